What follows belongs to an exercise in optimizing a design on an open flow for small area; a production flow would make more cautious choices.
Where RTL was checked, it was by simulation tests only, not by an equivalence proof against the original.
Order is by start time. A run may have started before the one above it ended, and the first run may already hold edits.
Some runs may be left out. An edit can pass the tests and still lose a function that they never use.
Function not checked in run 1: the RTL went through the layout flow alone.
No driver is modelled on the clock port, so clocking that relies on it looks cheaper here than on a real chip.
Power and IR drop assume default switching activity.

[flow/config.mk]
export PLATFORM = sky130hd
export DESIGN_NAME = ppu
export DESIGN_NICKNAME = ppu
export VERILOG_FILES = /design/flow/design.v
export SDC_FILE = /design/flow/constraint.sdc
export NUM_CORES = 4
export LEC_CHECK = 0
export CAP_MARGIN = 20
export CORE_MARGIN = 2
export CORE_UTILIZATION = 40
export SLEW_MARGIN = 20
[flow/constraint.sdc]
create_clock -name core_clock -period 40.0 [get_ports {clk}]
set_input_delay 8.0000 -clock core_clock [delete_from_list [all_inputs] [get_ports {clk}]]
set_output_delay 8.0000 -clock core_clock [all_outputs]
set_load 0.01 [all_outputs]
[flow/design.v]
`timescale 1ns / 1ps
module ppu(
	input wire clk,
	input wire rst,
	input wire sync,
	input wire [2:0] mode,
	input wire [7:0] data_i,
	input wire stb_i,
	output reg ack_i,
	output reg [7:0] data_o,
	output reg stb_o,
	input wire ack_o
);
parameter buffer_num = 32;
parameter buffer_index_bits = 4;
parameter buffer_size = buffer_num * 8 - 1;
/*verilator lint_off UNUSEDSIGNAL*/
reg [19:0] ring_line;  
/*verilator lint_on UNUSEDSIGNAL*/
reg output_available;
parameter LINE = 799;
parameter SCREEN = 524;
reg [9:0] sx;
reg [9:0] sy;
reg frame_alternate;
reg frame_alternate_delayed;
always @(posedge clk or negedge rst ) begin
	if (!rst) begin
		sx <= 0;
		sy <= 0;
		frame_alternate <= 0;
		frame_alternate_delayed <= 0;
  end else begin
    if (sync == 1) begin
      sx <= 0;
      sy <= 0;
      frame_alternate <= 0;
    end else begin
      frame_alternate_delayed <= frame_alternate;
      if (sx == LINE) begin   
        sx <= 0;
        if (sy == SCREEN) begin   
          sy <= 0;
          frame_alternate <= ~frame_alternate;
        end else begin
          sy <= sy + 1;
        end
      end else begin
        sx <= sx + 1;
      end
    end
	end
end
reg [7:0] frame_counter;
reg [9:0] pattern_counter;  
always @(posedge clk or negedge rst) begin
	if (!rst) begin
		frame_counter <= 0;
		pattern_counter <= 0;
	end else begin
		if (frame_alternate & !frame_alternate_delayed) begin
			frame_counter <= frame_counter + 1;
			if (frame_counter == 1) begin
				frame_counter <= 0;
				pattern_counter <= pattern_counter + 1;
			end
		end
		if (sync == 1) begin
			pattern_counter <= ring_line[19:10];
		end
	end
end
always @(posedge clk or negedge rst) begin
	if (!rst) begin
		ring_line <= 20'b0;
		ack_i <= 1'b0;
	end else if(stb_i == 1) begin
		ring_line <= {ring_line[11:0], data_i};
		ack_i <= 1'b1;
	end else begin
		ack_i <= 1'b0;
	end
end
reg [4:0] random_pattern;  
/*verilator lint_off UNUSEDSIGNAL*/
reg [0:0] pixel_pattern_r;  
reg [0:0] pixel_pattern_g;
reg [0:0] pixel_pattern_b;
/*verilator lint_off UNUSEDSIGNAL*/
always @(posedge clk or negedge rst) begin
	if (!rst) begin
		data_o <= 0;
		stb_o <= 0;
		output_available <= 1;
		random_pattern <= 0;
		pixel_pattern_r <= 0;
		pixel_pattern_g <= 0;
		pixel_pattern_b <= 0;
  end else begin
	if (ack_o==1) begin
		stb_o <= 0;
		output_available <= 1'b1;
	end
	if (output_available) begin
		case (mode)
			3'd0: begin
				data_o <= data_i;  
			end
			3'd1: begin
				if (((((sy+pattern_counter) ^ (sx+pattern_counter))%7) | (((sy+pattern_counter) ^ (sx+pattern_counter))%9))>1)  begin
					data_o[7:6] <= 2'b00;
					data_o[5:4] <= 2'b11;
				end else begin
					data_o[7:6] <= 2'b11;
					data_o[5:4] <= 2'b00;
				end
				if (((((sy+pattern_counter+1) ^ (sx+pattern_counter+1))%7) | (((sy+pattern_counter+1) ^ (sx+pattern_counter+1))%9))>1)  begin
					data_o[3:2] <= 2'b00;
				end else begin
					data_o[3:2] <= 2'b11;
				end
			end
			3'd2: begin
				data_o [7:6] <= {2{sx[5]}};
				data_o [5:4] <= {2{sx[6]}};
				data_o [3:2] <= {2{sx[7]}};
				data_o [1] <= 0;
			end
			3'd3: begin
				random_pattern <= ring_line[9:0];
				pixel_pattern_r <=  (((((sx>>1)+pattern_counter) ^ ((sy>>1)+pattern_counter)) %7) | ((((sx>>1)+pattern_counter) ^ ((sy>>1)+pattern_counter)) %11)) ^ random_pattern;
				pixel_pattern_g <=  (((((sx>>1)+pattern_counter) ^ ((sy>>1)+pattern_counter)) %7) | ((((sx>>1)+pattern_counter) ^ ((sy>>1)+pattern_counter)) %11)) ^ (random_pattern>>2);
				pixel_pattern_b <=  (((((sx>>1)+pattern_counter+3) ^ ((sy>>1)+pattern_counter+3)) %7) | ((((sx>>1)+pattern_counter+3) ^ ((sy>>1)+pattern_counter+3)) %11))  ^ (random_pattern>>4);
				data_o [7:6] <= {2{pixel_pattern_r[0]}};
				data_o [5:4] <= {2{pixel_pattern_g[0]}};
				data_o [3:2] <= {2{pixel_pattern_b[0]}};
				data_o [1:0] <= 0;
			end
			3'd4: begin
				data_o [7] <= (((sy>>2) + pattern_counter) ^ (sx>>2) ) % 7 < 1;
				data_o [6] <= (((sy>>2) + pattern_counter) ^ (sx>>2)) % 7 < 1;
				data_o [5] <= (((sy) + pattern_counter + pattern_counter) ^ (sx)) % 7 < 1;
				data_o [4] <= (((sy) + pattern_counter + pattern_counter) ^ (sx)) % 7 < 1;
				data_o [3] <= ((sy>>2) ^ (sx>>2)) % 7 < 1;
				data_o [2] <= ((sy>>2) ^ (sx>>2)) % 7 < 1;
				data_o [1:0] <= 0;
			end
			3'd5: begin
				data_o[7:6] <= (((sy >> 3) + (pattern_counter >> 2)) ^ (sx >> 3)) % 9 < 1 ? 2'b11 : 2'b00;  
				data_o[5:4] <= (((sy >> 3) + (pattern_counter >> 2)) ^ (sx >> 3)) % 9 < 1 ? 2'b10 : 2'b00;  
				data_o[3:2] <= (((sy >> 3) + (pattern_counter >> 2)) ^ (sx >> 3)) % 9 < 1 ? 2'b01 : 2'b00;  
				data_o[1:0] <= 2'b00;
				if ((((sy >> 3) + (pattern_counter >> 2) + 1) ^ (sx >> 3)) % 9 < 1) begin
					data_o[7:6] <= 2'b01;  
					data_o[5:4] <= 2'b01;  
					data_o[3:2] <= 2'b01;  
				end
			end
			3'd6: begin
			end
			3'd7: begin
			end
		endcase
		stb_o <= 1;
		output_available <= 1'b0;
	end
  end
end
endmodule
[flow/run.sh]
#!/bin/bash
# synth_recipe.tcl (not shown) runs the flow's synth.tcl, then flattens the netlist and writes it again
# the make line also repeats each setting of config.mk as NAME=value (left out here)
make -C /OpenROAD-flow-scripts/flow DESIGN_CONFIG=/design/flow/config.mk WORK_HOME=/design/flow/orfs CLKGATE_MAP_FILE= SYNTH_SCRIPT=/design/flow/synth_recipe.tcl finish
==> results of run 1 <==
worst reg2reg max path: cells and delay by family, from the launching register on:
kind                       cells  cell delay [ps]
AOI/OAI and AO/OA             26             7190
xor gates and xnor gates       2              880
adders and majority gates      6             1870
buffers and inverters          1              110
DFF                            1              530
and+or+nand+nor                8             2000
sequential cells by signal, indices dropped and copies added (netlist names), 3 cells and up:
register and cells:
pattern_counter 10, frame_counter 8, sy 10, ring_line 20
random_pattern 3, data_o 8, sx 10
worst min path at each step:
stage | endpoint | startpoint | slack (ps)
floorplan | pattern_counter[8] | ring_line[18] | 450
global placement | pattern_counter[8] | ring_line[18] | 470
detailed placement | frame_counter[7] | frame_counter[7] | 460
CTS | frame_counter[7] | frame_counter[7] | 480
global route | frame_counter[7] | frame_counter[7] | 500
finish | frame_counter[7] | frame_counter[7] | 480
per-layer routing:
layer | GRT usage, % | wire length [um]
met1 | 34.4 | 34400
met2 | 36.1 | 29900
met3 | 2.56 | 3860
met4 | 4.00 | 1060
met5 | 0 | 0
cells by family (layout without fill, tap and decap cells):
kind of cell | Yosys count | in the layout
flops | 77 | 77
simple gates | 1236 | 1236
buf+inv | 236 | 209
mux | 90 | 90
compound gates | 1101 | 1101
fa+ha+maj | 143 | 143
xor+xnor | 334 | 334
through the flow:
stage               worst slack (ps)  instances
CTS                            27570       3938
floorplan                      30160       3217
detailed placement             27650       3922
global route                   26240       3938
global placement               27740       3922
finish                         27330       3938
final cells by class:
cell class,instances,share of cell area (%)
clock buffers,9,0.941
clock inverters,7,0.303
inverters,111,1.74
multi-input cells,2904,82.2
flip-flops and latches,77,8.05
well taps,748,3.91
repair buffers,82,2.84
layout by cell type, fill, tap and decap left out, types with 14 or more instances in the layout:
master	instances
a211o_1	17
a211oi_1	61
a21boi_0	17
a21o_1	39
a21oi_1	234
a31oi_1	53
and2_1	38
and3_1	50
buf_4	57
clkdlybuf4s50_1	24
dfrtp_1	76
ha_1	111
inv_1	107
maj3_1	25
mux2_2	36
mux2i_1	51
nand2_1	296
nand2b_1	39
nand3_1	119
nand4_1	51
nor2_1	296
nor2b_1	37
nor3_1	114
nor4_1	35
o211ai_1	52
o21a_1	32
o21ai_0	212
o21ai_1	25
o21bai_1	22
o221ai_1	15
o22ai_1	35
o31a_1	15
o31ai_1	40
or2_2	34
or3_1	38
or4_1	14
xnor2_1	225
xor2_1	88
==> out/qor.tcl, run 1 <==
set qor(post_route_cells_drive_above_1_share_pct) 7.34
set qor(first_global_vias) 21657
set qor(timing_worst_setup_path_type) {register to register}
set qor(hold-worst-slack_ps) 479
set qor(grt_start_max_net_pins) 78
set qor(post_synth_fa_ha_maj_area_fraction_pct) 7.90
set qor(placedInstanceArea_mm2) 0.0236
set qor(reg2reg_from) {pattern_counter[0]}
set qor(setup_skew_after_layout_ps) 7.69
set qor(area_growth_syn_to_layout_pct) 6.31
set qor(io-pin-count) 26
set qor(slew_headroom_pct) 25.8
set qor(synth_top_cell_by_area) {xnor2_1}
set qor(drcViolationCount) 0
set qor(drt_first_pass_iters) 5
set qor(hpwlAfterDp_um) 53300
set qor(post_synth_main_area_contributors) {xnor2_1, dfrtp_1, ha_1, a21oi_1, nand2_1}
set qor(compound_cell_area_share_of_the_yosys_netlist_pct) 33.6
set qor(numClockSinks) 77
set qor(critical_path_launch_point_type) {register}
set qor(asyncSetResetFlopFracSynth_pct) 100
set qor(die_w_um) 241
set qor(synthXorXnorAreaFrac_pct) 14.1
set qor(gpl.final_weighted_congestion) 0.895
set qor(timing_hold_violations_final) 0
set qor(worstPathMaxFanout) 10
set qor(die-height_um) 241
set qor(maxClockFrequency_mhz) 78.9
set qor(ff2ff_path_depth) 43
set qor(cp_slowest_cell) {o31ai_1}
set qor(route.final.wire_length_um) 69300
set qor(num_vias) 24313
set qor(muxShareOfSynthArea_pct) 4.24
set qor(placement.io_buffers) 25
set qor(core_area_mm2) 0.0554
set qor(initial_util_pct) 40.6
set qor(total_cts_buffers) 9
set qor(count_of_flip_flops_with_a_built_in_enable_after_synthesis) 0
set qor(setup_tns_ps) 0
set qor(critical_path.startpoint) {pattern_counter[0]}
set qor(ctsHoldBuffers) 0
set qor(mappedNetlistNets) 3351
set qor(groute.usage.overall_pct) 23.1
set qor(min_delay_path_depth) 1
set qor(synth-warning-count) 1
set qor(syn-instance-count) 3217
set qor(cts.repair_timing.setup_buffer_count) 0
set qor(timing.critical_path.buf_inv) 1
set qor(status) {timing/DRC/antenna clean}
set qor(netlist-cell-type-count) 124
set qor(setup_violation_total_in_the_final_timing_report) 0
set qor(clockBufferDepth) 2
set qor(sequential_cell_area_mm2) 0.00193
set qor(setup_repair_after_global_routing_missed_its_margin) {false}
set qor(multi_input_area_mm2) 0.0197
set qor(synth_common_cells) {nand2_1, nor2_1, a21oi_1, xnor2_1, o21ai_0}
set qor(finalCritPeriodShare_pct) 31.7
set qor(final_util_pct) 43.2
set qor(vias_per_cell) 6.17
set qor(antenna_found_initial) 0
set qor(synth_top_area_share_pct) 8.79
set qor(reg2reg_to) {data_o[4]}
set qor(critPathCapture) {data_o[4]}
set qor(path_delay_family) {compound AO/OA/AOI/OAI gates}
set qor(synth_top_flop_cell) {dfrtp_1}
set qor(post_synth.cell_area_avg_um2) 7.00
set qor(worst_setup_hold_path_clk_slew_ps) 70
set qor(crit_path_frequent_cell) {a21oi_1}
set qor(critical_path_depth) 43
set qor(simple_gate_area_share_of_the_yosys_netlist_pct) 27.5
set qor(final_design_area_no_fill_mm2) 0.0239
set qor(timing.final.max_slew_violations) 0
set qor(fp_rows) 86
set qor(regToRegSetupSlack_ps) 27330
set qor(timing.critical_path.slowest_cell_delay_ps) 900
set qor(cts.root.buffer_cell) {clkbuf_16}
set qor(cts-resized-gates) 0
set qor(synth-seq-area-share_pct) 8.56
set qor(netlist_area_mm2) 0.0225
set qor(max_cap_violations) 0
set qor(tightestPinTransition_ps) 1100
set qor(layout.nets) 3319
set qor(period_minus_slack_ps) 12670
set qor(final.fill_count) 5716
set qor(h-tree-depth) 3
set qor(tritoncts) {yes}
set qor(routed_wire_length_per_instance_um) 17.6
set qor(yosys_register_bits) 77
set qor(hold_path.class) {register to register}
set qor(worstPathArrival_ps) 12930
set qor(drt-initial-drc-count) 2044
set qor(grt.overflow.total) 0
set qor(clock_insertion_delay_worst_skew_ps) 350
set qor(worst-endpoint-required_ps) 40260
set qor(drt.antenna.violating_nets) 0
set qor(grt_pass1_wl_um) 113000
set qor(die-area_mm2) 0.0582
set qor(dominant_combinational_cell_family_by_area_after_synthesis) {compound AO/OA/AOI/OAI gates}
set qor(critPathCaptureType) {register}
set qor(num_antenna_cells) 0
Power of run 1 is not shown: default switching activity piles up to over one toggle a cycle in this logic, so the estimate is an artifact.
==> inputs of run 2 (changes only) <==
==> flow/design.v (replaced) <==
`timescale 1ns / 1ps
module ppu(
	input wire clk,
	input wire rst,
	input wire sync,
	input wire [2:0] mode,
	input wire [7:0] data_i,
	input wire stb_i,
	output reg ack_i,
	output reg [7:0] data_o,
	output reg stb_o,
	input wire ack_o
);
function [11:0] radd;
	input [11:0] a;
	input [11:0] b;
	input        c;
	integer i;
	reg cy;
	begin
		cy = c;
		for (i = 0; i < 12; i = i + 1) begin
			radd[i] = a[i] ^ b[i] ^ cy;
			cy = (a[i] & b[i]) | (cy & (a[i] ^ b[i]));
		end
	end
endfunction
function [5:0] mod63;
	input [11:0] x;
	reg [6:0] s;
	begin
		s = {1'b0, x[5:0]} + {1'b0, x[11:6]};
		mod63 = s[5:0] + {5'b0, s[6]};
	end
endfunction
function odd11;
	input [10:0] x;
	reg [6:0] t;
	begin
		t = {2'b0, x[4:0]} + {6'b0, x[10]} + {2'b0, ~x[9:5]} + 7'd2;  
		case (t)
			7'd2, 7'd4, 7'd6, 7'd8, 7'd10, 7'd11, 7'd13, 7'd15, 7'd17, 7'd19, 7'd21, 7'd22, 7'd24, 7'd26, 7'd28, 7'd30, 7'd32, 7'd33, 7'd35, 7'd37, 7'd39, 7'd41, 7'd43, 7'd44, 7'd46, 7'd48, 7'd50, 7'd52, 7'd54, 7'd55, 7'd57, 7'd59, 7'd61, 7'd63, 7'd65: odd11 = 1'b0;
			default: odd11 = 1'b1;
		endcase
	end
endfunction
reg [19:0] ring_line;
reg [9:0] sx;
reg [9:0] sy;
reg frame_alternate;
reg frame_rise;       
reg frame_counter;
reg [9:0] pattern_counter;
wire sx_end = sx[9] & sx[8] & (&sx[4:0]);    
wire sy_end = sy[9] & sy[3] & sy[2];         
always @(posedge clk or negedge rst) begin
	if (!rst) begin
		sx <= 0;
		sy <= 0;
		frame_alternate <= 0;
		frame_rise <= 0;
	end else begin
		frame_rise <= !sync & sx_end & sy_end & !frame_alternate;
		if (sync) begin
			sx <= 0;
			sy <= 0;
			frame_alternate <= 0;
		end else if (sx_end) begin
			sx <= 0;
			if (sy_end) begin
				sy <= 0;
				frame_alternate <= ~frame_alternate;
			end else begin
				sy <= sy + 1'b1;
			end
		end else begin
			sx <= sx + 1'b1;
		end
	end
end
always @(posedge clk or negedge rst) begin
	if (!rst) begin
		frame_counter <= 0;
		pattern_counter <= 0;
	end else begin
		if (frame_rise)
			frame_counter <= ~frame_counter;
		if (sync)
			pattern_counter <= ring_line[19:10];
		else if (frame_rise & frame_counter)
			pattern_counter <= pattern_counter + 1'b1;
	end
end
always @(posedge clk or negedge rst) begin
	if (!rst) begin
		ring_line <= 20'b0;
		ack_i <= 1'b0;
	end else begin
		ack_i <= stb_i;
		if (stb_i)
			ring_line <= {ring_line[11:0], data_i};
	end
end
wire [9:0] pc = pattern_counter;
wire m1 = (mode == 3'd1);
wire m3 = (mode == 3'd3);
wire m4 = (mode == 3'd4);
wire m5 = (mode == 3'd5);
reg [11:0] ysel, pca, xsel, pcb;
always @(*) begin
	case (mode[2:1])
		2'b00: ysel = {2'b0, sy};             
		2'b01: ysel = {3'b0, sy[9:1]};        
		default: ysel = mode[0] ? {5'b0, sy[9:3]} : {4'b0, sy[9:2]};  
	endcase
	pca  = m5 ? {4'b0, pc[9:2]} : {2'b0, pc};
	xsel = mode[2] ? {2'b0, sy} : (mode[1] ? {3'b0, sx[9:1]} : {2'b0, sx});
	pcb  = mode[2] ? {1'b0, pc, 1'b0} : {2'b0, pc};
end
wire [11:0] ay = radd(ysel, pca, 1'b0);
wire [11:0] ax = radd(xsel, pcb, 1'b0);
wire [11:0] kk = {10'b0, mode[1], 1'b1};    
wire [11:0] by = radd(ay, kk, 1'b0);
wire [11:0] bx = radd(ax, kk, 1'b0);
wire [11:0] sx2 = {4'b0, sx[9:2]};
wire [11:0] sx3 = {5'b0, sx[9:3]};
wire [11:0] op1 = ay ^ (mode[2] ? (mode[0] ? sx3 : sx2) : ax);
wire [11:0] op2 = m4 ? (ax ^ {2'b0, sx}) : (by ^ (mode[2] ? sx3 : bx));
wire [7:0]  op3 = sy[9:2] ^ sx[9:2];
wire [5:0] r1 = mod63(op1);
wire [5:0] r2 = mod63(op2);
wire [5:0] r3 = mod63({4'b0, op3});
function z7;    
	input [5:0] r;
	z7 = (r == 0) | (r == 7) | (r == 14) | (r == 21) | (r == 28) | (r == 35) |
	     (r == 42) | (r == 49) | (r == 56) | (r == 63);
endfunction
function z9;    
	input [5:0] r;
	z9 = (r == 0) | (r == 9) | (r == 18) | (r == 27) | (r == 36) | (r == 45) |
	     (r == 54) | (r == 63);
endfunction
function lo1;   
	input [5:0] r;
	lo1 = (r == 0) | (r == 63) | (r == 1) | (r == 28) | (r == 36);
endfunction
function odd7;  
	input [5:0] r;
	case (r)
		6'd1, 6'd3, 6'd5, 6'd8, 6'd10, 6'd12, 6'd15, 6'd17, 6'd19, 6'd22, 6'd24, 6'd26, 6'd29, 6'd31, 6'd33, 6'd36, 6'd38, 6'd40, 6'd43, 6'd45, 6'd47, 6'd50, 6'd52, 6'd54, 6'd57, 6'd59, 6'd61: odd7 = 1'b1;
		default: odd7 = 1'b0;
	endcase
endfunction
wire fu = odd7(r1) | odd11(op1[10:0]);
wire fv = odd7(r2) | odd11(op2[10:0]);
reg [2:0] random_pattern;   
reg pixel_pattern_r, pixel_pattern_g, pixel_pattern_b;
wire slot = ~stb_o;   
always @(posedge clk or negedge rst) begin
	if (!rst) begin
		data_o <= 0;
		stb_o <= 0;
		random_pattern <= 0;
		pixel_pattern_r <= 0;
		pixel_pattern_g <= 0;
		pixel_pattern_b <= 0;
	end else if (slot) begin
		stb_o <= 1'b1;
		case (mode)
			3'd0: data_o <= data_i;
			3'd1: data_o[7:2] <= {{2{lo1(r1)}}, {2{~lo1(r1)}}, {2{lo1(r2)}}};
			3'd2: data_o[7:1] <= {{2{sx[5]}}, {2{sx[6]}}, {2{sx[7]}}, 1'b0};
			3'd3: begin
				random_pattern <= {ring_line[4], ring_line[2], ring_line[0]};
				pixel_pattern_r <= fu ^ random_pattern[0];
				pixel_pattern_g <= fu ^ random_pattern[1];
				pixel_pattern_b <= fv ^ random_pattern[2];
				data_o <= {{2{pixel_pattern_r}}, {2{pixel_pattern_g}},
				           {2{pixel_pattern_b}}, 2'b00};
			end
			3'd4: data_o <= {{2{z7(r1)}}, {2{z7(r2)}}, {2{z7(r3)}}, 2'b00};
			3'd5: data_o <= z9(r2) ? 8'b01010100 : (z9(r1) ? 8'b11100100 : 8'b00000000);
			default: ;
		endcase
	end else if (ack_o) begin
		stb_o <= 1'b0;
	end
end
endmodule
==> run 2 against run 1 <==
Effect of this change:
- setup slack worse by 4400 ps
- register-to-register slack improved by 4000 ps
- sequential cell count down 8
- utilization is 0.97 points higher
- area after synthesis is 64% lower
- fmax is 26% lower
- non-clock buffer count is 52 lower
==> out/qor.tcl, run 2 <==
set qor(routed_wire_length_per_instance_um) 16.7 ;# -4.9%
set qor(gpl.final_weighted_congestion) 0.855 ;# -4.4%
set qor(h-tree-depth) 3 ;# unchanged
set qor(max_flop_register) {ring_line}
set qor(tightestPinTransition_ps) 921 ;# -182 ps
set qor(cts.root.buffer_cell) {clkbuf_16}
set qor(max_cap_violations) 0 ;# unchanged
set qor(period_minus_slack_ps) 17050 ;# +4380 ps
set qor(worst-endpoint-required_ps) 40220 ;# -40 ps
set qor(worst_setup_hold_path_clk_slew_ps) 60 ;# about the same
set qor(synth-warning-count) 1 ;# unchanged
set qor(cp_slowest_cell) {mux4_2}
set qor(route.final.wire_length_um) 19900 ;# -71%
set qor(numClockSinks) 69 ;# -10%
set qor(preCtsSetupSlack_ps) 22680 ;# -4960 ps
set qor(worst_setup_margin_ps) 22950 ;# -4380 ps
set qor(fp_rows) 52 ;# -40%
set qor(cts-resized-gates) 0 ;# unchanged
set qor(regToRegSetupSlack_ps) 31330 ;# +4000 ps
set qor(synth-seq-area-share_pct) 21.1 ;# +13 points
set qor(clockBufferDepth) 2 ;# unchanged
set qor(path_delay_family) {adder cells}
set qor(numPlacedInstances) 1175 ;# -70%
set qor(setup_violation_total_in_the_final_timing_report) 0 ;# unchanged
set qor(syn-instance-count) 929 ;# -71%
set qor(setup_repair_after_global_routing_missed_its_margin) {false}
set qor(die-area_mm2) 0.0216 ;# -63%
set qor(num_antenna_cells) 0 ;# unchanged
set qor(layout.nets) 1039 ;# -69%
set qor(grt_pass1_wl_um) 33400 ;# -70%
set qor(core_area_mm2) 0.0201 ;# -64%
set qor(count_of_flip_flops_with_a_built_in_enable_after_synthesis) 0 ;# unchanged
set qor(first_global_vias) 6384 ;# -71%
set qor(netlist-cell-type-count) 78 ;# -37%
set qor(power.ir.vdd_worst_mv) 0.0353
set qor(timing_hold_violations_final) 0 ;# unchanged
set qor(placedInstanceArea_mm2) 0.00856 ;# -64%
set qor(area_growth_syn_to_layout_pct) 8.73
set qor(finalCritPeriodShare_pct) 42.6 ;# +11 points
set qor(worstPathMaxFanout) 72 ;# +62
set qor(final_design_area_no_fill_mm2) 0.00888 ;# -63%
set qor(worstPathArrival_ps) 17270 ;# +4340 ps
set qor(clock_insertion_delay_worst_skew_ps) 330 ;# -20 ps
set qor(groute.usage.overall_pct) 19.0 ;# -4.2 points
set qor(timing.critical_path.slowest_cell_delay_ps) 580 ;# -320 ps
set qor(num_vias) 6673 ;# -73%
set qor(antenna_found_initial) 0 ;# unchanged
set qor(synth_common_cells) {ha_1, nand2_1, dfrtp_1, nor2_1}
set qor(initial_util_pct) 40.6 ;# about the same
set qor(stdcell_count) 1192 ;# -70%
set qor(io-pin-count) 26 ;# unchanged
set qor(tritoncts) {yes}
set qor(drt_first_pass_iters) 5 ;# unchanged
set qor(final_cell_mix) {ha_1, nand2_1, dfrtp_1}
set qor(mostFrequentLayoutCell) {ha_1}
set qor(ctsHoldBuffers) 0 ;# unchanged
set qor(placement.io_buffers) 25 ;# unchanged
set qor(grt_start_max_net_pins) 73 ;# -6.4%
set qor(grt.overflow.total) 0 ;# unchanged
set qor(critPathCaptureType) {register}
set qor(post_route_cells_drive_above_1_share_pct) 8.79 ;# +1.4 points
set qor(cts.repair_timing.setup_buffer_count) 0 ;# unchanged
set qor(vias_per_cell) 5.60 ;# -9.3%
set qor(drt.antenna.violating_nets) 0 ;# unchanged
set qor(setup_tns_ps) 0 ;# unchanged
set qor(asyncSetResetFlopFracSynth_pct) 100 ;# unchanged
set qor(drt-initial-drc-count) 466 ;# -77%
set qor(crit_path_frequent_cell) {fa_1}
set qor(netlist_area_mm2) 0.00817 ;# -64%
set qor(setup_skew_after_layout_ps) 5.69 ;# -2.00 ps
set qor(die_w_um) 147 ;# -39%
set qor(synth_top_flop_cell) {dfrtp_1}
set qor(timing.critical_path.buf_inv) 8 ;# +7
set qor(timing.final.max_slew_violations) 0 ;# unchanged
set qor(maxClockFrequency_mhz) 58.6 ;# -26%
set qor(hpwlAfterDp_um) 15600 ;# -71%
set qor(status) {timing/DRC/antenna clean}
set qor(total_cts_buffers) 9 ;# unchanged
set qor(synth_top_area_share_pct) 21.1 ;# +12 points
set qor(synth_top_cell_by_area) {dfrtp_1}
set qor(largest_reg_flops) 20 ;# unchanged
set qor(mappedNetlistNets) 1051 ;# -69%
set qor(yosys_register_bits) 69 ;# -10%
set qor(synth_most_common_cell) {ha_1}
set qor(slew_headroom_pct) 38.2 ;# +12 points
set qor(hold_path.class) {register to register}
set qor(standby_leakage_power_nw) 3.91
set qor(drcViolationCount) 0 ;# unchanged
set qor(powerDensity_mw_per_mm2) 68.8
set qor(die-height_um) 147 ;# -39%
set qor(critical_path_launch_point_type) {input pin}
set qor(timing_worst_setup_path_type) {input pin to register}
set qor(post_synth.cell_area_avg_um2) 8.79 ;# +26%
set qor(post_synth_main_area_contributors) {dfrtp_1, ha_1, fa_1, xnor2_1, mux2_2}
==> run 2: changes by cell type in the layout (fill, tap and decap cells not counted), moves of 45 or more <==
cell | previous run | this run
a211oi_1 | 61 | 11
a21oi_1 | 234 | 38
a31oi_1 | 53 | 8
buf_4 | 57 | 5
inv_1 | 107 | 56
nand2_1 | 296 | 76
nand3_1 | 119 | 22
nor2_1 | 296 | 65
nor3_1 | 114 | 10
o21ai_0 | 212 | 46
xnor2_1 | 225 | 56
==> run 2: through the flow <==
step           hold slack [ps]  utilization [%]  power (W)
3_5_place_dp               444             42.6   0.000525
6_report                   447             44.2   0.000611
2_1_floorplan              419                -   0.000430
3_3_place_gp               436             42.6   0.000522
5_1_grt                    476             44.2   0.000667
4_1_cts                    452             44.1   0.000611
==> run 2: logic make-up after synthesis <==
logic type	share of synthesized area, %
AND/OR/NAND/NOR	15.6
adder cells (fa/ha/maj)	18.8
flip-flops	21.1
buffers and inverters	5.19
AO/OA/AOI/OAI	16.3
XOR/XNOR	11.7
multiplexers	11.1
==> run 2: final timing paths <==
path                            cells after the start             from            end
worst max-delay path                               40          mode[2]      data_o[2]
worst min-delay path                                1  frame_alternate     frame_rise
worst max register to register                     35            sx[0]      data_o[2]
worst min register to register                      1  frame_alternate     frame_rise
max in group asynchronous                           2              rst          sy[2]
min in group asynchronous                           2              rst  ring_line[10]
==> run 2: worst reg2reg max path: cells and delay by family (launching register included) <==
| kind | cells | cell delay, ps |
|---|---|---|
| DFF | 1 | 450 |
| buffers and inverters | 6 | 460 |
| adders and majority gates | 15 | 4720 |
| xor gates and xnor gates | 2 | 700 |
| muxes | 2 | 730 |
| and+or+nand+nor | 5 | 550 |
| AOI/OAI and AO/OA | 5 | 960 |
==> run 2: layer usage <==
layer	vias up	wire length (um)	track usage [%]
li1	3262	-	-
met1	3248	9430	26.5
met2	149	9490	31.5
met3	14	738	2.05
met4	0	267	4.95
met5	-	0	0
==> run 2: area by class of cell <==
| cell class | count | area, um2 |
|---|---|---|
| Timing Repair Buffer | 30 | 278 |
| Fill cell | 1967 | 11200 |
| Clock buffer | 12 | 256 |
| Tap cell | 270 | 338 |
| Inverter | 56 | 210 |
| Multi-Input combinational cell | 751 | 6020 |
| Clock inverter | 4 | 55.1 |
| Sequential cell | 69 | 1730 |
==> run 2: report_power, final <==
group | switching, W | leakage (nW) | internal, W
Sequential | 0.00000955 | 0.865 | 0.0000796
Clock | 0.0000297 | 0.149 | 0.0000520
Combinational | 0.000254 | 2.89 | 0.000186
==> inputs of run 3 (changes only) <==
==> flow/design.v (replaced) <==
`timescale 1ns / 1ps
module ppu(
	input wire clk,
	input wire rst,
	input wire sync,
	input wire [2:0] mode,
	input wire [7:0] data_i,
	input wire stb_i,
	output reg ack_i,
	output reg [7:0] data_o,
	output reg stb_o,
	input wire ack_o
);
function [11:0] radd;
	input [11:0] a;
	input [11:0] b;
	input        c;
	integer i;
	reg cy;
	begin
		cy = c;
		for (i = 0; i < 12; i = i + 1) begin
			radd[i] = a[i] ^ b[i] ^ cy;
			cy = (a[i] & b[i]) | (cy & (a[i] ^ b[i]));
		end
	end
endfunction
function [7:0] res79;
	input [11:0] x;
	reg [11:0] s, p, q;
	begin
		s = radd({6'b0, x[5:0]}, {6'b0, x[11:6]}, 1'b0);
		p = radd({9'b0, s[2:0]}, {9'b0, s[5:3]}, s[6]);
		q = radd({9'b0, s[2:0]}, {9'b0, ~s[5:3]}, s[6]);
		res79 = {q[3:0], p[3:0]};
	end
endfunction
function odd11;
	input [10:0] x;
	reg [11:0] e;
	reg k;
	begin
		e = radd({7'b0, x[4:0]}, {7'b0, ~x[9:5]}, x[10]);
		k = (e[5:0] >= 6'd9 && e[5:0] <= 6'd19) || (e[5:0] >= 6'd31 && e[5:0] <= 6'd41) || (e[5:0] >= 6'd53);
		odd11 = e[0] ^ k;
	end
endfunction
reg [19:0] ring_line;
reg [9:0] sx;
reg [9:0] sy;
reg frame_alternate;
reg frame_rise;       
reg frame_counter;
reg [9:0] pattern_counter;
wire sx_end = sx[9] & sx[8] & (&sx[4:0]);    
wire sy_end = sy[9] & sy[3] & sy[2];         
always @(posedge clk or negedge rst) begin
	if (!rst) begin
		sx <= 0;
		sy <= 0;
		frame_alternate <= 0;
		frame_rise <= 0;
	end else begin
		frame_rise <= !sync & sx_end & sy_end & !frame_alternate;
		if (sync) begin
			sx <= 0;
			sy <= 0;
			frame_alternate <= 0;
		end else if (sx_end) begin
			sx <= 0;
			if (sy_end) begin
				sy <= 0;
				frame_alternate <= ~frame_alternate;
			end else begin
				sy <= radd({2'b0, sy}, 12'b0, 1'b1);
			end
		end else begin
			sx <= radd({2'b0, sx}, 12'b0, 1'b1);
		end
	end
end
always @(posedge clk or negedge rst) begin
	if (!rst) begin
		frame_counter <= 0;
		pattern_counter <= 0;
	end else begin
		if (frame_rise)
			frame_counter <= ~frame_counter;
		if (sync)
			pattern_counter <= ring_line[19:10];
		else if (frame_rise & frame_counter)
			pattern_counter <= radd({2'b0, pattern_counter}, 12'b0, 1'b1);
	end
end
always @(posedge clk or negedge rst) begin
	if (!rst) begin
		ring_line <= 20'b0;
		ack_i <= 1'b0;
	end else begin
		ack_i <= stb_i;
		if (stb_i)
			ring_line <= {ring_line[11:0], data_i};
	end
end
wire [9:0] pc = pattern_counter;
wire m1 = (mode == 3'd1);
wire m3 = (mode == 3'd3);
wire m4 = (mode == 3'd4);
wire m5 = (mode == 3'd5);
reg [11:0] ysel, pca, xsel;
always @(*) begin
	case (mode[2:1])
		2'b00: ysel = {2'b0, sy};             
		2'b01: ysel = {3'b0, sy[9:1]};        
		default: ysel = mode[0] ? {5'b0, sy[9:3]} : {4'b0, sy[9:2]};  
	endcase
	pca  = m5 ? {4'b0, pc[9:2]} : {2'b0, pc};
	case (mode[2:1])
		2'b00: xsel = {2'b0, sx};             
		2'b01: xsel = {3'b0, sx[9:1]};        
		default: xsel = mode[0] ? {5'b0, sx[9:3]} : {3'b0, sy[9:1]};  
	endcase
end
wire [11:0] ay_f = radd(ysel, pca, 1'b0);
wire [11:0] ax_f = radd(xsel, {2'b0, pc & {10{~m5}}}, 1'b0);
wire [11:0] ky = {10'b0, mode[1], 1'b1};              
wire [11:0] kx = {10'b0, mode[1], ~m5};               
wire [11:0] ay = {1'b0, ay_f[10:0]};
wire [11:0] ax = {1'b0, ax_f[10:0]};
wire [11:0] by_f = radd(ay, ky, 1'b0);
wire [11:0] bx_f = radd(ax, kx, 1'b0);
wire [11:0] by = {1'b0, by_f[10:0]};
wire [11:0] bx = {1'b0, bx_f[10:0]};
wire [11:0] sx2 = {4'b0, sx[9:2]};
wire [11:0] op1 = ay ^ (m4 ? sx2 : ax);
wire [11:0] op2 = m4 ? ({ax[10:0], sy[0]} ^ {2'b0, sx}) : (by ^ bx);
wire [7:0]  op3 = sy[9:2] ^ sx[9:2];
wire [7:0] q1 = res79(op1);
wire [7:0] q2 = res79(op2);
wire [7:0] q3 = res79({4'b0, op3});
function z7;    
	input [3:0] t;
	z7 = (t == 0) | (t == 7) | (t == 14);
endfunction
function lo7;   
	input [3:0] t;
	lo7 = (t == 0) | (t == 7) | (t == 14) | (t == 1) | (t == 8) | (t == 15);
endfunction
function odd7;  
	input [3:0] t;
	odd7 = (t == 1) | (t == 3) | (t == 5) | (t == 8) | (t == 10) | (t == 12) | (t == 15);
endfunction
function z9;    
	input [3:0] t;
	z9 = (t == 7);
endfunction
function lo9;   
	input [3:0] t;
	lo9 = (t == 7) | (t == 8);
endfunction
wire lo1_1 = lo7(q1[3:0]) & lo9(q1[7:4]);
wire lo1_2 = lo7(q2[3:0]) & lo9(q2[7:4]);
wire fu = odd7(q1[3:0]) | odd11(op1[10:0]);
wire fv = odd7(q2[3:0]) | odd11(op2[10:0]);
reg [2:0] random_pattern;   
reg pixel_pattern_r, pixel_pattern_g, pixel_pattern_b;
wire slot = ~stb_o;   
always @(posedge clk or negedge rst) begin
	if (!rst) begin
		data_o <= 0;
		stb_o <= 0;
		random_pattern <= 0;
		pixel_pattern_r <= 0;
		pixel_pattern_g <= 0;
		pixel_pattern_b <= 0;
	end else if (slot) begin
		stb_o <= 1'b1;
		case (mode)
			3'd0: data_o <= data_i;
			3'd1: data_o[7:2] <= {{2{lo1_1}}, {2{~lo1_1}}, {2{lo1_2}}};
			3'd2: data_o[7:1] <= {{2{sx[5]}}, {2{sx[6]}}, {2{sx[7]}}, 1'b0};
			3'd3: begin
				random_pattern <= {ring_line[4], ring_line[2], ring_line[0]};
				pixel_pattern_r <= fu ^ random_pattern[0];
				pixel_pattern_g <= fu ^ random_pattern[1];
				pixel_pattern_b <= fv ^ random_pattern[2];
				data_o <= {{2{pixel_pattern_r}}, {2{pixel_pattern_g}},
				           {2{pixel_pattern_b}}, 2'b00};
			end
			3'd4: data_o <= {{2{z7(q1[3:0])}}, {2{z7(q2[3:0])}}, {2{z7(q3[3:0])}}, 2'b00};
			3'd5: data_o <= z9(q2[7:4]) ? 8'b01010100 : (z9(q1[7:4]) ? 8'b11100100 : 8'b00000000);
			default: ;
		endcase
	end else if (ack_o) begin
		stb_o <= 1'b0;
	end
end
endmodule
==> run 3 against run 2 <==
Effect of this change:
- total power shrank 8.3%
- largest cell class unchanged
- critical path type unchanged
- still clean on timing, DRC and antenna
- clock power down 5.6%
- utilization is 0.98 points higher
- count of clock-buffer cells in the layout shrank 3
==> out/qor.tcl, run 3 <==
set qor(mappedNetlistNets) 780 ;# -26%
set qor(synth_most_common_cell) {dfrtp_1}
set qor(die_w_um) 131 ;# -11%
set qor(grt_start_max_net_pins) 70 ;# -4.1%
set qor(total_cts_buffers) 9 ;# unchanged
set qor(die-height_um) 131 ;# -11%
set qor(timing.final.max_slew_violations) 0 ;# unchanged
set qor(setup_skew_after_layout_ps) 7.83 ;# +2.14 ps
set qor(h-tree-depth) 3 ;# unchanged
set qor(critPathCaptureType) {register}
set qor(initial_util_pct) 40.9 ;# +0.26 points
set qor(die-area_mm2) 0.0173 ;# -20%
set qor(numClockSinks) 69 ;# unchanged
set qor(ff2ff_path_depth) 33 ;# -5.7%
set qor(setup_repair_after_global_routing_missed_its_margin) {false}
set qor(synth_top_cell_by_area) {dfrtp_1}
set qor(powerDensity_mw_per_mm2) 78.1 ;# +14%
set qor(grt_pass1_wl_um) 25900 ;# -23%
set qor(worstPathArrival_ps) 17920 ;# +650 ps
set qor(count_of_flip_flops_with_a_built_in_enable_after_synthesis) 0 ;# unchanged
set qor(core_area_mm2) 0.0159 ;# -21%
set qor(critical_path_launch_point_type) {input pin}
set qor(synth_common_cells) {dfrtp_1, inv_1, fa_1, ha_1, o21ai_0}
set qor(period_minus_slack_ps) 17660 ;# +605 ps
set qor(placement.io_buffers) 25 ;# unchanged
set qor(status) {timing/DRC/antenna clean}
set qor(power.ir.vdd_worst_mv) 0.0480 ;# +36%
set qor(timing_hold_violations_final) 0 ;# unchanged
set qor(netlist_area_mm2) 0.00649 ;# -20%
set qor(fp_rows) 46 ;# -12%
set qor(first_global_vias) 4900 ;# -23%
set qor(standby_leakage_power_nw) 3.36 ;# -14%
set qor(clock_insertion_delay_worst_skew_ps) 340 ;# about the same
set qor(final_cell_mix) {dfrtp_1, inv_1, fa_1, ha_1, o21ai_0}
set qor(tightestPinTransition_ps) 931 ;# +9.59 ps
set qor(drcViolationCount) 0 ;# unchanged
set qor(max_flop_register) {ring_line}
set qor(final.fill_count) 1558 ;# -21%
set qor(worstPathMaxFanout) 14 ;# -81%
set qor(routed_wire_length_per_instance_um) 17.6 ;# +5.4%
set qor(clockBufferDepth) 2 ;# unchanged
set qor(netlist-cell-type-count) 55 ;# -29%
set qor(groute.usage.overall_pct) 18.8 ;# -0.21 points
set qor(grt.overflow.total) 0 ;# unchanged
set qor(num_vias) 4633 ;# -31%
set qor(hold_path.class) {register to register}
set qor(drt.antenna.violating_nets) 0 ;# unchanged
set qor(post_synth.cell_area_avg_um2) 9.93 ;# +13%
set qor(setup_tns_ps) 0 ;# unchanged
set qor(vias_per_cell) 5.28 ;# -5.7%
set qor(ctsHoldBuffers) 0 ;# unchanged
set qor(synth-seq-area-share_pct) 26.6 ;# +5.4 points
set qor(numPlacedInstances) 861 ;# -27%
set qor(stdcell_count) 878 ;# -26%
set qor(syn-instance-count) 654 ;# -30%
set qor(cts.root.buffer_cell) {clkbuf_16}
set qor(cts.repair_timing.setup_buffer_count) 0 ;# unchanged
set qor(worst-endpoint-required_ps) 40260 ;# +40 ps
set qor(antenna_found_initial) 0 ;# unchanged
set qor(drt-initial-drc-count) 326 ;# -30%
set qor(tritoncts) {yes}
set qor(layout.nets) 783 ;# -25%
set qor(timing_worst_setup_path_type) {input pin to register}
set qor(min_delay_path_depth) 1 ;# unchanged
set qor(cp_slowest_cell) {clkdlybuf4s50_1}
set qor(maxClockFrequency_mhz) 56.6 ;# -3.4%
set qor(io-pin-count) 26 ;# unchanged
set qor(slew_headroom_pct) 37.8 ;# -0.46 points
set qor(synth-warning-count) 1 ;# unchanged
set qor(largest_reg_flops) 20 ;# unchanged
set qor(post_route_cells_drive_above_1_share_pct) 8.16 ;# -0.63 points
set qor(timing.critical_path.buf_inv) 8 ;# unchanged
set qor(critical_path_depth) 36 ;# -10%
set qor(crit_path_frequent_cell) {fa_1}
set qor(cts-resized-gates) 0 ;# unchanged
set qor(finalCritPeriodShare_pct) 44.1 ;# +1.5 points
set qor(worst_setup_hold_path_clk_slew_ps) 60 ;# about the same
set qor(final_util_pct) 45.1 ;# +0.98 points
set qor(setup_violation_total_in_the_final_timing_report) 0 ;# unchanged
set qor(hold-worst-slack_ps) 451 ;# +3.70 ps
set qor(yosys_register_bits) 69 ;# unchanged
set qor(synth_top_flop_cell) {dfrtp_1}
set qor(synth_top_area_share_pct) 26.6 ;# +5.4 points
set qor(asyncSetResetFlopFracSynth_pct) 100 ;# unchanged
set qor(num_antenna_cells) 0 ;# unchanged
set qor(total_power_w) 0.000560 ;# -8.3%
set qor(timing.critical_path.slowest_cell_delay_ps) 760 ;# +180 ps
set qor(max_cap_violations) 0 ;# unchanged
set qor(route.final.wire_length_um) 15500 ;# -22%
set qor(post_synth_main_area_contributors) {dfrtp_1, fa_1, ha_1, mux2_2, xnor2_1}
set qor(mostFrequentLayoutCell) {dfrtp_1}
set qor(gpl.final_weighted_congestion) 0.883 ;# +3.3%
set qor(hpwlAfterDp_um) 12500 ;# -20%
set qor(area_growth_syn_to_layout_pct) 10.4
set qor(path_delay_family) {adder cells}
set qor(drt_first_pass_iters) 4 ;# -1
[run 3: changes by cell type in the layout (fill, tap and decap cells not counted), moves of 21 or more]
cell	delta
xnor2_1	-29
mux2i_1	-21
fa_1	+27
nand2_1	-35
nor2_1	-40
xor2_1	-21
ha_1	-23
[run 3: stage by stage]
stage / cell area, um2 / setup WS, ps
3_3_place_gp: 6870 / 22200
5_1_grt: 7170 / 21680
4_1_cts: 7160 / 22360
3_5_place_dp: 6870 / 22000
6_report: 7170 / 22340
2_1_floorplan: 6490 / 23570
[run 3: path summary, 6_finish.rpt]
kind	startpoint	to	slack (ps)
min in group asynchronous	rst	sy[5]	7860
setup / recovery	mode[2]	data_o[2]	22340
setup reg to reg	sy[2]	data_o[2]	31420
hold reg to reg	frame_alternate	frame_rise	450
max in group asynchronous	rst	data_o[0]	31550
hold / removal	frame_alternate	frame_rise	450
[run 3: metal layers]
layer  global-route usage [%]  wire [um]  vias to the layer above
li1                         -          -                     2243
met1                     25.7       7440                     2300
met4                     6.04        297                        0
met3                     2.28        319                       19
met2                     30.9       7410                       71
met5                        0          0                        -
[run 3: area by class of cell]
cell class | instances | area (um2) | share of cell area, %
Clock buffer | 9 | 225 | 3.14
Inverter | 61 | 229 | 3.19
Multi-Input combinational cell | 488 | 4390 | 61.2
Tap cell | 216 | 270 | 3.77
Clock inverter | 7 | 65.1 | 0.907
Sequential cell | 69 | 1730 | 24.1
Timing Repair Buffer | 28 | 268 | 3.73
[run 3: kinds of logic after synthesis]
logic type | Yosys count | synth area share, %
AO/OA/AOI/OAI | 136 | 13.7
XOR/XNOR | 50 | 6.74
buffers and inverters | 97 | 5.84
AND/OR/NAND/NOR | 149 | 12.5
adder cells (fa/ha/maj) | 110 | 27.6
multiplexers | 43 | 7.11
flip-flops | 69 | 26.6
[run 3: power by group]
group / switching [W] / leakage, nW / internal, W
logic: 0.000218 / 2.35 / 0.000176
registers: 0.00000939 / 0.867 / 0.0000800
clock network: 0.0000335 / 0.141 / 0.0000436
total: 0.000261 / 3.36 / 0.000299
==> inputs of run 4 (changes only) <==
--- a/flow/config.mk
+++ b/flow/config.mk
@@ -8,4 +8,5 @@
 export CAP_MARGIN = 20
 export CORE_MARGIN = 2
 export CORE_UTILIZATION = 40
+export CTS_BUF_LIST = sky130_fd_sc_hd__clkbuf_8
 export SLEW_MARGIN = 20
==> run 4 against run 3 <==
Effect of this change:
- die area unchanged
- final cell count unchanged
- area after synthesis unchanged
- still clean
==> out/qor.tcl, run 4 <==
set qor(status) {timing/DRC/antenna clean}
set qor(area_growth_syn_to_layout_pct) 8.88
set qor(critPathCaptureType) {register}
set qor(netlist_area_mm2) 0.00649 ;# unchanged
set qor(slew_headroom_pct) 37.0 ;# -0.82 points
set qor(hold_end) {frame_rise}
set qor(critical_path_launch_point_type) {input pin}
set qor(switching_share_pct) 48.0 ;# +1.4 points
set qor(numClockSinks) 69 ;# unchanged
set qor(gpl.final_weighted_congestion) 0.883 ;# unchanged
set qor(asyncSetResetFlopFracSynth_pct) 100 ;# unchanged
set qor(clockBufferDepth) 2 ;# unchanged
set qor(power.ir.vdd_worst_mv) 0.0480 ;# about the same
set qor(synth_top_flop_cell) {dfrtp_1}
set qor(final_cell_mix) {dfrtp_1, inv_1, fa_1, ha_1, o21ai_0}
set qor(synth_common_cells) {dfrtp_1, inv_1, fa_1, ha_1, o21ai_0}
set qor(die-area_mm2) 0.0173 ;# unchanged
set qor(worst-endpoint-required_ps) 40280 ;# +20 ps
set qor(initial_util_pct) 40.9 ;# unchanged
set qor(post_synth.cell_area_avg_um2) 9.93 ;# unchanged
set qor(mostFrequentLayoutCell) {dfrtp_1}
set qor(ff2ff_path_depth) 33 ;# unchanged
set qor(setup_repair_after_global_routing_missed_its_margin) {false}
set qor(num_antenna_cells) 0 ;# unchanged
set qor(die-height_um) 131 ;# unchanged
set qor(route.final.wire_length_um) 15300 ;# -1.2%
set qor(internal-power_w) 0.000280 ;# -6.6%
set qor(finalCritPeriodShare_pct) 44.0 ;# -0.13 points
set qor(combinational_group_share_of_total_power_pct) 73.2 ;# +2.9 points
set qor(core_area_mm2) 0.0159 ;# unchanged
set qor(max_cap_violations) 0 ;# unchanged
set qor(netlist-cell-type-count) 55 ;# unchanged
set qor(die_w_um) 131 ;# unchanged
set qor(timing.critical_path.slowest_cell_delay_ps) 760 ;# about the same
set qor(maxClockFrequency_mhz) 56.8 ;# +0.30%
set qor(worstPathMaxFanout) 14 ;# unchanged
set qor(grt_start_max_net_pins) 70 ;# unchanged
set qor(groute.usage.overall_pct) 18.6 ;# -0.17 points
set qor(fp_rows) 46 ;# unchanged
set qor(worst_setup_hold_path_clk_slew_ps) 80 ;# +20 ps
set qor(tritoncts) {yes}
set qor(timing_worst_setup_path_type) {input pin to register}
set qor(reg2reg_to) {data_o[2]}
set qor(vias_per_cell) 5.27 ;# -0.13%
set qor(regToRegSetupSlack_ps) 31430 ;# about the same
set qor(hold-worst-slack_ps) 454 ;# +3.00 ps
set qor(min_from) {frame_alternate}
set qor(cts.root.buffer_cell) {clkbuf_8}
set qor(routed_wire_length_per_instance_um) 17.4 ;# -1.2%
set qor(synth_top_area_share_pct) 26.6 ;# unchanged
set qor(min_delay_path_depth) 1 ;# unchanged
set qor(timing.critical_path.buf_inv) 8 ;# unchanged
set qor(worstPathArrival_ps) 17880 ;# -40 ps
set qor(synth_most_common_cell) {dfrtp_1}
set qor(synth-warning-count) 1 ;# unchanged
set qor(io-pin-count) 26 ;# unchanged
set qor(reg2reg_from) {sy[2]}
set qor(final.fill_count) 1565 ;# +0.45%
set qor(grt.overflow.total) 0 ;# unchanged
set qor(cts-resized-gates) 0 ;# unchanged
set qor(first_global_vias) 4885 ;# -0.31%
set qor(setup_skew_after_layout_ps) 8.23 ;# +0.407 ps
set qor(yosys_register_bits) 69 ;# unchanged
set qor(timing_hold_violations_final) 0 ;# unchanged
set qor(total_cts_buffers) 9 ;# unchanged
set qor(drt-initial-drc-count) 291 ;# -11%
set qor(tightestPinTransition_ps) 943 ;# +12.2 ps
set qor(drcViolationCount) 0 ;# unchanged
set qor(ctsHoldBuffers) 0 ;# unchanged
set qor(grt_pass1_wl_um) 25700 ;# -0.43%
set qor(h-tree-depth) 3 ;# unchanged
set qor(syn-instance-count) 654 ;# unchanged
set qor(hold_path.class) {register to register}
set qor(placement.io_buffers) 25 ;# unchanged
set qor(num_vias) 4627 ;# -0.13%
set qor(antenna_found_initial) 0 ;# unchanged
set qor(period_minus_slack_ps) 17600 ;# -52.4 ps
set qor(standby_leakage_power_nw) 3.31 ;# -1.4%
set qor(post_route_cells_drive_above_1_share_pct) 8.16 ;# unchanged
set qor(mappedNetlistNets) 780 ;# unchanged
set qor(hpwlAfterDp_um) 12500 ;# unchanged
set qor(timing.final.max_slew_violations) 0 ;# unchanged
set qor(largest_reg_flops) 20 ;# unchanged
set qor(cp_slowest_cell) {clkdlybuf4s50_1}
set qor(count_of_flip_flops_with_a_built_in_enable_after_synthesis) 0 ;# unchanged
set qor(drt.antenna.violating_nets) 0 ;# unchanged
set qor(share_seq_of_total_power_pct) 16.6 ;# +0.6 points
set qor(synth_top_cell_by_area) {dfrtp_1}
set qor(drt_first_pass_iters) 5 ;# +1
set qor(powerDensity_mw_per_mm2) 76.0 ;# -2.7%
set qor(setup_violation_total_in_the_final_timing_report) 0 ;# unchanged
set qor(critical_path_depth) 36 ;# unchanged
set qor(setup_tns_ps) 0 ;# unchanged
set qor(power_frac_clock_pct) 10.2 ;# -3.6 points
set qor(layout.nets) 783 ;# unchanged
set qor(cts.repair_timing.setup_buffer_count) 0 ;# unchanged
set qor(crit_path_frequent_cell) {fa_1}
set qor(max_flop_register) {ring_line}
set qor(switchingPower_w) 0.000258 ;# -1.3%
set qor(clock_insertion_delay_worst_skew_ps) 350 ;# about the same
set qor(synth-seq-area-share_pct) 26.6 ;# unchanged
set qor(post_synth_main_area_contributors) {dfrtp_1, fa_1, ha_1, mux2_2, xnor2_1}
set qor(path_delay_family) {adder cells}
## run 4: through the flow
step / total power (W) / setup slack [ps] / cell area (um2) / utilization (%) / instances
final: 0.000537 / 22400 / 7070 / 44.5 / 878
after global routing: 0.000595 / 21740 / 7070 / 44.5 / 878
after CTS: 0.000539 / 22410 / 7060 / 44.5 / 877
after detailed placement: 0.000481 / 22000 / 6870 / 43.3 / 861
after global placement: 0.000462 / 22200 / 6870 / 43.3 / 861
after floorplan: 0.000387 / 23570 / 6490 / - / 654
## run 4: area by class of cell
type / instances / area, um2 / area share [%]
clock buffer: 9 / 124 / 1.75
clock inverter: 7 / 65.1 / 0.920
inverter: 61 / 229 / 3.24
multi-input combinational: 488 / 4390 / 62.1
sequential: 69 / 1730 / 24.4
tap: 216 / 270 / 3.82
timing repair buffer: 28 / 268 / 3.79
## run 4: worst max path at each step
stage            start        end  slack [ps]
6_report       mode[2]  data_o[2]       22400
2_1_floorplan  mode[2]  data_o[3]       23570
4_1_cts        mode[2]  data_o[2]       22410
5_1_grt        mode[2]  data_o[2]       21740
3_5_place_dp   mode[2]  data_o[2]       22000
3_3_place_gp   mode[2]  data_o[3]       22200
## run 4: kinds of logic (layout without fill, tap and decap cells)
group | count (synthesis) | after routing | synth area share (%)
AO/OA/AOI/OAI | 136 | 136 | 13.7
XOR/XNOR | 50 | 50 | 6.74
adder cells (fa/ha/maj) | 110 | 110 | 27.6
buffers and inverters | 97 | 105 | 5.84
flip-flops | 69 | 69 | 26.6
multiplexers | 43 | 43 | 7.11
AND/OR/NAND/NOR | 149 | 149 | 12.5
## run 4: power by group through the flow
stage                     registers (W)  clock network, W  logic (W)
after floorplan               0.0000879                 0   0.000299
after global placement        0.0000901                 0   0.000372
after detailed placement      0.0000905                 0   0.000390
after CTS                     0.0000892         0.0000574   0.000393
after global routing          0.0000907         0.0000604   0.000444
final                         0.0000891         0.0000548   0.000393
## run 4: layer usage
layer  global-route usage [%]  vias to the layer above  share of wire [%]
met2                     30.7                       74                 48
met4                     5.37                        0                1.6
met1                     25.8                     2299                 47
met3                     2.16                       16                2.5
met5                        0                        -                  0
li1                         -                     2238                  -
==> inputs of run 5 (changes only) <==
==> flow/flow/run.sh (new file) <==
#!/bin/bash
# Standard ORFS layout, with two changes: port buffers use the smallest
# buffer cell, and clock tree synthesis adds no dummy loads.
set -euo pipefail
export BUFFER_PORTS_ARGS="-buffer_cell sky130_fd_sc_hd__buf_1"
export CTS_ARGS="-sink_clustering_enable -repair_clock_nets -dont_use_dummy_load -buf_list sky130_fd_sc_hd__clkbuf_8"
bash standard.sh > standard.log 2>&1
==> flow/standard.sh (new file) <==
#!/bin/bash
# synth_recipe.tcl (not shown) runs the flow's synth.tcl, then flattens the netlist and writes it again
# the make line also repeats each setting of config.mk as NAME=value (left out here)
make -C /OpenROAD-flow-scripts/flow DESIGN_CONFIG=/design/flow/config.mk WORK_HOME=/design/flow/orfs CLKGATE_MAP_FILE= SYNTH_SCRIPT=/design/flow/synth_recipe.tcl "${@:-finish}"
--- a/flow/config.mk
+++ b/flow/config.mk
@@ -5,8 +5,8 @@
 export SDC_FILE = /design/flow/constraint.sdc
 export NUM_CORES = 4
 export LEC_CHECK = 0
+export ABC_AREA = 1
 export CAP_MARGIN = 20
 export CORE_MARGIN = 2
 export CORE_UTILIZATION = 40
-export CTS_BUF_LIST = sky130_fd_sc_hd__clkbuf_8
 export SLEW_MARGIN = 20
removed: flow/run.sh
==> run 5 against run 4 <==
Effect of this change:
- via count increased by 7.6%
- global-route usage increased by 0.073 points
- die area is 1.3% lower
- clock skew is 23 ps higher
- register-to-register slack improved by 50 ps
- synthesized cell count increased by 20%
- first-iteration DRC count grew 10%
- hold slack gained 7.6 ps
- critical endpoint is now data_o[5]
==> out/qor.tcl, run 5 <==
set qor(synth_top_area_share_pct) 26.9 ;# +0.36 points
set qor(timing_hold_violations_final) 0 ;# unchanged
set qor(h-tree-depth) 3 ;# unchanged
set qor(timing_worst_setup_path_type) {input pin to register}
set qor(final_cell_mix) {nand2_1, inv_1, dfrtp_1}
set qor(synth-warning-count) 1 ;# unchanged
set qor(synth_most_common_cell) {nand2_1}
set qor(layout.nets) 933 ;# +19%
set qor(timing.final.max_slew_violations) 0 ;# unchanged
set qor(critical_path_launch_point_type) {input pin}
set qor(total_cts_buffers) 9 ;# unchanged
set qor(post_route_cells_drive_above_1_share_pct) 3.23 ;# -4.9 points
set qor(cts-resized-gates) 0 ;# unchanged
set qor(grt_pass1_wl_um) 24600 ;# -4.3%
set qor(antenna_found_initial) 0 ;# unchanged
set qor(reg2reg_from) {sy[2]}
set qor(setup_skew_after_layout_ps) 30.9 ;# +22.7 ps
set qor(placement.io_buffers) 25 ;# unchanged
set qor(clock_insertion_delay_worst_skew_ps) 360 ;# about the same
set qor(numClockSinks) 69 ;# unchanged
set qor(gpl.final_weighted_congestion) 0.899 ;# +1.8%
set qor(drt-initial-drc-count) 321 ;# +10%
set qor(die_w_um) 131 ;# -0.65%
set qor(synth_top_cell_by_area) {dfrtp_1}
set qor(worst-endpoint-required_ps) 40190 ;# -90 ps
set qor(min_from) {frame_rise}
set qor(setup_violation_total_in_the_final_timing_report) 0 ;# unchanged
set qor(reg2reg_to) {data_o[5]}
set qor(synth_top_flop_cell) {dfrtp_1}
set qor(num_vias) 4980 ;# +7.6%
set qor(largest_reg_flops) 20 ;# unchanged
set qor(syn-instance-count) 788 ;# +20%
set qor(synth-seq-area-share_pct) 26.9 ;# +0.36 points
set qor(vias_per_cell) 4.88 ;# -7.4%
set qor(drt.antenna.violating_nets) 0 ;# unchanged
set qor(groute.usage.overall_pct) 18.7 ;# +0.073 points
set qor(worst_setup_hold_path_clk_slew_ps) 50 ;# -30 ps
set qor(num_antenna_cells) 0 ;# unchanged
set qor(die-area_mm2) 0.0170 ;# -1.3%
set qor(period_minus_slack_ps) 16910 ;# -697 ps
set qor(maxClockFrequency_mhz) 59.1 ;# +4.1%
set qor(critPathCaptureType) {register}
set qor(cts.repair_timing.setup_buffer_count) 0 ;# unchanged
set qor(max_flop_register) {ring_line}
set qor(drcViolationCount) 0 ;# unchanged
set qor(core_area_mm2) 0.0158 ;# -0.72%
set qor(post_synth.cell_area_avg_um2) 8.13 ;# -18%
set qor(worstPathArrival_ps) 17100 ;# -780 ps
set qor(timing.critical_path.buf_inv) 9 ;# +1
set qor(routed_wire_length_per_instance_um) 14.4 ;# -17%
set qor(hold_end) {frame_counter}
set qor(min_delay_path_depth) 1 ;# unchanged
set qor(yosys_register_bits) 69 ;# unchanged
set qor(hold_path.class) {register to register}
set qor(fp_rows) 46 ;# unchanged
set qor(finalCritPeriodShare_pct) 42.3 ;# -1.7 points
set qor(timing.critical_path.slowest_cell_delay_ps) 520 ;# -240 ps
set qor(setup_tns_ps) 0 ;# unchanged
set qor(worstPathMaxFanout) 12 ;# -2
set qor(area_growth_syn_to_layout_pct) 6.39
set qor(synth_common_cells) {nand2_1, inv_1, dfrtp_1, nor2_1, o21ai_0}
set qor(io-pin-count) 26 ;# unchanged
set qor(netlist_area_mm2) 0.00641 ;# -1.3%
set qor(hpwlAfterDp_um) 12000 ;# -3.4%
set qor(die-height_um) 131 ;# -0.65%
set qor(cts.root.buffer_cell) {clkbuf_8}
set qor(ctsHoldBuffers) 0 ;# unchanged
set qor(cp_slowest_cell) {ha_1}
set qor(mostFrequentLayoutCell) {nand2_1}
set qor(regToRegSetupSlack_ps) 31480 ;# +50 ps
set qor(route.final.wire_length_um) 14700 ;# -3.9%
set qor(first_global_vias) 4800 ;# -1.7%
set qor(max_cap_violations) 0 ;# unchanged
set qor(initial_util_pct) 40.6 ;# -0.25 points
set qor(tritoncts) {yes}
set qor(tightestPinTransition_ps) 943 ;# -0.0139 ps
set qor(mappedNetlistNets) 914 ;# +17%
set qor(post_synth_main_area_contributors) {dfrtp_1, fa_1, ha_1, nand2_1, inv_1}
set qor(count_of_flip_flops_with_a_built_in_enable_after_synthesis) 0 ;# unchanged
set qor(grt_start_max_net_pins) 70 ;# unchanged
set qor(ff2ff_path_depth) 37 ;# +12%
set qor(crit_path_frequent_cell) {fa_1}
set qor(setup_repair_after_global_routing_missed_its_margin) {false}
set qor(status) {timing/DRC/antenna clean}
set qor(asyncSetResetFlopFracSynth_pct) 100 ;# unchanged
set qor(clockBufferDepth) 2 ;# unchanged
set qor(path_delay_family) {adder cells}
set qor(drt_first_pass_iters) 5 ;# unchanged
set qor(slew_headroom_pct) 37.1 ;# +0.20 points
set qor(grt.overflow.total) 0 ;# unchanged
set qor(netlist-cell-type-count) 33 ;# -40%
## run 5: changes by cell type in the layout (fill, tap and decap cells not counted), sizes merged, moves of 18 or more
cell           delta
nand3            +19
inv              +75
mux2i            -18
buf              +22
mux2             -24
nor2             +42
nand2           +122
clkdlybuf4s50    -24
o21ai            +19
## run 5: routing by layer
| layer | track usage, % | vias up | part of all wire [%] |
|---|---|---|---|
| met5 | 0 | - | 0 |
| met2 | 29.8 | 104 | 46 |
| met4 | 4.01 | 0 | 1.3 |
| li1 | - | 2530 | - |
| met3 | 3.14 | 18 | 4.2 |
| met1 | 26.9 | 2328 | 49 |
## run 5: final cells by class
cell class | count | area [um2]
multi-input cells | 556 | 4040
clock buffers | 9 | 124
flip-flops and latches | 69 | 1730
well taps | 216 | 270
repair buffers | 27 | 113
inverters | 144 | 541
fillers | 1638 | 8950
## run 5: how the worst max path moves through the flow
stage                     slack [ps]         to  depth (start not counted)    start
after floorplan                24060  data_o[5]                         39  mode[1]
after detailed placement       22860  data_o[5]                         39  mode[1]
after CTS                      23230  data_o[5]                         39  mode[1]
after global placement         23110  data_o[5]                         39  mode[1]
after global routing           22610  data_o[5]                         39  mode[1]
final                          23090  data_o[5]                         39  mode[1]
## run 5: cell families (layout without fill, tap and decap cells)
family / Yosys count / count (layout) / share of synthesized area [%]
muxes: 1 / 1 / 0.176
DFF: 69 / 69 / 26.9
AOI/OAI and AO/OA: 135 / 135 / 12.0
xor gates and xnor gates: 44 / 44 / 6.01
and+or+nand+nor: 266 / 266 / 17.0
buffers and inverters: 163 / 180 / 9.96
adders and majority gates: 110 / 110 / 27.9
## run 5: stage by stage
step                worst slack (ps)  util [%]  instances  hold WS, ps  area, um2
floorplan                      24060         -        788          439       6410
finish                         23090      43.2       1021          461       6820
global placement               23110      42.4       1012          448       6690
detailed placement             22860      42.4       1012          459       6690
CTS                            23230      43.2       1021          467       6820
global route                   22610      43.2       1021          476       6820
Power of run 5 is not shown: the default activity estimate is doubtful for this run.
==> inputs of run 6 (changes only) <==
==> flow/flow/run.sh (replaced) <==
#!/bin/bash
# Standard ORFS layout, with two changes: port buffers use the smallest
# buffer cell, and clock tree synthesis adds no dummy loads.
set -euo pipefail
export BUFFER_PORTS_ARGS="-buffer_cell sky130_fd_sc_hd__buf_1"
export CTS_ARGS="-sink_clustering_enable -repair_clock_nets -dont_use_dummy_load -buf_list sky130_fd_sc_hd__clkbuf_16 -sink_clustering_size 70 -sink_clustering_max_diameter 500"
bash standard.sh > standard.log 2>&1
==> run 6 against run 5 <==
Effect of this change:
- setup slack improved by 23 ps
- global-route usage rose by 0.17 points
- first-iteration DRC count fell by 1.9%
- die area did not move
- critical path depth did not move
- final cell count did not move
- non-clock buffer count did not move
- count of clock-buffer cells in the layout did not move
- clock skew fell by 8.7 ps
- via count fell by 0.10%
- critical path type unchanged
==> out/qor.tcl, run 6 <==
set qor(first_global_vias) 4846 ;# +0.96%
set qor(critical_path_launch_point_type) {input pin}
set qor(timing.final.max_slew_violations) 0 ;# unchanged
set qor(initial_util_pct) 40.6 ;# unchanged
set qor(layout.nets) 933 ;# unchanged
set qor(synth_common_cells) {nand2_1, inv_1, dfrtp_1, nor2_1, o21ai_0}
set qor(drt.antenna.violating_nets) 0 ;# unchanged
set qor(post_synth_main_area_contributors) {dfrtp_1, fa_1, ha_1, nand2_1, inv_1}
set qor(compound_cell_area_share_of_the_yosys_netlist_pct) 12.0 ;# unchanged
set qor(route.final.wire_length_um) 14700 ;# +0.29%
set qor(synth-seq-area-share_pct) 26.9 ;# unchanged
set qor(grt_pass1_wl_um) 24700 ;# +0.48%
set qor(h-tree-depth) 3 ;# unchanged
set qor(mappedNetlistNets) 914 ;# unchanged
set qor(synth_top_area_share_pct) 26.9 ;# unchanged
set qor(drcViolationCount) 0 ;# unchanged
set qor(synthXorXnorAreaFrac_pct) 6.01 ;# unchanged
set qor(die-height_um) 131 ;# unchanged
set qor(final_cell_mix) {nand2_1, inv_1, dfrtp_1}
set qor(tightestPinTransition_ps) 952 ;# +8.81 ps
set qor(post_route_cells_drive_above_1_share_pct) 3.23 ;# unchanged
set qor(worst_setup_hold_path_clk_slew_ps) 40 ;# about the same
set qor(grtUsageMet2_pct) 30.0 ;# +0.21 points
set qor(post_synth_fa_ha_maj_area_fraction_pct) 27.9 ;# unchanged
set qor(groute.usage.overall_pct) 18.8 ;# +0.17 points
set qor(num_vias) 4975 ;# -0.10%
set qor(setup_skew_after_layout_ps) 22.2 ;# -8.72 ps
set qor(grt_start_max_net_pins) 70 ;# unchanged
set qor(clock_insertion_delay_worst_skew_ps) 340 ;# -20 ps
set qor(tritoncts) {yes}
set qor(post_synth.cell_area_avg_um2) 8.13 ;# unchanged
set qor(count_of_flip_flops_with_a_built_in_enable_after_synthesis) 0 ;# unchanged
set qor(die_w_um) 131 ;# unchanged
set qor(netlist-cell-type-count) 33 ;# unchanged
set qor(hold-worst-slack_ps) 458 ;# -3.76 ps
set qor(numClockSinks) 69 ;# unchanged
set qor(slew_headroom_pct) 36.6 ;# -0.59 points
set qor(gpl.final_weighted_congestion) 0.899 ;# unchanged
set qor(timing_worst_setup_path_type) {input pin to register}
set qor(maxClockFrequency_mhz) 59.2 ;# +0.13%
set qor(max_flop_register) {ring_line}
set qor(syn-instance-count) 788 ;# unchanged
set qor(muxShareOfSynthArea_pct) 0.176 ;# unchanged
set qor(simple_gate_area_share_of_the_yosys_netlist_pct) 17.0 ;# unchanged
set qor(asyncSetResetFlopFracSynth_pct) 100 ;# unchanged
set qor(fp_rows) 46 ;# unchanged
set qor(mostFrequentLayoutCell) {nand2_1}
set qor(cp_slowest_cell) {ha_1}
set qor(synth_top_cell_by_area) {dfrtp_1}
set qor(synth-warning-count) 1 ;# unchanged
set qor(worstPathMaxFanout) 12 ;# unchanged
set qor(critPathCaptureType) {register}
set qor(grt.met1_usage_pct) 27.0 ;# +0.086 points
set qor(setup_violation_total_in_the_final_timing_report) 0 ;# unchanged
set qor(total_cts_buffers) 9 ;# unchanged
set qor(max_cap_violations) 0 ;# unchanged
set qor(timing_hold_violations_final) 0 ;# unchanged
set qor(io-pin-count) 26 ;# unchanged
set qor(synth_most_common_cell) {nand2_1}
set qor(dominant_combinational_cell_family_by_area_after_synthesis) {adder cells}
set qor(antenna_found_initial) 0 ;# unchanged
set qor(clockBufferDepth) 2 ;# unchanged
set qor(cts.repair_timing.setup_buffer_count) 0 ;# unchanged
set qor(min_delay_path_depth) 1 ;# unchanged
set qor(area_growth_syn_to_layout_pct) 7.97
set qor(setup_tns_ps) 0 ;# unchanged
set qor(synth_top_flop_cell) {dfrtp_1}
set qor(drt-initial-drc-count) 315 ;# -1.9%
set qor(met3_usage_pct) 3.01 ;# -0.12 points
set qor(yosys_register_bits) 69 ;# unchanged
set qor(status) {timing/DRC/antenna clean}
set qor(period_minus_slack_ps) 16880 ;# -22.7 ps
set qor(finalCritPeriodShare_pct) 42.2 ;# -0.057 points
set qor(cts.root.buffer_cell) {clkbuf_16}
set qor(netlist_area_mm2) 0.00641 ;# unchanged
set qor(worst-endpoint-required_ps) 40180 ;# about the same
set qor(grt_busiest_layer) {met2}
set qor(hold_path.class) {register to register}
set qor(largest_reg_flops) 20 ;# unchanged
set qor(num_antenna_cells) 0 ;# unchanged
set qor(routed_wire_length_per_instance_um) 14.4 ;# +0.29%
set qor(placement.io_buffers) 25 ;# unchanged
set qor(hpwlAfterDp_um) 12000 ;# unchanged
set qor(vias_per_cell) 4.87 ;# -0.10%
set qor(ctsHoldBuffers) 0 ;# unchanged
set qor(die-area_mm2) 0.0170 ;# unchanged
set qor(crit_path_frequent_cell) {fa_1}
set qor(core_area_mm2) 0.0158 ;# unchanged
set qor(drt_first_pass_iters) 5 ;# unchanged
set qor(ff2ff_path_depth) 37 ;# unchanged
set qor(worstPathArrival_ps) 17060 ;# -40 ps
set qor(setup_repair_after_global_routing_missed_its_margin) {false}
set qor(final.fill_count) 1615 ;# -1.4%
set qor(timing.critical_path.slowest_cell_delay_ps) 490 ;# -30 ps
set qor(grt.overflow.total) 0 ;# unchanged
set qor(cts-resized-gates) 0 ;# unchanged
[run 6: cell counts after synthesis]
Identical to the previous run, type by type.
[run 6: worst max-delay path, delay by kind of cell]
kind / cells / cell delay (ps)
AO/OA/AOI/OAI: 4 / 600
XOR/XNOR: 1 / 130
adder cells (fa/ha/maj): 18 / 6390
buffers and inverters: 9 / 1200
AND/OR/NAND/NOR: 7 / 720
[run 6: through the flow]
stage | cell area [um2] | utilization (%) | std cells | setup WS (ps)
3_3_place_gp | 6690 | 42.4 | 1012 | 23110
5_1_grt | 6920 | 43.9 | 1021 | 22590
3_5_place_dp | 6690 | 42.4 | 1012 | 22860
2_1_floorplan | 6410 | - | 788 | 24060
6_report | 6920 | 43.9 | 1021 | 23120
4_1_cts | 6920 | 43.9 | 1021 | 23190
[run 6: path summary, 6_finish.rpt]
path | start | end | slack (ps)
min reg2reg | frame_rise | frame_counter | 460
max | mode[1] | data_o[5] | 23120
max in group asynchronous | rst | data_o[3] | 31540
min | frame_rise | frame_counter | 460
max reg2reg | sy[2] | data_o[5] | 31480
min in group asynchronous | rst | frame_rise | 7860
[run 6: cells by family (layout without fill, tap and decap cells)]
family          after synthesis  after routing
buf+inv                     163            180
fa+ha+maj                   110            110
simple gates                266            266
flops                        69             69
xor+xnor                     44             44
compound gates              135            135
mux                           1              1
[run 6: cell type report]
cell class	count	area, um2	share of cell area [%]
Clock buffer	9	225	3.26
Inverter	144	541	7.81
Multi-Input combinational cell	556	4040	58.4
Sequential cell	69	1730	25.0
Tap cell	216	270	3.91
Timing Repair Buffer	27	113	1.63
[run 6: per-layer routing]
| metal | up-vias | routed length (um) |
|---|---|---|
| met4 | 0 | 223 |
| met5 | - | 0 |
| met2 | 82 | 6800 |
| met3 | 21 | 483 |
| li1 | 2534 | - |
| met1 | 2338 | 7210 |
Power of run 6 is not shown: the default activity estimate is doubtful for this run.
==> inputs of run 7 (changes only) <==
==> flow/flow/run.sh (replaced) <==
#!/bin/bash
# Standard ORFS layout, with two changes: port buffers use the smallest
# buffer cell, and clock tree synthesis adds no dummy loads.
set -euo pipefail
export BUFFER_PORTS_ARGS="-buffer_cell sky130_fd_sc_hd__buf_1"
export CTS_ARGS="-sink_clustering_enable -repair_clock_nets -dont_use_dummy_load -buf_list sky130_fd_sc_hd__clkbuf_8 -sink_clustering_size 35 -sink_clustering_max_diameter 200"
bash standard.sh > standard.log 2>&1
==> run 7 against run 6 <==
Effect of this change:
- area after synthesis unchanged
- hold slack gained 3.8 ps
- final area is 1.5% lower
- utilization down 0.64 points
- count of clock-buffer cells in the layout unchanged
- setup slack worse by 23 ps
- routed wire length shrank 0.29%
- non-clock buffer count did not move
- highest routed layer unchanged
==> out/qor.tcl, run 7 <==
set qor(mostFrequentLayoutCell) {nand2_1}
set qor(setup_violation_total_in_the_final_timing_report) 0 ;# unchanged
set qor(finalCritPeriodShare_pct) 42.3 ;# +0.057 points
set qor(clockBufferDepth) 2 ;# unchanged
set qor(post_synth.cell_area_avg_um2) 8.13 ;# unchanged
set qor(groute.usage.overall_pct) 18.7 ;# -0.17 points
set qor(max_flop_register) {ring_line}
set qor(post_synth_main_area_contributors) {dfrtp_1, fa_1, ha_1, nand2_1, inv_1}
set qor(worstPathMaxFanout) 12 ;# unchanged
set qor(hpwlAfterDp_um) 12000 ;# unchanged
set qor(worst_setup_margin_ps) 23090 ;# -22.7 ps
set qor(h-tree-depth) 3 ;# unchanged
set qor(antenna_found_initial) 0 ;# unchanged
set qor(mappedNetlistNets) 914 ;# unchanged
set qor(synth_top_cell_by_area) {dfrtp_1}
set qor(drt.antenna.violating_nets) 0 ;# unchanged
set qor(core_area_mm2) 0.0158 ;# unchanged
set qor(numClockSinks) 69 ;# unchanged
set qor(crit_path_frequent_cell) {fa_1}
set qor(synth_common_cells) {nand2_1, inv_1, dfrtp_1, nor2_1, o21ai_0}
set qor(preCtsSetupSlack_ps) 22860 ;# unchanged
set qor(reg2reg_from) {sy[2]}
set qor(cts.repair_timing.setup_buffer_count) 0 ;# unchanged
set qor(initial_util_pct) 40.6 ;# unchanged
set qor(asyncSetResetFlopFracSynth_pct) 100 ;# unchanged
set qor(count_of_flip_flops_with_a_built_in_enable_after_synthesis) 0 ;# unchanged
set qor(reg2reg_to) {data_o[5]}
set qor(syn-instance-count) 788 ;# unchanged
set qor(first_global_vias) 4800 ;# -0.95%
set qor(post_route_cells_drive_above_1_share_pct) 3.23 ;# unchanged
set qor(min_from) {frame_rise}
set qor(ctsHoldBuffers) 0 ;# unchanged
set qor(timing.critical_path.slowest_cell_delay_ps) 520 ;# +30 ps
set qor(status) {timing/DRC/antenna clean}
set qor(num_vias) 4980 ;# +0.10%
set qor(cp_slowest_cell) {ha_1}
set qor(die_w_um) 131 ;# unchanged
set qor(num_antenna_cells) 0 ;# unchanged
set qor(netlist-cell-type-count) 33 ;# unchanged
set qor(tritoncts) {yes}
set qor(period_minus_slack_ps) 16910 ;# +22.7 ps
set qor(critPathCaptureType) {register}
set qor(slew_headroom_pct) 37.1 ;# +0.59 points
set qor(gpl.final_weighted_congestion) 0.899 ;# unchanged
set qor(hold_path.class) {register to register}
set qor(drt_first_pass_iters) 5 ;# unchanged
set qor(routed_wire_length_per_instance_um) 14.4 ;# -0.29%
set qor(grt_pass1_wl_um) 24600 ;# -0.47%
set qor(stdcell_count) 1021 ;# unchanged
set qor(synth-seq-area-share_pct) 26.9 ;# unchanged
set qor(total_cts_buffers) 9 ;# unchanged
set qor(final.fill_count) 1638 ;# +1.4%
set qor(worst-endpoint-required_ps) 40190 ;# about the same
set qor(setup_skew_after_layout_ps) 30.9 ;# +8.72 ps
set qor(cts-resized-gates) 0 ;# unchanged
set qor(largest_reg_flops) 20 ;# unchanged
set qor(numPlacedInstances) 1012 ;# unchanged
set qor(cts.root.buffer_cell) {clkbuf_8}
set qor(setup_repair_after_global_routing_missed_its_margin) {false}
set qor(layout.nets) 933 ;# unchanged
set qor(maxClockFrequency_mhz) 59.1 ;# -0.13%
set qor(fp_rows) 46 ;# unchanged
set qor(die-area_mm2) 0.0170 ;# unchanged
set qor(timing_worst_setup_path_type) {input pin to register}
set qor(yosys_register_bits) 69 ;# unchanged
set qor(grt_start_max_net_pins) 70 ;# unchanged
set qor(worst_setup_hold_path_clk_slew_ps) 50 ;# about the same
set qor(max_cap_violations) 0 ;# unchanged
set qor(regToRegSetupSlack_ps) 31480 ;# about the same
set qor(io-pin-count) 26 ;# unchanged
set qor(worstPathArrival_ps) 17100 ;# +40 ps
set qor(critical_path_launch_point_type) {input pin}
set qor(route.final.wire_length_um) 14700 ;# -0.29%
set qor(synth_most_common_cell) {nand2_1}
set qor(grt.overflow.total) 0 ;# unchanged
set qor(min_delay_path_depth) 1 ;# unchanged
set qor(drcViolationCount) 0 ;# unchanged
set qor(vias_per_cell) 4.88 ;# +0.10%
set qor(ff2ff_path_depth) 37 ;# unchanged
set qor(final_cell_mix) {nand2_1, inv_1, dfrtp_1}
set qor(synth_top_area_share_pct) 26.9 ;# unchanged
set qor(setup_tns_ps) 0 ;# unchanged
set qor(critical_path.startpoint) {mode[1]}
set qor(netlist_area_mm2) 0.00641 ;# unchanged
set qor(tightestPinTransition_ps) 943 ;# -8.81 ps
set qor(placement.io_buffers) 25 ;# unchanged
set qor(timing_hold_violations_final) 0 ;# unchanged
set qor(synth-warning-count) 1 ;# unchanged
set qor(synth_top_flop_cell) {dfrtp_1}
set qor(hold_end) {frame_counter}
set qor(timing.final.max_slew_violations) 0 ;# unchanged
set qor(clock_insertion_delay_worst_skew_ps) 360 ;# +20 ps
set qor(die-height_um) 131 ;# unchanged
set qor(drt-initial-drc-count) 321 ;# +1.9%
set qor(area_growth_syn_to_layout_pct) 6.39
run 7: cell counts after synthesis:
No cell type changed its count.
run 7: how the worst max path moves through the flow:
stage / endpoint / slack [ps]
after floorplan: data_o[5] / 24060
after global placement: data_o[5] / 23110
after detailed placement: data_o[5] / 22860
after CTS: data_o[5] / 23230
after global routing: data_o[5] / 22610
final: data_o[5] / 23090
run 7: cell type report:
cell class	instances	area [um2]	area share, %
Sequential cell	69	1730	25.3
Multi-Input combinational cell	556	4040	59.3
Timing Repair Buffer	27	113	1.65
Inverter	144	541	7.93
Tap cell	216	270	3.96
Clock buffer	9	124	1.82
run 7: kinds of logic after synthesis:
| family | count (synthesis) | synth area share (%) |
|---|---|---|
| muxes | 1 | 0.176 |
| xor gates and xnor gates | 44 | 6.01 |
| AOI/OAI and AO/OA | 135 | 12.0 |
| adders and majority gates | 110 | 27.9 |
| DFF | 69 | 26.9 |
| and+or+nand+nor | 266 | 17.0 |
| buffers and inverters | 163 | 9.96 |
run 7: routing by layer:
| metal | up-vias | global-route usage, % | wire [um] |
|---|---|---|---|
| met4 | 0 | 4.01 | 197 |
| met3 | 18 | 3.14 | 617 |
| met2 | 104 | 29.8 | 6720 |
| met1 | 2328 | 26.9 | 7140 |
| met5 | - | 0 | 0 |
| li1 | 2530 | - | - |
run 7: metrics by stage:
stage / util (%) / area, um2 / hold slack (ps)
CTS: 43.2 / 6820 / 467
global route: 43.2 / 6820 / 476
floorplan: - / 6410 / 439
finish: 43.2 / 6820 / 461
detailed placement: 42.4 / 6690 / 459
global placement: 42.4 / 6690 / 448
run 7: critical path, delay by kind of cell:
| family | cells | cell delay [ps] |
|---|---|---|
| compound gates | 4 | 600 |
| xor+xnor | 1 | 130 |
| fa+ha+maj | 18 | 6420 |
| buf+inv | 9 | 1190 |
| simple gates | 7 | 730 |
Power of run 7 is not shown: the default activity estimate is doubtful for this run.
==> inputs of run 8 (changes only) <==
==> flow/flow/run.sh (replaced) <==
#!/bin/bash
# Standard ORFS layout with three changes:
#  - after the standard synthesis, the combinational logic is mapped again with
#    a stronger ABC area script (flow/reopt.sh); flip-flops and full adders are
#    kept as they are, and the result is proven equivalent with yosys (equiv_*)
#    before it replaces the standard netlist;
#  - port buffers use the smallest buffer cell (buf_1);
#  - clock tree synthesis uses clkbuf_8 and adds no dummy loads.
set -euo pipefail
export BUFFER_PORTS_ARGS="-buffer_cell sky130_fd_sc_hd__buf_1"
export CTS_ARGS="-sink_clustering_enable -repair_clock_nets -dont_use_dummy_load -buf_list sky130_fd_sc_hd__clkbuf_8"
R=orfs/results/${FLOW_PLATFORM}/ppu/base
bash standard.sh synth > standard_synth.log 2>&1
cp $R/1_2_yosys.v standard_1_2_yosys.v
if bash flow/reopt.sh standard_1_2_yosys.v reopt_1_2_yosys.v reopt; then
  cp reopt_1_2_yosys.v $R/1_2_yosys.v
  echo "reopt: using re-mapped netlist" > reopt_status.log
else
  echo "reopt: failed, keeping the standard netlist" > reopt_status.log
fi
bash standard.sh > standard.log 2>&1
==> flow/flow/dont_use.txt (new file) <==
sky130_fd_sc_hd__lpflow_bleeder_1
sky130_fd_sc_hd__lpflow_clkbufkapwr_1
sky130_fd_sc_hd__lpflow_clkbufkapwr_16
sky130_fd_sc_hd__lpflow_clkbufkapwr_2
sky130_fd_sc_hd__lpflow_clkbufkapwr_4
sky130_fd_sc_hd__lpflow_clkbufkapwr_8
sky130_fd_sc_hd__lpflow_clkinvkapwr_1
sky130_fd_sc_hd__lpflow_clkinvkapwr_16
sky130_fd_sc_hd__lpflow_clkinvkapwr_2
sky130_fd_sc_hd__lpflow_clkinvkapwr_4
sky130_fd_sc_hd__lpflow_clkinvkapwr_8
sky130_fd_sc_hd__lpflow_decapkapwr_12
sky130_fd_sc_hd__lpflow_decapkapwr_3
sky130_fd_sc_hd__lpflow_decapkapwr_4
sky130_fd_sc_hd__lpflow_decapkapwr_6
sky130_fd_sc_hd__lpflow_decapkapwr_8
sky130_fd_sc_hd__lpflow_inputiso0n_1
sky130_fd_sc_hd__lpflow_inputiso0p_1
sky130_fd_sc_hd__lpflow_inputiso1n_1
sky130_fd_sc_hd__lpflow_inputiso1p_1
sky130_fd_sc_hd__lpflow_inputisolatch_1
sky130_fd_sc_hd__lpflow_isobufsrc_1
sky130_fd_sc_hd__lpflow_isobufsrc_16
sky130_fd_sc_hd__lpflow_isobufsrc_2
sky130_fd_sc_hd__lpflow_isobufsrc_4
sky130_fd_sc_hd__lpflow_isobufsrc_8
sky130_fd_sc_hd__lpflow_isobufsrckapwr_16
sky130_fd_sc_hd__lpflow_lsbuf_lh_hl_isowell_tap_1
sky130_fd_sc_hd__lpflow_lsbuf_lh_hl_isowell_tap_2
sky130_fd_sc_hd__lpflow_lsbuf_lh_hl_isowell_tap_4
sky130_fd_sc_hd__lpflow_lsbuf_lh_isowell_4
sky130_fd_sc_hd__lpflow_lsbuf_lh_isowell_tap_1
sky130_fd_sc_hd__lpflow_lsbuf_lh_isowell_tap_2
sky130_fd_sc_hd__lpflow_lsbuf_lh_isowell_tap_4
sky130_fd_sc_hd__probe_p_8
sky130_fd_sc_hd__probec_p_8
==> flow/flow/reopt.abc (new file) <==
strash
dch -f
map -a
mfs2
strash
dch -f
map -a
mfs2
strash
dch -f
map -a
mfs2
strash
dch -f
map -a
mfs2
strash
dch -f
map -a
topo
==> flow/flow/reopt.sh (new file) <==
#!/bin/bash
# reopt.sh IN OUT LOGPREFIX : re-map the combinational logic of netlist IN into OUT,
# keeping flip-flops and full adders; then prove OUT equivalent to IN.
set -uo pipefail
IN=$1; OUT=$2; LOGP=$3
HERE=$(cd "$(dirname "$0")" && pwd)
LIB=$FLOW_HOME/platforms/sky130hd/lib/sky130_fd_sc_hd__tt_025C_1v80.lib
YOSYS=yosys
[ -x "$FLOW_HOME/../tools/install/yosys/bin/yosys" ] && YOSYS=$FLOW_HOME/../tools/install/yosys/bin/yosys
TOP=${FLOW_TOP:-ppu}
KEEP=$(grep -o 'sky130_fd_sc_hd__[a-z0-9_]*' "$IN" | sort -u | grep -E '__(df|sdf|edf|dl|fa_)' | tr '\n' ' ')
DU=$(sed 's/^/-dont_use /' "$HERE/dont_use.txt" | tr '\n' ' ')
cat > reopt.ys <<EOY
read_liberty -ignore_miss_func $LIB
read_verilog $IN
hierarchy -top $TOP
setattr -mod -set keep_hierarchy 1 $KEEP
flatten
opt_clean -purge
abc -liberty $LIB $DU -script $HERE/reopt.abc
opt_clean -purge
hilomap -singleton -hicell sky130_fd_sc_hd__conb_1 HI -locell sky130_fd_sc_hd__conb_1 LO
insbuf -buf sky130_fd_sc_hd__buf_1 A X
splitnets
opt_clean -purge
rename -enumerate -pattern ro_%
select $TOP
stat -liberty $LIB
write_verilog -noattr -noexpr -nohex -nodec -selected $OUT
EOY
$YOSYS -s reopt.ys > ${LOGP}_yosys.log 2>&1 || return 1 2>/dev/null || exit 1
cat > equiv.ys <<EOY
read_liberty -ignore_miss_func $LIB
blackbox $KEEP
read_verilog $IN
rename $TOP gold
read_verilog $OUT
rename $TOP gate
flatten
rename -hide w:_*
opt_clean -purge
equiv_make gold gate equiv
hierarchy -top equiv
equiv_simple
equiv_status -assert
EOY
$YOSYS -s equiv.ys > ${LOGP}_equiv.log 2>&1
==> run 8 against run 7 <==
Effect of this change:
- utilization is 0.84 points higher
- global-route usage grew 1.9 points
- routed wire length grew 4.8%
- highest routed layer unchanged
==> out/qor.tcl, run 8 <==
set qor(core_area_mm2) 0.0145 ;# -7.8%
set qor(placedInstanceArea_mm2) 0.00625 ;# -6.6%
set qor(cts.root.buffer_cell) {clkbuf_8}
set qor(tritoncts) {yes}
set qor(placement.io_buffers) 25 ;# unchanged
set qor(sequential_cell_area_mm2) 0.00173 ;# unchanged
set qor(crit_path_frequent_cell) {fa_1}
set qor(timing.final.max_slew_violations) 0 ;# unchanged
set qor(final.fill_count) 1527 ;# -6.8%
set qor(numClockSinks) 69 ;# unchanged
set qor(period_minus_slack_ps) 17710 ;# +801 ps
set qor(clock_insertion_delay_worst_skew_ps) 370 ;# about the same
set qor(syn-instance-count) 758 ;# -3.8%
set qor(ctsHoldBuffers) 0 ;# unchanged
set qor(vias_per_cell) 5.22 ;# +7.1%
set qor(drt.antenna.violating_nets) 0 ;# unchanged
set qor(cp_slowest_cell) {nor2_1}
set qor(worstPathArrival_ps) 17970 ;# +870 ps
set qor(routed_wire_length_per_instance_um) 15.8 ;# +10%
set qor(area_growth_syn_to_layout_pct) 7.82
set qor(hpwlAfterDp_um) 12300 ;# +2.2%
set qor(worstPathMaxFanout) 24 ;# +12
set qor(worst-endpoint-required_ps) 40260 ;# +70 ps
set qor(min_from) {ring_line[9]}
set qor(synth-warning-count) 1 ;# unchanged
set qor(worst_setup_hold_path_clk_slew_ps) 90 ;# +40 ps
set qor(die-area_mm2) 0.0158 ;# -7.1%
set qor(setup_skew_after_layout_ps) 31.6 ;# +0.704 ps
set qor(mostFrequentLayoutCell) {clkinv_1}
set qor(setup_repair_after_global_routing_missed_its_margin) {false}
set qor(fp_rows) 44 ;# -4.3%
set qor(setup_violation_total_in_the_final_timing_report) 0 ;# unchanged
set qor(num_antenna_cells) 0 ;# unchanged
set qor(critPathCaptureType) {register}
set qor(powerDensity_mw_per_mm2) 81.8
set qor(slew_headroom_pct) 38.6 ;# +1.5 points
set qor(gpl.final_weighted_congestion) 0.920 ;# +2.3%
set qor(post_synth.cell_area_avg_um2) 7.84 ;# -3.6%
set qor(mappedNetlistNets) 829 ;# -9.3%
set qor(groute.usage.overall_pct) 20.6 ;# +1.9 points
set qor(drt_first_pass_iters) 5 ;# unchanged
set qor(max_flop_register) {ring_line}
set qor(standby_leakage_power_nw) 2.48
set qor(timing_hold_violations_final) 0 ;# unchanged
set qor(ff2ff_path_depth) 37 ;# unchanged
set qor(first_global_vias) 4917 ;# +2.4%
set qor(layout.nets) 860 ;# -7.8%
set qor(power.ir.vdd_worst_mv) 0.0528
set qor(status) {timing/DRC/antenna clean}
set qor(die-height_um) 126 ;# -3.6%
set qor(finalCritPeriodShare_pct) 44.3 ;# +2.0 points
set qor(multi_input_area_mm2) 0.00364 ;# -10%
set qor(setup_tns_ps) 0 ;# unchanged
set qor(largest_reg_flops) 20 ;# unchanged
set qor(grt_pass1_wl_um) 25700 ;# +4.5%
set qor(h-tree-depth) 3 ;# unchanged
set qor(total_cts_buffers) 9 ;# unchanged
set qor(hold_path.class) {register to register}
set qor(num_vias) 5073 ;# +1.9%
set qor(min_delay_path_depth) 2 ;# +1
set qor(tightestPinTransition_ps) 917 ;# -25.3 ps
set qor(max_cap_violations) 0 ;# unchanged
set qor(grt_start_max_net_pins) 70 ;# unchanged
set qor(clockBufferDepth) 2 ;# unchanged
set qor(drcViolationCount) 0 ;# unchanged
set qor(io-pin-count) 26 ;# unchanged
set qor(initial_util_pct) 40.9 ;# +0.24 points
set qor(critical_path_launch_point_type) {input pin}
set qor(cts-resized-gates) 0 ;# unchanged
set qor(post_route_cells_drive_above_1_share_pct) 2.54 ;# -0.69 points
set qor(netlist_area_mm2) 0.00594 ;# -7.3%
set qor(drt-initial-drc-count) 409 ;# +27%
set qor(cts.repair_timing.setup_buffer_count) 0 ;# unchanged
set qor(final_design_area_no_fill_mm2) 0.00640 ;# -6.1%
set qor(grt.overflow.total) 0 ;# unchanged
set qor(route.final.wire_length_um) 15400 ;# +4.8%
set qor(timing_worst_setup_path_type) {input pin to register}
set qor(critical_path.startpoint) {mode[0]}
set qor(die_w_um) 126 ;# -3.6%
set qor(maxClockFrequency_mhz) 56.5 ;# -4.5%
set qor(reg2reg_from) {sy[2]}
set qor(timing.critical_path.slowest_cell_delay_ps) 730 ;# +210 ps
set qor(final_cell_mix) {clkinv_1, nand2_1, nor2_1}
set qor(antenna_found_initial) 0 ;# unchanged
## run 8: metal layers
| layer | track usage [%] | wire length [um] | share of wire (%) |
|---|---|---|---|
| met1 | 29.2 | 7340 | 48 |
| met2 | 31.8 | 6770 | 44 |
| met3 | 4.04 | 869 | 5.6 |
| met4 | 6.92 | 403 | 2.6 |
| met5 | 0 | 0 | 0 |
## run 8: critical path: cells and delay by family
kind                       cells  cell delay, ps
AOI/OAI and AO/OA              3             640
and+or+nand+nor                9            2000
buffers and inverters         11            2250
adders and majority gates     15            4950
xor gates and xnor gates       1             130
## run 8: power breakdown
group / internal (W) / switching, W / leakage (nW)
combinational: 0.000151 / 0.000244 / 1.55
sequential: 0.0000795 / 0.00000617 / 0.864
clock: 0.0000200 / 0.0000235 / 0.0647
## run 8: metrics by stage
step	instances	hold slack, ps	total power, W	setup slack (ps)	utilization, %
global placement	961	443	0.000475	22350	43.0
finish	971	462	0.000524	22290	44.1
CTS	970	464	0.000525	22430	43.9
detailed placement	961	455	0.000477	22050	43.0
global route	971	509	0.000592	21400	44.1
floorplan	758	439	0.000393	23770	-
## run 8: layout make-up
class                           instances  area share [%]
Multi-Input combinational cell        536            56.8
Sequential cell                        69            27.0
Inverter                              145            8.50
Clock buffer                            9            1.93
Timing Repair Buffer                   28            2.19
Tap cell                              184            3.60
## run 8: path summary, 6_finish.rpt
kind / slack [ps] / to
max in group asynchronous: 31890 / data_o[6]
min reg2reg: 460 / ring_line[17]
min: 460 / ring_line[17]
min in group asynchronous: 7550 / sy[5]
max reg2reg: 31210 / data_o[2]
max: 22290 / data_o[2]
==> inputs of run 9 (changes only) <==
--- a/flow/design.v
+++ b/flow/design.v
@@ -133,7 +133,24 @@
 wire [11:0] bx = {1'b0, bx_f[10:0]};
 wire [11:0] sx2 = {4'b0, sx[9:2]};
 wire [11:0] op1 = ay ^ (m4 ? sx2 : ax);
-wire [11:0] op2 = m4 ? ({ax[10:0], sy[0]} ^ {2'b0, sx}) : (by ^ bx);
+function [10:0] flips;
+	input [10:0] a;
+	input [1:0]  k;
+	integer i;
+	reg c;
+	begin
+		flips[0] = k[0];
+		c = a[0] & k[0];
+		flips[1] = k[1] ^ c;
+		c = (a[1] & k[1]) | (c & (a[1] ^ k[1]));
+		for (i = 2; i < 11; i = i + 1) begin
+			flips[i] = c;
+			c = c & a[i];
+		end
+	end
+endfunction
+wire [10:0] op2f = op1[10:0] ^ flips(ay[10:0], ky[1:0]) ^ flips(ax[10:0], kx[1:0]);
+wire [11:0] op2 = m4 ? ({ax[10:0], sy[0]} ^ {2'b0, sx}) : {1'b0, op2f};
 wire [7:0]  op3 = sy[9:2] ^ sx[9:2];
 wire [7:0] q1 = res79(op1);
 wire [7:0] q2 = res79(op2);
--- a/flow/flow/reopt.sh
+++ b/flow/flow/reopt.sh
@@ -10,7 +10,7 @@
 TOP=${FLOW_TOP:-ppu}
 KEEP=$(grep -o 'sky130_fd_sc_hd__[a-z0-9_]*' "$IN" | sort -u | grep -E '__(df|sdf|edf|dl|fa_)' | tr '\n' ' ')
 DU=$(sed 's/^/-dont_use /' "$HERE/dont_use.txt" | tr '\n' ' ')
-cat > reopt.ys <<EOY
+cat > ${LOGP}_reopt.ys <<EOY
 read_liberty -ignore_miss_func $LIB
 read_verilog $IN
 hierarchy -top $TOP
@@ -28,8 +28,8 @@
 stat -liberty $LIB
 write_verilog -noattr -noexpr -nohex -nodec -selected $OUT
 EOY
-$YOSYS -s reopt.ys > ${LOGP}_yosys.log 2>&1 || return 1 2>/dev/null || exit 1
-cat > equiv.ys <<EOY
+$YOSYS -s ${LOGP}_reopt.ys > ${LOGP}_yosys.log 2>&1 || return 1 2>/dev/null || exit 1
+cat > ${LOGP}_equiv.ys <<EOY
 read_liberty -ignore_miss_func $LIB
 blackbox $KEEP
 read_verilog $IN
@@ -44,4 +44,4 @@
 equiv_simple
 equiv_status -assert
 EOY
-$YOSYS -s equiv.ys > ${LOGP}_equiv.log 2>&1
+$YOSYS -s ${LOGP}_equiv.ys > ${LOGP}_equiv.log 2>&1
==> run 9 against run 8 <==
Effect of this change:
- still clean
- utilization rose by 0.44 points
- clock skew up 0.80 ps
- synthesized cell count is 4.2% lower
- routed wire length grew 2.6%
==> out/qor.tcl, run 9 <==
set qor(worstPathArrival_ps) 18360 ;# +390 ps
set qor(cts.repair_timing.setup_buffer_count) 0 ;# unchanged
set qor(clock_insertion_delay_worst_skew_ps) 350 ;# -20 ps
set qor(maxClockFrequency_mhz) 55.1 ;# -2.5%
set qor(num_antenna_cells) 0 ;# unchanged
set qor(setup_repair_after_global_routing_missed_its_margin) {false}
set qor(finalCritPeriodShare_pct) 45.4 ;# +1.1 points
set qor(grt.overflow.total) 0 ;# unchanged
set qor(synth-warning-count) 1 ;# unchanged
set qor(cts.root.buffer_cell) {clkbuf_8}
set qor(grt_start_max_net_pins) 70 ;# unchanged
set qor(route.final.wire_length_um) 15800 ;# +2.6%
set qor(timing.critical_path.slowest_cell_delay_ps) 760 ;# +30 ps
set qor(final_cell_mix) {clkinv_1, nor2_1, o21ai_0}
set qor(drt.antenna.violating_nets) 0 ;# unchanged
set qor(worst_setup_hold_path_clk_slew_ps) 60 ;# -30 ps
set qor(vias_per_cell) 5.39 ;# +3.2%
set qor(drt_first_pass_iters) 5 ;# unchanged
set qor(timing_hold_violations_final) 0 ;# unchanged
set qor(die-area_mm2) 0.0154 ;# -2.5%
set qor(crit_path_frequent_cell) {fa_1}
set qor(h-tree-depth) 3 ;# unchanged
set qor(fp_rows) 43 ;# -2.3%
set qor(antenna_found_initial) 0 ;# unchanged
set qor(layout.nets) 826 ;# -4.0%
set qor(die-height_um) 124 ;# -1.3%
set qor(worstPathMaxFanout) 15 ;# -38%
set qor(drt-initial-drc-count) 353 ;# -14%
set qor(timing_worst_setup_path_type) {input pin to register}
set qor(area_growth_syn_to_layout_pct) 7.59
set qor(mostFrequentLayoutCell) {clkinv_1}
set qor(post_synth.cell_area_avg_um2) 7.97 ;# +1.7%
set qor(period_minus_slack_ps) 18160 ;# +450 ps
set qor(tightestPinTransition_ps) 961 ;# +43.8 ps
set qor(setup_skew_after_layout_ps) 32.4 ;# +0.796 ps
set qor(post_route_cells_drive_above_1_share_pct) 2.65 ;# +0.11 points
set qor(num_vias) 5043 ;# -0.59%
set qor(max_flop_register) {ring_line}
set qor(drcViolationCount) 0 ;# unchanged
set qor(timing.final.max_slew_violations) 0 ;# unchanged
set qor(routed_wire_length_per_instance_um) 16.9 ;# +6.6%
set qor(max_cap_violations) 0 ;# unchanged
set qor(slew_headroom_pct) 35.7 ;# -2.9 points
set qor(worst-endpoint-required_ps) 40200 ;# -60 ps
set qor(setup_violation_total_in_the_final_timing_report) 0 ;# unchanged
set qor(numClockSinks) 69 ;# unchanged
set qor(groute.usage.overall_pct) 21.1 ;# +0.55 points
set qor(critPathCaptureType) {register}
set qor(status) {timing/DRC/antenna clean}
set qor(grt_pass1_wl_um) 26000 ;# +0.86%
set qor(largest_reg_flops) 20 ;# unchanged
set qor(tritoncts) {yes}
set qor(first_global_vias) 4933 ;# +0.33%
set qor(cp_slowest_cell) {nor2_1}
set qor(hold_path.class) {register to register}
set qor(netlist_area_mm2) 0.00579 ;# -2.6%
set qor(core_area_mm2) 0.0140 ;# -3.8%
set qor(die_w_um) 124 ;# -1.3%
set qor(total_cts_buffers) 9 ;# unchanged
set qor(placement.io_buffers) 25 ;# unchanged
set qor(setup_tns_ps) 0 ;# unchanged
set qor(hpwlAfterDp_um) 12900 ;# +4.7%
set qor(initial_util_pct) 41.4 ;# +0.49 points
set qor(clockBufferDepth) 2 ;# unchanged
set qor(ctsHoldBuffers) 0 ;# unchanged
set qor(cts-resized-gates) 0 ;# unchanged
set qor(syn-instance-count) 726 ;# -4.2%
set qor(mappedNetlistNets) 795 ;# -4.1%
set qor(io-pin-count) 26 ;# unchanged
set qor(gpl.final_weighted_congestion) 1.02 ;# +11%
set qor(critical_path_launch_point_type) {input pin}
## run 9: cell type report
type                    count  area (um2)
fillers                  1430        7760
multi-input cells         520        3550
flip-flops and latches     69        1730
inverters                 129         484
well taps                 180         225
clock buffers               9         124
repair buffers             28         118
## run 9: path summary, 6_finish.rpt
check                      slack (ps)                from  cells after the start                  to
min                               490  pattern_counter[5]                      1  pattern_counter[5]
max reg2reg                     30520               sx[3]                     40           data_o[4]
max                             21840             mode[2]                     41           data_o[4]
min reg2reg                       490  pattern_counter[5]                      1  pattern_counter[5]
max in group asynchronous       31540                 rst                      2  pattern_counter[9]
min in group asynchronous        7870                 rst                      2               sy[1]
## run 9: critical path: cells and delay by family
kind	cells	cell delay, ps
AOI/OAI and AO/OA	8	1610
xor gates and xnor gates	3	760
buffers and inverters	8	1130
adders and majority gates	14	5140
and+or+nand+nor	8	1680
## run 9: routing by layer
layer | wire length (um) | track usage, % | vias up
met1 | 7230 | 28.7 | 2421
met3 | 733 | 3.48 | 28
li1 | - | - | 2454
met5 | 0 | 0 | -
met2 | 7450 | 34.9 | 140
met4 | 369 | 6.21 | 0
## run 9: stage by stage
stage	utilization [%]	hold slack [ps]	setup WS [ps]	cells	area, um2
floorplan	-	448	23190	726	5790
global placement	43.6	472	21970	926	6100
detailed placement	43.6	481	21600	926	6100
CTS	44.5	491	21950	935	6220
global route	44.5	514	21040	935	6220
finish	44.5	489	21840	935	6220
Power of run 9 is not shown: the default activity estimate is doubtful for this run.
==> inputs of run 10 (changes only) <==
--- a/flow/flow/run.sh
+++ b/flow/flow/run.sh
@@ -8,7 +8,7 @@
 #  - clock tree synthesis uses clkbuf_8 and adds no dummy loads.
 set -euo pipefail
 export BUFFER_PORTS_ARGS="-buffer_cell sky130_fd_sc_hd__buf_1"
-export CTS_ARGS="-sink_clustering_enable -repair_clock_nets -dont_use_dummy_load -buf_list sky130_fd_sc_hd__clkbuf_8"
+export CTS_ARGS="-repair_clock_nets -dont_use_dummy_load -buf_list sky130_fd_sc_hd__clkbuf_8"
 R=orfs/results/${FLOW_PLATFORM}/ppu/base
 bash standard.sh synth > standard_synth.log 2>&1
 cp $R/1_2_yosys.v standard_1_2_yosys.v
--- a/flow/flow/reopt.sh
+++ b/flow/flow/reopt.sh
@@ -37,7 +37,8 @@
 read_verilog $OUT
 rename $TOP gate
 flatten
-rename -hide w:_*
+rename -hide w:_* w:ro_* w:flip*
+rename -hide c:ro_* c:flip*
 opt_clean -purge
 equiv_make gold gate equiv
 hierarchy -top equiv
==> run 10 against run 9 <==
Effect of this change:
- still clean on timing, DRC and antenna
- sequential cell count is the same
- clock skew is the same
- setup slack is the same
- via count is the same
==> out/qor.tcl, run 10 <==
set qor(cts.root.buffer_cell) {clkbuf_8}
set qor(first_global_vias) 4933 ;# unchanged
set qor(num_vias) 5043 ;# unchanged
set qor(post_synth.cell_area_avg_um2) 7.97 ;# unchanged
set qor(groute.usage.overall_pct) 21.1 ;# unchanged
set qor(routed_wire_length_per_instance_um) 16.9 ;# unchanged
set qor(final_design_area_no_fill_mm2) 0.00622 ;# unchanged
set qor(slew_headroom_pct) 35.7 ;# unchanged
set qor(gpl.final_weighted_congestion) 1.02 ;# unchanged
set qor(worst-endpoint-required_ps) 40200 ;# about the same
set qor(numPlacedInstances) 926 ;# unchanged
set qor(max_flop_register) {ring_line}
set qor(initial_util_pct) 41.4 ;# unchanged
set qor(synth-warning-count) 1 ;# unchanged
set qor(stdcell_count) 935 ;# unchanged
set qor(setup_skew_after_layout_ps) 32.4 ;# unchanged
set qor(tightestPinTransition_ps) 961 ;# unchanged
set qor(post_route_cells_drive_above_1_share_pct) 2.65 ;# unchanged
set qor(largest_reg_flops) 20 ;# unchanged
set qor(setup_tns_ps) 0 ;# unchanged
set qor(placedInstanceArea_mm2) 0.00610 ;# unchanged
set qor(hpwlAfterDp_um) 12900 ;# unchanged
set qor(drcViolationCount) 0 ;# unchanged
set qor(hold-worst-slack_ps) 489 ;# unchanged
set qor(vias_per_cell) 5.39 ;# unchanged
set qor(mostFrequentLayoutCell) {clkinv_1}
set qor(numClockSinks) 69 ;# unchanged
set qor(finalCritPeriodShare_pct) 45.4 ;# unchanged
set qor(num_antenna_cells) 0 ;# unchanged
set qor(timing_worst_setup_path_type) {input pin to register}
set qor(tritoncts) {yes}
set qor(die-height_um) 124 ;# unchanged
set qor(hold_path.class) {register to register}
set qor(crit_path_frequent_cell) {fa_1}
set qor(antenna_found_initial) 0 ;# unchanged
set qor(timing.critical_path.slowest_cell_delay_ps) 760 ;# about the same
set qor(core_area_mm2) 0.0140 ;# unchanged
set qor(cp_slowest_cell) {nor2_1}
set qor(h-tree-depth) 3 ;# unchanged
set qor(syn-instance-count) 726 ;# unchanged
set qor(final.fill_count) 1430 ;# unchanged
set qor(ctsHoldBuffers) 0 ;# unchanged
set qor(drt_first_pass_iters) 5 ;# unchanged
set qor(placement.io_buffers) 25 ;# unchanged
set qor(final_cell_mix) {clkinv_1, nor2_1, o21ai_0}
set qor(route.final.wire_length_um) 15800 ;# unchanged
set qor(maxClockFrequency_mhz) 55.1 ;# unchanged
set qor(worstPathMaxFanout) 15 ;# unchanged
set qor(netlist_area_mm2) 0.00579 ;# unchanged
set qor(die-area_mm2) 0.0154 ;# unchanged
set qor(setup_repair_after_global_routing_missed_its_margin) {false}
set qor(clock_insertion_delay_worst_skew_ps) 350 ;# about the same
set qor(mappedNetlistNets) 795 ;# unchanged
set qor(cts.repair_timing.setup_buffer_count) 0 ;# unchanged
set qor(max_cap_violations) 0 ;# unchanged
set qor(total_cts_buffers) 9 ;# unchanged
set qor(period_minus_slack_ps) 18160 ;# unchanged
set qor(critical_path_launch_point_type) {input pin}
set qor(die_w_um) 124 ;# unchanged
set qor(drt.antenna.violating_nets) 0 ;# unchanged
set qor(io-pin-count) 26 ;# unchanged
set qor(layout.nets) 826 ;# unchanged
set qor(worstPathArrival_ps) 18360 ;# about the same
set qor(timing_hold_violations_final) 0 ;# unchanged
set qor(area_growth_syn_to_layout_pct) 7.59 ;# unchanged
set qor(grt.overflow.total) 0 ;# unchanged
set qor(timing.final.max_slew_violations) 0 ;# unchanged
set qor(worst_setup_hold_path_clk_slew_ps) 60 ;# about the same
set qor(grt_pass1_wl_um) 26000 ;# unchanged
set qor(cts-resized-gates) 0 ;# unchanged
set qor(status) {timing/DRC/antenna clean}
set qor(clockBufferDepth) 2 ;# unchanged
set qor(setup_violation_total_in_the_final_timing_report) 0 ;# unchanged
set qor(fp_rows) 43 ;# unchanged
set qor(critPathCaptureType) {register}
set qor(grt_start_max_net_pins) 70 ;# unchanged
set qor(drt-initial-drc-count) 353 ;# unchanged
run 10: final timing paths:
path / from / endpoint / slack [ps] / depth (start not counted)
worst max-delay path: mode[2] / data_o[4] / 21840 / 41
worst min-delay path: pattern_counter[5] / pattern_counter[5] / 490 / 1
worst max register to register: sx[3] / data_o[4] / 30520 / 40
worst min register to register: pattern_counter[5] / pattern_counter[5] / 490 / 1
max in group asynchronous: rst / pattern_counter[9] / 31540 / 2
min in group asynchronous: rst / sy[1] / 7870 / 2
run 10: layer usage:
layer / up-vias / track usage (%) / routed length [um]
met3: 28 / 3.48 / 733
met1: 2421 / 28.7 / 7230
li1: 2454 / - / -
met5: - / 0 / 0
met4: 0 / 6.21 / 369
met2: 140 / 34.9 / 7450
run 10: per-stage QoR:
| step | utilization [%] | worst slack [ps] |
|---|---|---|
| CTS | 44.5 | 21950 |
| global placement | 43.6 | 21970 |
| finish | 44.5 | 21840 |
| floorplan | - | 23190 |
| detailed placement | 43.6 | 21600 |
| global route | 44.5 | 21040 |
run 10: worst max-delay path, delay by kind of cell:
family	cells	cell delay, ps
AOI/OAI and AO/OA	8	1610
xor gates and xnor gates	3	760
adders and majority gates	14	5140
buffers and inverters	8	1130
and+or+nand+nor	8	1680
run 10: final cells by class:
cell class	count	area [um2]	share of cell area [%]
multi-input combinational	520	3550	57.0
sequential	69	1730	27.7
timing repair buffer	28	118	1.89
inverter	129	484	7.78
tap	180	225	3.62
clock buffer	9	124	1.99
Power of run 10 is not shown: the default activity estimate is doubtful for this run.
==> inputs of run 11 (changes only) <==
--- a/flow/flow/run.sh
+++ b/flow/flow/run.sh
@@ -8,7 +8,7 @@
 #  - clock tree synthesis uses clkbuf_8 and adds no dummy loads.
 set -euo pipefail
 export BUFFER_PORTS_ARGS="-buffer_cell sky130_fd_sc_hd__buf_1"
-export CTS_ARGS="-repair_clock_nets -dont_use_dummy_load -buf_list sky130_fd_sc_hd__clkbuf_8"
+export CTS_ARGS="-sink_clustering_enable -repair_clock_nets -dont_use_dummy_load -buf_list {sky130_fd_sc_hd__clkbuf_2 sky130_fd_sc_hd__clkbuf_4 sky130_fd_sc_hd__clkbuf_8}"
 R=orfs/results/${FLOW_PLATFORM}/ppu/base
 bash standard.sh synth > standard_synth.log 2>&1
 cp $R/1_2_yosys.v standard_1_2_yosys.v
==> run 11 against run 10 <==
Effect of this change:
- die area is the same
- final cell count stayed put
- hold slack unchanged
- setup slack unchanged
- routed wire length did not move
- non-clock buffer count unchanged
- register-to-register slack is essentially flat
- utilization unchanged
- first-iteration DRC count unchanged
- final area is the same
- critical path depth stayed put
- count of clock-buffer cells in the layout unchanged
- largest cell class unchanged
==> out/qor.tcl, run 11 <==
set qor(num_vias) 5043 ;# unchanged
set qor(tightestPinTransition_ps) 961 ;# unchanged
set qor(grt_pass1_wl_um) 26000 ;# unchanged
set qor(die-height_um) 124 ;# unchanged
set qor(worstPathArrival_ps) 18360 ;# about the same
set qor(area_growth_syn_to_layout_pct) 7.59 ;# unchanged
set qor(final_cell_mix) {clkinv_1, nor2_1, o21ai_0}
set qor(groute.usage.overall_pct) 21.1 ;# unchanged
set qor(ctsHoldBuffers) 0 ;# unchanged
set qor(initial_util_pct) 41.4 ;# unchanged
set qor(antenna_found_initial) 0 ;# unchanged
set qor(layout.nets) 826 ;# unchanged
set qor(grt_start_max_net_pins) 70 ;# unchanged
set qor(tritoncts) {yes}
set qor(route.final.wire_length_um) 15800 ;# unchanged
set qor(num_antenna_cells) 0 ;# unchanged
set qor(cts-resized-gates) 0 ;# unchanged
set qor(cts.root.buffer_cell) {clkbuf_8}
set qor(synth-warning-count) 1 ;# unchanged
set qor(timing.critical_path.slowest_cell_delay_ps) 760 ;# about the same
set qor(setup_violation_total_in_the_final_timing_report) 0 ;# unchanged
set qor(setup_tns_ps) 0 ;# unchanged
set qor(h-tree-depth) 3 ;# unchanged
set qor(netlist_area_mm2) 0.00579 ;# unchanged
set qor(drcViolationCount) 0 ;# unchanged
set qor(setup_repair_after_global_routing_missed_its_margin) {false}
set qor(mappedNetlistNets) 795 ;# unchanged
set qor(syn-instance-count) 726 ;# unchanged
set qor(hold_path.class) {register to register}
set qor(finalCritPeriodShare_pct) 45.4 ;# unchanged
set qor(grt.overflow.total) 0 ;# unchanged
set qor(die-area_mm2) 0.0154 ;# unchanged
set qor(cp_slowest_cell) {nor2_1}
set qor(worst-endpoint-required_ps) 40200 ;# about the same
set qor(total_cts_buffers) 9 ;# unchanged
set qor(mostFrequentLayoutCell) {clkinv_1}
set qor(clockBufferDepth) 2 ;# unchanged
set qor(drt-initial-drc-count) 353 ;# unchanged
set qor(vias_per_cell) 5.39 ;# unchanged
set qor(timing_worst_setup_path_type) {input pin to register}
set qor(clock_insertion_delay_worst_skew_ps) 350 ;# about the same
set qor(drt.antenna.violating_nets) 0 ;# unchanged
set qor(numClockSinks) 69 ;# unchanged
set qor(io-pin-count) 26 ;# unchanged
set qor(worst_setup_hold_path_clk_slew_ps) 60 ;# about the same
set qor(drt_first_pass_iters) 5 ;# unchanged
set qor(status) {timing/DRC/antenna clean}
set qor(dr_wl_met3_um) 733 ;# unchanged
set qor(period_minus_slack_ps) 18160 ;# unchanged
set qor(top_signal_layer_used) {met4}
set qor(largest_reg_flops) 20 ;# unchanged
set qor(dr_wl_met2_um) 7450 ;# unchanged
set qor(timing.final.max_slew_violations) 0 ;# unchanged
set qor(max_flop_register) {ring_line}
set qor(max_cap_violations) 0 ;# unchanged
set qor(final.fill_count) 1430 ;# unchanged
set qor(crit_path_frequent_cell) {fa_1}
set qor(first_global_vias) 4933 ;# unchanged
set qor(gpl.final_weighted_congestion) 1.02 ;# unchanged
set qor(cts.repair_timing.setup_buffer_count) 0 ;# unchanged
set qor(routed_wire_length_per_instance_um) 16.9 ;# unchanged
set qor(timing_hold_violations_final) 0 ;# unchanged
set qor(sequential_cell_area_mm2) 0.00173 ;# unchanged
set qor(setup_skew_after_layout_ps) 32.4 ;# unchanged
set qor(placement.io_buffers) 25 ;# unchanged
set qor(post_synth.cell_area_avg_um2) 7.97 ;# unchanged
set qor(maxClockFrequency_mhz) 55.1 ;# unchanged
set qor(worstPathMaxFanout) 15 ;# unchanged
set qor(die_w_um) 124 ;# unchanged
set qor(slew_headroom_pct) 35.7 ;# unchanged
set qor(critPathCaptureType) {register}
set qor(critical_path_launch_point_type) {input pin}
set qor(hpwlAfterDp_um) 12900 ;# unchanged
set qor(fp_rows) 43 ;# unchanged
set qor(detail_route.wirelength.met1_um) 7230 ;# unchanged
set qor(multi_input_area_mm2) 0.00355 ;# unchanged
set qor(core_area_mm2) 0.0140 ;# unchanged
set qor(post_route_cells_drive_above_1_share_pct) 2.65 ;# unchanged
==> run 11: cell counts in the layout (fill, tap and decap cells not counted) <==
Identical to the previous run, type by type.
==> run 11: layout make-up <==
type	count	area share, %
multi-input combinational	520	57.0
sequential	69	27.7
inverter	129	7.78
tap	180	3.62
clock buffer	9	1.99
timing repair buffer	28	1.89
==> run 11: layer usage <==
| metal | vias up | GRT usage, % |
|---|---|---|
| li1 | 2454 | - |
| met1 | 2421 | 28.7 |
| met2 | 140 | 34.9 |
| met3 | 28 | 3.48 |
| met4 | 0 | 6.21 |
| met5 | - | 0 |
==> run 11: metrics by stage <==
step	setup slack [ps]	area (um2)	util [%]	hold slack (ps)	instances
6_report	21840	6220	44.5	489	935
3_3_place_gp	21970	6100	43.6	472	926
5_1_grt	21040	6220	44.5	514	935
3_5_place_dp	21600	6100	43.6	481	926
4_1_cts	21950	6220	44.5	491	935
2_1_floorplan	23190	5790	-	448	726
==> run 11: worst max-delay path: cells and delay by family <==
family / cells / cell delay, ps
buffers and inverters: 8 / 1130
and+or+nand+nor: 8 / 1680
AOI/OAI and AO/OA: 8 / 1610
xor gates and xnor gates: 3 / 760
adders and majority gates: 14 / 5140
==> run 11: path summary, 6_finish.rpt <==
kind,startpoint,to,slack [ps],depth (start not counted)
worst max-delay path,mode[2],data_o[4],21840,41
worst min-delay path,pattern_counter[5],pattern_counter[5],490,1
worst max register to register,sx[3],data_o[4],30520,40
worst min register to register,pattern_counter[5],pattern_counter[5],490,1
max in group asynchronous,rst,pattern_counter[9],31540,2
min in group asynchronous,rst,sy[1],7870,2
Power of run 11 is not shown: the default activity estimate is doubtful for this run.
==> inputs of run 12 (changes only) <==
--- a/flow/flow/run.sh
+++ b/flow/flow/run.sh
@@ -8,7 +8,7 @@
 #  - clock tree synthesis uses clkbuf_8 and adds no dummy loads.
 set -euo pipefail
 export BUFFER_PORTS_ARGS="-buffer_cell sky130_fd_sc_hd__buf_1"
-export CTS_ARGS="-sink_clustering_enable -repair_clock_nets -dont_use_dummy_load -buf_list {sky130_fd_sc_hd__clkbuf_2 sky130_fd_sc_hd__clkbuf_4 sky130_fd_sc_hd__clkbuf_8}"
+export CTS_ARGS="-sink_clustering_enable -repair_clock_nets -dont_use_dummy_load -buf_list sky130_fd_sc_hd__clkbuf_16 -sink_clustering_size 80 -sink_clustering_max_diameter 1000 -sink_buffer_max_cap_derate 1.0"
 R=orfs/results/${FLOW_PLATFORM}/ppu/base
 bash standard.sh synth > standard_synth.log 2>&1
 cp $R/1_2_yosys.v standard_1_2_yosys.v
==> run 12 against run 11 <==
Effect of this change:
- register-to-register slack about the same
- global-route usage grew 0.23 points
- setup slack got worse by 37 ps
- still clean
- sequential cell count unchanged
- final cell count unchanged
- hold slack worse by 3.7 ps
- final area is 1.6% higher
- via count increased by 0.32%
==> out/qor.tcl, run 12 <==
set qor(status) {timing/DRC/antenna clean}
set qor(mostFrequentLayoutCell) {clkinv_1}
set qor(placement.io_buffers) 25 ;# unchanged
set qor(route.final.wire_length_um) 15900 ;# +0.89%
set qor(multi_input_area_mm2) 0.00355 ;# unchanged
set qor(ctsHoldBuffers) 0 ;# unchanged
set qor(num_vias) 5059 ;# +0.32%
set qor(hpwlAfterDp_um) 12900 ;# unchanged
set qor(synth-warning-count) 1 ;# unchanged
set qor(drt-initial-drc-count) 461 ;# +31%
set qor(final_design_area_no_fill_mm2) 0.00633 ;# +1.6%
set qor(gpl.final_weighted_congestion) 1.02 ;# unchanged
set qor(reg2reg_from) {sx[3]}
set qor(timing.critical_path.buf_inv) 8 ;# unchanged
set qor(setup_repair_after_global_routing_missed_its_margin) {false}
set qor(io-pin-count) 26 ;# unchanged
set qor(netlist_area_mm2) 0.00579 ;# unchanged
set qor(final_cell_mix) {clkinv_1, nor2_1, o21ai_0}
set qor(worstPathMaxFanout) 15 ;# unchanged
set qor(syn-instance-count) 726 ;# unchanged
set qor(path_delay_family) {adder cells}
set qor(critical_path_depth) 41 ;# unchanged
set qor(period_minus_slack_ps) 18200 ;# +37.5 ps
set qor(setup_skew_after_layout_ps) 19.9 ;# -12.5 ps
set qor(ff2ff_path_depth) 40 ;# unchanged
set qor(grt_pass1_wl_um) 26100 ;# +0.64%
set qor(hold_path.class) {register to register}
set qor(cts.repair_timing.setup_buffer_count) 0 ;# unchanged
set qor(grt.overflow.total) 0 ;# unchanged
set qor(fp_rows) 43 ;# unchanged
set qor(area_growth_syn_to_layout_pct) 9.34
set qor(slew_headroom_pct) 34.9 ;# -0.76 points
set qor(num_antenna_cells) 0 ;# unchanged
set qor(reg2reg_to) {data_o[4]}
set qor(worst-endpoint-required_ps) 40200 ;# about the same
set qor(numClockSinks) 69 ;# unchanged
set qor(detail_route.wirelength.met1_um) 7230 ;# unchanged
set qor(crit_path_frequent_cell) {fa_1}
set qor(final_util_pct) 45.2 ;# +0.72 points
set qor(drt.antenna.violating_nets) 0 ;# unchanged
set qor(dr_wl_met3_um) 789 ;# +7.6%
set qor(worst_setup_hold_path_clk_slew_ps) 50 ;# about the same
set qor(antenna_found_initial) 0 ;# unchanged
set qor(groute.usage.overall_pct) 21.3 ;# +0.23 points
set qor(clockBufferDepth) 2 ;# unchanged
set qor(tritoncts) {yes}
set qor(critPathCaptureType) {register}
set qor(hold-worst-slack_ps) 486 ;# -3.74 ps
set qor(timing_hold_violations_final) 0 ;# unchanged
set qor(max_flop_register) {ring_line}
set qor(timing.final.max_slew_violations) 0 ;# unchanged
set qor(regToRegSetupSlack_ps) 30530 ;# about the same
set qor(max_cap_violations) 0 ;# unchanged
set qor(maxClockFrequency_mhz) 55.0 ;# -0.21%
set qor(worstPathArrival_ps) 18390 ;# +30 ps
set qor(cts-resized-gates) 0 ;# unchanged
set qor(drcViolationCount) 0 ;# unchanged
set qor(dr_wl_met2_um) 7520 ;# +0.97%
set qor(drt_first_pass_iters) 6 ;# +1
set qor(setup_tns_ps) 0 ;# unchanged
set qor(cts.root.buffer_cell) {clkbuf_16}
set qor(critical_path_launch_point_type) {input pin}
set qor(final.fill_count) 1411 ;# -1.3%
set qor(post_route_cells_drive_above_1_share_pct) 2.65 ;# unchanged
set qor(routed_wire_length_per_instance_um) 17.0 ;# +0.89%
set qor(initial_util_pct) 41.4 ;# unchanged
set qor(timing.critical_path.slowest_cell_delay_ps) 770 ;# about the same
set qor(die_w_um) 124 ;# unchanged
set qor(tightestPinTransition_ps) 973 ;# +11.3 ps
set qor(core_area_mm2) 0.0140 ;# unchanged
set qor(total_cts_buffers) 9 ;# unchanged
set qor(top_signal_layer_used) {met4}
set qor(die-height_um) 124 ;# unchanged
set qor(sequential_cell_area_mm2) 0.00173 ;# unchanged
set qor(grt_start_max_net_pins) 70 ;# unchanged
set qor(mappedNetlistNets) 795 ;# unchanged
set qor(critPathCapture) {data_o[4]}
set qor(cp_slowest_cell) {nor2_1}
set qor(min_delay_path_depth) 1 ;# unchanged
set qor(largest_reg_flops) 20 ;# unchanged
set qor(h-tree-depth) 3 ;# unchanged
set qor(setup_violation_total_in_the_final_timing_report) 0 ;# unchanged
set qor(vias_per_cell) 5.41 ;# +0.32%
set qor(finalCritPeriodShare_pct) 45.5 ;# +0.094 points
set qor(placedInstanceArea_mm2) 0.00610 ;# unchanged
set qor(critical_path.startpoint) {mode[2]}
set qor(clock_insertion_delay_worst_skew_ps) 340 ;# about the same
set qor(post_synth.cell_area_avg_um2) 7.97 ;# unchanged
set qor(die-area_mm2) 0.0154 ;# unchanged
set qor(layout.nets) 826 ;# unchanged
set qor(timing_worst_setup_path_type) {input pin to register}
set qor(first_global_vias) 4973 ;# +0.81%
[run 12: cell count changes in the layout (fill, tap and decap cells not counted)]
cell       delta
clkbuf_8      -9
clkbuf_16     +9
[run 12: metal layers]
metal / up-vias / GRT usage (%)
met3: 28 / 3.61
met1: 2438 / 28.6
met4: 0 / 7.20
met5: - / 0
li1: 2452 / -
met2: 141 / 35.2
[run 12: layout make-up]
cell class / instances / area share (%)
Multi-Input combinational cell: 520 / 56.1
Sequential cell: 69 / 27.3
Inverter: 129 / 7.65
Tap cell: 180 / 3.56
Timing Repair Buffer: 28 / 1.86
Clock buffer: 9 / 3.56
[run 12: worst min path at each step]
stage / startpoint / endpoint / slack [ps]
after floorplan: ring_line[3] / ring_line[11] / 450
after global placement: ring_line[9] / ring_line[17] / 470
after detailed placement: pattern_counter[5] / pattern_counter[5] / 480
after CTS: pattern_counter[5] / pattern_counter[5] / 490
after global routing: pattern_counter[5] / pattern_counter[5] / 510
final: pattern_counter[5] / pattern_counter[5] / 490
[run 12: per-stage QoR]
step | worst slack (ps) | instances
after floorplan | 23190 | 726
after global placement | 21970 | 926
after detailed placement | 21600 | 926
after CTS | 21930 | 935
after global routing | 21030 | 935
final | 21800 | 935
Power of run 12 is not shown: the default activity estimate is doubtful for this run.
==> inputs of run 13 (changes only) <==
--- a/flow/flow/run.sh
+++ b/flow/flow/run.sh
@@ -8,7 +8,8 @@
 #  - clock tree synthesis uses clkbuf_8 and adds no dummy loads.
 set -euo pipefail
 export BUFFER_PORTS_ARGS="-buffer_cell sky130_fd_sc_hd__buf_1"
-export CTS_ARGS="-sink_clustering_enable -repair_clock_nets -dont_use_dummy_load -buf_list sky130_fd_sc_hd__clkbuf_16 -sink_clustering_size 80 -sink_clustering_max_diameter 1000 -sink_buffer_max_cap_derate 1.0"
+export CTS_ARGS="-clk_nets clk -repair_clock_nets -dont_use_dummy_load -buf_list sky130_fd_sc_hd__clkbuf_2"
+export PRE_CTS_TCL="$PWD/flow/clock_buffer.tcl"
 R=orfs/results/${FLOW_PLATFORM}/ppu/base
 bash standard.sh synth > standard_synth.log 2>&1
 cp $R/1_2_yosys.v standard_1_2_yosys.v
==> flow/flow/clock_buffer.tcl (new file) <==
# Before clock tree synthesis: split the clock sinks into NBUF groups by
# position and drive each group from its own clkbuf_16 placed at the group's
# centre; the clock port then feeds only those NBUF buffers.
set nbuf 3
set block [ord::get_db_block]
set db [ord::get_db]
set master [$db findMaster sky130_fd_sc_hd__clkbuf_16]
set clknet [$block findNet clk]
set sinks {}
foreach it [$clknet getITerms] {
  set loc [[$it getInst] getLocation]
  lappend sinks [list [lindex $loc 0] [lindex $loc 1] $it]
}
set sinks [lsort -integer -index 0 $sinks]
set n [llength $sinks]
for {set g 0} {$g < $nbuf} {incr g} {
  set lo [expr {$g * $n / $nbuf}]
  set hi [expr {($g + 1) * $n / $nbuf - 1}]
  set net [odb::dbNet_create $block clknet_g$g]
  $net setSigType CLOCK
  set buf [odb::dbInst_create $block $master clkbuf_g$g]
  set sx 0; set sy 0; set k 0
  foreach s [lrange $sinks $lo $hi] {
    set sx [expr {$sx + [lindex $s 0]}]
    set sy [expr {$sy + [lindex $s 1]}]
    incr k
    set it [lindex $s 2]
    $it disconnect
    $it connect $net
  }
  [$buf findITerm A] connect $clknet
  [$buf findITerm X] connect $net
  $buf setLocation [expr {$sx / $k}] [expr {$sy / $k}]
  $buf setPlacementStatus PLACED
  puts "clock_buffer.tcl: clkbuf_g$g drives $k clock sinks"
}
==> run 13 against run 12 <==
Effect of this change:
- via count fell by 0.30%
- fmax is 0.78% higher
- still clean on timing, DRC and antenna
- first-iteration DRC count decreased by 20%
- critical path depth stayed put
- clock skew grew 30 ps
- final cell count fell by 0.32%
- setup slack improved by 140 ps
- area after synthesis is the same
- register-to-register slack lost 20 ps
==> out/qor.tcl, run 13 <==
set qor(status) {timing/DRC/antenna clean}
set qor(period_minus_slack_ps) 18050 ;# -140 ps
set qor(layout.nets) 823 ;# -0.36%
set qor(timing_hold_violations_final) 0 ;# unchanged
set qor(drt_first_pass_iters) 5 ;# -1
set qor(final_cell_mix) {clkinv_1, nor2_1, o21ai_0}
set qor(worstPathMaxFanout) 15 ;# unchanged
set qor(tightestPinTransition_ps) 966 ;# -6.37 ps
set qor(min_delay_path_depth) 1 ;# unchanged
set qor(num_antenna_cells) 0 ;# unchanged
set qor(worst_setup_hold_path_clk_slew_ps) 110 ;# +60 ps
set qor(num_vias) 5044 ;# -0.30%
set qor(cts-resized-gates) 0 ;# unchanged
set qor(maxClockFrequency_mhz) 55.4 ;# +0.78%
set qor(drt.antenna.violating_nets) 0 ;# unchanged
set qor(finalCritPeriodShare_pct) 45.1 ;# -0.35 points
set qor(timing_worst_setup_path_type) {input pin to register}
set qor(initial_util_pct) 41.4 ;# unchanged
set qor(groute.usage.overall_pct) 20.8 ;# -0.57 points
set qor(first_global_vias) 4933 ;# -0.80%
set qor(clock_insertion_delay_worst_skew_ps) 480 ;# +140 ps
set qor(tritoncts) {yes}
set qor(antenna_found_initial) 0 ;# unchanged
set qor(hold_path.class) {register to register}
set qor(synth-warning-count) 1 ;# unchanged
set qor(area_growth_syn_to_layout_pct) 7.01
set qor(critical_path_launch_point_type) {input pin}
set qor(die-height_um) 124 ;# unchanged
set qor(post_route_cells_drive_above_1_share_pct) 2.26 ;# -0.39 points
set qor(mappedNetlistNets) 795 ;# unchanged
set qor(max_flop_register) {ring_line}
set qor(slew_headroom_pct) 35.3 ;# +0.43 points
set qor(largest_reg_flops) 20 ;# unchanged
set qor(timing.critical_path.slowest_cell_delay_ps) 770 ;# about the same
set qor(core_area_mm2) 0.0140 ;# unchanged
set qor(gpl.final_weighted_congestion) 1.02 ;# unchanged
set qor(syn-instance-count) 726 ;# unchanged
set qor(setup_skew_after_layout_ps) 50.0 ;# +30.1 ps
set qor(crit_path_frequent_cell) {fa_1}
set qor(setup_violation_total_in_the_final_timing_report) 0 ;# unchanged
set qor(grt_start_max_net_pins) 70 ;# unchanged
set qor(hpwlAfterDp_um) 12900 ;# unchanged
set qor(total_cts_buffers) 3 ;# -6
set qor(drt-initial-drc-count) 367 ;# -20%
set qor(cts.repair_timing.setup_buffer_count) 0 ;# unchanged
set qor(grt_pass1_wl_um) 26100 ;# -0.21%
set qor(io-pin-count) 26 ;# unchanged
set qor(grt.overflow.total) 0 ;# unchanged
set qor(route.final.wire_length_um) 15800 ;# -0.51%
set qor(netlist_area_mm2) 0.00579 ;# unchanged
set qor(fp_rows) 43 ;# unchanged
set qor(placement.io_buffers) 25 ;# unchanged
set qor(drcViolationCount) 0 ;# unchanged
set qor(critPathCaptureType) {register}
set qor(vias_per_cell) 5.41 ;# about the same
set qor(max_cap_violations) 0 ;# unchanged
set qor(post_synth.cell_area_avg_um2) 7.97 ;# unchanged
set qor(setup_repair_after_global_routing_missed_its_margin) {false}
set qor(setup_tns_ps) 0 ;# unchanged
set qor(ctsHoldBuffers) 0 ;# unchanged
set qor(die-area_mm2) 0.0154 ;# unchanged
set qor(worst-endpoint-required_ps) 40320 ;# +120 ps
set qor(routed_wire_length_per_instance_um) 17.0 ;# -0.19%
set qor(mostFrequentLayoutCell) {clkinv_1}
set qor(worstPathArrival_ps) 18380 ;# about the same
set qor(cp_slowest_cell) {nor2_1}
set qor(die_w_um) 124 ;# unchanged
set qor(ff2ff_path_depth) 40 ;# unchanged
set qor(timing.final.max_slew_violations) 0 ;# unchanged
## run 13: layout make-up, clock buffers not listed
| cell class | instances | area (um2) |
|---|---|---|
| Timing Repair Buffer | 28 | 118 |
| Inverter | 129 | 484 |
| Sequential cell | 69 | 1730 |
| Buffer | 3 | 75.1 |
| Tap cell | 180 | 225 |
| Multi-Input combinational cell | 520 | 3550 |
| Fill cell | 1421 | 7800 |
## run 13: path summary, 6_finish.rpt
| path | from | slack, ps | end |
|---|---|---|---|
| setup / recovery | mode[2] | 21950 | data_o[4] |
| hold / removal | pattern_counter[5] | 490 | pattern_counter[5] |
| setup reg to reg | sx[3] | 30510 | data_o[4] |
| hold reg to reg | pattern_counter[5] | 490 | pattern_counter[5] |
| max in group asynchronous | rst | 31660 | pattern_counter[8] |
| min in group asynchronous | rst | 7690 | sy[0] |
## run 13: metal layers
metal	global-route usage, %	vias up	share of wire, %
li1	-	2451	-
met1	28.7	2409	45
met2	35.4	155	48
met3	2.28	29	5.0
met4	4.69	0	2.2
met5	0	-	0
## run 13: stage by stage
| step | worst slack [ps] | hold WS [ps] | utilization, % | area [um2] | instances |
|---|---|---|---|---|---|
| after detailed placement | 21600 | 481 | 43.6 | 6100 | 926 |
| after CTS | 22060 | 495 | 44.3 | 6190 | 932 |
| final | 21950 | 492 | 44.3 | 6190 | 932 |
| after global placement | 21970 | 472 | 43.6 | 6100 | 926 |
| after floorplan | 23190 | 448 | - | 5790 | 726 |
| after global routing | 21170 | 519 | 44.3 | 6190 | 932 |
## run 13: worst max-delay path: cells and delay by family
| kind | cells | cell delay [ps] |
|---|---|---|
| and+or+nand+nor | 8 | 1690 |
| xor gates and xnor gates | 3 | 770 |
| buffers and inverters | 8 | 1130 |
| adders and majority gates | 14 | 5130 |
| AOI/OAI and AO/OA | 8 | 1610 |
Power of run 13 is not shown: the default activity estimate is doubtful for this run.
==> inputs of run 14 (changes only) <==
==> flow/flow/clock_buffer.tcl (replaced) <==
# Before clock tree synthesis: split the clock sinks into four groups (halves
# by x, then each half by y) and drive each group from its own clock buffer
# placed at the group's centre; the clock port then feeds only those buffers.
set block [ord::get_db_block]
set db [ord::get_db]
set master [$db findMaster sky130_fd_sc_hd__clkbuf_8]
set clknet [$block findNet clk]
set sinks {}
foreach it [$clknet getITerms] {
  set loc [[$it getInst] getLocation]
  lappend sinks [list [lindex $loc 0] [lindex $loc 1] $it]
}
set sinks [lsort -integer -index 0 $sinks]
set n [llength $sinks]
set halves [list [lrange $sinks 0 [expr {$n / 2 - 1}]] [lrange $sinks [expr {$n / 2}] end]]
set groups {}
foreach h $halves {
  set h [lsort -integer -index 1 $h]
  set m [llength $h]
  lappend groups [lrange $h 0 [expr {$m / 2 - 1}]] [lrange $h [expr {$m / 2}] end]
}
set g 0
foreach grp $groups {
  set net [odb::dbNet_create $block clknet_g$g]
  $net setSigType CLOCK
  set buf [odb::dbInst_create $block $master clkbuf_g$g]
  set sx 0; set sy 0; set k 0
  foreach s $grp {
    set sx [expr {$sx + [lindex $s 0]}]
    set sy [expr {$sy + [lindex $s 1]}]
    incr k
    set it [lindex $s 2]
    $it disconnect
    $it connect $net
  }
  [$buf findITerm A] connect $clknet
  [$buf findITerm X] connect $net
  $buf setLocation [expr {$sx / $k}] [expr {$sy / $k}]
  $buf setPlacementStatus PLACED
  puts "clock_buffer.tcl: clkbuf_g$g drives $k clock sinks"
  incr g
}
==> run 14 against run 13 <==
Effect of this change:
- sequential share of layout area is 0.079 points higher
- routed wire length is 0.14% higher
- still clean
- sequential cell count is the same
- first-iteration DRC count rose by 19%
- final area down 0.28%
- largest cell class unchanged
- area after synthesis did not move
==> out/qor.tcl, run 14 <==
set qor(period_minus_slack_ps) 18010 ;# -44.1 ps
set qor(gpl.final_weighted_congestion) 1.02 ;# unchanged
set qor(num_vias) 5071 ;# +0.54%
set qor(tightestPinTransition_ps) 987 ;# +20.7 ps
set qor(worst_setup_hold_path_clk_slew_ps) 120 ;# about the same
set qor(grt_pass1_wl_um) 26000 ;# -0.32%
set qor(first_global_vias) 4941 ;# +0.16%
set qor(drt_first_pass_iters) 5 ;# unchanged
set qor(die_w_um) 124 ;# unchanged
set qor(grt_start_max_net_pins) 70 ;# unchanged
set qor(worst-endpoint-required_ps) 40330 ;# about the same
set qor(crit_path_frequent_cell) {fa_1}
set qor(drt-initial-drc-count) 438 ;# +19%
set qor(critPathCaptureType) {register}
set qor(worstPathArrival_ps) 18350 ;# -30 ps
set qor(tritoncts) {yes}
set qor(cts-resized-gates) 0 ;# unchanged
set qor(critical_path_depth) 41 ;# unchanged
set qor(final_cell_mix) {clkinv_1, nor2_1, o21ai_0}
set qor(mostFrequentLayoutCell) {clkinv_1}
set qor(critical_path_launch_point_type) {input pin}
set qor(grtUsageMet2_pct) 34.8 ;# -0.55 points
set qor(status) {timing/DRC/antenna clean}
set qor(drcViolationCount) 0 ;# unchanged
set qor(post_route_cells_drive_above_1_share_pct) 2.39 ;# +0.13 points
set qor(grt_busiest_layer) {met2}
set qor(setup_skew_after_layout_ps) 44.2 ;# -5.85 ps
set qor(initial_util_pct) 41.4 ;# unchanged
set qor(cts.repair_timing.setup_buffer_count) 0 ;# unchanged
set qor(total_cts_buffers) 3 ;# unchanged
set qor(antenna_found_initial) 1 ;# +1
set qor(mappedNetlistNets) 795 ;# unchanged
set qor(finalCritPeriodShare_pct) 45.0 ;# -0.11 points
set qor(met3_usage_pct) 2.10 ;# -0.17 points
set qor(placement.io_buffers) 25 ;# unchanged
set qor(numPlacedInstances) 926 ;# unchanged
set qor(max_flop_register) {ring_line}
set qor(ff2ff_path_depth) 40 ;# unchanged
set qor(timing.critical_path.buf_inv) 8 ;# unchanged
set qor(cp_slowest_cell) {nor2_1}
set qor(timing.final.max_slew_violations) 0 ;# unchanged
set qor(stdcell_count) 934 ;# +0.21%
set qor(ctsHoldBuffers) 0 ;# unchanged
set qor(grt.met1_usage_pct) 28.9 ;# +0.25 points
set qor(hold-worst-slack_ps) 468 ;# -24.2 ps
set qor(min_delay_path_depth) 2 ;# +1
set qor(post_synth.cell_area_avg_um2) 7.97 ;# unchanged
set qor(die-height_um) 124 ;# unchanged
set qor(setup_repair_after_global_routing_missed_its_margin) {false}
set qor(timing_hold_violations_final) 0 ;# unchanged
set qor(largest_reg_flops) 20 ;# unchanged
set qor(core_area_mm2) 0.0140 ;# unchanged
set qor(clock_insertion_delay_worst_skew_ps) 480 ;# about the same
set qor(setup_violation_total_in_the_final_timing_report) 0 ;# unchanged
set qor(maxClockFrequency_mhz) 55.5 ;# +0.24%
set qor(setup_tns_ps) 0 ;# unchanged
set qor(timing.critical_path.slowest_cell_delay_ps) 780 ;# about the same
set qor(worstPathMaxFanout) 15 ;# unchanged
set qor(vias_per_cell) 5.43 ;# +0.32%
set qor(route.final.wire_length_um) 15900 ;# +0.14%
set qor(grt.overflow.total) 0 ;# unchanged
set qor(layout.nets) 824 ;# +0.12%
set qor(drt.antenna.violating_nets) 0 ;# unchanged
set qor(timing_worst_setup_path_type) {input pin to register}
set qor(groute.usage.overall_pct) 20.8 ;# unchanged
set qor(area_growth_syn_to_layout_pct) 6.70
set qor(slew_headroom_pct) 34.0 ;# -1.4 points
set qor(fp_rows) 43 ;# unchanged
set qor(die-area_mm2) 0.0154 ;# unchanged
set qor(routed_wire_length_per_instance_um) 17.0 ;# about the same
set qor(hold_path.class) {register to register}
set qor(io-pin-count) 26 ;# unchanged
set qor(max_cap_violations) 0 ;# unchanged
set qor(netlist_area_mm2) 0.00579 ;# unchanged
set qor(path_delay_family) {adder cells}
set qor(syn-instance-count) 726 ;# unchanged
set qor(hpwlAfterDp_um) 12900 ;# unchanged
set qor(synth-warning-count) 1 ;# unchanged
==> run 14: cell type report, clock buffers not listed <==
class / count / area (um2)
inverter: 129 / 484
buffer: 4 / 55.1
multi-input combinational: 520 / 3550
tap: 180 / 225
timing repair buffer: 28 / 118
antenna: 1 / 2.50
sequential: 69 / 1730
fill: 1420 / 7820
==> run 14: worst paths after layout <==
check | start | to | slack, ps
hold / removal | ring_line[3] | ring_line[11] | 470
hold reg to reg | ring_line[3] | ring_line[11] | 470
setup / recovery | mode[2] | data_o[4] | 21990
setup reg to reg | sx[3] | data_o[4] | 30510
min in group asynchronous | rst | sy[1] | 7700
max in group asynchronous | rst | ring_line[10] | 31680
==> run 14: routing by layer <==
layer / up-vias / share of wire (%)
li1: 2447 / -
met1: 2449 / 46
met2: 151 / 47
met3: 24 / 4.8
met4: 0 / 2.1
met5: - / 0
==> run 14: per-stage QoR <==
| stage | instance area [um2] | utilization (%) | setup slack (ps) |
|---|---|---|---|
| final | 6170 | 44.1 | 21990 |
| after global routing | 6170 | 44.1 | 21200 |
| after CTS | 6170 | 44.1 | 22090 |
| after detailed placement | 6100 | 43.6 | 21600 |
| after global placement | 6100 | 43.6 | 21970 |
| after floorplan | 5790 | - | 23190 |
==> run 14: worst reg2reg max path: cells and delay by family, from the launching register on <==
family / cells / cell delay, ps
DFF: 1 / 500
and+or+nand+nor: 4 / 370
adders and majority gates: 15 / 5290
buffers and inverters: 7 / 480
xor gates and xnor gates: 3 / 700
AOI/OAI and AO/OA: 11 / 1960
Power of run 14 is not shown: the default activity estimate is doubtful for this run.
==> inputs of run 15 (changes only) <==
--- a/flow/flow/run.sh
+++ b/flow/flow/run.sh
@@ -1,11 +1,14 @@
 #!/bin/bash
-# Standard ORFS layout with three changes:
+# Standard ORFS layout (standard.sh) with these changes:
 #  - after the standard synthesis, the combinational logic is mapped again with
 #    a stronger ABC area script (flow/reopt.sh); flip-flops and full adders are
 #    kept as they are, and the result is proven equivalent with yosys (equiv_*)
 #    before it replaces the standard netlist;
 #  - port buffers use the smallest buffer cell (buf_1);
-#  - clock tree synthesis uses clkbuf_8 and adds no dummy loads.
+#  - before clock tree synthesis, flow/clock_buffer.tcl drives the flip-flops
+#    from four clkbuf_8 (one per quadrant of the sinks); CTS then only buffers
+#    the clock port's net to those four buffers, with no dummy loads.
+# Each tool's output goes to its own log file in this folder.
 set -euo pipefail
 export BUFFER_PORTS_ARGS="-buffer_cell sky130_fd_sc_hd__buf_1"
 export CTS_ARGS="-clk_nets clk -repair_clock_nets -dont_use_dummy_load -buf_list sky130_fd_sc_hd__clkbuf_2"
==> run 15 against run 14 <==
Effect of this change:
- still clean on timing, DRC and antenna
- area after synthesis unchanged
- via count is the same
- global-route usage unchanged
- hold slack stayed put
- sequential share of layout area unchanged
- utilization is the same
- fmax stayed put
- critical endpoint unchanged
==> out/qor.tcl, run 15 <==
set qor(groute.usage.overall_pct) 20.8 ;# unchanged
set qor(max_cap_violations) 0 ;# unchanged
set qor(grt_pass1_wl_um) 26000 ;# unchanged
set qor(antenna_found_initial) 1 ;# unchanged
set qor(syn-instance-count) 726 ;# unchanged
set qor(cp_slowest_cell) {nor2_1}
set qor(multi_input_area_mm2) 0.00355 ;# unchanged
set qor(die-height_um) 124 ;# unchanged
set qor(gpl.final_weighted_congestion) 1.02 ;# unchanged
set qor(setup_tns_ps) 0 ;# unchanged
set qor(drt-initial-drc-count) 438 ;# unchanged
set qor(status) {timing/DRC/antenna clean}
set qor(period_minus_slack_ps) 18010 ;# unchanged
set qor(worstPathArrival_ps) 18350 ;# about the same
set qor(area_growth_syn_to_layout_pct) 6.70 ;# unchanged
set qor(setup_skew_after_layout_ps) 44.2 ;# unchanged
set qor(finalCritPeriodShare_pct) 45.0 ;# unchanged
set qor(timing.critical_path.slowest_cell_delay_ps) 780 ;# about the same
set qor(setup_violation_total_in_the_final_timing_report) 0 ;# unchanged
set qor(drt.antenna.violating_nets) 0 ;# unchanged
set qor(netlist_area_mm2) 0.00579 ;# unchanged
set qor(critPathCaptureType) {register}
set qor(ctsHoldBuffers) 0 ;# unchanged
set qor(fp_rows) 43 ;# unchanged
set qor(total_cts_buffers) 3 ;# unchanged
set qor(drt_first_pass_iters) 5 ;# unchanged
set qor(die-area_mm2) 0.0154 ;# unchanged
set qor(critical_path_launch_point_type) {input pin}
set qor(worst-endpoint-required_ps) 40330 ;# about the same
set qor(grt.overflow.total) 0 ;# unchanged
set qor(crit_path_frequent_cell) {fa_1}
set qor(synth-warning-count) 1 ;# unchanged
set qor(routed_wire_length_per_instance_um) 17.0 ;# unchanged
set qor(slew_headroom_pct) 34.0 ;# unchanged
set qor(die_w_um) 124 ;# unchanged
set qor(timing_hold_violations_final) 0 ;# unchanged
set qor(io-pin-count) 26 ;# unchanged
set qor(setup_repair_after_global_routing_missed_its_margin) {false}
set qor(cts.repair_timing.setup_buffer_count) 0 ;# unchanged
set qor(tightestPinTransition_ps) 987 ;# unchanged
set qor(mappedNetlistNets) 795 ;# unchanged
set qor(drcViolationCount) 0 ;# unchanged
set qor(final.fill_count) 1420 ;# unchanged
set qor(clock_insertion_delay_worst_skew_ps) 480 ;# about the same
set qor(route.final.wire_length_um) 15900 ;# unchanged
set qor(timing.final.max_slew_violations) 0 ;# unchanged
set qor(worst_setup_hold_path_clk_slew_ps) 120 ;# about the same
set qor(num_vias) 5071 ;# unchanged
set qor(first_global_vias) 4941 ;# unchanged
set qor(layout.nets) 824 ;# unchanged
set qor(worstPathMaxFanout) 15 ;# unchanged
set qor(timing_worst_setup_path_type) {input pin to register}
set qor(vias_per_cell) 5.43 ;# unchanged
set qor(final_cell_mix) {clkinv_1, nor2_1, o21ai_0}
set qor(cts-resized-gates) 0 ;# unchanged
set qor(largest_reg_flops) 20 ;# unchanged
set qor(sequential_cell_area_mm2) 0.00173 ;# unchanged
set qor(maxClockFrequency_mhz) 55.5 ;# unchanged
set qor(core_area_mm2) 0.0140 ;# unchanged
set qor(mostFrequentLayoutCell) {clkinv_1}
set qor(max_flop_register) {ring_line}
set qor(tritoncts) {yes}
set qor(initial_util_pct) 41.4 ;# unchanged
set qor(hold_path.class) {register to register}
set qor(post_route_cells_drive_above_1_share_pct) 2.39 ;# unchanged
set qor(hpwlAfterDp_um) 12900 ;# unchanged
set qor(placement.io_buffers) 25 ;# unchanged
set qor(post_synth.cell_area_avg_um2) 7.97 ;# unchanged
set qor(grt_start_max_net_pins) 70 ;# unchanged
==> run 15: worst max-delay path, delay by kind of cell <==
kind / cells / cell delay [ps]
fa+ha+maj: 14 / 5140
simple gates: 8 / 1690
compound gates: 8 / 1580
buf+inv: 8 / 1130
xor+xnor: 3 / 760
==> run 15: through the flow <==
step | hold slack (ps) | cells | utilization (%) | setup slack, ps | area, um2
floorplan | 448 | 726 | - | 23190 | 5790
global placement | 472 | 926 | 43.6 | 21970 | 6100
detailed placement | 481 | 926 | 43.6 | 21600 | 6100
CTS | 478 | 933 | 44.1 | 22090 | 6170
global route | 521 | 934 | 44.1 | 21200 | 6170
finish | 468 | 934 | 44.1 | 21990 | 6170
==> run 15: layout make-up, clock buffers not listed <==
type                            count  area share (%)
Timing Repair Buffer               28            1.91
Sequential cell                    69            28.0
Buffer                              4           0.892
Antenna cell                        1          0.0405
Tap cell                          180            3.65
Inverter                          129            7.84
Multi-Input combinational cell    520            57.5
==> run 15: path summary, 6_finish.rpt <==
kind | start | end | slack, ps | cells after the start
max in group asynchronous | rst | ring_line[10] | 31680 | 2
min in group asynchronous | rst | sy[1] | 7700 | 2
min reg2reg | ring_line[3] | ring_line[11] | 470 | 2
min | ring_line[3] | ring_line[11] | 470 | 2
max reg2reg | sx[3] | data_o[4] | 30510 | 40
max | mode[2] | data_o[4] | 21990 | 41
==> run 15: layer usage <==
layer | share of wire (%) | vias to the layer above | track usage [%]
met1 | 46 | 2449 | 28.9
met2 | 47 | 151 | 34.8
li1 | - | 2447 | -
met3 | 4.8 | 24 | 2.10
met4 | 2.1 | 0 | 5.49
met5 | 0 | - | 0
Power of run 15 is not shown: the default activity estimate is doubtful for this run.
==> inputs of run 16 (changes only) <==
--- a/flow/config.mk
+++ b/flow/config.mk
@@ -6,7 +6,8 @@
 export NUM_CORES = 4
 export LEC_CHECK = 0
 export ABC_AREA = 1
-export CAP_MARGIN = 20
+export CAP_MARGIN = 0
 export CORE_MARGIN = 2
 export CORE_UTILIZATION = 40
-export SLEW_MARGIN = 20
+export GPL_TIMING_DRIVEN = 0
+export SLEW_MARGIN = 0
==> run 16 against run 15 <==
Effect of this change:
- still clean
- fmax decreased by 2.8%
- via count decreased by 1.0%
- register-to-register slack got worse by 330 ps
- clock skew decreased by 14 ps
- critical path type unchanged
- largest cell class unchanged
==> out/qor.tcl, run 16 <==
set qor(status) {timing/DRC/antenna clean}
set qor(final_cell_mix) {clkinv_1, nor2_1, o21ai_0}
set qor(core_area_mm2) 0.0140 ;# unchanged
set qor(max_cap_violations) 0 ;# unchanged
set qor(detail_route.wirelength.met1_um) 6960 ;# -4.1%
set qor(die_w_um) 124 ;# unchanged
set qor(groute.usage.overall_pct) 20.8 ;# +0.031 points
set qor(io-pin-count) 26 ;# unchanged
set qor(hpwlAfterDp_um) 12700 ;# -1.5%
set qor(clock_insertion_delay_worst_skew_ps) 470 ;# about the same
set qor(area_growth_syn_to_layout_pct) 7.94
set qor(route.final.wire_length_um) 15600 ;# -1.9%
set qor(crit_path_frequent_cell) {fa_1}
set qor(total_cts_buffers) 3 ;# unchanged
set qor(ff2ff_path_depth) 39 ;# -2.5%
set qor(worstPathArrival_ps) 18860 ;# +510 ps
set qor(initial_util_pct) 41.4 ;# unchanged
set qor(drt_first_pass_iters) 5 ;# unchanged
set qor(drcViolationCount) 0 ;# unchanged
set qor(vias_per_cell) 5.33 ;# -1.9%
set qor(worstPathMaxFanout) 15 ;# unchanged
set qor(gpl.final_weighted_congestion) 0.928 ;# -9.5%
set qor(cts.repair_timing.setup_buffer_count) 0 ;# unchanged
set qor(post_synth.cell_area_avg_um2) 7.97 ;# unchanged
set qor(preCtsSetupSlack_ps) 21190 ;# -415 ps
set qor(synth-warning-count) 1 ;# unchanged
set qor(min_delay_path_depth) 2 ;# unchanged
set qor(regToRegSetupSlack_ps) 30180 ;# -330 ps
set qor(cts-resized-gates) 0 ;# unchanged
set qor(drt.antenna.violating_nets) 0 ;# unchanged
set qor(routed_wire_length_per_instance_um) 16.5 ;# -2.7%
set qor(finalCritPeriodShare_pct) 46.3 ;# +1.3 points
set qor(maxClockFrequency_mhz) 54.0 ;# -2.8%
set qor(ctsHoldBuffers) 0 ;# unchanged
set qor(placement.io_buffers) 25 ;# unchanged
set qor(worst_setup_hold_path_clk_slew_ps) 130 ;# about the same
set qor(post_route_cells_drive_above_1_share_pct) 2.50 ;# +0.11 points
set qor(setup_repair_after_global_routing_missed_its_margin) {false}
set qor(grt_pass1_wl_um) 26200 ;# +0.72%
set qor(num_vias) 5018 ;# -1.0%
set qor(tightestPinTransition_ps) 1110 ;# +125 ps
set qor(final.fill_count) 1438 ;# +1.3%
set qor(mostFrequentLayoutCell) {clkinv_1}
set qor(first_global_vias) 5066 ;# +2.5%
set qor(layout.nets) 832 ;# +0.97%
set qor(dr_wl_met2_um) 7500 ;# -0.41%
set qor(critPathCaptureType) {register}
set qor(numPlacedInstances) 934 ;# +0.86%
set qor(dr_wl_met3_um) 826 ;# +9.1%
set qor(timing_hold_violations_final) 0 ;# unchanged
set qor(timing.final.max_slew_violations) 0 ;# unchanged
set qor(tritoncts) {yes}
set qor(timing_worst_setup_path_type) {input pin to register}
set qor(worst-endpoint-required_ps) 40330 ;# about the same
set qor(die-height_um) 124 ;# unchanged
set qor(slew_headroom_pct) 25.6 ;# -8.4 points
set qor(fp_rows) 43 ;# unchanged
set qor(antenna_found_initial) 1 ;# unchanged
set qor(die-area_mm2) 0.0154 ;# unchanged
set qor(max_flop_register) {ring_line}
set qor(netlist_area_mm2) 0.00579 ;# unchanged
set qor(grt_start_max_net_pins) 39 ;# -44%
set qor(stdcell_count) 942 ;# +0.86%
set qor(largest_reg_flops) 20 ;# unchanged
set qor(worst_setup_margin_ps) 21470 ;# -517 ps
set qor(critical_path_launch_point_type) {input pin}
set qor(grt.overflow.total) 0 ;# unchanged
set qor(period_minus_slack_ps) 18530 ;# +517 ps
set qor(placedInstanceArea_mm2) 0.00617 ;# +1.1%
set qor(setup_skew_after_layout_ps) 30.7 ;# -13.5 ps
set qor(setup_tns_ps) 0 ;# unchanged
set qor(final_design_area_no_fill_mm2) 0.00624 ;# +1.2%
set qor(timing.critical_path.slowest_cell_delay_ps) 860 ;# +80 ps
set qor(syn-instance-count) 726 ;# unchanged
set qor(cp_slowest_cell) {nor2_1}
set qor(mappedNetlistNets) 795 ;# unchanged
set qor(hold_path.class) {register to register}
set qor(drt-initial-drc-count) 444 ;# +1.4%
set qor(setup_violation_total_in_the_final_timing_report) 0 ;# unchanged
set qor(top_signal_layer_used) {met4}
==> run 16: area by class of cell, clock buffers not listed <==
type / count / area, um2 / area share, %
multi-input cells: 520 / 3550 / 56.8
flip-flops and latches: 69 / 1730 / 27.6
inverters: 129 / 484 / 7.75
well taps: 180 / 225 / 3.61
repair buffers: 28 / 159 / 2.54
plain buffers: 12 / 85.1 / 1.36
diodes: 1 / 2.50 / 0.0401
==> run 16: critical path: cells and delay by family <==
| family | cells | cell delay, ps |
|---|---|---|
| AND/OR/NAND/NOR | 8 | 1870 |
| adder cells (fa/ha/maj) | 14 | 5230 |
| AO/OA/AOI/OAI | 8 | 1790 |
| buffers and inverters | 8 | 1130 |
| XOR/XNOR | 3 | 810 |
==> run 16: path summary, 6_finish.rpt <==
kind / start / end
max in group asynchronous: rst / data_o[3]
worst max register to register: sx[3] / data_o[4]
worst max-delay path: mode[2] / data_o[4]
min in group asynchronous: rst / pattern_counter[1]
worst min register to register: ring_line[18] / pattern_counter[8]
worst min-delay path: ring_line[18] / pattern_counter[8]
==> run 16: per-stage QoR <==
stage	hold WS (ps)	utilization, %
after floorplan	448	-
after global placement	470	43.6
after detailed placement	482	44.1
after CTS	499	44.6
after global routing	516	44.6
final	499	44.6
==> run 16: metal layers <==
| metal | up-vias | track usage [%] |
|---|---|---|
| met5 | - | 0 |
| met4 | 0 | 5.95 |
| met3 | 19 | 2.71 |
| met2 | 132 | 35.0 |
| met1 | 2405 | 28.3 |
| li1 | 2462 | - |
Power of run 16 is not shown: the default activity estimate is doubtful for this run.
==> inputs of run 17 (changes only) <==
--- a/flow/flow/run.sh
+++ b/flow/flow/run.sh
@@ -1,7 +1,8 @@
 #!/bin/bash
 # Standard ORFS layout (standard.sh) with these changes:
 #  - after the standard synthesis, the combinational logic is mapped again with
-#    a stronger ABC area script (flow/reopt.sh); flip-flops and full adders are
+#    a stronger ABC area script (flow/reopt.sh, flow/reopt.abc, which
+#    includes a 60-second &deepsyn run); flip-flops and full adders are
 #    kept as they are, and the result is proven equivalent with yosys (equiv_*)
 #    before it replaces the standard netlist;
 #  - port buffers use the smallest buffer cell (buf_1);
==> flow/flow/reopt.abc (replaced) <==
strash
dch -f
map -a
mfs2
strash
&get -n
&deepsyn -T 60
&put
dch -f
map -a
mfs2
strash
dch -f
map -a
mfs2
strash
dch -f
map -a
topo
--- a/flow/config.mk
+++ b/flow/config.mk
@@ -6,8 +6,7 @@
 export NUM_CORES = 4
 export LEC_CHECK = 0
 export ABC_AREA = 1
-export CAP_MARGIN = 0
+export CAP_MARGIN = 20
 export CORE_MARGIN = 2
 export CORE_UTILIZATION = 40
-export GPL_TIMING_DRIVEN = 0
-export SLEW_MARGIN = 0
+export SLEW_MARGIN = 20
==> run 17 against run 16 <==
Effect of this change:
- sequential share of layout area is 0.68 points higher
- utilization is 0.73 points lower
- sequential cell count stayed put
- global-route usage is 0.27 points higher
- setup slack better by 170 ps
- die area is 1.3% lower
- critical path type unchanged
- highest routed layer unchanged
==> out/qor.tcl, run 17 <==
set qor(status) {timing/DRC/antenna clean}
set qor(die-height_um) 123 ;# -0.67%
set qor(regToRegSetupSlack_ps) 31020 ;# +840 ps
set qor(num_antenna_cells) 0 ;# -1
set qor(drt.antenna.violating_nets) 0 ;# unchanged
set qor(mappedNetlistNets) 785 ;# -1.3%
set qor(tritoncts) {yes}
set qor(critPathCaptureType) {register}
set qor(max_cap_violations) 0 ;# unchanged
set qor(largest_reg_flops) 20 ;# unchanged
set qor(numPlacedInstances) 917 ;# -1.8%
set qor(area_growth_syn_to_layout_pct) 6.84
set qor(sequential_cell_area_mm2) 0.00173 ;# unchanged
set qor(worstPathMaxFanout) 11 ;# -4
set qor(mostFrequentLayoutCell) {clkinv_1}
set qor(crit_path_frequent_cell) {fa_1}
set qor(drt_first_pass_iters) 5 ;# unchanged
set qor(critical_path_launch_point_type) {input pin}
set qor(setup_repair_after_global_routing_missed_its_margin) {false}
set qor(die_w_um) 123 ;# -0.67%
set qor(worst_setup_margin_ps) 21640 ;# +171 ps
set qor(vias_per_cell) 5.30 ;# -0.43%
set qor(placement.io_buffers) 25 ;# unchanged
set qor(total_cts_buffers) 3 ;# unchanged
set qor(first_global_vias) 4877 ;# -3.7%
set qor(worstPathArrival_ps) 18730 ;# -130 ps
set qor(routed_wire_length_per_instance_um) 16.4 ;# -0.61%
set qor(route.final.wire_length_um) 15200 ;# -2.5%
set qor(groute.usage.overall_pct) 21.1 ;# +0.27 points
set qor(timing.final.max_slew_violations) 0 ;# unchanged
set qor(cts-resized-gates) 0 ;# unchanged
set qor(gpl.final_weighted_congestion) 1.00 ;# +7.8%
set qor(stdcell_count) 924 ;# -1.9%
set qor(timing_hold_violations_final) 0 ;# unchanged
set qor(worst_setup_hold_path_clk_slew_ps) 110 ;# -20 ps
set qor(die-area_mm2) 0.0152 ;# -1.3%
set qor(hold_path.class) {register to register}
set qor(ff2ff_path_depth) 36 ;# -7.7%
set qor(max_flop_register) {ring_line}
set qor(drt-initial-drc-count) 322 ;# -27%
set qor(reg2reg_from) {sy[3]}
set qor(cp_slowest_cell) {nor2_1}
set qor(multi_input_area_mm2) 0.00348 ;# -1.9%
set qor(period_minus_slack_ps) 18360 ;# -171 ps
set qor(worst-endpoint-required_ps) 40370 ;# +40 ps
set qor(fp_rows) 43 ;# unchanged
set qor(initial_util_pct) 41.1 ;# -0.26 points
set qor(placedInstanceArea_mm2) 0.00603 ;# -2.4%
set qor(cts.repair_timing.setup_buffer_count) 0 ;# unchanged
set qor(setup_skew_after_layout_ps) 19.3 ;# -11.4 ps
set qor(core_area_mm2) 0.0139 ;# -0.77%
set qor(timing.critical_path.slowest_cell_delay_ps) 580 ;# -280 ps
set qor(netlist_area_mm2) 0.00571 ;# -1.4%
set qor(critPathCapture) {data_o[2]}
set qor(final_design_area_no_fill_mm2) 0.00610 ;# -2.4%
set qor(maxClockFrequency_mhz) 54.5 ;# +0.93%
set qor(final.fill_count) 1412 ;# -1.8%
set qor(post_route_cells_drive_above_1_share_pct) 2.82 ;# +0.33 points
set qor(syn-instance-count) 716 ;# -1.4%
set qor(antenna_found_initial) 0 ;# -1
set qor(final_cell_mix) {clkinv_1, nor2_1, nand2_1}
set qor(setup_violation_total_in_the_final_timing_report) 0 ;# unchanged
set qor(preCtsSetupSlack_ps) 21230 ;# +43.4 ps
set qor(layout.nets) 815 ;# -2.0%
set qor(clock_insertion_delay_worst_skew_ps) 480 ;# about the same
set qor(drcViolationCount) 0 ;# unchanged
set qor(finalCritPeriodShare_pct) 45.9 ;# -0.43 points
set qor(grt_pass1_wl_um) 24800 ;# -5.2%
set qor(synth-warning-count) 1 ;# unchanged
set qor(grt_start_max_net_pins) 70 ;# +79%
set qor(num_vias) 4901 ;# -2.3%
set qor(grt.overflow.total) 0 ;# unchanged
set qor(timing_worst_setup_path_type) {input pin to register}
set qor(setup_tns_ps) 0 ;# unchanged
set qor(post_synth.cell_area_avg_um2) 7.97 ;# about the same
set qor(io-pin-count) 26 ;# unchanged
set qor(tightestPinTransition_ps) 882 ;# -230 ps
set qor(ctsHoldBuffers) 0 ;# unchanged
set qor(critical_path.startpoint) {mode[2]}
set qor(reg2reg_to) {data_o[2]}
set qor(slew_headroom_pct) 41.2 ;# +16 points
set qor(hpwlAfterDp_um) 12400 ;# -2.0%
==> run 17: cell types whose count changed in the layout (fill, tap and decap cells not counted), moves of 4 or more <==
cell,delta
buf_1,-7
buf_4,+4
nand2_1,+8
nor2_1,+14
or2_2,+5
o22ai_1,+9
a21oi_1,-9
clkinv_1,-4
o32ai_1,-7
a31oi_1,-4
o21ai_0,-24
o221ai_1,-8
==> run 17: layer usage <==
layer	wire length [um]	vias to the layer above	GRT usage [%]
met4	432	0	7.10
met3	609	32	1.98
met5	0	-	0
li1	-	2357	-
met1	6900	2385	29.0
met2	7250	127	34.8
==> run 17: cell type report, clock buffers not listed <==
class	count	share of cell area (%)
multi-input combinational	514	57.1
sequential	69	28.3
inverter	125	7.70
tap	180	3.69
timing repair buffer	29	2.05
buffer	4	0.903
==> run 17: worst max-delay path: cells and delay by family <==
| kind | cells | cell delay [ps] |
|---|---|---|
| XOR/XNOR | 3 | 810 |
| AO/OA/AOI/OAI | 6 | 1320 |
| AND/OR/NAND/NOR | 6 | 1650 |
| adder cells (fa/ha/maj) | 14 | 5180 |
| buffers and inverters | 11 | 1730 |
==> run 17: worst min-delay path by stage <==
stage | start | to | slack [ps] | depth (start not counted)
floorplan | ring_line[3] | ring_line[11] | 450 | 2
finish | sx[0] | sx[0] | 500 | 1
detailed placement | data_o[0] | data_o[0] | 480 | 2
CTS | frame_counter | frame_counter | 500 | 1
global route | stb_o | stb_o | 520 | 1
global placement | ring_line[6] | ring_line[14] | 460 | 2
==> run 17: through the flow <==
stage,hold slack [ps],util (%)
global route,518,43.9
floorplan,448,-
finish,500,43.9
CTS,504,43.9
detailed placement,482,43.4
global placement,463,43.4
Power of run 17 is not shown: the default activity estimate is doubtful for this run.
==> inputs of run 18 (changes only) <==
--- a/flow/flow/run.sh
+++ b/flow/flow/run.sh
@@ -7,8 +7,8 @@
 #    before it replaces the standard netlist;
 #  - port buffers use the smallest buffer cell (buf_1);
 #  - before clock tree synthesis, flow/clock_buffer.tcl drives the flip-flops
-#    from four clkbuf_8 (one per quadrant of the sinks); CTS then only buffers
-#    the clock port's net to those four buffers, with no dummy loads.
+#    from six clkbuf_8 (2 x 3 groups of the sinks by position); CTS then only
+#    buffers the clock port's net to those six buffers, with no dummy loads.
 # Each tool's output goes to its own log file in this folder.
 set -euo pipefail
 export BUFFER_PORTS_ARGS="-buffer_cell sky130_fd_sc_hd__buf_1"
--- a/flow/flow/clock_buffer.tcl
+++ b/flow/flow/clock_buffer.tcl
@@ -1,6 +1,8 @@
-# Before clock tree synthesis: split the clock sinks into four groups (halves
-# by x, then each half by y) and drive each group from its own clock buffer
-# placed at the group's centre; the clock port then feeds only those buffers.
+# Before clock tree synthesis: split the clock sinks into NX x NY groups by
+# position (columns by x, then rows by y within each column) and drive each
+# group from its own clkbuf_8 placed at the group's centre.
+set nx 2
+set ny 3
 set block [ord::get_db_block]
 set db [ord::get_db]
 set master [$db findMaster sky130_fd_sc_hd__clkbuf_8]
@@ -12,12 +14,14 @@
 }
 set sinks [lsort -integer -index 0 $sinks]
 set n [llength $sinks]
-set halves [list [lrange $sinks 0 [expr {$n / 2 - 1}]] [lrange $sinks [expr {$n / 2}] end]]
 set groups {}
-foreach h $halves {
-  set h [lsort -integer -index 1 $h]
-  set m [llength $h]
-  lappend groups [lrange $h 0 [expr {$m / 2 - 1}]] [lrange $h [expr {$m / 2}] end]
+for {set i 0} {$i < $nx} {incr i} {
+  set col [lrange $sinks [expr {$i * $n / $nx}] [expr {($i + 1) * $n / $nx - 1}]]
+  set col [lsort -integer -index 1 $col]
+  set m [llength $col]
+  for {set j 0} {$j < $ny} {incr j} {
+    lappend groups [lrange $col [expr {$j * $m / $ny}] [expr {($j + 1) * $m / $ny - 1}]]
+  }
 }
 set g 0
 foreach grp $groups {
==> run 18 against run 17 <==
Effect of this change:
- via count shrank 0.24%
- routed wire length up 1.1%
- utilization increased by 0.20 points
- setup slack gained 62 ps
- critical path depth is the same
- area after synthesis unchanged
- fmax up 0.34%
- critical endpoint unchanged
- register-to-register slack gained 50 ps
- synthesized cell count unchanged
- final cell count is 0.22% higher
- global-route usage is 0.24 points higher
==> out/qor.tcl, run 18 <==
set qor(area_growth_syn_to_layout_pct) 7.32
set qor(critPathCaptureType) {register}
set qor(layout.nets) 817 ;# +0.25%
set qor(critical_path_launch_point_type) {input pin}
set qor(timing.final.max_slew_violations) 0 ;# unchanged
set qor(setup_violation_total_in_the_final_timing_report) 0 ;# unchanged
set qor(clock_insertion_delay_worst_skew_ps) 550 ;# +70 ps
set qor(mostFrequentLayoutCell) {clkinv_1}
set qor(drt_first_pass_iters) 5 ;# unchanged
set qor(drt-initial-drc-count) 323 ;# +0.31%
set qor(slew_headroom_pct) 41.3 ;# +0.12 points
set qor(core_area_mm2) 0.0139 ;# unchanged
set qor(groute.usage.overall_pct) 21.3 ;# +0.24 points
set qor(period_minus_slack_ps) 18300 ;# -62.0 ps
set qor(io-pin-count) 26 ;# unchanged
set qor(worst-endpoint-required_ps) 40440 ;# +70 ps
set qor(netlist_area_mm2) 0.00571 ;# unchanged
set qor(final_design_area_no_fill_mm2) 0.00612 ;# +0.45%
set qor(vias_per_cell) 5.28 ;# -0.46%
set qor(syn-instance-count) 716 ;# unchanged
set qor(timing.critical_path.slowest_cell_delay_ps) 580 ;# about the same
set qor(fp_rows) 43 ;# unchanged
set qor(final_cell_mix) {clkinv_1, nor2_1, nand2_1}
set qor(setup_repair_after_global_routing_missed_its_margin) {false}
set qor(sequential_cell_area_mm2) 0.00173 ;# unchanged
set qor(worst_setup_hold_path_clk_slew_ps) 100 ;# about the same
set qor(first_global_vias) 4919 ;# +0.86%
set qor(tritoncts) {yes}
set qor(max_cap_violations) 0 ;# unchanged
set qor(die-area_mm2) 0.0152 ;# unchanged
set qor(synth-warning-count) 1 ;# unchanged
set qor(drcViolationCount) 0 ;# unchanged
set qor(maxClockFrequency_mhz) 54.7 ;# +0.34%
set qor(grt_pass1_wl_um) 24900 ;# +0.56%
set qor(cts.repair_timing.setup_buffer_count) 0 ;# unchanged
set qor(ctsHoldBuffers) 0 ;# unchanged
set qor(hold-worst-slack_ps) 496 ;# -3.95 ps
set qor(placement.io_buffers) 25 ;# unchanged
set qor(tightestPinTransition_ps) 880 ;# -1.84 ps
set qor(post_synth.cell_area_avg_um2) 7.97 ;# unchanged
set qor(route.final.wire_length_um) 15400 ;# +1.1%
set qor(gpl.final_weighted_congestion) 1.00 ;# unchanged
set qor(setup_tns_ps) 0 ;# unchanged
set qor(routed_wire_length_per_instance_um) 16.6 ;# +0.89%
set qor(final.fill_count) 1421 ;# +0.64%
set qor(grt.overflow.total) 0 ;# unchanged
set qor(cts-resized-gates) 0 ;# unchanged
set qor(num_antenna_cells) 0 ;# unchanged
set qor(grt_start_max_net_pins) 70 ;# unchanged
set qor(largest_reg_flops) 20 ;# unchanged
set qor(antenna_found_initial) 0 ;# unchanged
set qor(worst_setup_margin_ps) 21710 ;# +62.0 ps
set qor(multi_input_area_mm2) 0.00348 ;# unchanged
set qor(finalCritPeriodShare_pct) 45.7 ;# -0.15 points
set qor(crit_path_frequent_cell) {fa_1}
set qor(setup_skew_after_layout_ps) 28.1 ;# +8.76 ps
set qor(preCtsSetupSlack_ps) 21230 ;# unchanged
set qor(mappedNetlistNets) 785 ;# unchanged
set qor(num_vias) 4889 ;# -0.24%
set qor(timing_worst_setup_path_type) {input pin to register}
set qor(worstPathArrival_ps) 18740 ;# about the same
set qor(hold_path.class) {register to register}
set qor(status) {timing/DRC/antenna clean}
set qor(drt.antenna.violating_nets) 0 ;# unchanged
set qor(hpwlAfterDp_um) 12400 ;# unchanged
set qor(initial_util_pct) 41.1 ;# unchanged
set qor(post_route_cells_drive_above_1_share_pct) 3.08 ;# +0.26 points
set qor(total_cts_buffers) 3 ;# unchanged
set qor(die_w_um) 123 ;# unchanged
set qor(cp_slowest_cell) {nor2_1}
set qor(max_flop_register) {ring_line}
set qor(timing_hold_violations_final) 0 ;# unchanged
set qor(die-height_um) 123 ;# unchanged
set qor(placedInstanceArea_mm2) 0.00603 ;# unchanged
set qor(worstPathMaxFanout) 11 ;# unchanged
## run 18: changes by cell type in the layout (fill, tap and decap cells not counted)
cell	previous run	this run
clkbuf_8	4	6
## run 18: worst paths after layout
path / startpoint / slack (ps) / end / cells past startpoint
worst max-delay path: mode[2] / 21710 / data_o[2] / 40
worst min-delay path: sx[0] / 500 / sx[0] / 1
worst max register to register: sy[3] / 31070 / data_o[2] / 36
worst min register to register: sx[0] / 500 / sx[0] / 1
max in group asynchronous: rst / 31750 / ring_line[10] / 2
min in group asynchronous: rst / 7640 / sx[7] / 2
## run 18: final cells by class, clock buffers not listed
class,count,share of cell area [%]
timing repair buffer,29,2.04
buffer,6,1.35
tap,180,3.68
sequential,69,28.2
inverter,125,7.66
multi-input combinational,514,56.8
## run 18: through the flow
stage          utilization [%]  std cells
6_report                  44.1        926
5_1_grt                   44.1        926
4_1_cts                   44.1        926
3_5_place_dp              43.4        917
3_3_place_gp              43.4        917
2_1_floorplan                -        716
## run 18: critical path: cells and delay by family
family,cells,cell delay (ps)
buf+inv,11,1760
fa+ha+maj,14,5170
compound gates,6,1320
simple gates,6,1650
xor+xnor,3,810
## run 18: metal layers
layer	vias up	track usage [%]	wire length (um)
li1	2356	-	-
met1	2387	29.0	7010
met2	113	34.8	7250
met3	33	2.35	621
met4	0	8.38	465
met5	-	0	0
Power of run 18 is not shown: the default activity estimate is doubtful for this run.

==> afterwards: timing with drivers on the ports <==
The flow's constraints put no driver on any port. The routed layouts listed below were extracted and timed again, unchanged, in two steps.
Step 1 sets driving cells, clkbuf_16 on the clock port and buf_2 on the other inputs (assumed; they add their load-dependent delay and slew).
Step 2 moves the port delays by t, midway between the first and last clock arrival at a register: inputs arrive t later, outputs are due t later. That takes back most of the time a late clock gives input paths.
Three values: ideal ports, drivers, drivers and shift; two values: the first two.
| run | t, ns | setup WS [ns] | hold WS [ns] | worst setup path at the end |
|---|---|---|---|---|
| run 1 | 0.388 | 27.332 / 27.332 / 27.332 | 0.479 / 0.479 / 0.479 | register to register |
| run 2 | 0.365 | 22.949 / 22.966 / 22.601 | 0.447 / 0.447 / 0.447 | input to register |
| run 3 | 0.369 | 22.344 / 22.352 / 21.983 | 0.451 / 0.451 / 0.451 | input to register |
| run 4 | 0.376 | 22.396 / 22.397 / 22.022 | 0.454 / 0.454 / 0.454 | input to register |
| run 5 | 0.370 | 23.093 / 23.100 / 22.730 | 0.461 / 0.461 / 0.461 | input to register |
| run 6 | 0.362 | 23.115 / 23.129 / 22.767 | 0.458 / 0.458 / 0.458 | input to register |
| run 7 | 0.370 | 23.093 / 23.100 / 22.730 | 0.461 / 0.461 / 0.461 | input to register |
| run 8 | 0.383 | 22.292 / 22.302 / 21.919 | 0.462 / 0.462 / 0.462 | input to register |
| run 9 | 0.371 | 21.842 / 21.854 / 21.483 | 0.489 / 0.489 / 0.489 | input to register |
| run 10 | 0.371 | 21.842 / 21.854 / 21.483 | 0.489 / 0.489 / 0.489 | input to register |
| run 11 | 0.371 | 21.842 / 21.854 / 21.483 | 0.489 / 0.489 / 0.489 | input to register |
| run 12 | 0.373 | 21.805 / 21.824 / 21.451 | 0.486 / 0.486 / 0.486 | input to register |
| run 13 | 0.484 | 21.945 / 21.952 / 21.468 | 0.492 / 0.492 / 0.492 | input to register |
| run 14 | 0.484 | 21.989 / 21.997 / 21.513 | 0.468 / 0.468 / 0.468 | input to register |
| run 15 | 0.484 | 21.989 / 21.997 / 21.513 | 0.468 / 0.468 / 0.468 | input to register |
| run 16 | 0.484 | 21.472 / 21.479 / 20.994 | 0.499 / 0.499 / 0.499 | input to register |
| run 17 | 0.499 | 21.643 / 21.648 / 21.149 | 0.500 / 0.500 / 0.500 | input to register |
| run 18 | 0.566 | 21.705 / 21.710 / 21.144 | 0.496 / 0.496 / 0.496 | input to register |
After both steps every run listed still meets setup and hold. The setup slack of run 18, which loses most, moves by +0.005 ns with the drivers and by -0.561 ns with both steps.
